Source: an optimization exercise on an open RTL-to-GDS flow (aim: small area). Production flows keep margins and buffers that such runs may drop.
Function was checked by simulation only, so behaviour that the tests miss may differ from the original.
Runs are listed by start time; runs that overlapped did not see each other's results, and the first one shown may already differ from the original design.
Some runs may be left out. An edit can pass the tests and still lose a function that they never use.
In runs 4, 6 and 9 to 16 the design's own scripts or RTL, not TritonCTS, make the clock network.
The clock input has no modelled driver; a real chip could not lean on it and would need a root buffer or a full tree.
Power and IR drop assume default switching activity.

**config.mk**
```make
export PLATFORM = sky130hd
export DESIGN_NAME = RX
export DESIGN_NICKNAME = RX
export VERILOG_FILES = /design/flow/design.v
export SDC_FILE = /design/flow/constraint.sdc
export NUM_CORES = 4
export LEC_CHECK = 0
export CAP_MARGIN = 20
export CORE_MARGIN = 2
export CORE_UTILIZATION = 40
export SLEW_MARGIN = 20
```
**constraint.sdc**
```tcl
create_clock -name core_clock -period 5.0 [get_ports {clk}]
set_input_delay 1.0000 -clock core_clock [delete_from_list [all_inputs] [get_ports {clk}]]
set_output_delay 1.0000 -clock core_clock [all_outputs]
set_load 0.01 [all_outputs]
```
**design.v**
```verilog
`timescale 1ns / 1ps
module RX(
    input wire          clk,  
    input wire          rst_n,
    input wire          rx_en,   
    input wire [1:0]    parity, 
    input wire [2:0]    data_bits,
    input wire          stop_bit,
    input wire [15:0]   rx_divisor,  
    input wire          rx,
    input wire          rx_data_read,  
    input wire          fifo_en,
    input wire          fifo_full,
    output reg          rx_success,  
    output reg [8:0]    rx_data,  
    output reg          rx_idle,
    output reg          rx_done,
    output reg [2:0]    error 
    );
    parameter IDLE = 3'b000,
              START = 3'b001,
              DATA_BIT = 3'b010,
              PARITY = 3'b011,
              STOP = 3'b100;
    reg [2:0]   state;
    reg [3:0]   no_bits;  
    reg [15:0]  counter; 
    reg [3:0]   sample_counter;  
    reg [2:0]   samples;  
    reg         rx_in;  
    reg         rx_sync1, rx_sync2, rx_d1;  
    reg [3:0]   frame_counter;     
    reg [3:0]   frame_size;
    reg [10:0]  temp_frame;  
    reg         parity_error;
    reg [1:0]   parity_mode;
    wire rx_negedge = ~rx_sync2 & rx_d1;  
    reg calc_even_parity, calc_odd_parity;
    wire rx_wire = rx_en ? rx : 1'b1;  
    wire start_detect = (state == IDLE) && rx_negedge;
    wire tick = (counter == 16'b0);  
    wire bit_end = tick && (sample_counter == 4'b1111);  
    wire bit_mid = tick && (sample_counter == 4'b1010);  
    always @(posedge clk or negedge rst_n) begin
        if (!rst_n) begin
            no_bits <= 4'b1000;
            frame_size <= 4'b1010;  
            parity_mode <= 2'b00;
        end
        else begin
            if (state == IDLE) begin
                case (data_bits)
                    3'b000 : no_bits <= 4'b0101;
                    3'b001 : no_bits <= 4'b0110;
                    3'b010 : no_bits <= 4'b0111;
                    3'b011 : no_bits <= 4'b1000;
                    3'b100 : no_bits <= 4'b1001;
                    default: no_bits <= 4'b1000;
                endcase
                frame_size <= no_bits + 4'b0001 + (^parity) + 4'b0001 + stop_bit;  
                parity_mode <= parity;
            end
            else begin
                no_bits <= no_bits;
                frame_size <= frame_size;
                parity_mode <= parity_mode;
            end
        end
    end
    always @(posedge clk or negedge rst_n) begin
        if (!rst_n) begin
            counter <= 16'b0;
            sample_counter <= 4'b0;
        end
        else if (start_detect) begin
            counter <= (rx_divisor >> 4) - 16'b1;
            sample_counter <= 4'b0;
        end
        else begin
            if (counter == 16'b0) begin
                counter <= (rx_divisor >> 4) - 16'b1;
                if (sample_counter >= 4'b1111)
                    sample_counter <= 4'b0; 
                else
                    sample_counter <= sample_counter + 4'b1;
            end else begin
                counter <= counter - 16'b1;
            end
        end
    end
    always @(posedge clk or negedge rst_n) begin
        if (!rst_n) begin
            frame_counter <= 4'b0;
        end
        else begin
            if (state == IDLE && rx_negedge) 
                frame_counter <= 4'b0;
            else if (bit_end) 
                frame_counter <= frame_counter + 4'b1;
            else 
                frame_counter <= frame_counter;
        end
    end
    always @(posedge clk or negedge rst_n) begin
        if (!rst_n) begin
            samples <= 3'b0;
        end
        else begin
            if (rx_idle) 
                samples <= 3'b0;
            else begin
                case (sample_counter)
                    4'b0111 : samples <= {samples[2:1], rx_sync2};
                    4'b1000 : samples <= {samples[2], rx_sync2, samples[0]};
                    4'b1001 : samples <= {rx_sync2, samples[1:0]};
                    default: samples <= samples;
                endcase
            end
        end
    end
    always @(posedge clk or negedge rst_n) begin
        if (!rst_n) begin
            rx_in <= 1'b1;
        end
        else begin
            rx_in <= (samples[2] && samples[1]) || (samples[1] && samples[0]) || (samples[0] && samples[2]);
        end
    end
    always @(posedge clk or negedge rst_n) begin
        if (!rst_n) begin
            rx_sync1 <= 1'b1;
            rx_sync2 <= 1'b1;
            rx_d1    <= 1'b1;
        end
        else begin
            rx_sync1 <= rx_wire;       
            rx_sync2 <= rx_sync1;  
            rx_d1    <= rx_sync2;  
        end
    end
    always @(posedge clk or negedge rst_n) begin
        if (!rst_n) begin
            state <= IDLE;
            rx_done <= 1'b0;
            rx_success <= 1'b0;
            temp_frame <= 11'b0;
            error <= 3'b0;
            rx_idle <= 1'b1;
        end
        else begin
            case (state)
                IDLE: begin
                    if (rx_negedge) begin
                        state <= START;
                        rx_idle <= 1'b0;
                    end
                    else begin
                        state <= IDLE;
                        rx_idle <= 1'b1;
                    end
                    rx_done <= 1'b0;
                    rx_success <= 1'b0;
                    temp_frame <= 11'b0;
                    error <= 3'b0;
                end
                START: begin
                    if (bit_mid) begin  
                        if (rx_in == 1) state <= IDLE;
                    end
                    else if (bit_end) begin
                        state <= DATA_BIT;
                    end
                    temp_frame[0] <= rx_in;  
                end
                DATA_BIT: begin
                    if (frame_counter <= no_bits) begin
                        temp_frame[frame_counter] <= rx_in;  
                    end
                    if (frame_counter == no_bits && bit_end) begin
                        state <= (^parity_mode) ? PARITY : STOP;  
                    end
                end
                PARITY: begin
                    temp_frame[frame_counter] <= rx_in;  
                    state <= (bit_end) ? STOP : PARITY;  
                end
                STOP: begin
                    if (frame_counter == (frame_size - 4'b1) && bit_mid) begin
                        state <= IDLE;
                        rx_done <= 1'b1;
                        rx_success <= ~parity_error;  
                        error[1] <= parity_error;  
                        if (fifo_en) begin
                            error[0] <= fifo_full;  
                        end
                        else begin
                            error[0] <= (rx_data_read) ? 1'b0 : 1'b1;  
                        end
                    end
                    else
                        state <= STOP;
                    if (rx_in != 1'b1) 
                        error[2] <= 1'b1;  
                    else 
                        error[2] <= 1'b0;
                end
                default: begin
                    state <= IDLE;
                    rx_done <= 1'b0;
                    rx_success <= 1'b0;
                    temp_frame <= 11'b0;
                    error <= 3'b0;
                    rx_idle <= 1'b1;
                end
            endcase
        end
    end
    always @(*) begin
        case (no_bits)
            4'b0101: calc_even_parity = ^temp_frame[5:1];   
            4'b0110: calc_even_parity = ^temp_frame[6:1];   
            4'b0111: calc_even_parity = ^temp_frame[7:1];   
            4'b1000: calc_even_parity = ^temp_frame[8:1];   
            4'b1001: calc_even_parity = ^temp_frame[9:1];   
            default: calc_even_parity = ^temp_frame[8:1];   
        endcase
        calc_odd_parity = ~calc_even_parity;    
    end
    always @(*) begin
        case (parity_mode)
            2'b00: parity_error = 1'b0;                               
            2'b01: parity_error = (temp_frame[no_bits + 4'b1] != calc_odd_parity);  
            2'b10: parity_error = (temp_frame[no_bits + 4'b1] != calc_even_parity); 
            default: parity_error = 1'b0;
        endcase
        case (no_bits)
            4'b0101 : rx_data = temp_frame[5:1];
            4'b0110 : rx_data = temp_frame[6:1];
            4'b0111 : rx_data = temp_frame[7:1];
            4'b1000 : rx_data = temp_frame[8:1];
            4'b1001 : rx_data = temp_frame[9:1];
            default: rx_data = temp_frame[8:1];
        endcase
    end
endmodule
```
**run.sh**
```bash
#!/bin/bash
# synth_recipe.tcl (not shown) runs the flow's synth.tcl, then flattens the netlist and writes it again
# the make line also repeats each setting of config.mk as NAME=value (left out here)
make -C /OpenROAD-flow-scripts/flow DESIGN_CONFIG=/design/flow/config.mk WORK_HOME=/design/flow/orfs CLKGATE_MAP_FILE= SYNTH_SCRIPT=/design/flow/synth_recipe.tcl finish
```
==> results of run 1 <==
cells in the final DEF (no fill, tap or decap), drive strengths merged, types with 4 or more instances in the layout:
cell           synthesis  layout
dfstp                  8       8
mux2i                  7       7
inv                   23      23
nor2b                  5       5
a21oi                 25      25
o21ai                 52      52
ha                    23      23
xnor2                 29      29
clkdlybuf4s50          0      38
clkbuf                18      13
nor3                  16      16
nor2                  45      45
nand2b                 8       8
a31oi                  5       5
nand3                 11      11
xor2                  19      19
nand4                  4       4
nand2                 61      61
nor4                   7       7
o21a                   4       4
dfrtp                 53      53
nand3b                 7       7
or3                    6       6
cell type report:
type,count,area (µm²)
Fill cell,981,5468
Multi-Input combinational cell,389,2569
Sequential cell,61,1536
Timing Repair Buffer,40,392.9
Tap cell,136,170.2
Clock buffer,13,158.9
Inverter,23,86.33
Clock inverter,2,35.03
worst paths after layout:
path	slack, ns	endpoint	depth (start not counted)	startpoint
min in group asynchronous	0.72	no_bits[1]	1	rst_n
setup reg to reg	2.17	error[1]	9	no_bits[0]
setup / recovery	1.81	rx_data[7]	6	no_bits[0]
hold / removal	0.36	rx_sync2	0	rx_sync1
max in group asynchronous	3.33	frame_size[3]	2	rst_n
hold reg to reg	0.36	rx_sync2	0	rx_sync1
sequential cells by signal, indices dropped and copies added (netlist names):
register and cells:
rx_d1 1, counter 16, frame_counter 4, rx_done 1
samples 3, temp_frame 11, sample_counter 4, no_bits 4
parity_mode 2, rx_idle 1, state 3, frame_size 4
rx_sync1 1, rx_in 1, error 3, rx_sync2 1
rx_success 1
where the power goes:
part	switching [µW]	leakage, µW	internal [µW]
Sequential	144	0.000776	629
Clock	188	0.0000995	254
Combinational	435	0.00120	353
Total	768	0.00207	1240
logic make-up (layout without fill, tap and decap cells):
| kind of cell | count (synthesis) | in the layout | synth area share [%] |
|---|---|---|---|
| AND/OR/NAND/NOR | 187 | 187 | 21.74 |
| AO/OA/AOI/OAI | 115 | 115 | 16.09 |
| flip-flops | 61 | 61 | 35.54 |
| XOR/XNOR | 50 | 50 | 10.80 |
| buffers and inverters | 48 | 78 | 5.036 |
| adder cells (fa/ha/maj) | 25 | 25 | 7.352 |
| multiplexers | 12 | 12 | 3.444 |
per-layer routing:
layer	vias to the layer above	wire length (µm)	track usage (%)
li1	1777	-	-
met1	1682	4477	23.22
met2	73	4429	27.90
met3	16	409	3.376
met4	0	212	7.418
met5	-	0	0
per-stage QoR:
step | hold slack [ns] | power (µW)
4_1_cts | 0.3622 | 2024
6_report | 0.3599 | 2004
5_1_grt | 0.3664 | 2171
2_1_floorplan | 0.3452 | 1369
3_3_place_gp | 0.3467 | 1549
3_5_place_dp | 0.3529 | 1570
critical path: cells and delay by family, from the launching register on:
family	cells	cell delay, ns
simple gates	3	0.34
fa+ha+maj	1	0.27
flops	1	0.59
buf+inv	2	0.65
==> summary.txt, run 1 <==
Die ar.: 11650 µm²
I/O pins: 44
count leader, synth: nand2_1
Via density: 5.343
Detailed Route WL: 9.528 mm
CP Max Fanout: 10
root buffer cell: clkbuf_8
Initial DRC Count: 233
Yosys cell types: 64
Post-DRT Antenna Nets: 0
Setup CP Type: register to primary output
Final Setup Violations: 0
CP max-delay cell: dfrtp_1
Via Count: 3548
Seq cells post-synth: 61
clock slew at reported path FFs: 0.06 ns
CP peak stage delay: 0.59 ns
CTS Buf Count: 9
Syn Nets: 551
vias in the first global route: 3436
TritonCTS clock tree: built
crit path DAT: 2.19 ns
EDFF count, synth: 0
post-route cell area: 4949 µm²
sequential share of the synthesized area: 35.54%
Critical Path RT: 4.00 ns
Period minus WS final: 3.188 ns
first-pass detailed-route iteration total: 4
leakage: 0.002072 µW
Final #Nets: 577
CP cell instances: inv_1, ha_1, nor3_1, nor2_1, nor2b_1, clkdlybuf4s50_1
status: no timing/DRC/antenna violations
slew margin rel.: 40.87%
post-CTS sizing: 0
Rows: 37
worst slew pin tran: 0.8837 ns
top post-synthesis cells by area: dfrtp_1 (31%), ha_1 (6.7%), o21ai_0 (6.0%)
setup slack after layout: 1.812 ns
largest net degree at the start of global routing: 32
dominant cell type by area after synthesis: dfrtp_1
core region area: 10420 µm²
antenna violations before repair: 0
CTS hold repair buffers: 0
Final Util: 47.51%
synth cell count leaders: nand2_1 (61), dfrtp_1 (53), o21ai_0 (52), nor2_1 (45), xnor2_1 (29)
Syn Inst Count: 498
Inserted Diodes: 0
die height: 108.0 µm
DP HPWL: 7.090 mm
FFs w/ async S/R, synth: 100.0%
synthesized area per cell: 8.681 µm²
first-pass GRT wire length: 16.18 mm
crit share post-route: 63.76%
final max-slew violation count: 0
port bufs: 39
Setup WS pre-CTS: 2.096 ns
WL/cell: 14.35 µm
CTS Sinks: 61
placed inst area: 4755 µm²
clk_skew: 0.01131 ns
final hold violations: 0
CP endpoint kind: primary output
crit start category: register
die width: 108.0 µm
RSZ-0062 raised after global routing: no
Clock Tree Buf Depth: 2
CTS H-tree depth: 3
peak supply drop: 0.0002065 V
Top FF cell, synth: dfrtp_1
max frequency: 0.3137 GHz
Total GRT Usage: 17.48%
Hold Path Class: register to register
setup TNS: 0 ns
Final GP Congestion: 0.8861
Area Growth Syn to Fin: 14.47%
cell area after synthesis: 4323 µm²
DRC Markers: 0
setup repair bufs after CTS: 0
share of layout cells above drive strength 1: 8.144%
Synth top area share: 30.68%
global route total overflow: 0
max-cap viol count: 0
initial cell density of the core: 41.50%
worst skew pair latency: 0.34 ns
final cell count without fillers: 664
yosys warns: 1
P per Cell Area: 404.9 nW/µm²
dpl cells: 649
==> inputs of run 2 (changes only) <==
==> design.v (replaced) <==
`timescale 1ns / 1ps
module RX(
    input wire          clk,
    input wire          rst_n,
    input wire          rx_en,
    input wire [1:0]    parity,
    input wire [2:0]    data_bits,
    input wire          stop_bit,
    input wire [15:0]   rx_divisor,
    input wire          rx,
    input wire          rx_data_read,
    input wire          fifo_en,
    input wire          fifo_full,
    output wire         rx_success,
    output wire [8:0]   rx_data,
    output wire         rx_idle,
    output wire         rx_done,
    output wire [2:0]   error
    );
    localparam S_WAIT  = 3'b000,
               S_DONE  = 3'b001,
               S_ABORT = 3'b010,
               S_START = 3'b100,
               S_DATA  = 3'b101,
               S_PAR   = 3'b110,
               S_STOP  = 3'b111;
    reg [2:0]  state;
    reg        rx_sync1, rx_sync2, rx_d1;
    reg [15:0] counter;
    reg [3:0]  sample_counter;
    reg [2:0]  samples;
    reg        rx_in;
    reg [2:0]  nb_code;       
    reg [3:0]  remain;        
    reg        par_en;
    reg        par_acc;
    reg [8:0]  shreg;
    reg        ovr;
    wire idle_st  = ~state[2];
    wire st_start = (state == S_START);
    wire st_data  = (state == S_DATA);
    wire st_par   = (state == S_PAR);
    wire st_stop  = (state == S_STOP);
    wire rx_negedge   = ~rx_sync2 & rx_d1;
    wire start_detect = idle_st & rx_negedge;
    wire tick    = (counter == 16'd1);
    wire bit_end = tick & (sample_counter == 4'd15);
    wire bit_mid = tick & (sample_counter == 4'd10);
    wire frame_end = st_stop & bit_mid & (remain == 4'd10);
    assign rx_idle = (state == S_WAIT);
    assign rx_done = (state == S_DONE);
    always @(posedge clk or negedge rst_n) begin
        if (!rst_n) begin
            rx_sync1 <= 1'b1;
            rx_sync2 <= 1'b1;
            rx_d1    <= 1'b1;
        end else begin
            rx_sync1 <= rx_en ? rx : 1'b1;
            rx_sync2 <= rx_sync1;
            rx_d1    <= rx_sync2;
        end
    end
    always @(posedge clk) begin
        if (start_detect | tick)
            counter <= {4'b0, rx_divisor[15:4]};
        else
            counter <= counter - 16'd1;
        if (start_detect)
            sample_counter <= 4'd0;
        else if (tick)
            sample_counter <= sample_counter + 4'd1;
    end
    always @(posedge clk) begin
        if (rx_idle)
            samples <= 3'b0;
        else begin
            if (sample_counter == 4'd7) samples[0] <= rx_sync2;
            if (sample_counter == 4'd8) samples[1] <= rx_sync2;
            if (sample_counter == 4'd9) samples[2] <= rx_sync2;
        end
        if (!frame_end)
            rx_in <= (samples[2] & samples[1]) | (samples[1] & samples[0]) | (samples[0] & samples[2]);
    end
    always @(posedge clk) begin
        if (idle_st) begin
            case (data_bits)
                3'd0: nb_code <= 3'd0;
                3'd1: nb_code <= 3'd1;
                3'd2: nb_code <= 3'd2;
                3'd4: nb_code <= 3'd4;
                default: nb_code <= 3'd3;
            endcase
            remain  <= {1'b0, nb_code} + {3'b0, stop_bit};
            par_en  <= parity[1] ^ parity[0];
            par_acc <= parity[0] & ~parity[1];
        end else begin
            if (bit_end & ~st_par)
                remain <= remain - 4'd1;
            if (bit_end & (st_data | st_par))
                par_acc <= par_acc ^ rx_in;
        end
    end
    wire [8:0] ins;
    assign ins[3:0] = 4'b0;
    assign ins[4] = (nb_code == 3'd0);
    assign ins[5] = (nb_code == 3'd1);
    assign ins[6] = (nb_code == 3'd2);
    assign ins[7] = (nb_code == 3'd3);
    assign ins[8] = (nb_code == 3'd4);
    always @(posedge clk) begin
        if (st_start)
            shreg <= ins;
        else if (st_data & bit_end)
            shreg <= ({1'b0, shreg[8:1]} & ~ins) | ({9{rx_in}} & ins);
    end
    always @(posedge clk)
        ovr <= fifo_en ? fifo_full : ~rx_data_read;
    always @(posedge clk or negedge rst_n) begin
        if (!rst_n)
            state <= S_WAIT;
        else if (idle_st)
            state <= rx_negedge ? S_START : S_WAIT;
        else case (state)
            S_START: if (bit_mid) begin
                         if (rx_in) state <= S_ABORT;
                     end else if (bit_end)
                         state <= S_DATA;
            S_DATA:  if (bit_end & shreg[0])
                         state <= par_en ? S_PAR : S_STOP;
            S_PAR:   if (bit_end)
                         state <= S_STOP;
            default: if (frame_end)
                         state <= S_DONE;
        endcase
    end
    assign rx_data    = shreg;
    assign error[2]   = ~rx_in;
    assign error[1]   = par_en & par_acc;
    assign error[0]   = ovr;
    assign rx_success = ~(par_en & par_acc);
endmodule
==> run 2 against run 1 <==
Routed wire length shrank 53%. Die area decreased by 41%. Critical path type unchanged. Highest routed layer unchanged. Sequential share of layout area is 7.6 points higher. Largest cell class unchanged. Hold slack better by 0.0011 ns.
==> summary.txt, run 2 <==
cell area after synthesis: 2484 µm² (was 4323 µm²)
final hold violations: 0 (unchanged)
setup repair bufs after CTS: 0 (unchanged)
multiplexer share of the synthesized area: 2.922% (was 3.444%)
max frequency: 0.3359 GHz (was 0.3137 GHz)
largest registers: counter x16, shreg x9 (was counter x16, temp_frame x11)
CP peak stage delay: 0.63 ns (was 0.59 ns)
commonest cells after routing, fill and taps aside: clkdlybuf4s50_1 (39), nor2_1 (29), nand2_1 (28), dfxtp_1 (28), o21ai_0 (19) (was nand2_1 (61), dfrtp_1 (53), o21ai_0 (52), nor2_1 (45), clkdlybuf4s50_1 (38))
RR Startpoint: state[2] (was no_bits[0])
CP Buf/Inv Count: 1 (was 2)
WL/cell: 11.97 µm (was 14.35 µm)
synthesized area per cell: 9.443 µm² (was 8.681 µm²)
CTS Buf Count: 5 (was 9)
Clock Tree Buf Depth: 2 (unchanged)
post-route cell area: 3012 µm² (was 4949 µm²)
post-CTS sizing: 0 (unchanged)
Final Setup Violations: 0 (unchanged)
Area Growth Syn to Fin: 21.26% (was 14.47%)
WL met3: 141 µm (was 409 µm)
worst skew pair latency: 0.30 ns (was 0.34 ns)
Synth Area in Simple Gates: 23.48% (was 21.74%)
Syn Inst Count: 263 (was 498)
slew margin rel.: 34.36% (was 40.87%)
root buffer cell: clkbuf_8 (unchanged)
dpl cells: 366 (was 649)
sequential share of the synthesized area: 46.90% (was 35.54%)
global route total overflow: 0 (unchanged)
Post-DRT Antenna Nets: 0 (unchanged)
die width: 82.80 µm (was 108.0 µm)
Final GP Congestion: 0.7792 (was 0.8861)
Inserted Diodes: 0 (unchanged)
end of the worst hold path: rx_sync2 (unchanged)
dominant cell type by area after synthesis: dfxtp_1 (was dfrtp_1)
Hold Startpoint: rx_sync1 (unchanged)
delay-heaviest family, CP: buffers and inverters (unchanged)
CP cell instances: nor3_1, clkdlybuf4s50_1 (was inv_1, ha_1, nor3_1, nor2_1, nor2b_1, clkdlybuf4s50_1)
core region area: 5956 µm² (was 10420 µm²)
Most flops, register: counter (unchanged)
CTS hold repair buffers: 0 (unchanged)
vias in the first global route: 1697 (was 3436)
max reg flops: 16 (unchanged)
WHS Path Cells: 0 (unchanged)
count leader, synth: nor2_1 (was nand2_1)
FFs w/ async S/R, synth: 12.24% (was 100.0%)
Die ar.: 6855 µm² (was 11650 µm²)
synth cell count leaders: nor2_1 (29), dfxtp_1 (28), nand2_1 (28), o21ai_0 (19), edfxtp_1 (15) (was nand2_1 (61), dfrtp_1 (53), o21ai_0 (52), nor2_1 (45), xnor2_1 (29))
initial cell density of the core: 41.70% (was 41.50%)
Initial DRC Count: 129 (was 233)
DR top layer: met4 (unchanged)
Critical Path RT: 4.00 ns (about the same)
CTS Sinks: 49 (was 61)
final max-slew violation count: 0 (unchanged)
multi-input combinational cell area: 1219 µm² (was 2569 µm²)
Detailed Route WL: 4.478 mm (was 9.528 mm)
Final Util: 50.57% (was 47.51%)
DP HPWL: 3.380 mm (was 7.090 mm)
clk_skew: 0.01023 ns (was 0.01131 ns)
RSZ-0062 raised after global routing: no (unchanged)
CP Max Fanout: 19 (was 10)
worst flop-to-flop path endpoint: state[0] (was error[1])
Period minus WS final: 2.977 ns (was 3.188 ns)
Via Count: 1857 (was 3548)
wl on met1: 2.066 mm (was 4.477 mm)
CTS H-tree depth: 2 (was 3)
flop2flop setup slack: 2.57 ns (was 2.17 ns)
top post-synthesis cells by area: dfxtp_1 (23%), edfxtp_1 (18%), ha_1 (5.5%) (was dfrtp_1 (31%), ha_1 (6.7%), o21ai_0 (6.0%))
worst slew pin tran: 0.9771 ns (was 0.8837 ns)
crit path DAT: 1.98 ns (was 2.19 ns)
Syn Nets: 303 (was 551)
EDFF count, synth: 15 (was 0)
post-layout total power: 1274 µW (was 2004 µW)
Seq cells post-synth: 49 (was 61)
leakage: 0.001125 µW (was 0.002072 µW)
Synth Area in XOR/XNOR: 6.700% (was 10.80%)
yosys warns: 1 (unchanged)
port bufs: 39 (unchanged)
DRC Markers: 0 (unchanged)
crit share post-route: 59.54% (was 63.76%)
DR WL met2: 2.228 mm (was 4.429 mm)
antenna violations before repair: 0 (unchanged)
CP endpoint kind: primary output (unchanged)
Rows: 28 (was 37)
Top FF cell, synth: dfxtp_1 (was dfrtp_1)
largest net degree at the start of global routing: 25 (was 32)
setup TNS: 0 ns (unchanged)
Compound-Gate Fraction of Synth Area: 10.03% (was 16.09%)
status: no timing/DRC/antenna violations (unchanged)
max-cap viol count: 0 (unchanged)
CP max-delay cell: clkdlybuf4s50_1 (was dfrtp_1)
clock slew at reported path FFs: 0.09 ns (was 0.06 ns)
I/O pins: 44 (unchanged)
TritonCTS clock tree: built (unchanged)
FF+latch area: 1165 µm² (was 1536 µm²)
fill cell count: 597 (was 981)
final cell count without fillers: 374 (was 664)
P per Cell Area: 423.2 nW/µm² (was 404.9 nW/µm²)
Yosys cell types: 53 (was 64)
Synth top area share: 22.57% (was 30.68%)
Via density: 4.965 (was 5.343)
Total GRT Usage: 14.30% (was 17.48%)
most common cell after layout, fill and taps aside: clkdlybuf4s50_1 (was nand2_1)
crit start category: register (unchanged)
share of layout cells above drive strength 1: 7.358% (was 8.144%)
main combinational cell family by area after synthesis: simple AND/OR/NAND/NOR gates (unchanged)
placed inst area: 2909 µm² (was 4755 µm²)
peak supply drop: 0.0002100 V (was 0.0002065 V)
first-pass detailed-route iteration total: 4 (unchanged)
Final #Nets: 338 (was 577)
Setup CP Type: register to primary output (unchanged)
first-pass GRT wire length: 7.514 mm (was 16.18 mm)
die height: 82.80 µm (was 108.0 µm)
Synth Area in Adders: 5.945% (was 7.352%)
reg2reg path depth: 5 (was 9)
Hold Path Class: register to register (unchanged)
[run 2: changes by cell type after synthesis, sizes merged, moves of 14 or more]
cell,delta
dfrtp,-50
nand2,-33
o21ai,-30
dfxtp,+28
xnor2,-16
a21oi,-15
edfxtp,+15
nor2,-14
[run 2: cells by family after synthesis]
family	after synthesis
and+or+nand+nor	110
DFF	49
AOI/OAI and AO/OA	44
buffers and inverters	22
xor gates and xnor gates	19
adders and majority gates	12
muxes	7
[run 2: layout make-up]
class	instances	area share, %
Multi-Input combinational cell	192	40.47
Sequential cell	49	38.68
Timing Repair Buffer	39	12.96
Clock buffer	7	3.241
Tap cell	75	3.116
Inverter	11	1.371
Clock inverter	1	0.1662
[run 2: where the power goes]
part           leakage, µW  switching [µW]  internal (µW)
Combinational     0.000630             179            198
Clock            0.0000534             127            129
Sequential        0.000441             118            524
Total              0.00112             424            851
[run 2: through the flow]
step           hold WS (ns)  setup WS [ns]
6_report             0.3610          2.023
5_1_grt              0.3648          1.896
4_1_cts              0.3644          1.995
3_5_place_dp         0.3513          2.339
3_3_place_gp         0.3476          2.338
2_1_floorplan        0.3452          2.915
[run 2: how the worst max path moves through the flow]
stage / startpoint / slack [ns] / cells after the start / end
after floorplan: state[2] / 2.91 / 7 / state[1]
after global placement: state[2] / 2.34 / 2 / rx_idle
after detailed placement: state[2] / 2.34 / 2 / rx_idle
after CTS: state[2] / 2.00 / 2 / rx_idle
after global routing: state[2] / 1.90 / 2 / rx_idle
final: state[2] / 2.02 / 2 / rx_idle
[run 2: metal layers]
layer / vias to the layer above / global-route usage (%)
met5: - / 0
met4: 0 / 3.443
met3: 4 / 3.571
met2: 31 / 25.16
met1: 840 / 17.55
li1: 982 / -
==> inputs of run 3 (changes only) <==
--- a/design.v
+++ b/design.v
@@ -62,12 +62,7 @@
     end
     always @(posedge clk) begin
-        if (start_detect | tick)
-            counter <= {4'b0, rx_divisor[15:4]};
-        else
-            counter <= counter - 16'd1;
-        if (start_detect)
-            sample_counter <= 4'd0;
-        else if (tick)
-            sample_counter <= sample_counter + 4'd1;
+        counter <= ({16{~idle_st}} & (counter - 16'd1)) |
+                   ({16{idle_st | tick}} & {4'b0, rx_divisor[15:4]});
+        sample_counter <= {4{~idle_st}} & (sample_counter + {3'b0, tick});
     end
     always @(posedge clk) begin
==> flow/run.sh (new file) <==
#!/bin/bash
# Standard layout, with the smallest buffer on the ports.
set -euo pipefail
export BUFFER_PORTS_ARGS="-buffer_cell sky130_fd_sc_hd__buf_1"
bash standard.sh > standard.log 2>&1
==> standard.sh (new file) <==
#!/bin/bash
# synth_recipe.tcl (not shown) runs the flow's synth.tcl, then flattens the netlist and writes it again
# the make line also repeats each setting of config.mk as NAME=value (left out here)
make -C /OpenROAD-flow-scripts/flow DESIGN_CONFIG=/design/flow/config.mk WORK_HOME=/design/flow/orfs CLKGATE_MAP_FILE= SYNTH_SCRIPT=/design/flow/synth_recipe.tcl "${@:-finish}"
--- a/config.mk
+++ b/config.mk
@@ -9,3 +9,4 @@
 export CORE_MARGIN = 2
 export CORE_UTILIZATION = 40
+export CTS_BUF_LIST = sky130_fd_sc_hd__clkbuf_2 sky130_fd_sc_hd__clkbuf_4 sky130_fd_sc_hd__clkbuf_8
 export SLEW_MARGIN = 20
removed: run.sh
==> run 3 against run 2 <==
Hold slack is essentially flat. Final cell count shrank 0.80%. Critical endpoint is now remain[0]. Highest routed layer unchanged. Flip-flop and latch count is the same. Count of clock-buffer cells in the layout is 2 lower. Combinational power decreased by 54%. Utilization fell by 4.3 points. Total power decreased by 25%. Via count is 1.6% higher. Sequential power decreased by 15%. Largest cell class unchanged. Clock power decreased by 6%.
==> summary.txt, run 3 <==
status: no timing/DRC/antenna violations (unchanged)
CP peak stage delay: 0.52 ns (was 0.63 ns)
Initial DRC Count: 118 (was 129)
global route total overflow: 0 (unchanged)
commonest cells after routing, fill and taps aside: buf_1 (39), nor2_1 (31), nand2_1 (30), dfxtp_1 (28), o21ai_0 (21) (was clkdlybuf4s50_1 (39), nor2_1 (29), nand2_1 (28), dfxtp_1 (28), o21ai_0 (19))
Area Growth Syn to Fin: 12.14% (was 21.26%)
WL/cell: 12.38 µm (was 11.97 µm)
final cell count without fillers: 371 (was 374)
Inserted Diodes: 0 (unchanged)
root buffer cell: clkbuf_8 (unchanged)
EDFF count, synth: 15 (unchanged)
largest net degree at the start of global routing: 26 (was 25)
final max-slew violation count: 0 (unchanged)
Most flops, register: counter (unchanged)
Detailed Route WL: 4.593 mm (was 4.478 mm)
worst skew pair latency: 0.31 ns (was 0.30 ns)
P per Cell Area: 351.0 nW/µm² (was 423.2 nW/µm²)
Top FF cell, synth: dfxtp_1 (unchanged)
Hold Path Class: register to register (unchanged)
Final #Nets: 333 (was 338)
peak supply drop: 0.0002322 V (was 0.0002100 V)
largest registers: counter x16, shreg x9 (unchanged)
core region area: 5921 µm² (was 5956 µm²)
top post-synthesis cells by area: dfxtp_1 (23%), edfxtp_1 (18%), nor2_1 (4.8%) (was dfxtp_1 (23%), edfxtp_1 (18%), ha_1 (5.5%))
leakage: 0.001024 µW (was 0.001125 µW)
Via Count: 1887 (was 1857)
Rows: 28 (unchanged)
share of layout cells above drive strength 1: 6.757% (was 7.358%)
post-CTS sizing: 0 (unchanged)
Period minus WS final: 2.554 ns (was 2.977 ns)
post-route cell area: 2739 µm² (was 3012 µm²)
Yosys cell types: 47 (was 53)
CP max-delay cell: o21ai_0 (was clkdlybuf4s50_1)
delay-heaviest family, CP: simple AND/OR/NAND/NOR gates (was buffers and inverters)
synthesized area per cell: 9.466 µm² (was 9.443 µm²)
Seq cells post-synth: 49 (unchanged)
crit start category: register (unchanged)
Final Setup Violations: 0 (unchanged)
die width: 82.14 µm (was 82.80 µm)
Clock Tree Buf Depth: 2 (unchanged)
crit share post-route: 51.08% (was 59.54%)
CTS hold repair buffers: 0 (unchanged)
setup repair bufs after CTS: 0 (unchanged)
port bufs: 39 (unchanged)
CTS Buf Count: 5 (unchanged)
cell area after synthesis: 2442 µm² (was 2484 µm²)
synth cell count leaders: nor2_1 (31), nand2_1 (30), dfxtp_1 (28), o21ai_0 (21), edfxtp_1 (15) (was nor2_1 (29), dfxtp_1 (28), nand2_1 (28), o21ai_0 (19), edfxtp_1 (15))
Post-DRT Antenna Nets: 0 (unchanged)
count leader, synth: nor2_1 (unchanged)
CTS Sinks: 49 (unchanged)
Setup CP Type: register to register (was register to primary output)
worst slew pin tran: 0.7664 ns (was 0.9771 ns)
antenna violations before repair: 0 (unchanged)
Total GRT Usage: 15.16% (was 14.30%)
Critical Path RT: 4.95 ns (was 4.00 ns)
max reg flops: 16 (unchanged)
Synth top area share: 22.95% (was 22.57%)
sequential share of the synthesized area: 47.69% (was 46.90%)
DP HPWL: 3.347 mm (was 3.380 mm)
Final Util: 46.26% (was 50.57%)
placed inst area: 2645 µm² (was 2909 µm²)
TritonCTS clock tree: built (unchanged)
first-pass GRT wire length: 7.741 mm (was 7.514 mm)
DRC Markers: 0 (unchanged)
final hold violations: 0 (unchanged)
Syn Nets: 296 (was 303)
Via density: 5.086 (was 4.965)
I/O pins: 44 (unchanged)
slew margin rel.: 48.85% (was 34.36%)
clock slew at reported path FFs: 0.09 ns (about the same)
CP cell instances: ha_1, nor4b_1, nand4_2, or3_1, o21ai_0 (was nor3_1, clkdlybuf4s50_1)
die height: 82.14 µm (was 82.80 µm)
Final GP Congestion: 0.8188 (was 0.7792)
vias in the first global route: 1717 (was 1697)
CP Max Fanout: 6 (was 19)
max-cap viol count: 0 (unchanged)
clk_skew: 0.01136 ns (was 0.01023 ns)
RSZ-0062 raised after global routing: no (unchanged)
first-pass detailed-route iteration total: 4 (unchanged)
initial cell density of the core: 41.25% (was 41.70%)
dominant cell type by area after synthesis: dfxtp_1 (unchanged)
setup TNS: 0 ns (unchanged)
Syn Inst Count: 258 (was 263)
CP endpoint kind: register (was primary output)
CTS H-tree depth: 2 (unchanged)
FFs w/ async S/R, synth: 12.24% (unchanged)
CP Buf/Inv Count: 0 (was 1)
crit path DAT: 2.50 ns (was 1.98 ns)
max frequency: 0.3915 GHz (was 0.3359 GHz)
Die ar.: 6747 µm² (was 6855 µm²)
yosys warns: 1 (unchanged)
dpl cells: 363 (was 366)
most common cell after layout, fill and taps aside: buf_1 (was clkdlybuf4s50_1)
run 3: per-layer routing:
| layer | vias to the layer above | routed length (µm) | global-route usage (%) |
|---|---|---|---|
| met5 | - | 0 | 0 |
| met4 | 0 | 70 | 6.000 |
| met3 | 5 | 230 | 3.696 |
| met2 | 46 | 2021 | 23.66 |
| met1 | 862 | 2270 | 20.20 |
| li1 | 974 | - | - |
run 3: cell families (layout without fill, tap and decap cells):
| family | count (synthesis) | in the layout | share of synthesized area (%) |
|---|---|---|---|
| AOI/OAI and AO/OA | 44 | 44 | 10.45 |
| xor gates and xnor gates | 20 | 20 | 7.172 |
| adders and majority gates | 10 | 10 | 5.021 |
| buffers and inverters | 22 | 60 | 3.688 |
| DFF | 49 | 49 | 47.69 |
| muxes | 5 | 5 | 2.049 |
| and+or+nand+nor | 108 | 108 | 23.92 |
run 3: final cells by class:
| type | instances | area [µm²] |
|---|---|---|
| fill | 595 | 3182 |
| multi-input combinational | 187 | 1187 |
| inverter | 12 | 45.04 |
| timing repair buffer | 40 | 153.9 |
| clock buffer | 5 | 68.82 |
| tap | 75 | 93.84 |
| clock inverter | 3 | 25.02 |
| sequential | 49 | 1165 |
run 3: stage by stage:
| step | hold WS, ns | worst slack [ns] | power [µW] |
|---|---|---|---|
| after floorplan | 0.3452 | 2.829 | 685.3 |
| after global placement | 0.3463 | 2.508 | 725.2 |
| after detailed placement | 0.3498 | 2.482 | 733.5 |
| after CTS | 0.3636 | 2.458 | 977.7 |
| after global routing | 0.3677 | 2.280 | 1036 |
| final | 0.3610 | 2.446 | 961.3 |
run 3: worst paths after layout:
| kind | from | end | slack, ns | cells past startpoint |
|---|---|---|---|---|
| max in group asynchronous | rst_n | rx_d1 | 4.18 | 1 |
| setup / recovery | counter[0] | remain[0] | 2.45 | 5 |
| min in group asynchronous | rst_n | state[0] | 0.54 | 1 |
| hold reg to reg | rx_sync1 | rx_sync2 | 0.36 | 0 |
| hold / removal | rx_sync1 | rx_sync2 | 0.36 | 0 |
| setup reg to reg | counter[0] | remain[0] | 2.45 | 5 |
run 3: worst reg2reg max path: stages, from the launching register on:
cell and delay (ns):
dfxtp_1 0.41, ha_1 0.17, nor4b_1 0.39, nand4_2 0.29
or3_1 0.42, o21ai_0 0.52
run 3: where the power goes:
| part | internal, µW | switching (µW) |
|---|---|---|
| logic | 91.4 | 82.3 |
| clock network | 101 | 139 |
| registers | 473 | 74.8 |
| total | 665 | 296 |
==> inputs of run 4 (changes only) <==
==> flow/run.sh (replaced) <==
#!/bin/bash
# Standard layout with: an area-oriented ABC mapping script, the smallest
# buffer on the ports, and a flat clock tree of three buffers.
set -euo pipefail
here=$(pwd)
cp -r "$FLOW_HOME/scripts" "$here/scripts"
cp "$here/flow/abc_area.script" "$here/scripts/abc_area.script"
SCRIPTS_DIR="$here/scripts" bash standard.sh synth > synth.log 2>&1
export BUFFER_PORTS_ARGS="-buffer_cell sky130_fd_sc_hd__buf_1"
export CTS_ARGS="-sink_clustering_enable -repair_clock_nets -dont_use_dummy_load -buf_list sky130_fd_sc_hd__clkbuf_4 -root_buf sky130_fd_sc_hd__clkbuf_4"
export POST_CTS_TCL="$here/flow/post_cts.tcl"
export TREE_CELL=sky130_fd_sc_hd__clkbuf_8
export TREE_N=3
bash standard.sh > layout.log 2>&1
==> flow/abc_area.script (new file) <==
&get -n
&st
&deepsyn -T 20
&dch -f
&nf -R 1000
&put
stime -c
==> flow/post_cts.tcl (new file) <==
# Replace the clock tree that CTS built by a flat one: the clock port drives
# TREE_N buffers of type TREE_CELL, each at the centre of a k-means cluster of
# the clock sinks.
set block [ord::get_db_block]
set clknet [$block findNet clk]
# undo the CTS tree: reconnect its sinks to the clock net, remove its buffers
set ctsinsts {}
foreach inst [$block getInsts] {
  if {[string match "clkbuf_*" [$inst getName]]} { lappend ctsinsts $inst }
}
foreach inst $ctsinsts {
  set onet [[$inst findITerm X] getNet]
  [$inst findITerm A] disconnect
  [$inst findITerm X] disconnect
  odb::dbInst_destroy $inst
  if {$onet != "NULL" && $onet != ""} {
    foreach it [$onet getITerms] { $it disconnect; $it connect $clknet }
    if {[$onet getName] != "clk"} { odb::dbNet_destroy $onet }
  }
}
set master [[ord::get_db] findMaster $::env(TREE_CELL)]
set nb $::env(TREE_N)
set sinks {}
foreach it [$clknet getITerms] {
  set loc [[$it getInst] getLocation]
  lappend sinks [list $it [lindex $loc 0] [lindex $loc 1]]
}
puts "clock tree: [llength $sinks] sinks, $nb x $::env(TREE_CELL)"
set sinks [lsort -integer -index 1 $sinks]
set n [llength $sinks]
set cent {}
for {set g 0} {$g < $nb} {incr g} {
  set s [lindex $sinks [expr {int(($g + 0.5) * $n / $nb)}]]
  lappend cent [list [lindex $s 1] [lindex $s 2]]
}
for {set iter 0} {$iter < 30} {incr iter} {
  set asg {}
  foreach s $sinks {
    set best 0; set bd 1e18
    for {set g 0} {$g < $nb} {incr g} {
      set c [lindex $cent $g]
      set d [expr {abs([lindex $s 1] - [lindex $c 0]) + abs([lindex $s 2] - [lindex $c 1])}]
      if {$d < $bd} { set bd $d; set best $g }
    }
    lappend asg $best
  }
  set nc {}
  for {set g 0} {$g < $nb} {incr g} {
    set sx 0; set sy 0; set k 0
    foreach s $sinks a $asg { if {$a == $g} { incr k; set sx [expr {$sx + [lindex $s 1]}]; set sy [expr {$sy + [lindex $s 2]}] } }
    if {$k > 0} { lappend nc [list [expr {$sx / $k}] [expr {$sy / $k}]] } else { lappend nc [lindex $cent $g] }
  }
  set cent $nc
}
for {set g 0} {$g < $nb} {incr g} {
  set inst [odb::dbInst_create $block $master "clktree_$g"]
  set net [odb::dbNet_create $block "clktree_net_$g"]
  $net setSigType CLOCK
  foreach s $sinks a $asg {
    if {$a == $g} { set it [lindex $s 0]; $it disconnect; $it connect $net }
  }
  set c [lindex $cent $g]
  $inst setLocation [expr {int([lindex $c 0])}] [expr {int([lindex $c 1])}]
  $inst setPlacementStatus PLACED
  [$inst findITerm A] connect $clknet
  [$inst findITerm X] connect $net
}
detailed_placement
check_placement -verbose
estimate_parasitics -placement
report_worst_slack -min
report_worst_slack -max
==> config.mk (replaced) <==
export PLATFORM = sky130hd
export DESIGN_NAME = RX
export DESIGN_NICKNAME = RX
export VERILOG_FILES = /design/flow/design.v
export SDC_FILE = /design/flow/constraint.sdc
export NUM_CORES = 4
export LEC_CHECK = 0
export ABC_AREA = 1
export CAP_MARGIN = 20
export CORE_MARGIN = 2
export CORE_UTILIZATION = 60
export SLEW_MARGIN = 20
==> run 4 against run 3 <==
Still clean on timing, DRC and antenna. Flip-flop and latch count did not move. Die area fell by 38%. Synthesized cell count fell by 13%. Clock power fell by 37%. Critical path type unchanged. Largest cell class is now registers. Largest power group unchanged. Highest routed layer unchanged.
==> summary.txt, run 4 <==
sequential share of the synthesized area: 52.99% (was 47.69%)
Detailed Route WL: 4.106 mm (was 4.593 mm)
I/O pins: 44 (unchanged)
largest net degree at the start of global routing: 24 (was 26)
Final GP Congestion: 0.8502 (was 0.8188)
count leader, synth: dfxtp_1 (was nor2_1)
synth cell count leaders: dfxtp_1 (28), nor2_1 (25), nand2_1 (21), a21oi_1 (19), o21ai_0 (18) (was nor2_1 (31), nand2_1 (30), dfxtp_1 (28), o21ai_0 (21), edfxtp_1 (15))
CP endpoint kind: register (unchanged)
Initial DRC Count: 178 (was 118)
Total GRT Usage: 21.46% (was 15.16%)
global route total overflow: 0 (unchanged)
Area Growth Syn to Fin: 11.16% (was 12.14%)
largest registers: counter x16, shreg x9 (unchanged)
RSZ-0062 raised after global routing: no (unchanged)
clock slew at reported path FFs: 0.11 ns (was 0.09 ns)
CP max-delay cell: dfrtp_1 (was o21ai_0)
CTS Sinks: 49 (unchanged)
Rows: 21 (was 28)
Hold Path Class: register to register (unchanged)
CP cell instances: clkinv_1, nor3_1, nor2_1, clkinv_1, o21ai_0, nor4b_1 (was ha_1, nor4b_1, nand4_2, or3_1, o21ai_0)
crit start category: register (unchanged)
clk_skew: 0.02249 ns (was 0.01136 ns)
crit path DAT: 3.22 ns (was 2.50 ns)
DP HPWL: 3.037 mm (was 3.347 mm)
max-cap viol count: 0 (unchanged)
commonest cells after routing, fill and taps aside: buf_1 (39), dfxtp_1 (28), nor2_1 (25), nand2_1 (21), a21oi_1 (19) (was buf_1 (39), nor2_1 (31), nand2_1 (30), dfxtp_1 (28), o21ai_0 (21))
EDFF count, synth: 15 (unchanged)
Die ar.: 4164 µm² (was 6747 µm²)
antenna violations before repair: 0 (unchanged)
status: no timing/DRC/antenna violations (unchanged)
yosys warns: 1 (unchanged)
CP Buf/Inv Count: 2 (was 0)
Post-DRT Antenna Nets: 0 (unchanged)
fill cell count: 290 (was 595)
FFs w/ async S/R, synth: 12.24% (unchanged)
Worst path most repeated cell: clkinv_1
leakage: 0.0009560 µW (was 0.001024 µW)
peak supply drop: 0.0003573 V (was 0.0002322 V)
final hold violations: 0 (unchanged)
multi-input combinational cell area: 980.9 µm² (was 1187 µm²)
dpl cells: 310 (was 363)
top post-synthesis cells by area: dfxtp_1 (25%), edfxtp_1 (20%), ha_1 (5.1%) (was dfxtp_1 (23%), edfxtp_1 (18%), nor2_1 (4.8%))
CP peak stage delay: 0.80 ns (was 0.52 ns)
FF+latch area: 1165 µm² (unchanged)
setup TNS: 0 ns (unchanged)
worst skew pair latency: 0.17 ns (was 0.31 ns)
Setup CP Type: register to register (unchanged)
Final #Nets: 307 (was 333)
max reg flops: 16 (unchanged)
delay-heaviest family, CP: simple AND/OR/NAND/NOR gates (unchanged)
die height: 64.53 µm (was 82.14 µm)
Syn Nets: 263 (was 296)
vias in the first global route: 1714 (was 1717)
share of layout cells above drive strength 1: 2.622% (was 6.757%)
first-pass detailed-route iteration total: 4 (unchanged)
Via Count: 1748 (was 1887)
crit share post-route: 65.05% (was 51.08%)
cell area after synthesis: 2198 µm² (was 2442 µm²)
Critical Path RT: 4.97 ns (was 4.95 ns)
initial cell density of the core: 64.36% (was 41.25%)
DRC Markers: 0 (unchanged)
final max-slew violation count: 0 (unchanged)
synthesized area per cell: 9.770 µm² (was 9.466 µm²)
Synth top area share: 25.50% (was 22.95%)
dominant cell type by area after synthesis: dfxtp_1 (unchanged)
Inserted Diodes: 0 (unchanged)
Seq cells post-synth: 49 (unchanged)
max frequency: 0.3075 GHz (was 0.3915 GHz)
Via density: 5.585 (was 5.086)
Top FF cell, synth: dfxtp_1 (unchanged)
first-pass GRT wire length: 7.182 mm (was 7.741 mm)
Final Util: 71.54% (was 46.26%)
post-layout total power: 866.1 µW (was 961.3 µW)
core region area: 3416 µm² (was 5921 µm²)
P per Cell Area: 354.5 nW/µm² (was 351.0 nW/µm²)
Period minus WS final: 3.252 ns (was 2.554 ns)
most common cell after layout, fill and taps aside: buf_1 (unchanged)
slew margin rel.: 54.73% (was 48.85%)
die width: 64.53 µm (was 82.14 µm)
Yosys cell types: 36 (was 47)
Syn Inst Count: 225 (was 258)
WL/cell: 13.12 µm (was 12.38 µm)
Final Setup Violations: 0 (unchanged)
Most flops, register: counter (unchanged)
port bufs: 39 (unchanged)
CP Max Fanout: 23 (was 6)
worst slew pin tran: 0.6790 ns (was 0.7664 ns)
final cell count without fillers: 313 (was 371)
[run 4: cell types whose count changed in the layout (fill, tap and decap cells not counted), moves of 6 or more]
cell and change:
a21oi_1 +9, xnor2_1 -8, nand2_1 -9, a21o_1 +6, clkinv_1 +12, nor2_1 -6, inv_1 -12
[run 4: final cells by class]
class | count | share of cell area, %
buffer | 3 | 1.690
inverter | 12 | 1.843
multi-input combinational | 163 | 40.14
sequential | 49 | 47.67
tap | 46 | 2.355
timing repair buffer | 40 | 6.298
[run 4: per-stage QoR]
step	area (µm²)	setup slack, ns	hold WS [ns]
final	2444	1.748	0.3642
after global routing	2444	1.303	0.3762
after detailed placement	2402	1.811	0.3485
after global placement	2402	1.772	0.3484
after floorplan	2198	2.018	0.3452
[run 4: worst reg2reg max path: stages, from the launching register on]
cell      delay, ns
dfrtp_1        0.80
clkinv_1       0.74
nor3_1         0.61
nor2_1         0.20
clkinv_1       0.19
o21ai_0        0.25
nor4b_1        0.28
[run 4: per-layer routing]
layer	vias to the layer above	global-route usage [%]	part of all wire (%)
met5	-	0	0
met4	0	4.255	0.66
met3	4	3.125	3.6
met2	38	41.02	51
met1	818	25.51	44
li1	888	-	-
[run 4: final timing paths]
kind                                 end  startpoint  depth (start not counted)  slack [ns]
worst max-delay path            shreg[8]    state[2]                          6        1.75
worst min-delay path            rx_sync2    rx_sync1                          0        0.36
worst max register to register  shreg[8]    state[2]                          6        1.75
worst min register to register  rx_sync2    rx_sync1                          0        0.36
max in group asynchronous          rx_d1       rst_n                          1        4.06
min in group asynchronous       state[2]       rst_n                          1        0.67
[run 4: cells by family (layout without fill, tap and decap cells)]
kind of cell,after synthesis,count (layout),synth area share [%]
adder cells (fa/ha/maj),10,10,5.578
buffers and inverters,13,55,2.390
XOR/XNOR,8,8,3.187
AO/OA/AOI/OAI,57,57,15.48
multiplexers,4,4,1.878
flip-flops,49,49,52.99
AND/OR/NAND/NOR,84,84,18.50
[run 4: report_power, final]
part	internal, µW	leakage [µW]	switching, µW	total (µW)
clock network	55.7	0.0000216	95.5	151
registers	482	0.000452	65.6	547
logic	84.4	0.000482	83.5	168
==> inputs of run 5 (changes only) <==
==> flow/run.sh (replaced) <==
#!/bin/bash
# Standard layout with: no adder cells and an area-oriented ABC mapping script, the smallest
# buffer on the ports, and a flat clock tree of three buffers.
set -euo pipefail
here=$(pwd)
cp -r "$FLOW_HOME/scripts" "$here/scripts"
cp "$here/flow/abc_area.script" "$here/scripts/abc_area.script"
ADDER_MAP_FILE= SCRIPTS_DIR="$here/scripts" bash standard.sh synth > synth.log 2>&1
export BUFFER_PORTS_ARGS="-buffer_cell sky130_fd_sc_hd__buf_1"
export CTS_ARGS="-sink_clustering_enable -repair_clock_nets -dont_use_dummy_load -buf_list sky130_fd_sc_hd__clkbuf_4 -root_buf sky130_fd_sc_hd__clkbuf_4"
export POST_CTS_TCL="$here/flow/post_cts.tcl"
export TREE_CELL=sky130_fd_sc_hd__clkbuf_8
export TREE_N=2
bash standard.sh > layout.log 2>&1
--- a/config.mk
+++ b/config.mk
@@ -9,4 +9,4 @@
 export CAP_MARGIN = 20
 export CORE_MARGIN = 2
-export CORE_UTILIZATION = 60
+export CORE_UTILIZATION = 80
 export SLEW_MARGIN = 20
==> run 5 against run 4 <==
The flow now stops in global placement. Synthesized cell count grew 4.0%. Area after synthesis shrank 2.0%.
==> summary.txt, run 5 <==
port bufs: 39 (unchanged)
Tool Error: [ERROR GPL-0301] Utilization 100.991 % exceeds 100%.
FFs w/ async S/R, synth: 12.24% (unchanged)
Rows: 18 (was 21)
top post-synthesis cells by area: dfxtp_1 (26%), edfxtp_1 (21%), nor2_1 (5.9%) (was dfxtp_1 (25%), edfxtp_1 (20%), ha_1 (5.1%))
count leader, synth: nor2_1 (was dfxtp_1)
Seq cells post-synth: 49 (unchanged)
initial cell density of the core: 85.37% (was 64.36%)
Yosys cell types: 35 (was 36)
Syn Nets: 263 (unchanged)
Syn Inst Count: 234 (was 225)
yosys warns: 1 (unchanged)
I/O pins: 44 (unchanged)
Synth top area share: 26.03% (was 25.50%)
die height: 55.88 µm (was 64.53 µm)
cell area after synthesis: 2153 µm² (was 2198 µm²)
EDFF count, synth: 15 (unchanged)
sequential share of the synthesized area: 54.10% (was 52.99%)
Fail Step: global placement
synthesized area per cell: 9.202 µm² (was 9.770 µm²)
Top FF cell, synth: dfxtp_1 (unchanged)
synth cell count leaders: nor2_1 (34), dfxtp_1 (28), nand2_1 (24), o21ai_0 (19) (was dfxtp_1 (28), nor2_1 (25), nand2_1 (21), a21oi_1 (19), o21ai_0 (18))
dominant cell type by area after synthesis: dfxtp_1 (unchanged)
status: aborted with a tool error (was no timing/DRC/antenna violations)
die width: 55.88 µm (was 64.53 µm)
run 5: cell count changes after synthesis, sizes merged, moves of 3 or more:
cell	change
a21o	-4
a21oi	-4
a22o	-4
ha	-9
mux2i	-3
nand2	+3
nand2b	+5
nor2	+9
nor4	+6
o22ai	+7
o31ai	-3
xnor2	+3
run 5: kinds of logic after synthesis:
kind of cell / Yosys count / synth area share (%)
xor gates and xnor gates: 11 / 4.474
and+or+nand+nor: 106 / 24.11
DFF: 49 / 54.10
AOI/OAI and AO/OA: 54 / 14.41
buffers and inverters: 13 / 2.440
adders and majority gates: 1 / 0.4649
==> inputs of run 6 (changes only) <==
--- a/flow/run.sh
+++ b/flow/run.sh
@@ -11,4 +11,4 @@
 export POST_CTS_TCL="$here/flow/post_cts.tcl"
 export TREE_CELL=sky130_fd_sc_hd__clkbuf_8
-export TREE_N=2
+export TREE_N=3
 bash standard.sh > layout.log 2>&1
--- a/config.mk
+++ b/config.mk
@@ -9,4 +9,4 @@
 export CAP_MARGIN = 20
 export CORE_MARGIN = 2
-export CORE_UTILIZATION = 80
+export CORE_UTILIZATION = 60
 export SLEW_MARGIN = 20
==> run 6 against run 5 <==
The run now finishes clean. Synthesized cell count is the same. Area after synthesis is the same.
==> summary.txt, run 6 <==
status: no timing/DRC/antenna violations (was aborted with a tool error)
Final Setup Violations: 0
Synth top area share: 26.03% (unchanged)
max frequency: 0.2889 GHz
Post-DRT Antenna Nets: 0
Yosys cell types: 35 (unchanged)
placed inst area: 2350 µm²
top post-synthesis cells by area: dfxtp_1 (26%), edfxtp_1 (21%), nor2_1 (5.9%) (unchanged)
critical path depth: 9
leakage: 0.0008386 µW
Final GP Congestion: 0.7750
DP HPWL: 2.806 mm
synthesized area per cell: 9.202 µm² (unchanged)
Initial DRC Count: 105
CP peak stage delay: 0.68 ns
Period minus WS final: 3.462 ns
commonest cells after routing, fill and taps aside: buf_1 (39), nor2_1 (34), dfxtp_1 (28), nand2_1 (24), o21ai_0 (19)
worst skew pair latency: 0.18 ns
Top FF cell, synth: dfxtp_1 (unchanged)
Via density: 5.408
synth cell count leaders: nor2_1 (34), dfxtp_1 (28), nand2_1 (24), o21ai_0 (19) (unchanged)
clk_skew: 0.04072 ns
Inserted Diodes: 0
I/O pins: 44 (unchanged)
clock slew at reported path FFs: 0.13 ns
grt peak-use layer: met2
CP cell instances: nor4_1, nand3_1, nor4_1, and3_1, nand3_1, nor2_1, o21ai_0, a21o_1, nor4b_1
most common cell after layout, fill and taps aside: buf_1
CP max-delay cell: nor4_1
final hold violations: 0
yosys warns: 1 (unchanged)
Critical Path RT: 4.94 ns
reg2reg path depth: 9
met2 GRT Util: 37.50%
WHS Path Cells: 0
count leader, synth: nor2_1 (unchanged)
die width: 63.91 µm (was 55.88 µm)
worst slew pin tran: 0.9085 ns
Detailed Route WL: 3.763 mm
Die ar.: 4084 µm²
max reg flops: 16
largest registers: counter x16, shreg x9
CP Max Fanout: 6
port bufs: 39 (unchanged)
Seq cells post-synth: 49 (unchanged)
Final Util: 70.54%
max-cap viol count: 0
first-pass detailed-route iteration total: 5
FFs w/ async S/R, synth: 12.24% (unchanged)
EDFF count, synth: 15 (unchanged)
RSZ-0062 raised after global routing: no
Hold Path Class: register to register
Area Growth Syn to Fin: 11.04%
peak supply drop: 0.0003598 V
vias in the first global route: 1627
CP Buf/Inv Count: 0
Most flops, register: counter
DRC Markers: 0
dominant cell type by area after synthesis: dfxtp_1 (unchanged)
P per Cell Area: 385.2 nW/µm²
setup slack after layout: 1.538 ns
slew margin rel.: 39.21%
met1 Usage GRT: 26.27%
crit share post-route: 69.24%
delay-heaviest family, CP: simple AND/OR/NAND/NOR gates
Final #Nets: 306
WL/cell: 11.72 µm
cell area after synthesis: 2153 µm² (unchanged)
Syn Nets: 263 (unchanged)
final max-slew violation count: 0
post-route cell area: 2391 µm²
Hold Slack: 0.3624 ns
Rows: 21 (was 18)
die height: 63.91 µm (was 55.88 µm)
setup TNS: 0 ns
fill cell count: 286
antenna violations before repair: 0
core region area: 3390 µm²
Total GRT Usage: 21.10%
largest net degree at the start of global routing: 24
Via Count: 1736
Setup WS pre-CTS: 1.580 ns
share of layout cells above drive strength 1: 2.182%
initial cell density of the core: 63.53% (was 85.37%)
global route total overflow: 0
Syn Inst Count: 234 (unchanged)
crit start category: register
sequential share of the synthesized area: 54.10% (unchanged)
crit path DAT: 3.40 ns
CTS Sinks: 49
first-pass GRT wire length: 6.858 mm
met3 Usage GRT: 4.754%
CP endpoint kind: register
Setup CP Type: register to register
==> run 6: cell counts after synthesis <==
No cell type changed its count.
==> run 6: metrics by stage <==
stage | cells | power [µW]
after floorplan | 234 | 720.9
after global placement | 318 | 775.3
after detailed placement | 318 | 783.7
after global routing | 321 | 986.2
final | 321 | 921.1
==> run 6: power by group <==
| group | switching (µW) | leakage, µW | internal, µW | total, µW |
|---|---|---|---|---|
| logic | 103 | 0.000365 | 89.8 | 192 |
| clock network | 92.6 | 0.0000216 | 55.6 | 148 |
| registers | 83.1 | 0.000452 | 497 | 581 |
| total | 278 | 0.000839 | 643 | 921 |
==> run 6: final timing paths <==
check                           slack (ns)  endpoint        from
min in group asynchronous             0.70  state[0]       rst_n
worst max-delay path                  1.54  shreg[8]  counter[8]
max in group asynchronous             4.03     rx_d1       rst_n
worst max register to register        1.54  shreg[8]  counter[8]
worst min register to register        0.36  rx_sync2    rx_sync1
worst min-delay path                  0.36  rx_sync2    rx_sync1
==> run 6: area by class of cell <==
class	count	area [µm²]	area share (%)
Buffer	3	41.29	1.727
Timing Repair Buffer	39	146.4	6.122
Inverter	12	45.04	1.884
Multi-Input combinational cell	172	935.9	39.14
Tap cell	46	57.56	2.407
Sequential cell	49	1165	48.72
==> run 6: worst register-to-register path, cell delays in order (launching register included) <==
cell,delay (ns)
dfxtp_1,0.38
nor4_1,0.43
nand3_1,0.14
nor4_1,0.68
and3_1,0.35
nand3_1,0.20
nor2_1,0.26
o21ai_0,0.17
a21o_1,0.28
nor4b_1,0.33
==> run 6: per-layer routing <==
metal | vias to the layer above | part of all wire [%]
li1 | 918 | -
met1 | 772 | 47
met2 | 42 | 47
met3 | 4 | 4.4
met4 | 0 | 0.90
met5 | - | 0
==> run 6: kinds of logic (layout without fill, tap and decap cells) <==
group / Yosys count / in the layout / share of synthesized area [%]
simple gates: 106 / 106 / 24.11
compound gates: 54 / 54 / 14.41
flops: 49 / 49 / 54.10
buf+inv: 13 / 54 / 2.440
xor+xnor: 11 / 11 / 4.474
fa+ha+maj: 1 / 1 / 0.4649
==> inputs of run 7 (changes only) <==
--- a/flow/run.sh
+++ b/flow/run.sh
@@ -1,5 +1,5 @@
 #!/bin/bash
 # Standard layout with: no adder cells and an area-oriented ABC mapping script, the smallest
-# buffer on the ports, and a flat clock tree of three buffers.
+# buffer on the ports, and a flat clock tree of at least three buffers.
 set -euo pipefail
 here=$(pwd)
@@ -12,3 +12,4 @@
 export TREE_CELL=sky130_fd_sc_hd__clkbuf_8
 export TREE_N=3
+export TREE_SLEW=0.100
 bash standard.sh > layout.log 2>&1
==> flow/post_cts.tcl (replaced) <==
# Replace the clock tree that CTS built by a flat one: the clock port drives
# N buffers of type TREE_CELL, each at the centre of a k-means cluster of the
# clock sinks. N starts at TREE_N and grows until the estimated clock-pin slew
# is at most TREE_SLEW (ns).
set block [ord::get_db_block]
set clknet [$block findNet clk]

proc flatten_clock {} {
  # reconnect every clock sink to the clock net and remove the tree buffers
  global block clknet
  set tree {}
  foreach inst [$block getInsts] {
    set n [$inst getName]
    if {[string match "clkbuf_*" $n] || [string match "clktree_*" $n]} { lappend tree $inst }
  }
  foreach inst $tree {
    set onet [[$inst findITerm X] getNet]
    [$inst findITerm A] disconnect
    [$inst findITerm X] disconnect
    odb::dbInst_destroy $inst
    if {$onet != "NULL" && $onet != ""} {
      foreach it [$onet getITerms] { $it disconnect; $it connect $clknet }
      odb::dbNet_destroy $onet
    }
  }
}

proc build_tree {nb} {
  global block clknet
  set master [[ord::get_db] findMaster $::env(TREE_CELL)]
  set sinks {}
  foreach it [$clknet getITerms] {
    set loc [[$it getInst] getLocation]
    lappend sinks [list $it [lindex $loc 0] [lindex $loc 1]]
  }
  set sinks [lsort -integer -index 1 $sinks]
  set n [llength $sinks]
  set cent {}
  for {set g 0} {$g < $nb} {incr g} {
    set s [lindex $sinks [expr {int(($g + 0.5) * $n / $nb)}]]
    lappend cent [list [lindex $s 1] [lindex $s 2]]
  }
  for {set iter 0} {$iter < 30} {incr iter} {
    set asg {}
    foreach s $sinks {
      set best 0; set bd 1e18
      for {set g 0} {$g < $nb} {incr g} {
        set c [lindex $cent $g]
        set d [expr {abs([lindex $s 1] - [lindex $c 0]) + abs([lindex $s 2] - [lindex $c 1])}]
        if {$d < $bd} { set bd $d; set best $g }
      }
      lappend asg $best
    }
    set nc {}
    for {set g 0} {$g < $nb} {incr g} {
      set sx 0; set sy 0; set k 0
      foreach s $sinks a $asg { if {$a == $g} { incr k; set sx [expr {$sx + [lindex $s 1]}]; set sy [expr {$sy + [lindex $s 2]}] } }
      if {$k > 0} { lappend nc [list [expr {$sx / $k}] [expr {$sy / $k}]] } else { lappend nc [lindex $cent $g] }
    }
    set cent $nc
  }
  for {set g 0} {$g < $nb} {incr g} {
    set inst [odb::dbInst_create $block $master "clktree_$g"]
    set net [odb::dbNet_create $block "clktree_net_$g"]
    $net setSigType CLOCK
    foreach s $sinks a $asg {
      if {$a == $g} { set it [lindex $s 0]; $it disconnect; $it connect $net }
    }
    set c [lindex $cent $g]
    $inst setLocation [expr {int([lindex $c 0])}] [expr {int([lindex $c 1])}]
    $inst setPlacementStatus PLACED
    [$inst findITerm A] connect $clknet
    [$inst findITerm X] connect $net
  }
  detailed_placement
  estimate_parasitics -placement
  set w 0
  foreach pin [get_pins -hierarchical */CLK] {
    set s [get_property $pin slew_max]
    if {$s > $w} { set w $s }
  }
  return $w
}

set_propagated_clock [all_clocks]
flatten_clock
set nb $::env(TREE_N)
while 1 {
  set w [build_tree $nb]
  puts "clock tree: $nb x $::env(TREE_CELL), worst estimated clock-pin slew $w"
  if {$w <= $::env(TREE_SLEW) || $nb >= 8} break
  flatten_clock
  incr nb
}
check_placement -verbose
report_worst_slack -min
report_worst_slack -max
==> run 7 against run 6 <==
The flow now stops in clock tree synthesis. Synthesized cell count unchanged. Area after synthesis did not move.
==> summary.txt, run 7 <==
Syn Inst Count: 234 (unchanged)
sequential share of the synthesized area: 54.10% (unchanged)
die height: 63.91 µm (unchanged)
initial cell density of the core: 63.53% (unchanged)
Seq cells post-synth: 49 (unchanged)
FFs w/ async S/R, synth: 12.24% (unchanged)
Syn Nets: 263 (unchanged)
Tool Error: Error: cts.tcl, 90 can't read "block": no such variable
dpl cells: 318 (unchanged)
Yosys cell types: 35 (unchanged)
Synth top area share: 26.03% (unchanged)
I/O pins: 44 (unchanged)
die width: 63.91 µm (unchanged)
Final GP Congestion: 0.7750 (unchanged)
Rows: 21 (unchanged)
CTS Sinks: 49 (unchanged)
yosys warns: 1 (unchanged)
EDFF count, synth: 15 (unchanged)
Setup WS pre-CTS: 1.580 ns (unchanged)
top post-synthesis cells by area: dfxtp_1 (26%), edfxtp_1 (21%), nor2_1 (5.9%) (unchanged)
synthesized area per cell: 9.202 µm² (unchanged)
Top FF cell, synth: dfxtp_1 (unchanged)
count leader, synth: nor2_1 (unchanged)
Fail Step: clock tree synthesis
synth cell count leaders: nor2_1 (34), dfxtp_1 (28), nand2_1 (24), o21ai_0 (19) (unchanged)
status: aborted with a tool error (was no timing/DRC/antenna violations)
cell area after synthesis: 2153 µm² (unchanged)
dominant cell type by area after synthesis: dfxtp_1 (unchanged)
DP HPWL: 2.806 mm (unchanged)
port bufs: 39 (unchanged)
-- run 7: cell counts after synthesis --
No cell type changed its count.
-- run 7: worst max path at each step --
| stage | from | endpoint | slack, ns | cells past startpoint |
|---|---|---|---|---|
| 3_5_place_dp | counter[8] | shreg[8] | 1.58 | 9 |
| 3_3_place_gp | counter[8] | shreg[8] | 1.74 | 9 |
| 2_1_floorplan | counter[0] | shreg[8] | 2.32 | 8 |
-- run 7: cell families after synthesis --
logic type,count (synthesis),share of synthesized area (%)
flip-flops,49,54.10
buffers and inverters,13,2.440
AO/OA/AOI/OAI,54,14.41
XOR/XNOR,11,4.474
adder cells (fa/ha/maj),1,0.4649
AND/OR/NAND/NOR,106,24.11
-- run 7: metrics by stage --
step                      instance area, µm²  hold slack, ns
after detailed placement                2350          0.3481
after global placement                  2350          0.3475
after floorplan                         2153          0.3452
-- run 7: power by group through the flow --
| stage | registers [µW] | logic, µW | clock network (µW) |
|---|---|---|---|
| 2_1_floorplan | 575 | 145 | 0 |
| 3_3_place_gp | 587 | 188 | 0 |
| 3_5_place_dp | 591 | 193 | 0 |
==> inputs of run 8 (changes only) <==
--- a/design.v
+++ b/design.v
@@ -26,6 +26,5 @@
                S_STOP  = 3'b111;
     reg [2:0]  state;
-    reg        rx_sync1, rx_sync2, rx_d1;
-    reg [15:0] counter;
+        reg [15:0] counter;
     reg [3:0]  sample_counter;
     reg [2:0]  samples;
@@ -42,5 +41,5 @@
     wire st_par   = (state == S_PAR);
     wire st_stop  = (state == S_STOP);
-    wire rx_negedge   = ~rx_sync2 & rx_d1;
+    wire rx_negedge;
     wire start_detect = idle_st & rx_negedge;
     wire tick    = (counter == 16'd1);
@@ -50,15 +49,18 @@
     assign rx_idle = (state == S_WAIT);
     assign rx_done = (state == S_DONE);
+    reg nrx_sync1, nrx_sync2, nrx_d1;
     always @(posedge clk or negedge rst_n) begin
         if (!rst_n) begin
-            rx_sync1 <= 1'b1;
-            rx_sync2 <= 1'b1;
-            rx_d1    <= 1'b1;
+            nrx_sync1 <= 1'b0;
+            nrx_sync2 <= 1'b0;
+            nrx_d1    <= 1'b0;
         end else begin
-            rx_sync1 <= rx_en ? rx : 1'b1;
-            rx_sync2 <= rx_sync1;
-            rx_d1    <= rx_sync2;
+            nrx_sync1 <= rx_en & ~rx;
+            nrx_sync2 <= nrx_sync1;
+            nrx_d1    <= nrx_sync2;
         end
     end
+    wire rx_sync2 = ~nrx_sync2;
+    assign rx_negedge = nrx_sync2 & ~nrx_d1;
     always @(posedge clk) begin
         counter <= ({16{~idle_st}} & (counter - 16'd1)) |
@@ -67,11 +69,10 @@
     end
     always @(posedge clk) begin
+        if (sample_counter == 4'd7) samples[0] <= rx_sync2;
+        if (sample_counter == 4'd8) samples[1] <= rx_sync2;
         if (rx_idle)
-            samples <= 3'b0;
-        else begin
-            if (sample_counter == 4'd7) samples[0] <= rx_sync2;
-            if (sample_counter == 4'd8) samples[1] <= rx_sync2;
-            if (sample_counter == 4'd9) samples[2] <= rx_sync2;
-        end
+            samples[2] <= 1'b0;
+        else if (sample_counter == 4'd9)
+            samples[2] <= rx_sync2;
         if (!frame_end)
             rx_in <= (samples[2] & samples[1]) | (samples[1] & samples[0]) | (samples[0] & samples[2]);
==> run 8 against run 7 <==
The flow again stops in clock tree synthesis. Synthesized cell count decreased by 4.3%. Area after synthesis decreased by 0.99%.
==> summary.txt, run 8 <==
status: aborted with a tool error (unchanged)
Fail Step: clock tree synthesis (unchanged)
Tool Error: Error: cts.tcl, 90 can't read "block": no such variable (unchanged)
sequential share of the synthesized area: 55.40% (was 54.10%)
port bufs: 39 (unchanged)
dpl cells: 308 (was 318)
Seq cells post-synth: 49 (unchanged)
FFs w/ async S/R, synth: 12.24% (unchanged)
DP HPWL: 2.873 mm (was 2.806 mm)
dominant cell type by area after synthesis: dfxtp_1 (unchanged)
synth cell count leaders: nor2_1 (31), dfxtp_1 (26), nand2_1 (24), o21ai_0 (20) (was nor2_1 (34), dfxtp_1 (28), nand2_1 (24), o21ai_0 (19))
Syn Nets: 253 (was 263)
Yosys cell types: 35 (unchanged)
initial cell density of the core: 63.39% (was 63.53%)
CTS Sinks: 49 (unchanged)
top post-synthesis cells by area: dfxtp_1 (24%), edfxtp_1 (24%), dfrtp_1 (7.0%) (was dfxtp_1 (26%), edfxtp_1 (21%), nor2_1 (5.9%))
die width: 63.61 µm (was 63.91 µm)
die height: 63.61 µm (was 63.91 µm)
count leader, synth: nor2_1 (unchanged)
synthesized area per cell: 9.518 µm² (was 9.202 µm²)
Rows: 21 (unchanged)
Top FF cell, synth: dfxtp_1 (unchanged)
Synth top area share: 24.41% (was 26.03%)
Final GP Congestion: 0.7646 (was 0.7750)
Syn Inst Count: 224 (was 234)
yosys warns: 1 (unchanged)
cell area after synthesis: 2132 µm² (was 2153 µm²)
EDFF count, synth: 17 (was 15)
I/O pins: 44 (unchanged)
==> run 8: through the flow <==
stage	cell area [µm²]	worst slack, ns	hold slack (ns)
2_1_floorplan	2132	2.300	0.3312
3_3_place_gp	2328	1.665	0.3332
3_5_place_dp	2328	1.553	0.3379
==> run 8: kinds of logic after synthesis <==
logic type | count (synthesis) | synth area share [%]
AND/OR/NAND/NOR | 99 | 22.59
AO/OA/AOI/OAI | 57 | 16.08
flip-flops | 49 | 55.40
XOR/XNOR | 9 | 3.697
buffers and inverters | 9 | 1.761
adder cells (fa/ha/maj) | 1 | 0.4695
==> run 8: power by group through the flow <==
| stage | combinational (µW) | clock [µW] | sequential (µW) |
|---|---|---|---|
| after detailed placement | 108 | 0 | 533 |
| after floorplan | 86.8 | 0 | 519 |
| after global placement | 103 | 0 | 533 |
==> run 8: how the worst max path moves through the flow <==
stage,depth (start not counted),slack (ns),to,startpoint
detailed placement,9,1.55,shreg[8],counter[1]
global placement,5,1.67,shreg[8],state[2]
floorplan,9,2.30,shreg[8],counter[1]
==> inputs of run 9 (changes only) <==
--- a/design.v
+++ b/design.v
@@ -26,5 +26,6 @@
                S_STOP  = 3'b111;
     reg [2:0]  state;
-        reg [15:0] counter;
+    reg        rx_sync1, rx_sync2, rx_d1;
+    reg [15:0] counter;
     reg [3:0]  sample_counter;
     reg [2:0]  samples;
@@ -41,5 +42,5 @@
     wire st_par   = (state == S_PAR);
     wire st_stop  = (state == S_STOP);
-    wire rx_negedge;
+    wire rx_negedge   = ~rx_sync2 & rx_d1;
     wire start_detect = idle_st & rx_negedge;
     wire tick    = (counter == 16'd1);
@@ -49,18 +50,15 @@
     assign rx_idle = (state == S_WAIT);
     assign rx_done = (state == S_DONE);
-    reg nrx_sync1, nrx_sync2, nrx_d1;
     always @(posedge clk or negedge rst_n) begin
         if (!rst_n) begin
-            nrx_sync1 <= 1'b0;
-            nrx_sync2 <= 1'b0;
-            nrx_d1    <= 1'b0;
+            rx_sync1 <= 1'b1;
+            rx_sync2 <= 1'b1;
+            rx_d1    <= 1'b1;
         end else begin
-            nrx_sync1 <= rx_en & ~rx;
-            nrx_sync2 <= nrx_sync1;
-            nrx_d1    <= nrx_sync2;
+            rx_sync1 <= rx_en ? rx : 1'b1;
+            rx_sync2 <= rx_sync1;
+            rx_d1    <= rx_sync2;
         end
     end
-    wire rx_sync2 = ~nrx_sync2;
-    assign rx_negedge = nrx_sync2 & ~nrx_d1;
     always @(posedge clk) begin
         counter <= ({16{~idle_st}} & (counter - 16'd1)) |
@@ -69,10 +67,11 @@
     end
     always @(posedge clk) begin
-        if (sample_counter == 4'd7) samples[0] <= rx_sync2;
-        if (sample_counter == 4'd8) samples[1] <= rx_sync2;
         if (rx_idle)
-            samples[2] <= 1'b0;
-        else if (sample_counter == 4'd9)
-            samples[2] <= rx_sync2;
+            samples <= 3'b0;
+        else begin
+            if (sample_counter == 4'd7) samples[0] <= rx_sync2;
+            if (sample_counter == 4'd8) samples[1] <= rx_sync2;
+            if (sample_counter == 4'd9) samples[2] <= rx_sync2;
+        end
         if (!frame_end)
             rx_in <= (samples[2] & samples[1]) | (samples[1] & samples[0]) | (samples[0] & samples[2]);
--- a/flow/post_cts.tcl
+++ b/flow/post_cts.tcl
@@ -3,6 +3,6 @@
 # clock sinks. N starts at TREE_N and grows until the estimated clock-pin slew
 # is at most TREE_SLEW (ns).
-set block [ord::get_db_block]
-set clknet [$block findNet clk]
+set ::block [ord::get_db_block]
+set ::clknet [$::block findNet clk]
 
 proc flatten_clock {} {
==> run 9 against run 8 <==
Synthesized cell count increased by 4.5%. Area after synthesis increased by 1.0%. The run now finishes clean.
==> summary.txt, run 9 <==
status: no timing/DRC/antenna violations (was aborted with a tool error)
Hold Path Class: register to register
final max-slew violation count: 0
worst skew pair latency: 0.14 ns
Via density: 5.382
final hold violations: 0
Initial DRC Count: 107
synth cell count leaders: nor2_1 (34), dfxtp_1 (28), nand2_1 (24), o21ai_0 (19) (was nor2_1 (31), dfxtp_1 (26), nand2_1 (24), o21ai_0 (20))
reg2reg path depth: 9
antenna violations before repair: 0
WHS Path Cells: 0
Final Util: 70.95%
crit start category: register
vias in the first global route: 1657
top post-synthesis cells by area: dfxtp_1 (26%), edfxtp_1 (21%), nor2_1 (5.9%) (was dfxtp_1 (24%), edfxtp_1 (24%), dfrtp_1 (7.0%))
DRC Markers: 0
worst slew pin tran: 0.9054 ns
CP peak stage delay: 0.68 ns
worst flop-to-flop path endpoint: shreg[8]
Die ar.: 4084 µm²
clk_skew: 0.01460 ns
first-pass GRT wire length: 6.948 mm
RSZ-0062 raised after global routing: no
die width: 63.91 µm (was 63.61 µm)
Syn Inst Count: 234 (was 224)
Period minus WS final: 3.394 ns
sequential share of the synthesized area: 54.10% (was 55.40%)
initial cell density of the core: 63.53% (was 63.39%)
Seq cells post-synth: 49 (unchanged)
clock slew at reported path FFs: 0.07 ns
FFs w/ async S/R, synth: 12.24% (unchanged)
Final #Nets: 307
CP max-delay cell: nor4_1
peak supply drop: 0.0002998 V
count leader, synth: nor2_1 (unchanged)
end of the worst hold path: rx_sync2
dominant cell type by area after synthesis: dfxtp_1 (unchanged)
Total GRT Usage: 21.52%
synthesized area per cell: 9.202 µm² (was 9.518 µm²)
CP Max Fanout: 6
P per Cell Area: 390.1 nW/µm²
first-pass detailed-route iteration total: 4
Hold Startpoint: rx_sync1
Final GP Congestion: 0.7750 (was 0.7646)
CP endpoint kind: register
I/O pins: 44 (unchanged)
max frequency: 0.2947 GHz
Yosys cell types: 35 (unchanged)
global route total overflow: 0
DP HPWL: 2.806 mm (was 2.873 mm)
max reg flops: 16
Final Setup Violations: 0
max-cap viol count: 0
port bufs: 39 (unchanged)
Detailed Route WL: 3.764 mm
Most flops, register: counter
flop2flop setup slack: 1.61 ns
Rows: 21 (unchanged)
RR Startpoint: counter[8]
leakage: 0.0008458 µW
share of layout cells above drive strength 1: 2.536%
Synth top area share: 26.03% (was 24.41%)
Syn Nets: 263 (was 253)
cell area after synthesis: 2153 µm² (was 2132 µm²)
Area Growth Syn to Fin: 11.68%
Via Count: 1733
Inserted Diodes: 0
Critical Path RT: 4.94 ns
commonest cells after routing, fill and taps aside: buf_1 (39), nor2_1 (34), dfxtp_1 (28), nand2_1 (24), o21ai_0 (19)
die height: 63.91 µm (was 63.61 µm)
crit share post-route: 67.87%
Post-DRT Antenna Nets: 0
WL/cell: 11.69 µm
setup TNS: 0 ns
Top FF cell, synth: dfxtp_1 (unchanged)
largest net degree at the start of global routing: 24
largest registers: counter x16, shreg x9
Setup CP Type: register to register
crit path DAT: 3.33 ns
most common cell after layout, fill and taps aside: buf_1
EDFF count, synth: 15 (was 17)
core region area: 3390 µm²
slew margin rel.: 39.41%
yosys warns: 1 (unchanged)
CP cell instances: nor4_1, nand3_1, nor4_1, and3_1, nand3_1, nor2_1, o21ai_0, a21o_1, nor4b_1
CTS Sinks: 49 (unchanged)
## run 9: metrics by stage
stage / hold slack, ns / total power, µW / cell area (µm²) / instances / worst slack (ns)
3_5_place_dp: 0.3481 / 783.7 / 2350 / 318 / 1.580
3_3_place_gp: 0.3475 / 775.3 / 2350 / 318 / 1.740
2_1_floorplan: 0.3452 / 720.9 / 2153 / 234 / 2.320
6_report: 0.3611 / 938.2 / 2405 / 322 / 1.606
5_1_grt: 0.3670 / 1006 / 2405 / 322 / 1.227
## run 9: worst max path at each step
stage | start | end | slack, ns
finish | counter[8] | shreg[8] | 1.61
global route | counter[8] | shreg[8] | 1.23
detailed placement | counter[8] | shreg[8] | 1.58
global placement | counter[8] | shreg[8] | 1.74
floorplan | counter[0] | shreg[8] | 2.32
## run 9: per-layer routing
layer  routed length (µm)  global-route usage [%]  up-vias  part of all wire, %
met2                 1795                   38.02       41                   48
met4                   26                   4.076        0                 0.69
met1                 1777                   26.42      769                   47
li1                     -                       -      920                    -
met5                    0                       0        -                    0
met3                  165                   5.810        3                  4.4
## run 9: area by class of cell
type,instances,area (µm²)
Tap cell,46,57.56
Buffer,4,55.05
Timing Repair Buffer,39,146.4
Sequential cell,49,1165
Inverter,12,45.04
Multi-Input combinational cell,172,935.9
Fill cell,280,984.7
## run 9: cells by family after synthesis
kind of cell	share of synthesized area (%)
buffers and inverters	2.440
XOR/XNOR	4.474
AO/OA/AOI/OAI	14.41
adder cells (fa/ha/maj)	0.4649
AND/OR/NAND/NOR	24.11
flip-flops	54.10
## run 9: worst max-delay path, delay by kind of cell, from the launching register on
kind,cells,cell delay [ns]
DFF,1,0.37
and+or+nand+nor,7,2.38
AOI/OAI and AO/OA,2,0.45
## run 9: power breakdown
group	internal, µW	switching, µW
sequential	498	84.2
combinational	89.8	103
clock	73.1	90.6
total	661	277
==> inputs of run 10 (changes only) <==
--- a/design.v
+++ b/design.v
@@ -26,6 +26,5 @@
                S_STOP  = 3'b111;
     reg [2:0]  state;
-    reg        rx_sync1, rx_sync2, rx_d1;
-    reg [15:0] counter;
+        reg [15:0] counter;
     reg [3:0]  sample_counter;
     reg [2:0]  samples;
@@ -42,5 +41,5 @@
     wire st_par   = (state == S_PAR);
     wire st_stop  = (state == S_STOP);
-    wire rx_negedge   = ~rx_sync2 & rx_d1;
+    wire rx_negedge;
     wire start_detect = idle_st & rx_negedge;
     wire tick    = (counter == 16'd1);
@@ -50,15 +49,18 @@
     assign rx_idle = (state == S_WAIT);
     assign rx_done = (state == S_DONE);
+    reg nrx_sync1, nrx_sync2, nrx_d1;
     always @(posedge clk or negedge rst_n) begin
         if (!rst_n) begin
-            rx_sync1 <= 1'b1;
-            rx_sync2 <= 1'b1;
-            rx_d1    <= 1'b1;
+            nrx_sync1 <= 1'b0;
+            nrx_sync2 <= 1'b0;
+            nrx_d1    <= 1'b0;
         end else begin
-            rx_sync1 <= rx_en ? rx : 1'b1;
-            rx_sync2 <= rx_sync1;
-            rx_d1    <= rx_sync2;
+            nrx_sync1 <= rx_en & ~rx;
+            nrx_sync2 <= nrx_sync1;
+            nrx_d1    <= nrx_sync2;
         end
     end
+    wire rx_sync2 = ~nrx_sync2;
+    assign rx_negedge = nrx_sync2 & ~nrx_d1;
     always @(posedge clk) begin
         counter <= ({16{~idle_st}} & (counter - 16'd1)) |
@@ -67,11 +69,10 @@
     end
     always @(posedge clk) begin
+        if (sample_counter == 4'd7) samples[0] <= rx_sync2;
+        if (sample_counter == 4'd8) samples[1] <= rx_sync2;
         if (rx_idle)
-            samples <= 3'b0;
-        else begin
-            if (sample_counter == 4'd7) samples[0] <= rx_sync2;
-            if (sample_counter == 4'd8) samples[1] <= rx_sync2;
-            if (sample_counter == 4'd9) samples[2] <= rx_sync2;
-        end
+            samples[2] <= 1'b0;
+        else if (sample_counter == 4'd9)
+            samples[2] <= rx_sync2;
         if (!frame_end)
             rx_in <= (samples[2] & samples[1]) | (samples[1] & samples[0]) | (samples[0] & samples[2]);
==> run 10 against run 9 <==
Clock skew grew 0.016 ns. Critical path depth unchanged. Sequential share of layout area grew 1.1 points. Worst setup slack lost 0.064 ns. Largest cell class unchanged. Die area is 0.92% lower. Still clean on timing, DRC and antenna. Critical endpoint unchanged. Area after synthesis is 0.99% lower. Final cell count is 3.1% lower. Maximum frequency fell by 1.8%. Routed wire length grew 2.2%. First-iteration DRC count rose by 31%. Clock power rose by 2%.
==> summary.txt, run 10 <==
clock slew at reported path FFs: 0.10 ns (was 0.07 ns)
crit path DAT: 3.39 ns (was 3.33 ns)
crit start category: register (unchanged)
leakage: 0.0008659 µW (was 0.0008458 µW)
crit share post-route: 69.15% (was 67.87%)
Synth top area share: 24.41% (was 26.03%)
DP HPWL: 2.873 mm (was 2.806 mm)
WL/cell: 12.32 µm (was 11.69 µm)
EDFF count, synth: 17 (was 15)
synthesized area per cell: 9.518 µm² (was 9.202 µm²)
Total GRT Usage: 21.50% (was 21.52%)
vias in the first global route: 1572 (was 1657)
Synth Area in XOR/XNOR: 3.697% (was 4.474%)
largest net degree at the start of global routing: 21 (was 24)
Via Count: 1732 (was 1733)
first-pass detailed-route iteration total: 4 (unchanged)
share of layout cells above drive strength 1: 1.504% (was 2.536%)
clk_skew: 0.03051 ns (was 0.01460 ns)
antenna violations before repair: 0 (unchanged)
CP endpoint kind: register (unchanged)
max reg flops: 16 (unchanged)
core region area: 3363 µm² (was 3390 µm²)
sequential share of the synthesized area: 55.40% (was 54.10%)
count leader, synth: nor2_1 (unchanged)
multiplexer share of the synthesized area: 0% (unchanged)
I/O pins: 44 (unchanged)
Final #Nets: 297 (was 307)
Area Growth Syn to Fin: 11.80% (was 11.68%)
Hold Slack: 0.3578 ns (was 0.3611 ns)
die width: 63.61 µm (was 63.91 µm)
post-layout total power: 800.3 µW (was 938.2 µW)
Via density: 5.551 (was 5.382)
Yosys cell types: 35 (unchanged)
top post-synthesis cells by area: dfxtp_1 (24%), edfxtp_1 (24%), dfrtp_1 (7.0%) (was dfxtp_1 (26%), edfxtp_1 (21%), nor2_1 (5.9%))
Detailed Route WL: 3.845 mm (was 3.764 mm)
CTS Sinks: 49 (unchanged)
Compound-Gate Fraction of Synth Area: 16.08% (was 14.41%)
Final Setup Violations: 0 (unchanged)
final max-slew violation count: 0 (unchanged)
commonest cells after routing, fill and taps aside: buf_1 (39), nor2_1 (31), dfxtp_1 (26), nand2_1 (24), o21ai_0 (20) (was buf_1 (39), nor2_1 (34), dfxtp_1 (28), nand2_1 (24), o21ai_0 (19))
final cell count without fillers: 312 (was 322)
setup TNS: 0 ns (unchanged)
RSZ-0062 raised after global routing: no (unchanged)
Most flops, register: counter (unchanged)
Inserted Diodes: 0 (unchanged)
initial cell density of the core: 63.39% (was 63.53%)
Die ar.: 4046 µm² (was 4084 µm²)
Top FF cell, synth: dfxtp_1 (unchanged)
main combinational cell family by area after synthesis: simple AND/OR/NAND/NOR gates (unchanged)
first-pass GRT wire length: 6.962 mm (was 6.948 mm)
peak supply drop: 0.0002884 V (was 0.0002998 V)
DRC Markers: 0 (unchanged)
Syn Nets: 253 (was 263)
slew margin rel.: 36.23% (was 39.41%)
Hold Path Class: register to register (unchanged)
Final GP Congestion: 0.7646 (was 0.7750)
Seq cells post-synth: 49 (unchanged)
max-cap viol count: 0 (unchanged)
Rows: 21 (unchanged)
synth cell count leaders: nor2_1 (31), dfxtp_1 (26), nand2_1 (24), o21ai_0 (20) (was nor2_1 (34), dfxtp_1 (28), nand2_1 (24), o21ai_0 (19))
Post-DRT Antenna Nets: 0 (unchanged)
Critical Path RT: 4.93 ns (was 4.94 ns)
die height: 63.61 µm (was 63.91 µm)
Period minus WS final: 3.458 ns (was 3.394 ns)
Synth Area in Simple Gates: 22.59% (was 24.11%)
worst slew pin tran: 0.9492 ns (was 0.9054 ns)
cell area after synthesis: 2132 µm² (was 2153 µm²)
final hold violations: 0 (unchanged)
Initial DRC Count: 140 (was 107)
port bufs: 39 (unchanged)
status: no timing/DRC/antenna violations (unchanged)
worst skew pair latency: 0.15 ns (was 0.14 ns)
Syn Inst Count: 224 (was 234)
most common cell after layout, fill and taps aside: buf_1 (unchanged)
global route total overflow: 0 (unchanged)
dominant cell type by area after synthesis: dfxtp_1 (unchanged)
largest registers: counter x16, shreg x9 (unchanged)
yosys warns: 1 (unchanged)
FFs w/ async S/R, synth: 12.24% (unchanged)
Synth Area in Adders: 0.4695% (was 0.4648%)
max frequency: 0.2892 GHz (was 0.2947 GHz)
P per Cell Area: 335.7 nW/µm² (was 390.1 nW/µm²)
dpl cells: 308 (was 318)
CP Max Fanout: 9 (was 6)
Setup CP Type: register to register (unchanged)
[run 10: changes by cell type in the layout (fill, tap and decap cells not counted), sizes merged, moves of 2 or more]
cell    change
clkinv      -4
nor3b       +4
a22o        +4
a21oi       +2
dfxtp       -2
nor2        -3
nor4        -3
o22ai       -7
or3b        -2
dfrtp       +3
edfxtp      +2
dfstp       -3
nand2b      -2
[run 10: routing by layer]
| metal | vias up | part of all wire [%] | GRT usage [%] |
|---|---|---|---|
| met5 | - | 0 | 0 |
| met4 | 0 | 0.70 | 4.076 |
| met3 | 4 | 5.0 | 4.286 |
| met2 | 42 | 47 | 35.92 |
| met1 | 783 | 47 | 29.27 |
| li1 | 903 | - | - |
[run 10: cell families (layout without fill, tap and decap cells)]
family	Yosys count	count (layout)
simple gates	99	99
xor+xnor	9	9
compound gates	57	57
flops	49	49
fa+ha+maj	1	1
buf+inv	9	51
[run 10: layout make-up]
| cell class | count | area, µm² |
|---|---|---|
| plain buffers | 4 | 55.05 |
| fillers | 303 | 979.7 |
| inverters | 8 | 30.03 |
| multi-input cells | 166 | 913.4 |
| flip-flops and latches | 49 | 1181 |
| well taps | 46 | 57.56 |
| repair buffers | 39 | 146.4 |
[run 10: critical path, stage by stage, from the launching register on]
cell,delay (ns)
dfxtp_1,0.38
nor4_1,0.28
and4b_1,0.22
nand3_1,0.13
nor2_1,0.34
nand3_1,0.21
nor3_1,0.76
nor2_1,0.30
a21o_1,0.29
nor4b_1,0.32
[run 10: final timing paths]
path / from / end / slack (ns) / cells after the start
max: counter[1] / shreg[8] / 1.54 / 9
min: nrx_sync1 / nrx_sync2 / 0.36 / 0
min reg2reg: nrx_sync1 / nrx_sync2 / 0.36 / 0
min in group asynchronous: rst_n / nrx_sync2 / 0.70 / 1
max reg2reg: counter[1] / shreg[8] / 1.54 / 9
max in group asynchronous: rst_n / state[1] / 4.06 / 1
[run 10: through the flow]
stage	setup slack [ns]	util (%)	cell area, µm²
detailed placement	1.553	69.23	2328
floorplan	2.300	-	2132
global route	0.9747	70.87	2384
finish	1.542	70.87	2384
global placement	1.665	69.23	2328
[run 10: power breakdown]
group	switching (µW)	total, µW	internal (µW)
Clock	94.3	168	73.2
Combinational	46.0	106	60.2
Sequential	61.2	527	465
==> inputs of run 11 (changes only) <==
--- a/flow/run.sh
+++ b/flow/run.sh
@@ -12,4 +12,4 @@
 export TREE_CELL=sky130_fd_sc_hd__clkbuf_8
 export TREE_N=3
-export TREE_SLEW=0.100
+export TREE_SLEW=0.105
 bash standard.sh > layout.log 2>&1
--- a/config.mk
+++ b/config.mk
@@ -9,4 +9,4 @@
 export CAP_MARGIN = 20
 export CORE_MARGIN = 2
-export CORE_UTILIZATION = 60
+export CORE_UTILIZATION = 70
 export SLEW_MARGIN = 20
==> run 11 against run 10 <==
Sequential power barely moved. Synthesized cell count did not move. Largest power group unchanged. Combinational power barely moved. Utilization rose by 8.6 points. First-iteration DRC count fell by 42%.
==> summary.txt, run 11 <==
die width: 59.19 µm (was 63.61 µm)
leakage: 0.0008659 µW (unchanged)
Inserted Diodes: 0 (unchanged)
largest net degree at the start of global routing: 21 (unchanged)
delay-heaviest family, CP: simple AND/OR/NAND/NOR gates (unchanged)
setup TNS: 0 ns (unchanged)
peak supply drop: 0.0003423 V (was 0.0002884 V)
Period minus WS final: 3.357 ns (was 3.458 ns)
first-pass detailed-route iteration total: 4 (unchanged)
core region area: 2978 µm² (was 3363 µm²)
CP peak stage delay: 0.80 ns (was 0.76 ns)
I/O pins: 44 (unchanged)
CP max-delay cell: nor3_1 (unchanged)
clock slew at reported path FFs: 0.10 ns (about the same)
Yosys cell types: 35 (unchanged)
most common cell after layout, fill and taps aside: buf_1 (unchanged)
yosys warns: 1 (unchanged)
Final GP Congestion: 0.8319 (was 0.7646)
Syn Inst Count: 224 (unchanged)
Setup CP Type: register to register (unchanged)
post-route cell area: 2367 µm² (was 2384 µm²)
slew margin rel.: 33.11% (was 36.23%)
final hold violations: 0 (unchanged)
RSZ-0062 raised after global routing: no (unchanged)
Most flops, register: counter (unchanged)
Synth top area share: 24.41% (unchanged)
dominant cell type by area after synthesis: dfxtp_1 (unchanged)
sequential share of the synthesized area: 55.40% (unchanged)
Initial DRC Count: 81 (was 140)
Die ar.: 3503 µm² (was 4046 µm²)
Critical Path RT: 4.98 ns (was 4.93 ns)
FFs w/ async S/R, synth: 12.24% (unchanged)
cell area after synthesis: 2132 µm² (unchanged)
placed inst area: 2312 µm² (was 2328 µm²)
Top FF cell, synth: dfxtp_1 (unchanged)
Final Setup Violations: 0 (unchanged)
Via density: 5.843 (was 5.551)
Post-DRT Antenna Nets: 0 (unchanged)
final max-slew violation count: 0 (unchanged)
fill cell count: 210 (was 303)
P per Cell Area: 336.6 nW/µm² (was 335.7 nW/µm²)
CTS Sinks: 49 (unchanged)
max frequency: 0.2979 GHz (was 0.2892 GHz)
CP Buf/Inv Count: 0 (unchanged)
Hold Path Class: register to register (unchanged)
Syn Nets: 253 (unchanged)
crit share post-route: 67.13% (was 69.15%)
EDFF count, synth: 17 (unchanged)
Detailed Route WL: 3.988 mm (was 3.845 mm)
commonest cells after routing, fill and taps aside: buf_1 (39), nor2_1 (31), dfxtp_1 (26), nand2_1 (24), o21ai_0 (20) (unchanged)
top post-synthesis cells by area: dfxtp_1 (24%), edfxtp_1 (24%), dfrtp_1 (7.0%) (unchanged)
max reg flops: 16 (unchanged)
crit start category: register (unchanged)
Area Growth Syn to Fin: 11.03% (was 11.80%)
first-pass GRT wire length: 6.506 mm (was 6.962 mm)
Rows: 20 (was 21)
share of layout cells above drive strength 1: 1.504% (unchanged)
largest registers: counter x16, shreg x9 (unchanged)
status: no timing/DRC/antenna violations (unchanged)
synth cell count leaders: nor2_1 (31), dfxtp_1 (26), nand2_1 (24), o21ai_0 (20) (unchanged)
WL/cell: 13.34 µm (was 12.32 µm)
initial cell density of the core: 71.60% (was 63.39%)
DRC Markers: 0 (unchanged)
CP Max Fanout: 9 (unchanged)
crit path DAT: 3.34 ns (was 3.39 ns)
port bufs: 39 (unchanged)
synthesized area per cell: 9.518 µm² (unchanged)
CP endpoint kind: register (unchanged)
Total GRT Usage: 24.33% (was 21.50%)
die height: 59.19 µm (was 63.61 µm)
Seq cells post-synth: 49 (unchanged)
global route total overflow: 0 (unchanged)
DP HPWL: 2.908 mm (was 2.873 mm)
worst skew pair latency: 0.15 ns (about the same)
antenna violations before repair: 0 (unchanged)
vias in the first global route: 1521 (was 1572)
max-cap viol count: 0 (unchanged)
CP cell instances: nor4_1, and4b_1, nand3_1, nor2_1, nand3_1, nor3_1, nor2_1, a21o_1, nor4b_1 (unchanged)
worst slew pin tran: 0.9957 ns (was 0.9492 ns)
Via Count: 1747 (was 1732)
clk_skew: 0.03980 ns (was 0.03051 ns)
Final #Nets: 297 (unchanged)
count leader, synth: nor2_1 (unchanged)
==> run 11: cell counts after synthesis <==
No cell type changed its count.
==> run 11: path summary, 6_finish.rpt <==
path	startpoint	endpoint	slack, ns	depth (start not counted)
worst max-delay path	counter[1]	shreg[8]	1.64	9
worst min-delay path	nrx_sync1	nrx_sync2	0.37	0
worst max register to register	counter[1]	shreg[8]	1.64	9
worst min register to register	nrx_sync1	nrx_sync2	0.37	0
max in group asynchronous	rst_n	state[1]	4.05	1
min in group asynchronous	rst_n	nrx_sync1	0.69	1
==> run 11: layer usage <==
| layer | track usage [%] | up-vias | share of wire, % | routed length, µm |
|---|---|---|---|---|
| met1 | 31.29 | 800 | 46 | 1837 |
| met3 | 4.585 | 8 | 4.1 | 163 |
| met4 | 8.766 | 0 | 1.6 | 63 |
| li1 | - | 895 | - | - |
| met5 | 0 | - | 0 | 0 |
| met2 | 40.82 | 44 | 48 | 1924 |
==> run 11: through the flow <==
step                hold slack (ns)  util, %  setup WS (ns)  std cells  total power (µW)
floorplan                    0.3312        -          2.300        224             605.9
detailed placement           0.3448    77.65          1.726        295             639.3
finish                       0.3677    79.50          1.643        299             796.8
global route                 0.3766    79.50          1.353        299             836.5
global placement             0.3322    77.65          1.703        295             634.9
==> run 11: worst register-to-register path: cells and delay by family, from the launching register on <==
kind | cells | cell delay [ns]
simple gates | 8 | 2.53
flops | 1 | 0.37
compound gates | 1 | 0.29
==> run 11: kinds of logic (layout without fill, tap and decap cells) <==
| logic type | Yosys count | count (layout) | synth area share (%) |
|---|---|---|---|
| xor+xnor | 9 | 9 | 3.697 |
| fa+ha+maj | 1 | 1 | 0.4695 |
| compound gates | 57 | 57 | 16.08 |
| flops | 49 | 49 | 55.40 |
| simple gates | 99 | 99 | 22.59 |
| buf+inv | 9 | 51 | 1.761 |
==> run 11: area by class of cell <==
class	instances	area, µm²	area share, %
buffer	4	55.05	2.326
tap	33	41.29	1.744
sequential	49	1181	49.89
multi-input combinational	166	913.4	38.58
timing repair buffer	39	146.4	6.184
inverter	8	30.03	1.268
==> run 11: report_power, final <==
group / total, µW / switching, µW / internal (µW)
clock: 166 / 92.9 / 73.1
sequential: 526 / 60.2 / 465
combinational: 105 / 45.2 / 60.1
total: 797 / 198 / 599
==> inputs of run 12 (changes only) <==
--- a/flow/run.sh
+++ b/flow/run.sh
@@ -12,4 +12,4 @@
 export TREE_CELL=sky130_fd_sc_hd__clkbuf_8
 export TREE_N=3
-export TREE_SLEW=0.105
+export TREE_SLEW=0.110
 bash standard.sh > layout.log 2>&1
--- a/flow/post_cts.tcl
+++ b/flow/post_cts.tcl
@@ -2,5 +2,5 @@
 # N buffers of type TREE_CELL, each at the centre of a k-means cluster of the
 # clock sinks. N starts at TREE_N and grows until the estimated clock-pin slew
-# is at most TREE_SLEW (ns).
+# is at most TREE_SLEW (ns), trying a few clusterings for each N.
 set ::block [ord::get_db_block]
 set ::clknet [$::block findNet clk]
@@ -26,5 +26,5 @@
 }
 
-proc build_tree {nb} {
+proc build_tree {nb {seed 0}} {
   global block clknet
   set master [[ord::get_db] findMaster $::env(TREE_CELL)]
@@ -38,5 +38,5 @@
   set cent {}
   for {set g 0} {$g < $nb} {incr g} {
-    set s [lindex $sinks [expr {int(($g + 0.5) * $n / $nb)}]]
+    set s [lindex $sinks [expr {(int(($g + 0.5) * $n / $nb) + $seed * 7 * ($g + 1)) % $n}]]
     lappend cent [list [lindex $s 1] [lindex $s 2]]
   }
@@ -67,5 +67,13 @@
       if {$a == $g} { set it [lindex $s 0]; $it disconnect; $it connect $net }
     }
-    set c [lindex $cent $g]
+    # put the buffer at the centre of its cluster's bounding box
+    set x0 1e18; set x1 -1e18; set y0 1e18; set y1 -1e18
+    foreach s $sinks a $asg {
+      if {$a == $g} {
+        set x0 [expr {min($x0, [lindex $s 1])}]; set x1 [expr {max($x1, [lindex $s 1])}]
+        set y0 [expr {min($y0, [lindex $s 2])}]; set y1 [expr {max($y1, [lindex $s 2])}]
+      }
+    }
+    set c [list [expr {($x0 + $x1) / 2}] [expr {($y0 + $y1) / 2}]]
     $inst setLocation [expr {int([lindex $c 0])}] [expr {int([lindex $c 1])}]
     $inst setPlacementStatus PLACED
@@ -87,10 +95,17 @@
 set nb $::env(TREE_N)
 while 1 {
-  set w [build_tree $nb]
-  puts "clock tree: $nb x $::env(TREE_CELL), worst estimated clock-pin slew $w"
-  if {$w <= $::env(TREE_SLEW) || $nb >= 8} break
-  flatten_clock
+  # try a few starting points for the clustering and keep the best
+  set best_w 1e9; set best_seed 0
+  for {set seed 0} {$seed < 6} {incr seed} {
+    set w [build_tree $nb $seed]
+    puts "clock tree: $nb x $::env(TREE_CELL), start $seed, worst estimated clock-pin slew $w"
+    flatten_clock
+    if {$w < $best_w} { set best_w $w; set best_seed $seed }
+  }
+  if {$best_w <= $::env(TREE_SLEW) || $nb >= 4} break
   incr nb
 }
+set w [build_tree $nb $best_seed]
+puts "clock tree chosen: $nb x $::env(TREE_CELL), start $best_seed, worst estimated clock-pin slew $w"
 check_placement -verbose
 report_worst_slack -min
--- a/config.mk
+++ b/config.mk
@@ -9,4 +9,4 @@
 export CAP_MARGIN = 20
 export CORE_MARGIN = 2
-export CORE_UTILIZATION = 70
+export CORE_UTILIZATION = 60
 export SLEW_MARGIN = 20
==> run 12 against run 11 <==
Final cell count increased by 4.0%. First-iteration DRC count increased by 32%. Via count decreased by 1.3%. Final area increased by 0.11%. Clock power decreased by 8%. Total power decreased by 1.6%. Routed wire length increased by 0.75%. Critical endpoint unchanged.
==> summary.txt, run 12 <==
peak supply drop: 0.0002821 V (was 0.0003423 V)
I/O pins: 44 (unchanged)
commonest cells after routing, fill and taps aside: buf_1 (39), nor2_1 (31), dfxtp_1 (26), nand2_1 (24), o21ai_0 (20) (unchanged)
Detailed Route WL: 4.018 mm (was 3.988 mm)
max frequency: 0.2923 GHz (was 0.2979 GHz)
Most flops, register: counter (unchanged)
RSZ-0062 raised after global routing: no (unchanged)
count leader, synth: nor2_1 (unchanged)
fill cell count: 299 (was 210)
synthesized area per cell: 9.518 µm² (unchanged)
Final Setup Violations: 0 (unchanged)
Setup WS pre-CTS: 1.553 ns (was 1.726 ns)
die width: 63.61 µm (was 59.19 µm)
CP Buf/Inv Count: 0 (unchanged)
Initial DRC Count: 107 (was 81)
CP cell instances: nor4_1, and4b_1, nand3_1, nor2_1, nand3_1, nor3_1, nor2_1, a21o_1, nor4b_1 (unchanged)
final hold violations: 0 (unchanged)
most common cell after layout, fill and taps aside: buf_1 (unchanged)
clk_skew: 0.01448 ns (was 0.03980 ns)
initial cell density of the core: 63.39% (was 71.60%)
Period minus WS final: 3.421 ns (was 3.357 ns)
Die ar.: 4046 µm² (was 3503 µm²)
FFs w/ async S/R, synth: 12.24% (unchanged)
EDFF count, synth: 17 (unchanged)
leakage: 0.0008587 µW (was 0.0008659 µW)
max reg flops: 16 (unchanged)
met1 Usage GRT: 29.59% (was 31.29%)
placed inst area: 2328 µm² (was 2312 µm²)
CP peak stage delay: 0.76 ns (was 0.80 ns)
largest net degree at the start of global routing: 21 (unchanged)
Final GP Congestion: 0.7646 (was 0.8319)
first-pass detailed-route iteration total: 4 (unchanged)
Final #Nets: 296 (was 297)
top post-synthesis cells by area: dfxtp_1 (24%), edfxtp_1 (24%), dfrtp_1 (7.0%) (unchanged)
Hold Slack: 0.3604 ns (was 0.3677 ns)
sequential share of the synthesized area: 55.40% (unchanged)
P per Cell Area: 330.9 nW/µm² (was 336.6 nW/µm²)
crit path DAT: 3.38 ns (was 3.34 ns)
worst slew pin tran: 0.9380 ns (was 0.9957 ns)
met2 GRT Util: 37.89% (was 40.82%)
Total GRT Usage: 21.84% (was 24.33%)
met3 Usage GRT: 2.679% (was 4.585%)
final max-slew violation count: 0 (unchanged)
DRC Markers: 0 (unchanged)
clock slew at reported path FFs: 0.11 ns (was 0.10 ns)
CP Max Fanout: 9 (unchanged)
Yosys cell types: 35 (unchanged)
vias in the first global route: 1578 (was 1521)
Rows: 21 (was 20)
Synth top area share: 24.41% (unchanged)
post-route cell area: 2370 µm² (was 2367 µm²)
Inserted Diodes: 0 (unchanged)
antenna violations before repair: 0 (unchanged)
first-pass GRT wire length: 7.141 mm (was 6.506 mm)
crit share post-route: 68.43% (was 67.13%)
yosys warns: 1 (unchanged)
setup TNS: 0 ns (unchanged)
grt peak-use layer: met2 (unchanged)
largest registers: counter x16, shreg x9 (unchanged)
Via density: 5.547 (was 5.843)
CP max-delay cell: nor3_1 (unchanged)
Critical Path RT: 4.96 ns (was 4.98 ns)
setup slack after layout: 1.579 ns (was 1.643 ns)
Seq cells post-synth: 49 (unchanged)
CP endpoint kind: register (unchanged)
Post-DRT Antenna Nets: 0 (unchanged)
worst skew pair latency: 0.16 ns (was 0.15 ns)
multi-input combinational cell area: 913.4 µm² (unchanged)
cell area after synthesis: 2132 µm² (unchanged)
core region area: 3363 µm² (was 2978 µm²)
Area Growth Syn to Fin: 11.15% (was 11.03%)
FF+latch area: 1181 µm² (unchanged)
Via Count: 1725 (was 1747)
synth cell count leaders: nor2_1 (31), dfxtp_1 (26), nand2_1 (24), o21ai_0 (20) (unchanged)
Syn Nets: 253 (unchanged)
CTS Sinks: 49 (unchanged)
WL/cell: 12.92 µm (was 13.34 µm)
crit start category: register (unchanged)
Syn Inst Count: 224 (unchanged)
Hold Path Class: register to register (unchanged)
status: no timing/DRC/antenna violations (unchanged)
Top FF cell, synth: dfxtp_1 (unchanged)
global route total overflow: 0 (unchanged)
share of layout cells above drive strength 1: 1.132% (was 1.504%)
die height: 63.61 µm (was 59.19 µm)
dominant cell type by area after synthesis: dfxtp_1 (unchanged)
Setup CP Type: register to register (unchanged)
port bufs: 39 (unchanged)
DP HPWL: 2.873 mm (was 2.908 mm)
slew margin rel.: 36.99% (was 33.11%)
max-cap viol count: 0 (unchanged)
delay-heaviest family, CP: simple AND/OR/NAND/NOR gates (unchanged)
[run 12: cell counts after synthesis]
Identical to the previous run, type by type.
[run 12: worst paths after layout]
kind	startpoint	endpoint	slack, ns	cells after the start
max	counter[1]	shreg[8]	1.58	9
min	nrx_sync1	nrx_sync2	0.36	0
max reg2reg	counter[1]	shreg[8]	1.58	9
min reg2reg	nrx_sync1	nrx_sync2	0.36	0
max in group asynchronous	rst_n	state[0]	4.05	1
min in group asynchronous	rst_n	nrx_d1	0.69	1
[run 12: cells by family (layout without fill, tap and decap cells)]
group	after synthesis	count (layout)	share of synthesized area, %
DFF	49	49	55.40
adders and majority gates	1	1	0.4695
AOI/OAI and AO/OA	57	57	16.08
and+or+nand+nor	99	99	22.59
buffers and inverters	9	50	1.761
xor gates and xnor gates	9	9	3.697
[run 12: through the flow]
step | std cells | total power, µW | util [%]
6_report | 311 | 784.2 | 70.46
5_1_grt | 311 | 832.3 | 70.46
3_5_place_dp | 308 | 641.0 | 69.23
3_3_place_gp | 308 | 636.0 | 69.23
2_1_floorplan | 224 | 605.9 | -
[run 12: area by class of cell]
| class | instances | area share [%] |
|---|---|---|
| Sequential cell | 49 | 49.84 |
| Multi-Input combinational cell | 166 | 38.54 |
| Timing Repair Buffer | 39 | 6.177 |
| Tap cell | 46 | 2.429 |
| Buffer | 3 | 1.742 |
| Inverter | 8 | 1.267 |
[run 12: where the power goes]
part / internal, µW / switching (µW) / leakage [µW]
clock network: 55.7 / 96.6 / 0.0000216
logic: 60.2 / 45.9 / 0.000374
registers: 465 / 60.8 / 0.000463
[run 12: layer usage]
layer	vias up	wire length, µm	part of all wire (%)
li1	897	-	-
met1	787	1795	45
met2	37	2014	50
met3	4	170	4.2
met4	0	37	0.92
met5	-	0	0
==> inputs of run 13 (changes only) <==
==> flow/abc_area.script (replaced) <==
&get -n
&st
&deepsyn -T 30
&dch -f
&nf -R 1000 -F 8 -A 12 -C 24
&put
stime -c
==> run 13 against run 12 <==
Sequential power rose by 7.8%. Utilization up 0.11 points. Hold slack gained 0.014 ns. Total power rose by 11%. Maximum frequency increased by 24%. Clock power down 5%. Via count is 0.64% lower. First-iteration DRC count increased by 38%. Synthesized cell count down 1.3%. Highest routed layer unchanged.
==> summary.txt, run 13 <==
Inserted Diodes: 0 (unchanged)
Synth top area share: 24.51% (was 24.41%)
max-cap viol count: 0 (unchanged)
CP max-delay cell: dfxtp_1 (was nor3_1)
EDFF count, synth: 17 (unchanged)
crit path DAT: 2.75 ns (was 3.38 ns)
WL/cell: 12.74 µm (was 12.92 µm)
Seq cells post-synth: 49 (unchanged)
core region area: 3363 µm² (unchanged)
max frequency: 0.3627 GHz (was 0.2923 GHz)
multi-input combinational cell area: 897.1 µm² (was 913.4 µm²)
Total GRT Usage: 21.31% (was 21.84%)
RSZ-0062 raised after global routing: no (unchanged)
largest net degree at the start of global routing: 24 (was 21)
synth cell count leaders: nand2_1 (28), dfxtp_1 (26), o21ai_0 (21), a21oi_1 (20), nor2_1 (19) (was nor2_1 (31), dfxtp_1 (26), nand2_1 (24), o21ai_0 (20))
initial cell density of the core: 63.13% (was 63.39%)
first-pass GRT wire length: 6.982 mm (was 7.141 mm)
max reg flops: 16 (unchanged)
Area Growth Syn to Fin: 11.79% (was 11.15%)
Hold Path Class: register to register (unchanged)
I/O pins: 44 (unchanged)
Yosys cell types: 33 (was 35)
FFs w/ async S/R, synth: 12.24% (unchanged)
antenna violations before repair: 0 (unchanged)
clk_skew: 0.01114 ns (was 0.01448 ns)
DRC Markers: 0 (unchanged)
Post-DRT Antenna Nets: 0 (unchanged)
post-route cell area: 2374 µm² (was 2370 µm²)
final hold violations: 0 (unchanged)
first-pass detailed-route iteration total: 4 (unchanged)
vias in the first global route: 1625 (was 1578)
Die ar.: 4030 µm² (was 4046 µm²)
Setup WS pre-CTS: 1.676 ns (was 1.553 ns)
reg2reg path depth: 10 (was 9)
FF+latch area: 1181 µm² (unchanged)
CP cell instances: nor4_1, and4b_1, nand3_1, nor2_1, nand3_1, nor3_1, nor2_1, a21oi_1, clkinv_1, o21ai_0 (was nor4_1, and4b_1, nand3_1, nor2_1, nand3_1, nor3_1, nor2_1, a21o_1, nor4b_1)
CTS Sinks: 49 (unchanged)
delay-heaviest family, CP: simple AND/OR/NAND/NOR gates (unchanged)
fill cell count: 292 (was 299)
final max-slew violation count: 0 (unchanged)
Detailed Route WL: 3.950 mm (was 4.018 mm)
Via Count: 1714 (was 1725)
Most flops, register: counter (unchanged)
global route total overflow: 0 (unchanged)
die width: 63.49 µm (was 63.61 µm)
Setup CP Type: register to register (unchanged)
leakage: 0.0008493 µW (was 0.0008587 µW)
crit start category: register (unchanged)
setup slack after layout: 2.243 ns (was 1.579 ns)
Initial DRC Count: 148 (was 107)
clock slew at reported path FFs: 0.10 ns (was 0.11 ns)
Via density: 5.529 (was 5.547)
top post-synthesis cells by area: dfxtp_1 (25%), edfxtp_1 (24%), dfrtp_1 (7.1%) (was dfxtp_1 (24%), edfxtp_1 (24%), dfrtp_1 (7.0%))
Rows: 21 (unchanged)
cell area after synthesis: 2123 µm² (was 2132 µm²)
port bufs: 39 (unchanged)
most common cell after layout, fill and taps aside: buf_1 (unchanged)
P per Cell Area: 367.3 nW/µm² (was 330.9 nW/µm²)
dominant cell type by area after synthesis: dfxtp_1 (unchanged)
count leader, synth: nand2_1 (was nor2_1)
Critical Path RT: 5.00 ns (was 4.96 ns)
status: no timing/DRC/antenna violations (unchanged)
crit share post-route: 55.15% (was 68.43%)
critical path depth: 10 (was 9)
CP Buf/Inv Count: 1 (was 0)
peak supply drop: 0.0002712 V (was 0.0002821 V)
CP endpoint kind: register (unchanged)
placed inst area: 2327 µm² (was 2328 µm²)
DP HPWL: 2.939 mm (was 2.873 mm)
Syn Nets: 250 (was 253)
synthesized area per cell: 9.608 µm² (was 9.518 µm²)
die height: 63.49 µm (was 63.61 µm)
Final #Nets: 295 (was 296)
yosys warns: 1 (unchanged)
commonest cells after routing, fill and taps aside: buf_1 (39), nand2_1 (28), dfxtp_1 (26), o21ai_0 (21), a21oi_1 (20) (was buf_1 (39), nor2_1 (31), dfxtp_1 (26), nand2_1 (24), o21ai_0 (20))
worst skew pair latency: 0.15 ns (was 0.16 ns)
Period minus WS final: 2.757 ns (was 3.421 ns)
sequential share of the synthesized area: 55.63% (was 55.40%)
worst slew pin tran: 0.6176 ns (was 0.9380 ns)
Hold Slack: 0.3743 ns (was 0.3604 ns)
setup TNS: 0 ns (unchanged)
Final Setup Violations: 0 (unchanged)
Top FF cell, synth: dfxtp_1 (unchanged)
WHS Path Cells: 0 (unchanged)
share of layout cells above drive strength 1: 1.894% (was 1.132%)
Final Util: 70.57% (was 70.46%)
largest registers: counter x16, shreg x9 (unchanged)
Final GP Congestion: 0.8781 (was 0.7646)
CP Max Fanout: 7 (was 9)
Syn Inst Count: 221 (was 224)
slew margin rel.: 58.73% (was 36.99%)
CP peak stage delay: 0.36 ns (was 0.76 ns)
[run 13: cell count changes in the layout (fill, tap and decap cells not counted), moves of 2 or more]
cell	delta
a21oi_1	+3
nand2_1	+4
xnor2_1	+2
a31oi_1	-2
nor2_1	-12
xor2_1	+2
clkinv_1	+2
[run 13: final timing paths]
kind	startpoint	end	slack, ns
max	counter[1]	shreg[7]	2.24
min reg2reg	nrx_sync1	nrx_sync2	0.37
min in group asynchronous	rst_n	nrx_d1	0.69
max in group asynchronous	rst_n	state[0]	4.07
max reg2reg	counter[1]	shreg[7]	2.24
min	nrx_sync1	nrx_sync2	0.37
[run 13: metrics by stage]
| stage | cells | total power [µW] |
|---|---|---|
| after floorplan | 221 | 685.1 |
| after global placement | 306 | 725.7 |
| after detailed placement | 306 | 732.2 |
| after global routing | 310 | 930.0 |
| final | 310 | 871.8 |
[run 13: cell type report]
class | instances | share of cell area, %
Sequential cell | 49 | 49.76
Multi-Input combinational cell | 161 | 37.80
Timing Repair Buffer | 41 | 6.695
Tap cell | 46 | 2.425
Inverter | 10 | 1.581
Buffer | 3 | 1.740
[run 13: kinds of logic after synthesis]
group                      synth area share (%)
and+or+nand+nor                           19.80
AOI/OAI and AO/OA                         16.62
xor gates and xnor gates                  5.362
DFF                                       55.63
adders and majority gates                0.4714
buffers and inverters                     2.122
[run 13: metal layers]
layer  track usage [%]  wire [µm]
met5                 0          0
met1             26.62       1747
met4             1.630         10
met2             40.26       2012
met3             3.214        180
[run 13: power by group]
| part | switching (µW) | leakage, µW | internal (µW) |
|---|---|---|---|
| Sequential | 81.8 | 0.000460 | 485 |
| Combinational | 73.1 | 0.000368 | 87.1 |
| Clock | 89.6 | 0.0000216 | 55.5 |
==> inputs of run 14 (changes only) <==
==> flow/run.sh (replaced) <==
#!/bin/bash
# Standard layout with these changes:
#  - synthesis without adder cells and with an area-oriented ABC script; the
#    script's deepsyn step is run with several random seeds and the smallest
#    netlist is kept (registers are the standard synthesis's in every trial)
#  - the smallest buffer on the ports
#  - a flat clock tree of clkbuf_8 buffers fed by the clock port (post_cts.tcl)
set -euo pipefail
here=$(pwd)
seeds="0 1 2 3 4 5 6 7 8 9 10 11"
ncores=${NUM_CORES:-4}
run_trial() {
  local s=$1 t="$here/trial_$1"
  mkdir -p "$t"
  cp -r "$FLOW_HOME/scripts" "$t/scripts"
  sed "s/SEED/$s/" "$here/flow/abc_area.script" > "$t/scripts/abc_area.script"
  sed "s|WORK_HOME=[^ ]*|WORK_HOME=$t/orfs|" "$here/standard.sh" > "$t/standard.sh"
  ADDER_MAP_FILE= SCRIPTS_DIR="$t/scripts" bash "$t/standard.sh" synth > "$t/synth.log" 2>&1 || true
}
n=0
for s in $seeds; do
  run_trial $s &
  n=$((n + 1))
  if [ $((n % ncores)) -eq 0 ]; then wait; fi
done
wait
best=""; best_area=""
for s in $seeds; do
  f="$here/trial_$s/orfs/reports/sky130hd/RX/base/synth_stat.txt"
  [ -f "$f" ] || continue
  a=$(awk '/Chip area for module/ {print $NF}' "$f")
  echo "trial $s: synthesis area $a" | tee -a "$here/trials.log"
  if [ -z "$best" ] || awk -v a="$a" -v b="$best_area" 'BEGIN {exit !(a < b)}'; then
    best=$s; best_area=$a
  fi
done
echo "chosen trial $best: $best_area" | tee -a "$here/trials.log"
cp -a "$here/trial_$best/orfs" "$here/orfs"
export BUFFER_PORTS_ARGS="-buffer_cell sky130_fd_sc_hd__buf_1"
export CTS_ARGS="-sink_clustering_enable -repair_clock_nets -dont_use_dummy_load -buf_list sky130_fd_sc_hd__clkbuf_4 -root_buf sky130_fd_sc_hd__clkbuf_4"
export POST_CTS_TCL="$here/flow/post_cts.tcl"
export TREE_CELL=sky130_fd_sc_hd__clkbuf_8
export TREE_N=3
export TREE_SLEW=0.110
bash standard.sh > layout.log 2>&1
==> flow/abc_area.script (replaced) <==
&get -n
&st
&deepsyn -T 240 -J 50 -S SEED
&dch -f
&nf -R 1000 -F 8 -A 12 -C 24
&put
stime -c
==> run 14 against run 13 <==
Final area fell by 2.3%. Still clean on timing, DRC and antenna. Critical path depth shrank 1. Routed wire length decreased by 5.9%. Worst setup slack worse by 0.25 ns. Utilization shrank 1.1 points. Clock power is 3% higher. Global-route usage fell by 0.19 points.
==> summary.txt, run 14 <==
status: no timing/DRC/antenna violations (unchanged)
commonest cells after routing, fill and taps aside: buf_1 (39), nor2_1 (27), dfxtp_1 (26), a21oi_1 (25), edfxtp_1 (17) (was buf_1 (39), nand2_1 (28), dfxtp_1 (26), o21ai_0 (21), a21oi_1 (20))
Final #Nets: 286 (was 295)
Hold Path Class: register to register (unchanged)
die width: 62.78 µm (was 63.49 µm)
Top FF cell, synth: dfxtp_1 (unchanged)
Hold Startpoint: nrx_sync1 (unchanged)
Critical Path RT: 4.95 ns (was 5.00 ns)
flop2flop setup slack: 2.00 ns (was 2.24 ns)
peak supply drop: 0.0002247 V (was 0.0002712 V)
Hold Slack: 0.3618 ns (was 0.3743 ns)
Syn Nets: 242 (was 250)
worst flop-to-flop path endpoint: shreg[8] (was shreg[7])
final max-slew violation count: 0 (unchanged)
switching power share of the total: 29.38% (was 28.04%)
WL/cell: 12.35 µm (was 12.74 µm)
cell area after synthesis: 2073 µm² (was 2123 µm²)
max-cap viol count: 0 (unchanged)
count leader, synth: nor2_1 (was nand2_1)
Post-DRT Antenna Nets: 0 (unchanged)
met1 Usage GRT: 26.71% (was 26.62%)
met2 GRT Util: 36.42% (was 40.26%)
DRC Markers: 0 (unchanged)
largest net degree at the start of global routing: 25 (was 24)
Die ar.: 3941 µm² (was 4030 µm²)
WHS Path Cells: 0 (unchanged)
first-pass detailed-route iteration total: 4 (unchanged)
Syn Inst Count: 213 (was 221)
post-layout total power: 899.5 µW (was 871.8 µW)
crit share post-route: 60.05% (was 55.15%)
synthesized area per cell: 9.734 µm² (was 9.608 µm²)
crit start category: register (unchanged)
Total GRT Usage: 21.12% (was 21.31%)
Area Growth Syn to Fin: 11.83% (was 11.79%)
Detailed Route WL: 3.716 mm (was 3.950 mm)
grt peak-use layer: met2 (unchanged)
dominant cell type by area after synthesis: dfxtp_1 (unchanged)
worst skew pair latency: 0.16 ns (was 0.15 ns)
CP endpoint kind: register (unchanged)
end of the worst hold path: nrx_sync2 (unchanged)
Setup CP Type: register to register (unchanged)
core region area: 3337 µm² (was 3363 µm²)
port bufs: 39 (unchanged)
clock slew at reported path FFs: 0.10 ns (about the same)
most common cell after layout, fill and taps aside: buf_1 (unchanged)
vias in the first global route: 1556 (was 1625)
sequential share of the synthesized area: 56.97% (was 55.63%)
Final Setup Violations: 0 (unchanged)
EDFF count, synth: 17 (unchanged)
worst slew pin tran: 0.6532 ns (was 0.6176 ns)
Period minus WS final: 3.003 ns (was 2.757 ns)
Most flops, register: counter (unchanged)
largest registers: counter x16, shreg x9 (unchanged)
slew margin rel.: 56.46% (was 58.73%)
Seq pwr share: 63.7% (was 65.0%)
yosys warns: 1 (unchanged)
Rows: 21 (unchanged)
reg2reg path depth: 9 (was 10)
FFs w/ async S/R, synth: 12.24% (unchanged)
Via Count: 1675 (was 1714)
Yosys cell types: 33 (unchanged)
first-pass GRT wire length: 6.693 mm (was 6.982 mm)
CTS Sinks: 49 (unchanged)
clock power share: 16.6% (about the same)
Final GP Congestion: 0.7919 (was 0.8781)
final hold violations: 0 (unchanged)
Via density: 5.565 (was 5.529)
max reg flops: 16 (unchanged)
RR Startpoint: counter[0] (was counter[1])
crit path DAT: 2.96 ns (was 2.75 ns)
global route total overflow: 0 (unchanged)
I/O pins: 44 (unchanged)
antenna violations before repair: 0 (unchanged)
P_sw: 264.2 µW (was 244.5 µW)
share of layout cells above drive strength 1: 1.569% (was 1.894%)
Seq cells post-synth: 49 (unchanged)
setup TNS: 0 ns (unchanged)
synth cell count leaders: nor2_1 (27), dfxtp_1 (26), a21oi_1 (25), edfxtp_1 (17) (was nand2_1 (28), dfxtp_1 (26), o21ai_0 (21), a21oi_1 (20), nor2_1 (19))
leakage: 0.0008712 µW (was 0.0008493 µW)
combinational share of power: 19.7% (was 18.4%)
CP Max Fanout: 7 (unchanged)
P per Cell Area: 388.0 nW/µm² (was 367.3 nW/µm²)
internal power: 635.2 µW (was 627.4 µW)
top post-synthesis cells by area: dfxtp_1 (25%), edfxtp_1 (25%), dfrtp_1 (7.2%) (was dfxtp_1 (25%), edfxtp_1 (24%), dfrtp_1 (7.1%))
max frequency: 0.3330 GHz (was 0.3627 GHz)
clk_skew: 0.01895 ns (was 0.01114 ns)
Initial DRC Count: 105 (was 148)
initial cell density of the core: 62.13% (was 63.13%)
RSZ-0062 raised after global routing: no (unchanged)
Synth top area share: 25.11% (was 24.51%)
die height: 62.78 µm (was 63.49 µm)
Inserted Diodes: 0 (unchanged)
met3 Usage GRT: 4.324% (was 3.214%)
DP HPWL: 2.669 mm (was 2.939 mm)
[run 14: how the worst max path moves through the flow]
| stage | slack, ns | endpoint | start | cells past startpoint |
|---|---|---|---|---|
| 2_1_floorplan | 2.52 | shreg[8] | counter[9] | 9 |
| 3_3_place_gp | 2.08 | shreg[8] | counter[0] | 9 |
| 3_5_place_dp | 1.99 | shreg[8] | counter[0] | 9 |
| 5_1_grt | 1.74 | shreg[8] | counter[9] | 9 |
| 6_report | 2.00 | shreg[8] | counter[0] | 9 |
[run 14: logic make-up after synthesis]
| logic type | after synthesis | synth area share, % |
|---|---|---|
| AO/OA/AOI/OAI | 62 | 17.32 |
| flip-flops | 49 | 56.97 |
| buffers and inverters | 12 | 2.354 |
| adder cells (fa/ha/maj) | 1 | 0.4828 |
| XOR/XNOR | 8 | 3.380 |
| AND/OR/NAND/NOR | 81 | 19.49 |
[run 14: metal layers]
layer,routed length (µm),vias up
met5,0,-
met4,46,0
met3,156,5
met2,1849,42
met1,1663,767
li1,-,861
[run 14: per-stage QoR]
step	setup WS, ns	util, %	cell area, µm²	std cells
finish	1.997	69.48	2318	301
global route	1.740	69.48	2318	301
detailed placement	1.992	68.24	2277	298
global placement	2.076	68.24	2277	298
floorplan	2.521	-	2073	213
[run 14: area by class of cell]
type / count / area, µm²
fillers: 283 / 1018
flip-flops and latches: 49 / 1181
repair buffers: 40 / 153.9
multi-input cells: 152 / 843.3
inverters: 11 / 41.29
plain buffers: 3 / 41.29
well taps: 46 / 57.56
[run 14: worst max-delay path, stage by stage, from the launching register on]
cell,delay [ns]
dfxtp_1,0.43
nor4b_1,0.29
and4_1,0.35
and3_1,0.28
and3_1,0.31
o21ai_0,0.13
nand2b_1,0.27
clkinv_1,0.17
o21ai_0,0.23
nor4b_1,0.34
[run 14: power by group through the flow]
stage / registers, µW / logic, µW / clock network (µW)
after floorplan: 566 / 131 / 0
after global placement: 578 / 173 / 0
after detailed placement: 580 / 178 / 0
after global routing: 587 / 207 / 166
final: 573 / 177 / 149
==> inputs of run 15 (changes only) <==
--- a/flow/run.sh
+++ b/flow/run.sh
@@ -2,5 +2,5 @@
 # Standard layout with these changes:
 #  - synthesis without adder cells and with an area-oriented ABC script; the
-#    script's deepsyn step is run with several random seeds and the smallest
+#    script's deepsyn step is run with several random seeds and two mapper settings and the smallest
 #    netlist is kept (registers are the standard synthesis's in every trial)
 #  - the smallest buffer on the ports
@@ -8,5 +8,5 @@
 set -euo pipefail
 here=$(pwd)
-seeds="0 1 2 3 4 5 6 7 8 9 10 11"
+seeds="0 1 2 3 4 5 6 7 8 9 10 11 12 13 14 15 16 17 18 19 20 21 22 23"
 ncores=${NUM_CORES:-4}
 run_trial() {
@@ -14,5 +14,7 @@
   mkdir -p "$t"
   cp -r "$FLOW_HOME/scripts" "$t/scripts"
-  sed "s/SEED/$s/" "$here/flow/abc_area.script" > "$t/scripts/abc_area.script"
+  # even trials and odd trials use two settings of the area mapper
+  if [ $((s % 2)) -eq 0 ]; then nf="-F 8 -A 12 -C 24"; else nf="-F 4 -A 16 -C 32"; fi
+  sed "s/SEED/$((s / 2))/; s/NFARGS/$nf/" "$here/flow/abc_area.script" > "$t/scripts/abc_area.script"
   sed "s|WORK_HOME=[^ ]*|WORK_HOME=$t/orfs|" "$here/standard.sh" > "$t/standard.sh"
   ADDER_MAP_FILE= SCRIPTS_DIR="$t/scripts" bash "$t/standard.sh" synth > "$t/synth.log" 2>&1 || true
==> flow/abc_area.script (replaced) <==
&get -n
&st
&deepsyn -T 240 -J 50 -S SEED
&dch -f
&nf -R 1000 NFARGS
&put
stime -c
==> run 15 against run 14 <==
Still clean on timing, DRC and antenna. Routed wire length stayed put. Sequential share of layout area did not move. Utilization did not move. Hold slack is the same. Synthesized cell count stayed put. First-iteration DRC count unchanged. Global-route usage stayed put. Register-to-register slack barely moved. Worst setup slack unchanged. Sequential power about the same. Total power unchanged. Critical path type unchanged. Critical endpoint unchanged. Largest cell class unchanged. Largest power group unchanged.
==> summary.txt, run 15 <==
CTS Sinks: 49 (unchanged)
WL/cell: 12.35 µm (unchanged)
Die ar.: 3941 µm² (unchanged)
max-cap viol count: 0 (unchanged)
met2 GRT Util: 36.42% (unchanged)
vias in the first global route: 1556 (unchanged)
Synth top area share: 25.11% (unchanged)
CP endpoint kind: register (unchanged)
Syn Nets: 242 (unchanged)
Most flops, register: counter (unchanged)
Period minus WS final: 3.003 ns (unchanged)
port bufs: 39 (unchanged)
Via Count: 1675 (unchanged)
Inserted Diodes: 0 (unchanged)
setup TNS: 0 ns (unchanged)
final cell count without fillers: 301 (unchanged)
max reg flops: 16 (unchanged)
cell area after synthesis: 2073 µm² (unchanged)
Post-DRT Antenna Nets: 0 (unchanged)
first-pass GRT wire length: 6.693 mm (unchanged)
global route total overflow: 0 (unchanged)
clk_skew: 0.01895 ns (unchanged)
Final Setup Violations: 0 (unchanged)
Via density: 5.565 (unchanged)
Initial DRC Count: 105 (unchanged)
Final Util: 69.48% (unchanged)
met1 Usage GRT: 26.71% (unchanged)
CP Max Fanout: 7 (unchanged)
Yosys cell types: 33 (unchanged)
Hold Startpoint: nrx_sync1 (unchanged)
status: no timing/DRC/antenna violations (unchanged)
grt peak-use layer: met2 (unchanged)
Top FF cell, synth: dfxtp_1 (unchanged)
slew margin rel.: 56.46% (unchanged)
sequential share of the synthesized area: 56.97% (unchanged)
Syn Inst Count: 213 (unchanged)
antenna violations before repair: 0 (unchanged)
EDFF count, synth: 17 (unchanged)
multiplexer share of the synthesized area: 0% (unchanged)
Synth Area in Adders: 0.4828% (unchanged)
P per Cell Area: 388.0 nW/µm² (unchanged)
die height: 62.78 µm (unchanged)
DP HPWL: 2.669 mm (unchanged)
CP cell instances: nor4b_1, and4_1, and3_1, and3_1, o21ai_0, nand2b_1, clkinv_1, o21ai_0, nor4b_1 (unchanged)
Detailed Route WL: 3.716 mm (unchanged)
I/O pins: 44 (unchanged)
final hold violations: 0 (unchanged)
Synth Area in Simple Gates: 19.49% (unchanged)
Area Growth Syn to Fin: 11.83% (unchanged)
reg2reg path depth: 9 (unchanged)
main combinational cell family by area after synthesis: simple AND/OR/NAND/NOR gates (unchanged)
first-pass detailed-route iteration total: 4 (unchanged)
clock slew at reported path FFs: 0.10 ns (about the same)
yosys warns: 1 (unchanged)
dominant cell type by area after synthesis: dfxtp_1 (unchanged)
crit path DAT: 2.96 ns (about the same)
Setup CP Type: register to register (unchanged)
Final #Nets: 286 (unchanged)
largest net degree at the start of global routing: 25 (unchanged)
synthesized area per cell: 9.734 µm² (unchanged)
worst flop-to-flop path endpoint: shreg[8] (unchanged)
core region area: 3337 µm² (unchanged)
count leader, synth: nor2_1 (unchanged)
FFs w/ async S/R, synth: 12.24% (unchanged)
post-route cell area: 2318 µm² (unchanged)
max frequency: 0.3330 GHz (unchanged)
worst skew pair latency: 0.16 ns (about the same)
placed inst area: 2277 µm² (unchanged)
top post-synthesis cells by area: dfxtp_1 (25%), edfxtp_1 (25%), dfrtp_1 (7.2%) (unchanged)
dpl cells: 298 (unchanged)
crit share post-route: 60.05% (unchanged)
WHS Path Cells: 0 (unchanged)
RR Startpoint: counter[0] (unchanged)
Hold Path Class: register to register (unchanged)
Compound-Gate Fraction of Synth Area: 17.32% (unchanged)
end of the worst hold path: nrx_sync2 (unchanged)
most common cell after layout, fill and taps aside: buf_1 (unchanged)
Critical Path RT: 4.95 ns (about the same)
Seq cells post-synth: 49 (unchanged)
Total GRT Usage: 21.12% (unchanged)
met3 Usage GRT: 4.324% (unchanged)
final max-slew violation count: 0 (unchanged)
RSZ-0062 raised after global routing: no (unchanged)
synth cell count leaders: nor2_1 (27), dfxtp_1 (26), a21oi_1 (25), edfxtp_1 (17) (unchanged)
Rows: 21 (unchanged)
flop2flop setup slack: 2.00 ns (about the same)
DRC Markers: 0 (unchanged)
Synth Area in XOR/XNOR: 3.380% (unchanged)
CP max-delay cell: dfxtp_1 (unchanged)
CP peak stage delay: 0.43 ns (about the same)
worst slew pin tran: 0.6532 ns (unchanged)
commonest cells after routing, fill and taps aside: buf_1 (39), nor2_1 (27), dfxtp_1 (26), a21oi_1 (25), edfxtp_1 (17) (unchanged)
largest registers: counter x16, shreg x9 (unchanged)
share of layout cells above drive strength 1: 1.569% (unchanged)
peak supply drop: 0.0002247 V (unchanged)
initial cell density of the core: 62.13% (unchanged)
Final GP Congestion: 0.7919 (unchanged)
die width: 62.78 µm (unchanged)
crit start category: register (unchanged)
leakage: 0.0008712 µW (unchanged)
[run 15: stage by stage]
step                      hold slack [ns]  worst slack, ns  total power [µW]
after global placement             0.3467            2.076             751.1
after floorplan                    0.3312            2.521             697.5
after detailed placement           0.3485            1.992             758.1
after global routing               0.3791            1.740             960.7
final                              0.3618            1.997             899.5
[run 15: cells by family (layout without fill, tap and decap cells)]
| group | count (synthesis) | after routing |
|---|---|---|
| AND/OR/NAND/NOR | 81 | 81 |
| AO/OA/AOI/OAI | 62 | 62 |
| flip-flops | 49 | 49 |
| buffers and inverters | 12 | 54 |
| XOR/XNOR | 8 | 8 |
| adder cells (fa/ha/maj) | 1 | 1 |
[run 15: cell type report]
class                      instances  area (µm²)
buffer                             3       41.29
fill                             283        1018
inverter                          11       41.29
multi-input combinational        152       843.3
sequential                        49        1181
tap                               46       57.56
timing repair buffer              40       153.9
[run 15: worst max path at each step]
stage,cells past startpoint,from,endpoint,slack (ns)
after floorplan,9,counter[9],shreg[8],2.52
after global placement,9,counter[0],shreg[8],2.08
after detailed placement,9,counter[0],shreg[8],1.99
after global routing,9,counter[9],shreg[8],1.74
final,9,counter[0],shreg[8],2.00
[run 15: layer usage]
layer	vias up	part of all wire [%]
li1	861	-
met1	767	45
met2	42	50
met3	5	4.2
met4	0	1.2
met5	-	0
[run 15: critical path: cells and delay by family, from the launching register on]
family,cells,cell delay (ns)
and+or+nand+nor,6,1.84
DFF,1,0.43
AOI/OAI and AO/OA,2,0.36
buffers and inverters,1,0.17
[run 15: report_power, final]
group / switching [µW] / internal [µW] / leakage, µW
clock: 93.3 / 55.6 / 0.0000216
combinational: 95.7 / 81.5 / 0.000386
sequential: 75.3 / 498 / 0.000463
==> inputs of run 16 (changes only) <==
--- a/flow/run.sh
+++ b/flow/run.sh
@@ -2,5 +2,5 @@
 # Standard layout with these changes:
 #  - synthesis without adder cells and with an area-oriented ABC script; the
-#    script's deepsyn step is run with several random seeds and two mapper settings and the smallest
+#    script's deepsyn step is run with several random seeds and the smallest
 #    netlist is kept (registers are the standard synthesis's in every trial)
 #  - the smallest buffer on the ports
@@ -8,5 +8,5 @@
 set -euo pipefail
 here=$(pwd)
-seeds="0 1 2 3 4 5 6 7 8 9 10 11 12 13 14 15 16 17 18 19 20 21 22 23"
+seeds="0 1 2 3 4 5 6 7 8 9 10 11"
 ncores=${NUM_CORES:-4}
 run_trial() {
@@ -14,9 +14,7 @@
   mkdir -p "$t"
   cp -r "$FLOW_HOME/scripts" "$t/scripts"
-  # even trials and odd trials use two settings of the area mapper
-  if [ $((s % 2)) -eq 0 ]; then nf="-F 8 -A 12 -C 24"; else nf="-F 4 -A 16 -C 32"; fi
-  sed "s/SEED/$((s / 2))/; s/NFARGS/$nf/" "$here/flow/abc_area.script" > "$t/scripts/abc_area.script"
+  sed "s/SEED/$s/" "$here/flow/abc_area.script" > "$t/scripts/abc_area.script"
   sed "s|WORK_HOME=[^ ]*|WORK_HOME=$t/orfs|" "$here/standard.sh" > "$t/standard.sh"
-  ADDER_MAP_FILE= SCRIPTS_DIR="$t/scripts" bash "$t/standard.sh" synth > "$t/synth.log" 2>&1 || true
+  ADDER_MAP_FILE= SCRIPTS_DIR="$t/scripts" bash "$t/standard.sh" synth "MIN_BUF_CELL_AND_PORTS=sky130_fd_sc_hd__buf_1 A X" > "$t/synth.log" 2>&1 || true
 }
 n=0
==> flow/abc_area.script (replaced) <==
&get -n
&st
&deepsyn -T 240 -J 50 -S SEED
&dch -f
&nf -R 1000 -F 8 -A 12 -C 24
&put
stime -c
==> run 16 against run 15 <==
Worst setup slack improved by 0.061 ns. Via count down 0.84%. Synthesized cell count is the same. Flip-flop and latch count is the same. Sequential power is essentially flat. Clock skew shrank 0.010 ns. Utilization unchanged. Hold slack improved by 0.018 ns. Total power decreased by 0.43%. Area after synthesis shrank 0.18%. Sequential share of layout area unchanged. Maximum frequency rose by 2.1%.
==> summary.txt, run 16 <==
yosys warns: 1 (unchanged)
status: no timing/DRC/antenna violations (unchanged)
P per Cell Area: 386.3 nW/µm² (was 388.0 nW/µm²)
vias in the first global route: 1510 (was 1556)
share of layout cells above drive strength 1: 1.569% (unchanged)
largest net degree at the start of global routing: 25 (unchanged)
first-pass GRT wire length: 6.196 mm (was 6.693 mm)
crit start category: register (unchanged)
crit path DAT: 2.92 ns (was 2.96 ns)
Syn Nets: 242 (unchanged)
Inserted Diodes: 0 (unchanged)
DP HPWL: 2.580 mm (was 2.669 mm)
Post-DRT Antenna Nets: 0 (unchanged)
die width: 62.73 µm (was 62.78 µm)
antenna violations before repair: 0 (unchanged)
DRC Markers: 0 (unchanged)
setup TNS: 0 ns (unchanged)
Final Setup Violations: 0 (unchanged)
WHS Path Cells: 0 (unchanged)
die height: 62.73 µm (was 62.78 µm)
cell area after synthesis: 2069 µm² (was 2073 µm²)
Setup CP Type: register to register (unchanged)
Die ar.: 3935 µm² (was 3941 µm²)
Syn Inst Count: 213 (unchanged)
CP max-delay cell: nor4_1 (was dfxtp_1)
clock slew at reported path FFs: 0.10 ns (about the same)
core region area: 3337 µm² (unchanged)
WL/cell: 11.56 µm (was 12.35 µm)
I/O pins: 44 (unchanged)
RSZ-0062 raised after global routing: no (unchanged)
Initial DRC Count: 105 (unchanged)
dominant cell type by area after synthesis: dfxtp_1 (unchanged)
final max-slew violation count: 0 (unchanged)
max-cap viol count: 0 (unchanged)
Area Growth Syn to Fin: 12.03% (was 11.83%)
peak supply drop: 0.0002493 V (was 0.0002247 V)
Period minus WS final: 2.942 ns (was 3.003 ns)
clk_skew: 0.009000 ns (was 0.01895 ns)
commonest cells after routing, fill and taps aside: buf_1 (39), nor2_1 (27), dfxtp_1 (26), a21oi_1 (25), edfxtp_1 (17) (unchanged)
top post-synthesis cells by area: dfxtp_1 (25%), edfxtp_1 (25%), dfrtp_1 (7.3%) (was dfxtp_1 (25%), edfxtp_1 (25%), dfrtp_1 (7.2%))
worst flop-to-flop path endpoint: shreg[8] (unchanged)
largest registers: counter x16, shreg x9 (unchanged)
Hold Path Class: register to register (unchanged)
CP Launch Point: counter[9] (was counter[0])
worst slew pin tran: 0.6340 ns (was 0.6532 ns)
Top FF cell, synth: dfxtp_1 (unchanged)
CTS Sinks: 49 (unchanged)
leakage: 0.0008712 µW (unchanged)
post-layout total power: 895.6 µW (was 899.5 µW)
most common cell after layout, fill and taps aside: buf_1 (unchanged)
Most flops, register: counter (unchanged)
Via Count: 1661 (was 1675)
Critical Path RT: 4.98 ns (was 4.95 ns)
Via density: 5.518 (was 5.565)
flop2flop setup slack: 2.06 ns (was 2.00 ns)
synth cell count leaders: nor2_1 (27), dfxtp_1 (26), a21oi_1 (25), edfxtp_1 (17) (unchanged)
count leader, synth: nor2_1 (unchanged)
synthesized area per cell: 9.716 µm² (was 9.734 µm²)
crit share post-route: 58.84% (was 60.05%)
CP peak stage delay: 0.39 ns (was 0.43 ns)
sequential share of the synthesized area: 57.07% (was 56.97%)
Final GP Congestion: 0.7631 (was 0.7919)
initial cell density of the core: 62.02% (was 62.13%)
max reg flops: 16 (unchanged)
CP Max Fanout: 7 (unchanged)
Detailed Route WL: 3.481 mm (was 3.716 mm)
Yosys cell types: 33 (unchanged)
EDFF count, synth: 17 (unchanged)
Synth top area share: 25.15% (was 25.11%)
worst skew pair latency: 0.16 ns (about the same)
max frequency: 0.3399 GHz (was 0.3330 GHz)
final hold violations: 0 (unchanged)
RR Startpoint: counter[9] (was counter[0])
Rows: 21 (unchanged)
Critical Path End: shreg[8] (unchanged)
CP cell instances: nor4_1, and4_1, and3_1, and3_1, o21ai_0, nand2b_1, clkinv_1, o21ai_0, nor4b_1 (was nor4b_1, and4_1, and3_1, and3_1, o21ai_0, nand2b_1, clkinv_1, o21ai_0, nor4b_1)
global route total overflow: 0 (unchanged)
Total GRT Usage: 19.13% (was 21.12%)
first-pass detailed-route iteration total: 4 (unchanged)
reg2reg path depth: 9 (unchanged)
Final #Nets: 286 (unchanged)
slew margin rel.: 57.73% (was 56.46%)
Seq cells post-synth: 49 (unchanged)
FFs w/ async S/R, synth: 12.24% (unchanged)
CP endpoint kind: register (unchanged)
port bufs: 39 (unchanged)
-- run 16: cell count changes after synthesis --
cell and change:
buf_1 +1, buf_4 -1
-- run 16: metal layers --
metal / wire [µm] / share of wire [%] / track usage [%] / vias to the layer above
met1: 1568 / 45 / 22.13 / 763
li1: - / - / - / 866
met2: 1785 / 51 / 36.69 / 29
met3: 97 / 2.8 / 3.243 / 3
met5: 0 / 0 / 0 / -
met4: 30 / 0.86 / 4.167 / 0
-- run 16: how the worst min path moves through the flow --
stage | start | endpoint | slack [ns]
after floorplan | nrx_sync1 | nrx_sync2 | 0.33
after global placement | nrx_sync1 | nrx_sync2 | 0.35
after detailed placement | nrx_sync1 | nrx_sync2 | 0.36
after global routing | nrx_sync1 | nrx_sync2 | 0.39
final | nrx_sync1 | nrx_sync2 | 0.38
-- run 16: cells by family after synthesis --
kind of cell,after synthesis,share of synthesized area [%]
compound gates,62,17.35
xor+xnor,8,3.386
fa+ha+maj,1,0.4837
buf+inv,12,2.176
flops,49,57.07
simple gates,81,19.53
-- run 16: final cells by class --
type	instances	area [µm²]
tap	46	57.56
sequential	49	1181
inverter	11	41.29
buffer	3	41.29
multi-input combinational	152	843.3
fill	287	1018
timing repair buffer	40	153.9
-- run 16: power breakdown --
part	internal (µW)	total, µW	switching (µW)
logic	81.5	176	94.8
registers	498	571	72.9
clock network	55.6	148	92.9
total	635	896	261
-- run 16: through the flow --
step           std cells  setup WS, ns  utilization, %  cell area, µm²  hold WS [ns]
6_report             301         2.058           69.48            2318        0.3794
5_1_grt              301         1.728           69.48            2318        0.3949
3_5_place_dp         298         2.102           68.24            2277        0.3595
3_3_place_gp         298         2.092           68.24            2277        0.3491
2_1_floorplan        213         2.521               -            2069        0.3312
-- run 16: critical path, delay by kind of cell (launching register included) --
kind                   cells  cell delay, ns
AND/OR/NAND/NOR            6            1.93
AO/OA/AOI/OAI              2            0.35
flip-flops                 1            0.34
buffers and inverters      1            0.16

afterwards: timing with drivers on the ports:
How much do the figures lean on ideal ports? The routed layouts below were timed once more, with nothing changed but the port constraints. Step 1 (the two cells are an assumption about what drives the block):
set clk [get_ports {clk}]
set_driving_cell -lib_cell sky130_fd_sc_hd__clkbuf_16 $clk
set_driving_cell -lib_cell sky130_fd_sc_hd__buf_2 [delete_from_list [all_inputs] $clk]
Step 2 moves the port delays by t, midway between the first and last clock arrival at a register: inputs arrive t later, outputs are due t later. That takes back most of the time a late clock gives input paths. Three values: ideal ports, drivers, drivers and shift; two values: the first two.
| run | t (ns) | setup slack, ns | worst register clock-pin slew, ns |
|---|---|---|---|
| run 1 | 0.372 | 1.812 / 1.778 / 2.111 | 0.07 / 0.07 |
| run 2 | 0.318 | 2.023 / 1.996 / 2.314 | 0.09 / 0.09 |
| run 3 | 0.333 | 2.446 / 2.446 / 2.446 | 0.10 / 0.10 |
| run 4 | 0.197 | 1.748 / 1.748 / 1.748 | 0.11 / 0.11 |
| run 6 | 0.203 | 1.538 / 1.538 / 1.538 | 0.13 / 0.13 |
| run 9 | 0.190 | 1.606 / 1.606 / 1.606 | 0.08 / 0.08 |
| run 10 | 0.191 | 1.542 / 1.543 / 1.543 | 0.10 / 0.10 |
| run 11 | 0.187 | 1.643 / 1.643 / 1.643 | 0.10 / 0.10 |
| run 12 | 0.198 | 1.579 / 1.579 / 1.579 | 0.11 / 0.11 |
| run 13 | 0.187 | 2.243 / 2.243 / 2.243 | 0.10 / 0.10 |
| run 14 | 0.191 | 1.997 / 1.997 / 1.997 | 0.10 / 0.10 |
| run 15 | 0.191 | 1.997 / 1.997 / 1.997 | 0.10 / 0.10 |
| run 16 | 0.194 | 2.058 / 2.058 / 2.058 | 0.10 / 0.10 |
After both steps every run listed still meets setup and hold.
